This design comes from an exercise in tuning for small area on the open sky130 flow, not from production work. At most, simulation tests tie the RTL to the original design; equivalence was not proved. Runs are listed by start time; runs that overlapped did not see each other's results, and the first one shown may already differ from the original design. The series may have gaps, and a smaller design here may also do less where the tests do not look. The RTL of runs 1 and 4 was laid out without a check of its function.

==> design.v <==
module debouncer (
    input CLK,
    input RST_N,
    input btn_in,   
    output reg btn_out 
);
    parameter CLK_FREQ = 50_000_000;
    parameter DB_TARGET = 20;  
    reg [4:0] db_cnt;
    reg btn_sync1, btn_sync2, btn_stable;
    always @(posedge CLK or negedge RST_N) begin
        if (!RST_N) begin
            btn_sync1 <= 0;
            btn_sync2 <= 0;
            btn_stable <= 0;
            db_cnt <= 0;
            btn_out <= 0;
        end else begin
            btn_sync1 <= btn_in;
            btn_sync2 <= btn_sync1;
            if (btn_sync2 != btn_stable) begin
                db_cnt <= db_cnt + 20'b1;  
                if (db_cnt == DB_TARGET - 1) begin
                    btn_stable <= btn_sync2; 
                    db_cnt <= 0;
                end
            end else begin
                db_cnt <= 0;  
            end
            btn_out <= btn_stable;
        end
    end
endmodule
module UART_RX(
    input RX,
    input CLK,
    input RST_N,
    output reg [5:0] FLOOR,
    output reg HALLup,  
    output reg HALLdown,  
    output reg CARcall,  
    output reg ERR  
);
parameter CLKRATE = 4'd8;  
parameter HALFCLK = 4'd4;
localparam IDLE = 3'd0;  
localparam START = 3'd1;  
localparam DATA = 3'd2;  
localparam STOP = 3'd3;  
reg [2:0] rx_state;  
reg [2:0] clk_cnt; 
reg [2:0] bit_cnt;  
reg [7:0] rx_byte; 
reg rx_done;  
reg [7:0] rx_buffer [0:7];  
reg [2:0] rx_buffer_idx;  
reg rx_buffer_rdy;  
reg [2:0] cmd_len;  
reg [5:0] parsed_floor_num;  
reg [3:0] parsed_len; 
reg [7:0] parsed_digit1, parsed_digit0;  
always @(posedge CLK or negedge RST_N) begin
    if (!RST_N) begin
        rx_state <= IDLE;
        clk_cnt <= 10'd0;
        bit_cnt <= 3'd0;
        rx_byte <= 8'd0;
        rx_done <= 1'b0;
        rx_buffer_idx <= 3'd0;
        rx_buffer_rdy <= 1'b0;
        cmd_len <= 3'd0;
        HALLup <= 1'b0;
        HALLdown <= 1'b0;
        CARcall <= 1'b0;
        ERR <= 1'b0;
        FLOOR <= 6'd0;
    end else begin
        rx_done <= 1'b0;
        rx_buffer_rdy <= 1'b0;
        HALLup <= 1'b0;
        HALLdown <= 1'b0;
        CARcall <= 1'b0;
        ERR <= 1'b0;
        case (rx_state)
            IDLE: begin  
                if (RX == 1'b0) begin
                    rx_state <= START;
                    clk_cnt <= 10'd0;
                end
            end
            START: begin 
                if (clk_cnt == HALFCLK) begin  
                    if (RX == 1'b0) begin
                        rx_state <= DATA;
                        clk_cnt <= 10'd0;
                        bit_cnt <= 3'd0;
                    end else begin
                        rx_state <= IDLE;  
                    end
                end else clk_cnt <= clk_cnt + 1'b1;
            end
            DATA: begin
                if (clk_cnt == CLKRATE - 1) begin
                    clk_cnt <= 10'd0;
                    rx_byte[bit_cnt] <= RX; 
                    if (bit_cnt == 3'd7)
                        rx_state <= STOP;  
                    else
                        bit_cnt <= bit_cnt + 1'b1;
                end else clk_cnt <= clk_cnt + 1'b1;
            end
            STOP: begin
                if (clk_cnt == CLKRATE - 1) begin
                    if (RX == 1'b1) rx_done <= 1'b1;  
                    rx_state <= IDLE;
                    clk_cnt <= 10'd0;
                end else clk_cnt <= clk_cnt + 1'b1;
            end
        endcase
        if (rx_done) begin  
            if (rx_byte == 8'h0D) begin   
                rx_buffer_rdy <= 1'b1;
                cmd_len <= rx_buffer_idx;
                rx_buffer_idx <= 3'd0;
            end else if (rx_buffer_idx < 3'd7) begin
                rx_buffer[rx_buffer_idx] <= rx_byte;
                rx_buffer_idx <= rx_buffer_idx + 1'b1;
            end
        end
        if (rx_buffer_rdy) begin
            parsed_floor_num = 6'd0;  
            if (rx_buffer[0] == 8'h43) begin   
                parsed_len = (cmd_len - 1) - 3'd1 + 1'd1;  
                if (parsed_len == 1) begin
                    parsed_digit0 = rx_buffer[3'd1] - 8'd48;  
                    if (parsed_digit0 <= 9)
                        parsed_floor_num = parsed_digit0;
                end else if (parsed_len == 2) begin
                    parsed_digit1 = rx_buffer[3'd1] - 8'd48;      
                    parsed_digit0 = rx_buffer[3'd1 + 1] - 8'd48;  
                    if (parsed_digit1 <= 9 && parsed_digit0 <= 9)
                        parsed_floor_num = (parsed_digit1 * 10) + parsed_digit0;
                end
                if (parsed_floor_num < 1 || parsed_floor_num > 32)
                    parsed_floor_num = 6'd0;  
                if (parsed_floor_num >= 1 && parsed_floor_num <= 32) begin
                    CARcall <= 1'b1;
                    FLOOR <= parsed_floor_num;
                end else ERR <= 1'b1;
            end else if (cmd_len >= 3 && 
                         rx_buffer[cmd_len-2] == 8'h55 &&  
                         rx_buffer[cmd_len-1] == 8'h50) begin  
                parsed_len = (cmd_len - 3) - 3'd0 + 1'd1;  
                if (parsed_len == 1) begin
                    parsed_digit0 = rx_buffer[3'd0] - 8'd48;  
                    if (parsed_digit0 <= 9)
                        parsed_floor_num = parsed_digit0;
                end else if (parsed_len == 2) begin
                    parsed_digit1 = rx_buffer[3'd0] - 8'd48;      
                    parsed_digit0 = rx_buffer[3'd0 + 1] - 8'd48;  
                    if (parsed_digit1 <= 9 && parsed_digit0 <= 9)
                        parsed_floor_num = (parsed_digit1 * 10) + parsed_digit0;
                end
                if (parsed_floor_num < 1 || parsed_floor_num > 32)
                    parsed_floor_num = 6'd0;  
                if (parsed_floor_num >= 1 && parsed_floor_num <= 32) begin
                    HALLup <= 1'b1;
                    FLOOR <= parsed_floor_num;
                end else ERR <= 1'b1;
            end else if (cmd_len >= 5 && 
                         rx_buffer[cmd_len-4] == 8'h44 &&  
                         rx_buffer[cmd_len-3] == 8'h4F &&  
                         rx_buffer[cmd_len-2] == 8'h57 &&  
                         rx_buffer[cmd_len-1] == 8'h4E) begin  
                parsed_len = (cmd_len - 5) - 3'd0 + 1'd1;  
                if (parsed_len == 1) begin
                    parsed_digit0 = rx_buffer[3'd0] - 8'd48; 
                    if (parsed_digit0 <= 9)
                        parsed_floor_num = parsed_digit0;
                end else if (parsed_len == 2) begin
                    parsed_digit1 = rx_buffer[3'd0] - 8'd48;     
                    parsed_digit0 = rx_buffer[3'd0 + 1] - 8'd48; 
                    if (parsed_digit1 <= 9 && parsed_digit0 <= 9)
                        parsed_floor_num = (parsed_digit1 * 10) + parsed_digit0;
                end
                if (parsed_floor_num < 1 || parsed_floor_num > 32)
                    parsed_floor_num = 6'd0;  
                if (parsed_floor_num >= 1 && parsed_floor_num <= 32) begin
                    HALLdown <= 1'b1;
                    FLOOR <= parsed_floor_num;
                end else ERR <= 1'b1;
            end else ERR <= 1'b1;  
        end
    end
end
endmodule
module UART_TX (
output reg TX,
input [5:0] FLOOR,     
input [1:0] DIR,       
input ERR,
input CLK,
input RST_N,
input TX_temp_stop     
);
parameter CLKRATE = 4'd8;  
parameter T_TICK  = 11'd2000;  
reg [10:0] sec_counter;
reg one_sec_tick; 
always @(posedge CLK or negedge RST_N) begin
if (!RST_N) begin
sec_counter   <= 26'd0;
one_sec_tick  <= 1'b0;
end else if (sec_counter >= T_TICK - 1) begin
sec_counter   <= 26'd0;
one_sec_tick  <= 1'b1;
end else begin
sec_counter   <= sec_counter + 1'b1;
one_sec_tick  <= 1'b0;
end
end
reg [2:0] cnt;
reg tick;
always @(posedge CLK or negedge RST_N) begin
if (!RST_N) begin
cnt  <= 16'd0;
tick <= 1'b0;
end else if (cnt >= CLKRATE - 1) begin
cnt  <= 16'd0;
tick <= 1'b1;
end else begin
cnt  <= cnt + 1'b1;
tick <= 1'b0;
end
end
reg [7:0] msg [0:31]; 
reg [5:0] len;  
reg [5:0] msg_idx;  
reg [3:0] bit_idx;  
reg tx_busy;  
reg abort_req;
reg [7:0] floor_tens;
reg [7:0] floor_ones;
always @(posedge CLK or negedge RST_N) begin
if (!RST_N) begin
TX       <= 1'b1;
tx_busy  <= 1'b0;
msg_idx  <= 6'd0;
bit_idx  <= 4'd0;
len      <= 6'd0;
abort_req<= 1'b0;
end else begin
if (TX_temp_stop && tx_busy)
abort_req <= 1'b1;
    if (ERR && !tx_busy && !TX_temp_stop) begin
        msg[0]  <= "E";
        msg[1]  <= "R"; msg[2]  <= "R"; msg[3]  <= ":";
        msg[4]  <= "C"; msg[5]  <= "M";
        msg[6]  <= "D";
        msg[7]  <= "\r"; msg[8] <= "\n";  
        len     <= 6'd9;     
        tx_busy <= 1'b1;
        msg_idx <= 6'd0;
        bit_idx <= 4'd0;
    end
    else if (!ERR && one_sec_tick && !tx_busy && !TX_temp_stop) begin
        floor_tens = (FLOOR / 10) + 8'd48;
        floor_ones = (FLOOR % 10) + 8'd48;
        msg[0]  <= "F";
        msg[1]  <= ":";
        msg[2]  <= floor_tens;
        msg[3]  <= floor_ones;
        msg[4]  <= ",";
        msg[5]  <= "D";
        msg[6]  <= "I";
        msg[7]  <= "R";
        msg[8]  <= ":";
        case(DIR)
            2'b00: begin  
                msg[9]  <= "U";
                msg[10] <= "P";
                msg[11] <= "\r";
                msg[12] <= "\n";
                len     <= 6'd13;
            end
            2'b01: begin  
                msg[9]  <= "S";
                msg[10] <= "T";
                msg[11] <= "O";
                msg[12] <= "P";
                msg[13] <= "\r";
                msg[14] <= "\n";
                len     <= 6'd15;
            end
            2'b10: begin  
                msg[9]  <= "D";
                msg[10] <= "O";
                msg[11] <= "W";
                msg[12] <= "N";
                msg[13] <= "\r";
                msg[14] <= "\n";
                len     <= 6'd15;
            end
            default: begin  
                msg[9]  <= "?";
                msg[10] <= "\r";
                msg[11] <= "\n";
                len     <= 6'd12;
            end
        endcase
        tx_busy <= 1'b1;
        msg_idx <= 6'd0;
        bit_idx <= 4'd0;
    end
    if (tick) begin
        if (tx_busy) begin
            case (bit_idx)
                4'd0:  TX <= 1'b0;  
                4'd1, 4'd2, 4'd3, 4'd4, 4'd5, 4'd6, 4'd7, 4'd8:
                       TX <= msg[msg_idx][bit_idx-1];
                4'd9:  TX <= 1'b1;   
                default: TX <= 1'b1;
            endcase
            if (bit_idx == 4'd9) begin
                bit_idx <= 4'd0;  
                if (abort_req) begin
                    tx_busy   <= 1'b0;
                    abort_req <= 1'b0;
                end else if (msg_idx < len - 1) begin
                    msg_idx <= msg_idx + 1'b1;
                end else begin
                    tx_busy <= 1'b0;  
                end
            end else begin
                bit_idx <= bit_idx + 1'b1;
            end
        end else begin
            TX <= 1'b1;
            if (!TX_temp_stop)
                abort_req <= 1'b0;
        end
    end
end
end
endmodule
module elevator_controller (
input CLK,
input RST_N,
input BTN_OPEN_db,
input BTN_CLOSE_db,
input EMG_STOP,
input UART_RX,  
input TX_temp_stop_db,  
output UART_TX, 
output reg MOTOR_UP,
output reg MOTOR_DN,
output reg DOOR_OPEN_DRV,
output reg DOOR_CLOSE_DRV,
output [5:0] o_current_floor,
output [1:0] o_report_dir
);
localparam TICK         = 2000;  
 localparam BAUD_RATE         = 115200; 
localparam DOOR_TIME         = 1*TICK; 
localparam DWELL_TIME        = 3*TICK; 
localparam FLOOR_TRAVEL_TIME = 2*TICK; 
localparam MIN_FLOOR         = 1;
localparam MAX_FLOOR         = 32;
localparam FLOOR_BITS        = 6;
localparam START_FLOOR       = 6'd1;
localparam S_IDLE_STOP    = 4'd0;
localparam S_DOOR_OPEN    = 4'd1;  
localparam S_DWELL        = 4'd2;
localparam S_DOOR_CLOSE   = 4'd3;  
localparam S_MOVING_UP    = 4'd4;
localparam S_MOVING_DOWN  = 4'd5;  
localparam S_EMG_STOP     = 4'd6;
localparam DIR_UP   = 2'b00;
localparam DIR_STOP = 2'b01;
localparam DIR_DOWN = 2'b10;
reg [FLOOR_BITS-1:0] current_floor;
reg [3:0] state, next_state;
reg [12:0] timer;
reg [1:0] current_dir;
reg [1:0] report_dir;
reg [3:0]  saved_state;
reg [12:0] saved_timer;
reg [3:0]  resume_state;
reg        resume_pending;
reg [1:0] next_dir;
reg        timer_load_req_c;
reg [12:0] timer_load_value_c;
reg close_req;
reg [MAX_FLOOR:MIN_FLOOR] hall_up_calls;  
reg [MAX_FLOOR:MIN_FLOOR] hall_down_calls;
reg [MAX_FLOOR:MIN_FLOOR] car_calls;  
wire [FLOOR_BITS-1:0] rx_floor;  
wire rx_hall_up, rx_hall_down, rx_car_call, rx_err_pulse;  
reg  tx_err_req;  
 UART_RX i_uart_rx (
 .CLK(CLK), .RST_N(RST_N), .RX(UART_RX),
 .FLOOR(rx_floor), .HALLup(rx_hall_up), .HALLdown(rx_hall_down),
 .CARcall(rx_car_call), .ERR(rx_err_pulse)
 );
 UART_TX i_uart_tx (
 .CLK(CLK), .RST_N(RST_N), .FLOOR(current_floor),
 .DIR(report_dir), .ERR(tx_err_req), .TX(UART_TX), .TX_temp_stop(TX_temp_stop_db)
 );
reg clr_hall_up_c, clr_hall_down_c;
always @(posedge CLK or negedge RST_N) begin
integer k;
if (!RST_N) begin
    state           <= S_IDLE_STOP;
    current_floor   <= START_FLOOR;
    timer           <= 32'd0;
    current_dir     <= DIR_STOP;
    hall_up_calls   <= 'b0;
    hall_down_calls <= 'b0;
    car_calls       <= 'b0;
    tx_err_req      <= 1'b0; 
    saved_state     <= S_IDLE_STOP;
    saved_timer     <= 32'd0;
    resume_state    <= S_IDLE_STOP;
    resume_pending  <= 1'b0;
    close_req       <= 1'b0;
end else begin
    if (EMG_STOP) begin
        if (state != S_EMG_STOP) begin
            saved_state <= state;
            saved_timer <= timer;
        end
        state          <= S_EMG_STOP;
        current_dir    <= DIR_STOP;
        resume_pending <= 1'b0;    
        close_req      <= 1'b0;
    end else begin
        state <= next_state;
       current_dir <= next_dir;
       if (state != next_state) begin
           if (timer_load_req_c)
               timer <= timer_load_value_c;
           else
               timer <= 32'd0;
       end else begin
            case (state)
                S_MOVING_UP, S_MOVING_DOWN, S_DOOR_OPEN, S_DOOR_CLOSE:
                    timer <= timer + 1; 
                S_DWELL: begin
                    if (BTN_OPEN_db) timer <= 32'd0; 
                    else              timer <= timer + 1; 
                end
                default: timer <= 32'd0; 
            endcase
		 end
        if (state == S_EMG_STOP && next_state == S_IDLE_STOP) begin
            resume_state   <= saved_state;
            if (saved_state == S_DOOR_OPEN  ||
                saved_state == S_DOOR_CLOSE ||
                saved_state == S_DWELL      ||
                saved_state == S_MOVING_UP  ||
                saved_state == S_MOVING_DOWN) begin
                resume_pending <= 1'b1;
            end else begin
                resume_pending <= 1'b0;
            end
        end
        if (state == S_IDLE_STOP && resume_pending && next_state == resume_state) begin
            resume_pending <= 1'b0;
        end
        if (state == S_DOOR_OPEN || state == S_DWELL) begin
            if (BTN_OPEN_db)       close_req <= 1'b0;
            else if (BTN_CLOSE_db) close_req <= 1'b1;
        end
        if (next_state == S_DOOR_CLOSE) close_req <= 1'b0;
        if (state == S_MOVING_UP && next_state == S_IDLE_STOP && current_floor < MAX_FLOOR)
            current_floor <= current_floor + 1'd1;
        if (state == S_MOVING_DOWN && next_state == S_IDLE_STOP && current_floor > MIN_FLOOR)
            current_floor <= current_floor - 1'd1;
         if (rx_hall_up   && rx_floor >= MIN_FLOOR && rx_floor <= MAX_FLOOR) hall_up_calls[rx_floor]   <= 1'b1; 
         if (rx_hall_down && rx_floor >= MIN_FLOOR && rx_floor <= MAX_FLOOR) hall_down_calls[rx_floor] <= 1'b1; 
         if (rx_car_call  && rx_floor >= MIN_FLOOR && rx_floor <= MAX_FLOOR) car_calls[rx_floor]       <= 1'b1; 
         if (rx_err_pulse) tx_err_req <= 1'b1; 
         else              tx_err_req <= 1'b0; 
        if (next_state == S_DOOR_OPEN && state != S_DOOR_OPEN) begin
            car_calls[current_floor] <= 1'b0;
            if (clr_hall_up_c)   hall_up_calls[current_floor]   <= 1'b0;
            if (clr_hall_down_c) hall_down_calls[current_floor] <= 1'b0;
        end
    end
end
end
always @(*) begin
reg stop_here;  
reg call_in_dir_up;  
reg call_in_dir_down;  
reg any_call_above;  
reg any_call_below;  
integer i;
reg [FLOOR_BITS-1:0] closest_call_above;  
reg [FLOOR_BITS-1:0] closest_call_below;  
reg [FLOOR_BITS-1:0] dist_up;  
reg [FLOOR_BITS-1:0] dist_down;
reg is_highest_call;  
reg is_lowest_call; 
stop_here = 1'b0;
call_in_dir_up = 1'b0;
call_in_dir_down = 1'b0;
any_call_above = 1'b0;
any_call_below = 1'b0;
closest_call_above = current_floor;
closest_call_below = current_floor;
timer_load_req_c   = 1'b0;
timer_load_value_c = 32'd0;
clr_hall_up_c   = 1'b0;
clr_hall_down_c = 1'b0;
for (i = MIN_FLOOR; i <= MAX_FLOOR; i = i + 1) begin
    if (i > current_floor) begin
        if (hall_up_calls[i] || hall_down_calls[i] || car_calls[i]) begin
            any_call_above = 1'b1;
            if (closest_call_above == current_floor) closest_call_above = i;
            else if (i < closest_call_above) closest_call_above = i;
        end
        if (hall_up_calls[i] || car_calls[i]) call_in_dir_up = 1'b1;
    end else if (i < current_floor) begin
        if (hall_up_calls[i] || hall_down_calls[i] || car_calls[i]) begin
            any_call_below = 1'b1;
            if (closest_call_below == current_floor) closest_call_below = i;
            else if (i > closest_call_below) closest_call_below = i;
        end
        if (hall_down_calls[i] || car_calls[i]) call_in_dir_down = 1'b1;
    end
end
is_highest_call = (hall_up_calls[current_floor] || hall_down_calls[current_floor] || car_calls[current_floor]) && !any_call_above;
is_lowest_call  = (hall_up_calls[current_floor] || hall_down_calls[current_floor] || car_calls[current_floor]) && !any_call_below;
stop_here = (car_calls[current_floor]) ||
            (hall_up_calls[current_floor] && current_dir != DIR_DOWN) ||
            (hall_down_calls[current_floor] && current_dir != DIR_UP) ||
            (current_dir == DIR_UP && is_highest_call) ||
            (current_dir == DIR_DOWN && is_lowest_call) ||
            (current_dir == DIR_STOP && (hall_up_calls[current_floor] || hall_down_calls[current_floor]));
next_dir = current_dir;
next_state    = state;
MOTOR_UP      = 1'b0;
MOTOR_DN    = 1'b0;
DOOR_OPEN_DRV = 1'b0;
DOOR_CLOSE_DRV= 1'b0;
case (state)
S_IDLE_STOP: begin
            if (resume_pending) begin
                next_state = resume_state;  
                if (resume_state == S_MOVING_UP)
                    next_dir = DIR_UP;
                else if (resume_state == S_MOVING_DOWN)
                    next_dir = DIR_DOWN;
                else
                    next_dir = DIR_STOP;  
                if (resume_state == S_DOOR_OPEN || resume_state == S_DOOR_CLOSE) begin
                    timer_load_req_c   = 1'b1;
                    timer_load_value_c = 32'd0;  
                end else if (resume_state == S_DWELL ||
                             resume_state == S_MOVING_UP ||
                             resume_state == S_MOVING_DOWN) begin
                    timer_load_req_c   = 1'b1;
                    timer_load_value_c = saved_timer;
                end
            end else if (stop_here) begin  
                next_state = S_DOOR_OPEN;
            end else if (current_dir == DIR_UP) begin  
                if (any_call_above) begin  
                    next_state = S_MOVING_UP;
                end else if (any_call_below) begin  
                    next_state = S_MOVING_DOWN;
                    next_dir   = DIR_DOWN;  
                end else begin
                    next_dir = DIR_STOP;  
                end
            end else if (current_dir == DIR_DOWN) begin  
                if (any_call_below) begin  
                    next_state = S_MOVING_DOWN;
                end else if (any_call_above) begin  
                    next_state = S_MOVING_UP;
                    next_dir   = DIR_UP;  
                end else begin
                    next_dir = DIR_STOP;  
                end
            end else begin  
                if (any_call_above && !any_call_below) begin
                    next_state = S_MOVING_UP; 
                    next_dir   = DIR_UP;  
                end else if (!any_call_above && any_call_below) begin
                    next_state = S_MOVING_DOWN;
                    next_dir   = DIR_DOWN;  
                end else if (any_call_above && any_call_below) begin
                    dist_up   = closest_call_above - current_floor;
                    dist_down = current_floor - closest_call_below;
                    if (dist_up <= dist_down) begin  
                        next_state = S_MOVING_UP;
                        next_dir   = DIR_UP;  
                   end else begin
						  next_state = S_MOVING_DOWN;
                    next_dir   = DIR_DOWN;  
                    end
                end
            end
        end
    S_MOVING_UP: begin
        MOTOR_UP = 1'b1;  
		  next_dir = DIR_UP;
        if (current_floor >= MAX_FLOOR || timer >= FLOOR_TRAVEL_TIME - 1)
            next_state = S_IDLE_STOP;
    end
    S_MOVING_DOWN: begin
        MOTOR_DN = 1'b1;  
		  next_dir = DIR_DOWN;
        if (current_floor <= MIN_FLOOR || timer >= FLOOR_TRAVEL_TIME - 1)
            next_state = S_IDLE_STOP;
    end
    S_DOOR_OPEN: begin
        DOOR_OPEN_DRV = 1'b1;
        if (timer >= DOOR_TIME - 1) begin
            if (close_req || BTN_CLOSE_db) next_state = S_DOOR_CLOSE;  
            else                           next_state = S_DWELL;       
        end
    end
    S_DWELL: begin
        DOOR_OPEN_DRV = 1'b1;
        if (BTN_OPEN_db) begin
            next_state = S_DOOR_OPEN;                 
        end else if (BTN_CLOSE_db || close_req) begin
            next_state = S_DOOR_CLOSE;            
        end else if (timer >= DWELL_TIME - 1) begin
            next_state = S_DOOR_CLOSE;            
        end
    end
    S_DOOR_CLOSE: begin
        DOOR_CLOSE_DRV = 1'b1;
        if (BTN_OPEN_db) next_state = S_DOOR_OPEN;                
        else if (timer >= DOOR_TIME - 1) next_state = S_IDLE_STOP;  
    end
    S_EMG_STOP: begin
	 next_dir = DIR_STOP;
        if (!EMG_STOP) next_state = S_IDLE_STOP;  
    end
endcase
case (state)
    S_MOVING_UP:   report_dir = DIR_UP;
    S_MOVING_DOWN: report_dir = DIR_DOWN;
    default:       report_dir = DIR_STOP;
endcase
if (state != S_DOOR_OPEN && next_state == S_DOOR_OPEN) begin
    reg at_up, at_dn;
    at_up = hall_up_calls[current_floor];  
    at_dn = hall_down_calls[current_floor]; 
    if (at_up || at_dn) begin
        if (at_up && at_dn) begin
            if (current_dir == DIR_UP) begin
                if (any_call_above) begin
                    clr_hall_up_c   = 1'b1;
                    clr_hall_down_c = 1'b0;
                end else begin
                    clr_hall_up_c   = 1'b1;
                    clr_hall_down_c = 1'b1;
                end
            end else if (current_dir == DIR_DOWN) begin
                if (any_call_below) begin
                    clr_hall_up_c   = 1'b0;
                    clr_hall_down_c = 1'b1;
                end else begin
                    clr_hall_up_c   = 1'b1;
                    clr_hall_down_c = 1'b1;
                end
            end else begin
                if (any_call_above && !any_call_below) begin
                    clr_hall_up_c   = 1'b1;
                    clr_hall_down_c = 1'b0;
                end else if (!any_call_above && any_call_below) begin
                    clr_hall_up_c   = 1'b0;
                    clr_hall_down_c = 1'b1;
                end else if (any_call_above && any_call_below) begin
                    dist_up   = closest_call_above - current_floor;
                    dist_down = current_floor - closest_call_below;
                    if (dist_up < dist_down) begin
                        clr_hall_up_c   = 1'b1; clr_hall_down_c = 1'b0;
                    end else begin
                        clr_hall_up_c   = 1'b0; clr_hall_down_c = 1'b1;
                    end
                end else begin
                    clr_hall_up_c   = 1'b1;
                    clr_hall_down_c = 1'b1;
                end
            end
        end else begin
            clr_hall_up_c   = at_up;
            clr_hall_down_c = at_dn;
        end
    end
end
if (MOTOR_UP && MOTOR_DN) begin
    MOTOR_UP = 1'b0;
    MOTOR_DN = 1'b0;
end
if (DOOR_OPEN_DRV && DOOR_CLOSE_DRV) begin
    DOOR_OPEN_DRV = 1'b0;
    DOOR_CLOSE_DRV = 1'b0;
end
if (DOOR_OPEN_DRV || state == S_DWELL || state == S_DOOR_OPEN) begin
    MOTOR_UP = 1'b0;
    MOTOR_DN = 1'b0;
end
end
assign o_current_floor = current_floor;
assign o_report_dir    = report_dir;
endmodule
module elevator_display_controller (
    input [5:0] current_floor,    
    input [1:0] report_dir,       
    output reg [6:0] HEX7_O,  
    output reg [6:0] HEX6_O,  
    output      [6:0] HEX5_O,     
    output      [6:0] HEX4_O,     
    output reg [6:0] HEX3_O,
    output reg [6:0] HEX2_O,
    output reg [6:0] HEX1_O,
    output reg [6:0] HEX0_O
);
localparam SEG_0 = 7'b1000000;
localparam SEG_1 = 7'b1111001;
localparam SEG_2 = 7'b0100100;
localparam SEG_3 = 7'b0110000;
localparam SEG_4 = 7'b0011001;
localparam SEG_5 = 7'b0010010;
localparam SEG_6 = 7'b0000010;
localparam SEG_7 = 7'b1111000;
localparam SEG_8 = 7'b0000000;
localparam SEG_9 = 7'b0010000;
localparam SEG_U = 7'b1000001;
localparam SEG_P = 7'b0001100;
localparam SEG_D = 7'b0100001;
localparam SEG_O = 7'b1000000;
localparam SEG_W = 7'b0010101;
localparam SEG_N = 7'b0101011;
localparam SEG_S = 7'b0010010;
localparam SEG_T = 7'b0000111;
localparam SEG_BLANK = 7'b1111111;
function [6:0] bcd_to_seg;
    input [3:0] bin;
    begin
        case (bin)
            4'd0: bcd_to_seg = SEG_0;
            4'd1: bcd_to_seg = SEG_1;
            4'd2: bcd_to_seg = SEG_2;
            4'd3: bcd_to_seg = SEG_3;
            4'd4: bcd_to_seg = SEG_4;
            4'd5: bcd_to_seg = SEG_5;
            4'd6: bcd_to_seg = SEG_6;
            4'd7: bcd_to_seg = SEG_7;
            4'd8: bcd_to_seg = SEG_8;
            4'd9: bcd_to_seg = SEG_9;
            default: bcd_to_seg = SEG_BLANK;
        endcase
    end
endfunction
wire [3:0] floor_tens = current_floor / 10;
wire [3:0] floor_ones = current_floor % 10;   
assign HEX5_O = bcd_to_seg(floor_tens);
assign HEX4_O = bcd_to_seg(floor_ones);
always @(*) begin
    case (report_dir)
        2'b00: begin   
            HEX7_O = SEG_U;
            HEX6_O = SEG_P;
            HEX3_O = SEG_BLANK;
            HEX2_O = SEG_BLANK;
            HEX1_O = SEG_BLANK;
            HEX0_O = SEG_BLANK;
        end
        2'b10: begin   
            HEX7_O = SEG_BLANK;
            HEX6_O = SEG_BLANK;
            HEX3_O = SEG_D;
            HEX2_O = SEG_O;
            HEX1_O = SEG_W;
            HEX0_O = SEG_N;
        end
        default: begin   
            HEX7_O = SEG_BLANK;
            HEX6_O = SEG_BLANK;
            HEX3_O = SEG_S;
            HEX2_O = SEG_T;
            HEX1_O = SEG_O;
            HEX0_O = SEG_P;
        end
    endcase
end
endmodule
module ELEVATOR_TOP (
    input CLK,
    input RST_N,
    input BTN_OPEN,
    input BTN_CLOSE,
    input EMG_STOP,  
    input UART_RXD, 
    input BTN_TX_STOP,
    output UART_TXD, 
    output [6:0] HEX0,
    output [6:0] HEX1,
    output [6:0] HEX2,
    output [6:0] HEX3,
    output [6:0] HEX4,
    output [6:0] HEX5,
    output [6:0] HEX6,
    output [6:0] HEX7,
    output MOTOR_UP,
    output MOTOR_DN,
    output DOOR_OPEN_DRV,
    output DOOR_CLOSE_DRV  
);
    wire [5:0] floor_w;
    wire [1:0] dir_w;
    wire btn_open_db;
    wire btn_close_db;
    wire btn_emg_db;
    wire tx_stop_db;  
    debouncer db_open (
        .CLK     (CLK),
        .RST_N    (RST_N),
        .btn_in  (~BTN_OPEN),      
        .btn_out (btn_open_db)
    );
    debouncer db_close (
        .CLK     (CLK),
        .RST_N    (RST_N),
        .btn_in  (~BTN_CLOSE),     
        .btn_out (btn_close_db)
    );
    debouncer db_emg (
        .CLK     (CLK),
        .RST_N    (RST_N),
        .btn_in  (~EMG_STOP),      
        .btn_out (btn_emg_db)
    );
  debouncer db_txstop (  
 .CLK     (CLK),
 .RST_N    (RST_N),
 .btn_in  (~BTN_TX_STOP),
 .btn_out (tx_stop_db)
 );
    elevator_controller i_controller ( 
        .CLK (CLK), 
        .RST_N (RST_N), 
        .BTN_OPEN_db (btn_open_db), 
        .BTN_CLOSE_db (btn_close_db), 
        .EMG_STOP (btn_emg_db), 
         .UART_RX (UART_RXD),  
         .TX_temp_stop_db(tx_stop_db),  
        .UART_TX (UART_TXD),  
        .MOTOR_UP (MOTOR_UP), 
        .MOTOR_DN (MOTOR_DN), 
        .DOOR_OPEN_DRV (DOOR_OPEN_DRV), 
        .DOOR_CLOSE_DRV (DOOR_CLOSE_DRV), 
        .o_current_floor(floor_w), 
        .o_report_dir (dir_w) 
    );
 elevator_display_controller i_display ( 
         .current_floor (floor_w),
         .report_dir    (dir_w),
         .HEX7_O        (HEX7),
         .HEX6_O        (HEX6),
         .HEX5_O        (HEX5),
         .HEX4_O        (HEX4),
         .HEX3_O        (HEX3),
         .HEX2_O        (HEX2),
         .HEX1_O        (HEX1),
         .HEX0_O        (HEX0)
       );
endmodule
==> run.sh <==
#!/bin/bash
# synth_recipe.tcl (not shown) runs the flow's synth.tcl, then flattens the netlist and writes it again
# the make line also repeats each setting of config.mk as NAME=value (left out here)
make -C /OpenROAD-flow-scripts/flow DESIGN_CONFIG=/design/flow/config.mk WORK_HOME=/design/flow/orfs CLKGATE_MAP_FILE= SYNTH_SCRIPT=/design/flow/synth_recipe.tcl finish
==> config.mk <==
export PLATFORM = sky130hd
export DESIGN_NAME = ELEVATOR_TOP
export DESIGN_NICKNAME = ELEVATOR_TOP
export VERILOG_FILES = /design/flow/design.v
export SDC_FILE = /design/flow/constraint.sdc
export NUM_CORES = 4
export LEC_CHECK = 0
export CAP_MARGIN = 20
export CORE_MARGIN = 2
export CORE_UTILIZATION = 40
export SLEW_MARGIN = 20
==> constraint.sdc <==
create_clock -name core_clock -period 25.0 [get_ports {CLK}]
set_input_delay 5.0000 -clock core_clock [delete_from_list [all_inputs] [get_ports {CLK}]]
set_output_delay 5.0000 -clock core_clock [all_outputs]
set_load 0.01 [all_outputs]
==> flow_summary.yaml, run 1 <==
synthesis:
  syn_area_per_cell_um2: 8.260
  synth_top_family_by_area: "compound AO/OA/AOI/OAI gates"
  synth_xor_xnor_area_share: 0.03724
  synth.distinct_cells: 130
  synth_flop_cell: "dfrtp_1"
  yosysSeqAreaShare: 0.3116
  synthAdderAreaFrac: 0.05834
  muxShareOfSynthArea: 0.05280
  synth-simple-area-share: 0.2356
  yosys_warnings: 143
  syn_area_um2: 28700
  synth_compound_area_frac: 0.2561
  synth_edf_count: 91
  ys_ff_latch: 339
  async_flop_share: 0.7316
  netlist_instances: 3474
drt:
  drtPass1Iterations: 5
  routedWlPerCell_um: 21.37
  drt_iter0_drc: 3191
  post-route-drc-count: 0
  viasPerCell: 6.248
  wirelength_um: 93860
  routed-via-count: 27450
  ant_nets: 0
timing:
  max_freq_mhz: 51.10
  clock_skew_ns: 0.02771
  fin_crit_sh: 0.7828
  max_slew.worst_pin.slew_ns: 1.131
  max_slew_margin: 0.2393
  finalHoldViolCount: 0
  rsz0062_at_grt: "no"
  setup_viol: 0
  drv_slew: 0
  period_needed_ns: 19.57
  setup_tns_ns: 0
floorplan:
  core_um2: 71240
  rows: 98
  fp.dieW_um: 271.8
  die_h_um: 271.8
  ioPinCount: 68
  start_util: 0.4028
  die_area_um2: 73900
clocking:
  cts-buffers-inserted: 40
  clock_tree.buffer_depth: 3
  cts_hold_buffers: 0
  cts_tree: "done"
  htreeDepth: 2
  cts.clk_slew.worst_paths_ns: 0.06
  post_cts_resized: 0
  cts.sinks: 339
  clock_latency_ns: 0.57
  cts_setup_buffers: 0
  root_buffer: "clkbuf_16"
place:
  hpwl_um: 67440
  routabilityCongestion: 0.9547
  io_buffers: 62
global_route:
  track_usage: 0.2485
  grt_pass1_vias: 25940
  overflow: 0
  grt_max_degree: 128
  grt_pass1_wl_um: 148800
  antenna_found_initial: 1
worst_setup_path:
  rrSetupSlack_ns: 5.43
  cp.required_ns: 25.45
  end_kind: "flip-flop"
  cpMaxStageDelayCell: "dfrtp_2"
  crit_path_start_kind: "flip-flop"
  cp_data_arrival_time_ns: 20.02
  crit_top_cell: "a21oi_1"
  max_stage_delay_ns: 0.84
  critPathKind: "flip-flop to flip-flop"
  crit_fanout: 38
job:
  maxCapViolations: 0
cells_and_area:
  drive_above_1_share: 0.08800
  fin_util: 0.4390
  diodes: 0
  areaGrowthSynthToFinish_pct: 8.995
  fin_nets: 3549
  fillers: 7097
min_path:
  hp-class: "flip-flop to flip-flop"
outcome:
  status: "complete, no violations"
## cell usage after synthesis, types with 13 or more instances
master	count	area (um2)
edfxtp_1	91	2733
ha_1	125	1564
nand3b_1	13	97.59
nand3_1	123	615.6
o2111ai_1	16	140.1
buf_4	41	307.8
buf_1	27	101.4
o22ai_1	19	118.9
o21a_1	26	195.2
o21ai_0	229	1146
and2_1	48	300.3
a211oi_1	48	360.4
nand2b_1	54	337.8
nand2_1	321	1205
nor4_1	40	250.2
mux2i_1	31	310.3
xnor2_1	84	735.7
dfrtp_1	245	6131
and3_1	23	143.9
a21o_1	48	360.4
clkbuf_1	129	484.2
or3_1	37	231.5
nor3b_1	18	135.1
buf_2	15	75.07
nor3_1	129	645.6
a21oi_1	326	1632
inv_1	90	337.8
nor2_1	383	1438
a211o_1	15	131.4
mux2_2	37	416.7
o211ai_1	24	180.2
or2_2	31	193.9
o31ai_1	29	217.7
nor2b_1	36	225.2
a22o_1	20	175.2
xor2_1	33	289.0
mux4_2	35	788.3
a22oi_1	23	172.7
nand4_1	28	175.2
a31oi_1	86	538.0
## cell families after synthesis
logic type | after synthesis
buffers and inverters | 313
adder cells (fa/ha/maj) | 131
multiplexers | 103
other | 2
AND/OR/NAND/NOR | 1359
XOR/XNOR | 119
flip-flops | 339
AO/OA/AOI/OAI | 1108
## cells in the final DEF (no fill, tap or decap), drive strengths merged, types with 50 or more instances in the layout
master,synthesis,final
xnor2,86,86
nor3,135,135
a31oi,88,88
nor2,384,384
and2,50,50
nand2,321,321
nand2b,54,54
clkdlybuf4s50,0,61
clkbuf,129,52
edfxtp,91,91
dfrtp,245,245
a21oi,332,332
inv,90,97
a211oi,56,56
nand3,124,124
ha,125,125
o21ai,239,239
## cell type report
type | instances | area [um2] | area share
Clock buffer | 52 | 1137 | 0.03636
Clock inverter | 21 | 266.5 | 0.008521
Inverter | 97 | 364.1 | 0.01164
Multi-Input combinational cell | 2835 | 18450 | 0.5899
Sequential cell | 339 | 8954 | 0.2863
Tap cell | 950 | 1189 | 0.03800
Timing Repair Buffer | 99 | 915.9 | 0.02928
## final timing paths
| check | startpoint | end | cells after the start |
|---|---|---|---|
| max in group asynchronous | RST_N | i_controller.saved_timer[6] | 2 |
| min in group asynchronous | RST_N | db_emg.btn_sync1 | 1 |
| setup reg to reg | i_controller.current_floor[2] | i_controller.current_floor[5] | 70 |
| hold reg to reg | db_txstop.btn_sync1 | db_txstop.btn_sync2 | 0 |
| hold / removal | db_txstop.btn_sync1 | db_txstop.btn_sync2 | 0 |
| setup / recovery | i_controller.current_floor[2] | i_controller.current_floor[5] | 70 |
## through the flow
step	instances	hold slack [ns]	instance area (um2)	worst slack [ns]
2_1_floorplan	3487	0.3312	28740	8.075
3_3_place_gp	4320	0.3367	29870	6.064
3_5_place_dp	4320	0.3373	29870	5.842
4_1_cts	4393	0.3596	31270	5.779
5_1_grt	4393	0.3724	31280	3.705
6_report	4393	0.3558	31280	5.430
## flip-flops by register name (all words and copies together) (netlist names), 6 cells and up, named ones only
register / flops
i_controller.current_floor: 6
i_controller.timer: 13
i_controller.i_uart_rx.FLOOR: 6
i_controller.hall_down_calls: 32
i_controller.car_calls: 32
i_controller.i_uart_tx.msg: 27
i_controller.i_uart_rx.rx_byte: 8
i_controller.saved_timer: 13
i_controller.i_uart_rx.rx_buffer: 64
i_controller.i_uart_tx.msg_idx: 6
i_controller.hall_up_calls: 32
i_controller.i_uart_tx.sec_counter: 11
## worst max-delay path: cells and delay by family (launching register included)
kind / cells / cell delay [ns]
DFF: 1 / 0.84
adders and majority gates: 4 / 1.08
and+or+nand+nor: 18 / 4.41
buffers and inverters: 3 / 0.67
AOI/OAI and AO/OA: 41 / 11.75
xor gates and xnor gates: 4 / 0.64
## per-layer routing
metal  up-vias  global-route usage  part of all wire
li1      12790                   -                 -
met1     13280              0.3434              0.44
met2      1135              0.3912              0.44
met3       241             0.04267             0.080
met4         2             0.08820             0.037
met5         -                   0           0.00020
Power of run 1 is not shown: the default activity estimate is doubtful for this run.
==> run 2: changes to the inputs <==
==> design.v (replaced) <==
module debouncer (
    input  CLK,
    input  RST_N,
    input  btn_in,
    output reg btn_out
);
    reg [4:0] db_cnt;            
    reg btn_sync1, btn_sync2, btn_stable;
    wire diff = btn_sync2 ^ btn_stable;
    wire hit  = db_cnt[4] & db_cnt[1] & db_cnt[0];
    always @(posedge CLK or negedge RST_N) begin
        if (!RST_N) begin
            btn_sync1  <= 1'b0;
            btn_sync2  <= 1'b0;
            btn_stable <= 1'b0;
            db_cnt     <= 5'd0;
            btn_out    <= 1'b0;
        end else begin
            btn_sync1  <= btn_in;
            btn_sync2  <= btn_sync1;
            btn_stable <= btn_stable ^ (diff & hit);
            db_cnt     <= (diff & ~hit) ? db_cnt + 5'd1 : 5'd0;
            btn_out    <= btn_stable;
        end
    end
endmodule
module UART_RX (
    input        RX,
    input        CLK,
    input        RST_N,
    output [5:0] FLOOR,
    output       HALLup,
    output       HALLdown,
    output       CARcall,
    output       ERR
);
    localparam IDLE = 2'd0, START = 2'd1, DATA = 2'd2, STOP = 2'd3;
    localparam P_ST   = 4'd0,  P_C   = 4'd1,  P_C1  = 4'd2,  P_C2 = 4'd3,
               P_N1   = 4'd4,  P_N2  = 4'd5,  P_U   = 4'd6,  P_UP = 4'd7,
               P_D    = 4'd8,  P_DO  = 4'd9,  P_DOW = 4'd10, P_DOWN = 4'd11,
               P_BAD  = 4'd12;
    reg [1:0] rx_state;
    reg [2:0] clk_cnt;
    reg [8:0] sr;
    reg       rdy1, rdy2;
    reg [3:0] ps;
    reg [5:0] val;
    wire       rx_done = (rx_state == IDLE) && (clk_cnt == 3'd0) && sr[0];
    wire [7:0] b       = sr[8:1];
    wire       is_dig  = (b[7:4] == 4'h3) && (b[3:0] <= 4'd9);
    wire       is_C    = (b == 8'h43);
    wire       is_U    = (b == 8'h55);
    wire       is_P    = (b == 8'h50);
    wire       is_D    = (b == 8'h44);
    wire       is_O    = (b == 8'h4F);
    wire       is_W    = (b == 8'h57);
    wire       is_N    = (b == 8'h4E);
    wire       is_CR   = (b == 8'h0D);
    reg [3:0] ps_n;
    always @(*) begin
        ps_n = P_BAD;
        case (ps)
            P_ST:   if (is_C) ps_n = P_C; else if (is_dig) ps_n = P_N1;
            P_C:    if (is_dig) ps_n = P_C1;
            P_C1:   if (is_dig) ps_n = P_C2;
            P_N1:   if (is_dig) ps_n = P_N2; else if (is_U) ps_n = P_U; else if (is_D) ps_n = P_D;
            P_N2:   if (is_U) ps_n = P_U; else if (is_D) ps_n = P_D;
            P_U:    if (is_P) ps_n = P_UP;
            P_D:    if (is_O) ps_n = P_DO;
            P_DO:   if (is_W) ps_n = P_DOW;
            P_DOW:  if (is_N) ps_n = P_DOWN;
            default: ps_n = P_BAD;
        endcase
    end
    wire first_dig = (ps == P_ST) || (ps == P_C);
    wire [5:0] val10 = {val[2:0], 3'b000} + {val[4:0], 1'b0} + {2'b00, b[3:0]};
    always @(posedge CLK or negedge RST_N) begin
        if (!RST_N) begin
            rx_state <= IDLE;
            clk_cnt  <= 3'd1;
            rdy1     <= 1'b0;
            rdy2     <= 1'b0;
            ps       <= P_ST;
        end else begin
            rdy1 <= rx_done & is_CR;
            rdy2 <= rdy1;
            case (rx_state)
                IDLE: begin
                    if (RX == 1'b0) begin
                        rx_state <= START;
                        clk_cnt  <= 3'd0;
                    end else
                        clk_cnt  <= 3'd1;
                end
                START: begin
                    if (clk_cnt == 3'd4) begin
                        if (RX == 1'b0) begin
                            rx_state <= DATA;
                            clk_cnt  <= 3'd0;
                        end else
                            rx_state <= IDLE;
                    end else
                        clk_cnt <= clk_cnt + 3'd1;
                end
                DATA: begin
                    if (clk_cnt == 3'd7) begin
                        if (sr[1]) rx_state <= STOP;
                    end
                    clk_cnt <= clk_cnt + 3'd1;
                end
                STOP: begin
                    if (clk_cnt == 3'd7) rx_state <= IDLE;
                    clk_cnt <= clk_cnt + 3'd1;
                end
            endcase
            if (rdy2)
                ps <= P_ST;
            else if (rx_done && !is_CR)
                ps <= ps_n;
        end
    end
    always @(posedge CLK) begin
        if (rx_state == START && clk_cnt == 3'd4)
            sr <= 9'h100;
        else if (rx_state == DATA && clk_cnt == 3'd7)
            sr <= {RX, sr[8:1]};
        else if (rx_state == STOP && clk_cnt == 3'd7)
            sr[0] <= RX;
        if (rx_done && is_dig)
            val <= first_dig ? {2'b00, b[3:0]} : val10;
    end
    wire vok = (val[5] ? (val[4:0] == 5'd0) : (val[4:0] != 5'd0));
    wire c_ok  = (ps == P_C1) || (ps == P_C2);
    wire up_ok = (ps == P_UP);
    wire dn_ok = (ps == P_DOWN);
    assign FLOOR    = val;
    assign CARcall  = rdy2 & vok & c_ok;
    assign HALLup   = rdy2 & vok & up_ok;
    assign HALLdown = rdy2 & vok & dn_ok;
    assign ERR      = rdy2 & ~(vok & (c_ok | up_ok | dn_ok));
endmodule
module UART_TX (
    output reg  TX,
    input [4:0] FLOOR,       
    input       UP,          
    input       DN,          
    input       ERR,
    input       CLK,
    input       RST_N,
    input       TX_temp_stop
);
    reg [10:0] sec;
    wire sec_wrap = &{sec[10:6], sec[3:0]};           
    wire one_sec_tick = (sec == 11'd0);
    wire tick = (sec[2:0] == 3'd0);
    always @(posedge CLK or negedge RST_N) begin
        if (!RST_N) sec <= 11'h7FF;
        else if (sec_wrap) sec <= {10'd0, sec[4]};
        else sec <= sec + 11'd1;
    end
    reg [1:0] mt;
    reg [4:0] mf;
    reg [3:0] msg_idx;
    reg [3:0] bit_idx;
    reg tx_busy;
    reg abort_req;
    function [7:0] digit_tens;
        input [4:0] f;
        begin
            if (f >= 5'd29) digit_tens = "3";
            else if (f >= 5'd19) digit_tens = "2";
            else if (f >= 5'd9) digit_tens = "1";
            else digit_tens = "0";
        end
    endfunction
    function [7:0] digit_ones;
        input [4:0] f;
        reg [5:0] n;
        begin
            n = f + 6'd1;
            if (n >= 6'd30) n = n - 6'd30;
            else if (n >= 6'd20) n = n - 6'd20;
            else if (n >= 6'd10) n = n - 6'd10;
            digit_ones = {4'h3, n[3:0]};
        end
    endfunction
    reg [7:0] ch;
    always @(*) begin
        if (mt == 2'b11) begin
            case (msg_idx)
                4'd0: ch = "E";
                4'd1: ch = "R";
                4'd2: ch = "R";
                4'd3: ch = ":";
                4'd4: ch = "C";
                4'd5: ch = "M";
                4'd6: ch = "D";
                4'd7: ch = 8'h0D;
                default: ch = 8'h0A;
            endcase
        end else begin
            case (msg_idx)
                4'd0: ch = "F";
                4'd1: ch = ":";
                4'd2: ch = digit_tens(mf);
                4'd3: ch = digit_ones(mf);
                4'd4: ch = ",";
                4'd5: ch = "D";
                4'd6: ch = "I";
                4'd7: ch = "R";
                4'd8: ch = ":";
                4'd9: ch = (mt == 2'b00) ? "U" : (mt == 2'b01) ? "S" : "D";
                4'd10: ch = (mt == 2'b00) ? "P" : (mt == 2'b01) ? "T" : "O";
                4'd11: ch = (mt == 2'b00) ? 8'h0D : (mt == 2'b01) ? "O" : "W";
                4'd12: ch = (mt == 2'b00) ? 8'h0A : (mt == 2'b01) ? "P" : "N";
                4'd13: ch = 8'h0D;
                default: ch = 8'h0A;
            endcase
        end
    end
    wire last = (mt == 2'b11) ? (msg_idx == 4'd8) :
                (mt == 2'b00) ? (msg_idx == 4'd12) : (msg_idx == 4'd14);
    always @(posedge CLK or negedge RST_N) begin
        if (!RST_N) begin
            TX        <= 1'b1;
            tx_busy   <= 1'b0;
            abort_req <= 1'b0;
        end else begin
            if (TX_temp_stop && tx_busy)
                abort_req <= 1'b1;
            if ((ERR || one_sec_tick) && !tx_busy && !TX_temp_stop)
                tx_busy <= 1'b1;
            if (tick) begin
                if (tx_busy) begin
                    case (bit_idx)
                        4'd0: TX <= 1'b0;
                        4'd1, 4'd2, 4'd3, 4'd4, 4'd5, 4'd6, 4'd7, 4'd8:
                              TX <= ch[bit_idx - 4'd1];
                        default: TX <= 1'b1;
                    endcase
                    if (bit_idx == 4'd9) begin
                        if (abort_req) begin
                            tx_busy   <= 1'b0;
                            abort_req <= 1'b0;
                        end else if (last)
                            tx_busy <= 1'b0;
                    end
                end else begin
                    TX <= 1'b1;
                    if (!TX_temp_stop)
                        abort_req <= 1'b0;
                end
            end
        end
    end
    always @(posedge CLK) begin
        if ((ERR || one_sec_tick) && !tx_busy && !TX_temp_stop) begin
            mt      <= ERR ? 2'b11 : {DN, ~UP & ~DN};
            mf      <= FLOOR;
            msg_idx <= 4'd0;
            bit_idx <= 4'd0;
        end else if (tick && tx_busy) begin
            if (bit_idx == 4'd9) begin
                bit_idx <= 4'd0;
                if (!abort_req && !last)
                    msg_idx <= msg_idx + 4'd1;
            end else
                bit_idx <= bit_idx + 4'd1;
        end
    end
endmodule
module elevator_controller (
    input        CLK,
    input        RST_N,
    input        BTN_OPEN_db,
    input        BTN_CLOSE_db,
    input        EMG_STOP,
    input        UART_RX,
    input        TX_temp_stop_db,
    output       UART_TX,
    output       MOTOR_UP,
    output       MOTOR_DN,
    output       DOOR_OPEN_DRV,
    output       DOOR_CLOSE_DRV,
    output [4:0] o_floor,        
    output       o_up,
    output       o_dn
);
    localparam S_IDLE = 3'd0, S_MU = 3'd1, S_MD = 3'd2, S_DC = 3'd3,
               S_DO   = 3'd4, S_DW = 3'd5;
    localparam M_NORM = 2'd0, M_EMG = 2'd1, M_RES = 2'd2;
    localparam D_UP = 2'b00, D_STOP = 2'b01, D_DOWN = 2'b10;
    reg [2:0]  st;
    reg [1:0]  mode;
    reg [1:0]  dir;
    reg [4:0]  f;
    reg [12:0] timer;
    reg        close_req;
    reg        tx_err_req;
    reg [31:0] hu, hd, cc;      
    wire [5:0] rx_floor;
    wire rx_hall_up, rx_hall_down, rx_car_call, rx_err_pulse;
    UART_RX i_uart_rx (
        .CLK(CLK), .RST_N(RST_N), .RX(UART_RX),
        .FLOOR(rx_floor), .HALLup(rx_hall_up), .HALLdown(rx_hall_down),
        .CARcall(rx_car_call), .ERR(rx_err_pulse)
    );
    wire norm = (mode == M_NORM);
    wire res  = (mode == M_RES);
    wire emg  = EMG_STOP;
    assign MOTOR_UP       = norm & (st == S_MU);
    assign MOTOR_DN       = norm & (st == S_MD);
    assign DOOR_OPEN_DRV  = norm & ((st == S_DO) | (st == S_DW));
    assign DOOR_CLOSE_DRV = norm & (st == S_DC);
    assign o_floor = f;
    assign o_up    = MOTOR_UP;
    assign o_dn    = MOTOR_DN;
    UART_TX i_uart_tx (
        .CLK(CLK), .RST_N(RST_N), .FLOOR(f), .UP(o_up), .DN(o_dn),
        .ERR(tx_err_req), .TX(UART_TX), .TX_temp_stop(TX_temp_stop_db)
    );
    wire [31:0] anyc = hu | hd | cc;
    reg  [31:0] above_m, below_m;
    integer i;
    always @(*) begin
        for (i = 0; i < 32; i = i + 1) begin
            above_m[i] = (i > f);
            below_m[i] = (i < f);
        end
    end
    wire [31:0] A = anyc & above_m;
    wire [31:0] B = anyc & below_m;
    wire any_above = |A;
    wire any_below = |B;
    function [4:0] lowest;
        input [31:0] x;
        integer k;
        begin
            lowest = 5'd0;
            for (k = 31; k >= 0; k = k - 1) if (x[k]) lowest = k;
        end
    endfunction
    function [4:0] highest;
        input [31:0] x;
        integer k;
        begin
            highest = 5'd0;
            for (k = 0; k < 32; k = k + 1) if (x[k]) highest = k;
        end
    endfunction
    wire [4:0] ca = lowest(A);
    wire [4:0] cb = highest(B);
    wire at_up = hu[f];
    wire at_dn = hd[f];
    wire at_cc = cc[f];
    wire at_any = at_up | at_dn | at_cc;
    wire d_up = (dir == D_UP);
    wire d_dn = dir[1];
    wire d_st = dir[0];
    wire stop_here = at_cc | (at_up & ~d_dn) | (at_dn & ~d_up) |
                     (d_up & at_any & ~any_above) | (d_dn & at_any & ~any_below);
    wire [5:0] sum_ab = ca + cb;
    wire [5:0] two_f  = {f, 1'b0};
    wire up_le = (sum_ab <= two_f);
    wire up_lt = (sum_ab <  two_f);
    wire t_door  = &{timer[10:6], timer[3:0]};                
    wire t_move  = &{timer[11:7], timer[4:0]};                
    wire t_dwell = timer[12] & timer[10] & timer[9] & timer[8] &
                   timer[6] & timer[5] & timer[3] & timer[2] & timer[1] & timer[0];  
    reg [2:0] nst;
    reg [1:0] ndir;
    always @(*) begin
        nst  = st;
        ndir = dir;
        case (st)
            S_IDLE: begin
                if (stop_here)
                    nst = S_DO;
                else if (d_up) begin
                    if (any_above) nst = S_MU;
                    else if (any_below) begin nst = S_MD; ndir = D_DOWN; end
                    else ndir = D_STOP;
                end else if (d_dn) begin
                    if (any_below) nst = S_MD;
                    else if (any_above) begin nst = S_MU; ndir = D_UP; end
                    else ndir = D_STOP;
                end else begin
                    if (any_above && (!any_below || up_le)) begin nst = S_MU; ndir = D_UP; end
                    else if (any_below) begin nst = S_MD; ndir = D_DOWN; end
                end
            end
            S_MU: begin
                ndir = D_UP;
                if (f == 5'd31 || t_move) nst = S_IDLE;
            end
            S_MD: begin
                ndir = D_DOWN;
                if (f == 5'd0 || t_move) nst = S_IDLE;
            end
            S_DO: begin
                if (t_door) nst = (close_req || BTN_CLOSE_db) ? S_DC : S_DW;
            end
            S_DW: begin
                if (BTN_OPEN_db) nst = S_DO;
                else if (BTN_CLOSE_db || close_req || t_dwell) nst = S_DC;
            end
            S_DC: begin
                if (BTN_OPEN_db) nst = S_DO;
                else if (t_door) nst = S_IDLE;
            end
            default: ;
        endcase
    end
    wire open_ev = ~emg & ((norm & (nst == S_DO) & (st != S_DO)) | (res & (st == S_DO)));
    wire clr_up = at_up & (~at_dn | d_up | (d_dn & ~any_below) |
                  (d_st & ((any_above & ~any_below) | (any_above & any_below & up_lt) | (~any_above & ~any_below))));
    wire clr_dn = at_dn & (~at_up | d_dn | (d_up & ~any_above) |
                  (d_st & ((~any_above & any_below) | (any_above & any_below & ~up_lt) | (~any_above & ~any_below))));
    wire [31:0] f_hot = 32'd1 << f;
    wire [31:0] rx_hot = 32'd1 << (rx_floor[4:0] - 5'd1);
    always @(posedge CLK or negedge RST_N) begin
        if (!RST_N) begin
            st         <= S_IDLE;
            mode       <= M_NORM;
            dir        <= D_STOP;
            f          <= 5'd0;
            close_req  <= 1'b0;
            tx_err_req <= 1'b0;
            hu         <= 32'd0;
            hd         <= 32'd0;
            cc         <= 32'd0;
        end else if (emg) begin
            mode      <= M_EMG;
            if (res) st <= S_IDLE;
            dir       <= D_STOP;
            close_req <= 1'b0;
        end else begin
            case (mode)
                M_NORM: begin
                    st  <= nst;
                    dir <= ndir;
                end
                M_EMG: begin
                    mode <= (st == S_IDLE) ? M_NORM : M_RES;
                    dir  <= D_STOP;
                end
                default: begin
                    mode <= M_NORM;
                    dir  <= (st == S_MU) ? D_UP : (st == S_MD) ? D_DOWN : D_STOP;
                end
            endcase
            if (norm) begin
                if (st == S_DO || st == S_DW) begin
                    if (BTN_OPEN_db)       close_req <= 1'b0;
                    else if (BTN_CLOSE_db) close_req <= 1'b1;
                end
                if (nst == S_DC) close_req <= 1'b0;
                if (st == S_MU && t_move && f != 5'd31) f <= f + 5'd1;
                if (st == S_MD && t_move && f != 5'd0)  f <= f - 5'd1;
            end
            tx_err_req <= rx_err_pulse;
            hu <= (hu | (rx_hall_up   ? rx_hot : 32'd0)) & ~((open_ev & clr_up) ? f_hot : 32'd0);
            hd <= (hd | (rx_hall_down ? rx_hot : 32'd0)) & ~((open_ev & clr_dn) ? f_hot : 32'd0);
            cc <= (cc | (rx_car_call  ? rx_hot : 32'd0)) & ~(open_ev ? f_hot : 32'd0);
        end
    end
    always @(posedge CLK) begin
        if (!emg) begin
            if (norm)
                timer <= (nst != st) ? 13'd0 : timer + 13'd1;
            else if (res && (st == S_DO || st == S_DC))
                timer <= 13'd0;
        end
    end
endmodule
module elevator_display_controller (
    input  [4:0] floor_idx,      
    input        up,
    input        dn,
    output [6:0] HEX7_O,
    output [6:0] HEX6_O,
    output [6:0] HEX5_O,
    output [6:0] HEX4_O,
    output [6:0] HEX3_O,
    output [6:0] HEX2_O,
    output [6:0] HEX1_O,
    output [6:0] HEX0_O
);
    localparam SEG_U = 7'b1000001;
    localparam SEG_P = 7'b0001100;
    localparam SEG_D = 7'b0100001;
    localparam SEG_O = 7'b1000000;
    localparam SEG_W = 7'b0010101;
    localparam SEG_N = 7'b0101011;
    localparam SEG_S = 7'b0010010;
    localparam SEG_T = 7'b0000111;
    localparam SEG_BLANK = 7'b1111111;
    function [6:0] seg;
        input [3:0] d;
        begin
            case (d)
                4'd0: seg = 7'b1000000;
                4'd1: seg = 7'b1111001;
                4'd2: seg = 7'b0100100;
                4'd3: seg = 7'b0110000;
                4'd4: seg = 7'b0011001;
                4'd5: seg = 7'b0010010;
                4'd6: seg = 7'b0000010;
                4'd7: seg = 7'b1111000;
                4'd8: seg = 7'b0000000;
                default: seg = 7'b0010000;
            endcase
        end
    endfunction
    wire [5:0] n = floor_idx + 6'd1;
    wire [1:0] tens = (n >= 6'd30) ? 2'd3 : (n >= 6'd20) ? 2'd2 : (n >= 6'd10) ? 2'd1 : 2'd0;
    wire [5:0] ones = n - tens * 6'd10;
    assign HEX5_O = seg({2'b00, tens});
    assign HEX4_O = seg(ones[3:0]);
    assign HEX7_O = up ? SEG_U : SEG_BLANK;
    assign HEX6_O = up ? SEG_P : SEG_BLANK;
    assign HEX3_O = up ? SEG_BLANK : dn ? SEG_D : SEG_S;
    assign HEX2_O = up ? SEG_BLANK : dn ? SEG_O : SEG_T;
    assign HEX1_O = up ? SEG_BLANK : dn ? SEG_W : SEG_O;
    assign HEX0_O = up ? SEG_BLANK : dn ? SEG_N : SEG_P;
endmodule
module ELEVATOR_TOP (
    input CLK,
    input RST_N,
    input BTN_OPEN,
    input BTN_CLOSE,
    input EMG_STOP,
    input UART_RXD,
    input BTN_TX_STOP,
    output UART_TXD,
    output [6:0] HEX0,
    output [6:0] HEX1,
    output [6:0] HEX2,
    output [6:0] HEX3,
    output [6:0] HEX4,
    output [6:0] HEX5,
    output [6:0] HEX6,
    output [6:0] HEX7,
    output MOTOR_UP,
    output MOTOR_DN,
    output DOOR_OPEN_DRV,
    output DOOR_CLOSE_DRV
);
    wire [4:0] floor_w;
    wire up_w, dn_w;
    wire btn_open_db, btn_close_db, btn_emg_db, tx_stop_db;
    debouncer db_open   (.CLK(CLK), .RST_N(RST_N), .btn_in(~BTN_OPEN),    .btn_out(btn_open_db));
    debouncer db_close  (.CLK(CLK), .RST_N(RST_N), .btn_in(~BTN_CLOSE),   .btn_out(btn_close_db));
    debouncer db_emg    (.CLK(CLK), .RST_N(RST_N), .btn_in(~EMG_STOP),    .btn_out(btn_emg_db));
    debouncer db_txstop (.CLK(CLK), .RST_N(RST_N), .btn_in(~BTN_TX_STOP), .btn_out(tx_stop_db));
    elevator_controller i_controller (
        .CLK(CLK), .RST_N(RST_N),
        .BTN_OPEN_db(btn_open_db), .BTN_CLOSE_db(btn_close_db), .EMG_STOP(btn_emg_db),
        .UART_RX(UART_RXD), .TX_temp_stop_db(tx_stop_db), .UART_TX(UART_TXD),
        .MOTOR_UP(MOTOR_UP), .MOTOR_DN(MOTOR_DN),
        .DOOR_OPEN_DRV(DOOR_OPEN_DRV), .DOOR_CLOSE_DRV(DOOR_CLOSE_DRV),
        .o_floor(floor_w), .o_up(up_w), .o_dn(dn_w)
    );
    elevator_display_controller i_display (
        .floor_idx(floor_w), .up(up_w), .dn(dn_w),
        .HEX7_O(HEX7), .HEX6_O(HEX6), .HEX5_O(HEX5), .HEX4_O(HEX4),
        .HEX3_O(HEX3), .HEX2_O(HEX2), .HEX1_O(HEX1), .HEX0_O(HEX0)
    );
endmodule
==> run 2 against run 1 <==
Non-clock buffer count decreased by 17. Sequential share of layout area is 4.8 points higher. Largest cell class unchanged. Utilization increased by 0.57 points. Synthesized cell count down 50%. Routed wire length decreased by 54%. Setup slack gained 9.2 ns. Final area down 47%. Clock-buffer cell count fell by 11. Clock skew fell by 0.014 ns. Still clean on timing, DRC and antenna.
==> flow_summary.yaml, run 2 <==
outcome:
  status: "complete, no violations"
cells_and_area:
  drive_above_1_share: 0.07794
  fin_nets: 1798
  layout.cells.most_common: "a21oi_1"
  reg_top3: "i_controller.cc x32, i_controller.hd x32, i_controller.hu x32"
  diodes: 0
  areaGrowthSynthToFinish_pct: 10.53
  final_cell_mix: "a21oi_1 (259), nor2_1 (212), dfrtp_1 (155), nand2_1 (112), o21ai_0 (69)"
  final_area_um2: 16630
job:
  maxCapViolations: 0
synthesis:
  yosysSeqAreaShare: 0.3693
  yosysMostFrequentCell: "a21oi_1"
  netlist_instances: 1751
  synth.top_cells.by_count: "a21oi_1 (259), nor2_1 (212), dfrtp_1 (157)"
  synth_edf_count: 26
  yosysTopAreaCell: "dfrtp_1"
  async_flop_share: 0.7738
  syn_area_um2: 15050
  synth.distinct_cells: 91
  yosys_warnings: 5
  synthTopCellsByArea: "dfrtp_1 (26%), a21oi_1 (8.6%), nor2_1 (5.3%), edfxtp_1 (5.2%), ha_1 (5.2%)"
  yosys.area.top_type_share: 0.2611
  syn_area_per_cell_um2: 8.594
  ys_ff_latch: 221
  synth_flop_cell: "dfrtp_1"
clocking:
  cts_tree: "done"
  clock_latency_ns: 0.53
  cts-buffers-inserted: 27
  cts.sinks: 221
  cts_hold_buffers: 0
  root_buffer: "clkbuf_16"
  cts.clk_slew.worst_paths_ns: 0.06
  post_cts_resized: 0
  htreeDepth: 1
  clock_tree.buffer_depth: 3
  cts_setup_buffers: 0
drt:
  drt_iter0_drc: 1370
  ant_nets: 0
  wirelength_um: 43550
  viasPerCell: 5.942
  wl_met3_um: 3698
  top_layer_used: "met4"
  wl_met2_um: 19900
  routed-via-count: 13410
  post-route-drc-count: 0
  m1WireLength_um: 18630
  drtPass1Iterations: 6
  routedWlPerCell_um: 19.31
worst_setup_path:
  rrSetupSlack_ns: 17.59
  cp_data_arrival_time_ns: 5.40
  crit_fanout: 40
  end_kind: "output port"
  cp.required_ns: 20.00
  critPathKind: "flip-flop to output port"
  startpoint: "i_controller.f[0]"
  crit_path_start_kind: "flip-flop"
  r2r-start: "i_controller.f[0]"
floorplan:
  ioPinCount: 68
  core_um2: 37400
  fp.dieW_um: 198.0
  rows: 71
  die_area_um2: 39190
  start_util: 0.4024
  die_h_um: 198.0
global_route:
  antenna_found_initial: 0
  track_usage: 0.2212
  grt_max_degree: 107
  grt_pass1_wl_um: 69410
  grt_pass1_vias: 12560
  overflow: 0
place:
  hpwl_um: 30870
  io_buffers: 61
  routabilityCongestion: 0.9613
  place_area_um2: 15740
min_path:
  hp-class: "flip-flop to flip-flop"
  min_from: "db_close.btn_sync1"
timing:
  clock_skew_ns: 0.01346
  setup_viol: 0
  setup_tns_ns: 0
  drv_slew: 0
  fin_crit_sh: 0.4159
  max_slew.worst_pin.slew_ns: 1.017
  period_needed_ns: 10.40
  finalHoldViolCount: 0
  max_slew_margin: 0.3155
  rsz0062_at_grt: "no"
  max_freq_mhz: 96.17
==> run 2: worst max-delay path, stage by stage (launching register included) <==
cell	delay [ns]
dfrtp_2	0.71
buf_4	0.57
ha_1	0.32
nand2_1	0.11
nor2_1	0.16
ha_1	0.28
a21boi_0	0.17
o311a_1	0.20
nor2_1	0.17
ha_1	0.18
inv_1	0.05
fa_1	0.37
xnor2_1	0.15
xnor2_1	0.54
nor2_1	0.08
a21oi_1	0.14
o22a_1	0.14
clkdlybuf4s50_1	0.53
==> run 2: final cells by class <==
cell class,instances,area [um2]
fill,3654,20770
multi-input combinational,1333,8574
sequential,221,5560
timing repair buffer,82,807.0
clock buffer,41,758.2
tap,511,639.4
inverter,60,225.2
clock inverter,8,68.82
==> run 2: logic make-up (layout without fill, tap and decap cells) <==
kind of cell             count (synthesis)  count (layout)  synth area share
flip-flops                             221             221            0.3693
other                                    2               6         0.0004991
buffers and inverters                  201             191           0.06294
AO/OA/AOI/OAI                          537             537            0.2188
adder cells (fa/ha/maj)                 68              68           0.05820
AND/OR/NAND/NOR                        614             614            0.2019
XOR/XNOR                                64              64           0.03725
multiplexers                            44              44           0.05105
==> run 2: per-layer routing <==
metal  track usage  up-vias
li1              -     6301
met1        0.3068     6447
met2        0.3505      565
met3       0.03986       92
met4       0.07018        0
met5             0        -
==> run 2: metrics by stage <==
stage | util | std cells | hold WS, ns | setup slack [ns]
after global routing | 0.4447 | 2256 | 0.3540 | 14.08
final | 0.4447 | 2256 | 0.3485 | 14.60
after detailed placement | 0.4208 | 2203 | 0.3356 | 15.12
after floorplan | - | 1755 | 0.3312 | 15.91
after CTS | 0.4429 | 2252 | 0.3516 | 14.57
after global placement | 0.4208 | 2203 | 0.3338 | 15.27
==> run 2: final timing paths <==
check	cells after the start	to
setup reg to reg	24	i_controller.timer[7]
setup / recovery	17	HEX4[4]
max in group asynchronous	2	i_controller.f[0]
hold reg to reg	0	db_close.btn_sync2
hold / removal	0	db_close.btn_sync2
min in group asynchronous	1	async pin
Power of run 2 is not shown: the default activity estimate is doubtful for this run.
==> run 3: changes to the inputs <==
--- a/config.mk
+++ b/config.mk
@@ -7,5 +7,6 @@
 export LEC_CHECK = 0
 export CAP_MARGIN = 20
 export CORE_MARGIN = 2
-export CORE_UTILIZATION = 40
+export CORE_UTILIZATION = 60
+export CTS_BUF_LIST = sky130_fd_sc_hd__clkbuf_4
 export SLEW_MARGIN = 20
==> run 3 against run 2 <==
Synthesized area unchanged. Global-route usage up 10 points. Non-clock buffer count fell by 3. Clock-buffer cell count increased by 50. Sequential share of layout area up 0.69 points. Worst hold slack worse by 0.0024 ns. Clock skew rose by 0.041 ns. Fmax rose by 1.1%. Routed wire length is 2.0% lower. First-iteration DRC count up 27%.
==> flow_summary.yaml, run 3 <==
outcome:
  status: "complete, no violations"
synthesis:
  netlist_instances: 1751
  synth.top_cells.by_count: "a21oi_1 (259), nor2_1 (212), dfrtp_1 (157)"
  synth.distinct_cells: 91
  synth_edf_count: 26
  yosysMostFrequentCell: "a21oi_1"
  synth_xor_xnor_area_share: 0.03725
  yosysTopAreaCell: "dfrtp_1"
  muxShareOfSynthArea: 0.05105
  synth_compound_area_frac: 0.2188
  synthTopCellsByArea: "dfrtp_1 (26%), a21oi_1 (8.6%), nor2_1 (5.3%), edfxtp_1 (5.2%), ha_1 (5.2%)"
  synth-simple-area-share: 0.2019
  yosys_warnings: 5
  async_flop_share: 0.7738
  yosys.area.top_type_share: 0.2611
  yosysSeqAreaShare: 0.3693
  synthAdderAreaFrac: 0.05820
  synth_top_family_by_area: "compound AO/OA/AOI/OAI gates"
  ys_ff_latch: 221
  syn_area_per_cell_um2: 8.594
  synth_flop_cell: "dfrtp_1"
  syn_area_um2: 15050
timing:
  period_needed_ns: 10.29
  fin_crit_sh: 0.4115
  rsz0062_at_grt: "no"
  max_slew.worst_pin.slew_ns: 1.124
  drv_slew: 0
  max_freq_mhz: 97.19
  clock_skew_ns: 0.05417
  max_slew_margin: 0.2436
  setup_viol: 0
  finalHoldViolCount: 0
  setup_tns_ns: 0
floorplan:
  rows: 57
  start_util: 0.6152
  die_area_um2: 26360
  die_h_um: 162.4
  fp.dieW_um: 162.4
  core_um2: 24460
  ioPinCount: 68
drt:
  routedWlPerCell_um: 20.03
  viasPerCell: 6.501
  post-route-drc-count: 0
  ant_nets: 0
  routed-via-count: 13860
  wirelength_um: 42700
  drtPass1Iterations: 6
  drt_iter0_drc: 1734
cells_and_area:
  stdcell_count: 2132
  multi_input_area_um2: 8573
  areaGrowthSynthToFinish_pct: 8.306
  fin_nets: 1828
  fin_util: 0.6663
  drive_above_1_share: 0.1079
  fillers: 2067
  reg_top3: "i_controller.cc x32, i_controller.hd x32, i_controller.hu x32"
  final_cell_mix: "a21oi_1 (259), nor2_1 (212), dfrtp_1 (155), nand2_1 (112), clkbuf_4 (91)"
  register_area_um2: 5560
  layout.cells.most_common: "a21oi_1"
clocking:
  cts_setup_buffers: 0
  htreeDepth: 2
  cts.sinks: 221
  clock_latency_ns: 0.73
  post_cts_resized: 0
  cts_hold_buffers: 0
  root_buffer: "clkbuf_4"
  cts_tree: "done"
  cts-buffers-inserted: 60
  clock_tree.buffer_depth: 3
  cts.clk_slew.worst_paths_ns: 0.06
worst_setup_path:
  max_stage_delay_ns: 0.58
  crit_fanout: 63
  path_depth: 14
  end_kind: "output port"
  path_delay_family: "buffers and inverters"
  rr_worst_depth: 26
  critPathKind: "flip-flop to output port"
  cpMaxStageDelayCell: "buf_4"
  r2r-start: "i_controller.f[1]"
  rrSetupSlack_ns: 17.50
  r2r-end: "i_controller.hu[7]"
  path_cells: "buf_4 -> inv_1 -> ha_1 -> o311a_1 -> nor2_1 -> ha_1 -> inv_1 -> fa_1 -> xnor2_1 -> xnor2_1 -> nor2_1 -> a21oi_1 -> o22a_1 -> clkdlybuf4s50_1"
  cp.required_ns: 20.00
  cp_data_arrival_time_ns: 5.29
  crit_buf_inv: 4
  crit_path_start_kind: "flip-flop"
min_path:
  worstHoldPathCells: 0
  timing.hold.worst_endpoint: "db_open.btn_sync2"
  hp-class: "flip-flop to flip-flop"
  min_from: "db_open.btn_sync1"
global_route:
  busiest_layer: "met2"
  track_usage: 0.3227
  use_met2: 0.4847
  grt_pass1_vias: 12870
  grt_max_degree: 99
  met1_usage: 0.4635
  grt_pass1_wl_um: 68010
  overflow: 0
  grtUsageMet3: 0.08021
  antenna_found_initial: 1
place:
  hpwl_um: 29600
  dp.cells: 2017
  routabilityCongestion: 0.9902
  io_buffers: 61
job:
  maxCapViolations: 0
-- run 3: changes by cell type in the layout (fill, tap and decap cells not counted), moves of 2 or more --
cell       before  now
clkbuf_16      27    0
clkbuf_1       11    0
clkbuf_8        3    0
clkinv_1        5   19
buf_16          2    0
clkbuf_4        1   91
-- run 3: layout make-up --
cell class              instances  share of cell area
diodes                          1           0.0001535
clock buffers                  91             0.04192
clock inverters                23            0.006218
inverters                      60             0.01382
multi-input cells            1333              0.5260
flip-flops and latches        221              0.3412
well taps                     324             0.02487
repair buffers                 79             0.04583
-- run 3: worst max-delay path by stage --
| stage | to | slack, ns | start |
|---|---|---|---|
| after floorplan | HEX4[4] | 15.91 | i_controller.f[0] |
| after global placement | HEX4[4] | 15.60 | i_controller.f[2] |
| after detailed placement | HEX4[4] | 15.49 | i_controller.f[2] |
| after CTS | HEX4[4] | 14.73 | i_controller.f[2] |
| after global routing | HEX4[4] | 14.46 | i_controller.f[2] |
| final | HEX4[4] | 14.71 | i_controller.f[2] |
-- run 3: cells by family after synthesis --
family,after synthesis
buffers and inverters,201
AND/OR/NAND/NOR,614
multiplexers,44
other,2
XOR/XNOR,64
AO/OA/AOI/OAI,537
adder cells (fa/ha/maj),68
flip-flops,221
-- run 3: worst register-to-register path, delay by kind of cell, from the launching register on --
kind            cells  cell delay [ns]
buf+inv             5             1.46
compound gates     12             2.83
simple gates        4             0.86
flops               1             0.35
fa+ha+maj           4             1.64
xor+xnor            1             0.21
-- run 3: layer usage --
metal / share of wire / vias up / wire length, um
li1: - / 6439 / -
met1: 0.43 / 6613 / 18430
met2: 0.44 / 706 / 18580
met3: 0.11 / 103 / 4524
met4: 0.027 / 0 / 1168
met5: 0 / - / 0
-- run 3: metrics by stage --
| step | worst slack [ns] | hold WS, ns | cell area [um2] |
|---|---|---|---|
| final | 14.71 | 0.3461 | 16300 |
| after global routing | 14.46 | 0.3564 | 16300 |
| after CTS | 14.73 | 0.3497 | 16300 |
| after detailed placement | 15.49 | 0.3371 | 15510 |
| after global placement | 15.60 | 0.3334 | 15510 |
| after floorplan | 15.91 | 0.3312 | 15060 |
Power of run 3 is not shown: the default activity estimate is doubtful for this run.
==> run 4: changes to the inputs <==
--- a/design.v
+++ b/design.v
@@ -4,10 +4,11 @@
     input  btn_in,
     output reg btn_out
 );
-    reg [4:0] db_cnt;            
+    reg [4:0] db_cnt;
     reg btn_sync1, btn_sync2, btn_stable;
     wire diff = btn_sync2 ^ btn_stable;
-    wire hit  = db_cnt[4] & db_cnt[1] & db_cnt[0];
+    wire hit  = db_cnt[4] & ~db_cnt[2] & ~db_cnt[0];
+    wire run  = diff & ~hit;
     always @(posedge CLK or negedge RST_N) begin
         if (!RST_N) begin
             btn_sync1  <= 1'b0;
@@ -19,7 +20,7 @@
             btn_sync1  <= btn_in;
             btn_sync2  <= btn_sync1;
             btn_stable <= btn_stable ^ (diff & hit);
-            db_cnt     <= (diff & ~hit) ? db_cnt + 5'd1 : 5'd0;
+            db_cnt     <= run ? {db_cnt[3:0], ~(db_cnt[4] ^ db_cnt[0])} : 5'd0;
             btn_out    <= btn_stable;
         end
     end
@@ -141,9 +142,10 @@
 endmodule
 module UART_TX (
     output reg  TX,
-    input [4:0] FLOOR,       
-    input       UP,          
-    input       DN,          
+    input [1:0] TENS,
+    input [3:0] ONES,
+    input       UP,
+    input       DN,
     input       ERR,
     input       CLK,
     input       RST_N,
@@ -159,67 +161,36 @@
         else sec <= sec + 11'd1;
     end
     reg [1:0] mt;
-    reg [4:0] mf;
+    reg [1:0] mtens;
+    reg [3:0] mones;
     reg [3:0] msg_idx;
-    reg [3:0] bit_idx;
+    reg [3:0] bc;           
     reg tx_busy;
     reg abort_req;
-    function [7:0] digit_tens;
-        input [4:0] f;
-        begin
-            if (f >= 5'd29) digit_tens = "3";
-            else if (f >= 5'd19) digit_tens = "2";
-            else if (f >= 5'd9) digit_tens = "1";
-            else digit_tens = "0";
-        end
-    endfunction
-    function [7:0] digit_ones;
-        input [4:0] f;
-        reg [5:0] n;
-        begin
-            n = f + 6'd1;
-            if (n >= 6'd30) n = n - 6'd30;
-            else if (n >= 6'd20) n = n - 6'd20;
-            else if (n >= 6'd10) n = n - 6'd10;
-            digit_ones = {4'h3, n[3:0]};
-        end
-    endfunction
+    wire err = (mt == 2'b11);
     reg [7:0] ch;
     always @(*) begin
-        if (mt == 2'b11) begin
-            case (msg_idx)
-                4'd0: ch = "E";
-                4'd1: ch = "R";
-                4'd2: ch = "R";
-                4'd3: ch = ":";
-                4'd4: ch = "C";
-                4'd5: ch = "M";
-                4'd6: ch = "D";
-                4'd7: ch = 8'h0D;
-                default: ch = 8'h0A;
-            endcase
-        end else begin
-            case (msg_idx)
-                4'd0: ch = "F";
-                4'd1: ch = ":";
-                4'd2: ch = digit_tens(mf);
-                4'd3: ch = digit_ones(mf);
-                4'd4: ch = ",";
-                4'd5: ch = "D";
-                4'd6: ch = "I";
-                4'd7: ch = "R";
-                4'd8: ch = ":";
-                4'd9: ch = (mt == 2'b00) ? "U" : (mt == 2'b01) ? "S" : "D";
-                4'd10: ch = (mt == 2'b00) ? "P" : (mt == 2'b01) ? "T" : "O";
-                4'd11: ch = (mt == 2'b00) ? 8'h0D : (mt == 2'b01) ? "O" : "W";
-                4'd12: ch = (mt == 2'b00) ? 8'h0A : (mt == 2'b01) ? "P" : "N";
-                4'd13: ch = 8'h0D;
-                default: ch = 8'h0A;
-            endcase
-        end
+        case (msg_idx)
+            4'd0:  ch = "F";
+            4'd1:  ch = ":";
+            4'd2:  ch = {6'b001100, mtens};
+            4'd3:  ch = {4'h3, mones};
+            4'd4:  ch = ",";
+            4'd5:  ch = "D";
+            4'd6:  ch = err ? "E" : "I";
+            4'd7:  ch = "R";
+            4'd8:  ch = err ? "R" : ":";
+            4'd9:  ch = err ? ":" : (mt == 2'b00) ? "U" : (mt == 2'b01) ? "S" : "D";
+            4'd10: ch = err ? "C" : (mt == 2'b00) ? "P" : (mt == 2'b01) ? "T" : "O";
+            4'd11: ch = err ? "M" : (mt == 2'b00) ? 8'h0D : (mt == 2'b01) ? "O" : "W";
+            4'd12: ch = err ? "D" : (mt == 2'b00) ? 8'h0A : (mt == 2'b01) ? "P" : "N";
+            4'd13: ch = 8'h0D;
+            default: ch = 8'h0A;
+        endcase
     end
-    wire last = (mt == 2'b11) ? (msg_idx == 4'd8) :
-                (mt == 2'b00) ? (msg_idx == 4'd12) : (msg_idx == 4'd14);
+    wire last = (msg_idx == 4'd14) | ((mt == 2'b00) & (msg_idx == 4'd12));
+    wire load = (ERR || one_sec_tick) && !tx_busy && !TX_temp_stop;
+    wire cend = (bc == 4'd8);
     always @(posedge CLK or negedge RST_N) begin
         if (!RST_N) begin
             TX        <= 1'b1;
@@ -228,17 +199,12 @@
         end else begin
             if (TX_temp_stop && tx_busy)
                 abort_req <= 1'b1;
-            if ((ERR || one_sec_tick) && !tx_busy && !TX_temp_stop)
+            if (load)
                 tx_busy <= 1'b1;
             if (tick) begin
                 if (tx_busy) begin
-                    case (bit_idx)
-                        4'd0: TX <= 1'b0;
-                        4'd1, 4'd2, 4'd3, 4'd4, 4'd5, 4'd6, 4'd7, 4'd8:
-                              TX <= ch[bit_idx - 4'd1];
-                        default: TX <= 1'b1;
-                    endcase
-                    if (bit_idx == 4'd9) begin
+                    TX <= bc[3] ? ~bc[0] : ch[bc[2:0]];
+                    if (cend) begin
                         if (abort_req) begin
                             tx_busy   <= 1'b0;
                             abort_req <= 1'b0;
@@ -254,18 +220,19 @@
         end
     end
     always @(posedge CLK) begin
-        if ((ERR || one_sec_tick) && !tx_busy && !TX_temp_stop) begin
+        if (load) begin
             mt      <= ERR ? 2'b11 : {DN, ~UP & ~DN};
-            mf      <= FLOOR;
-            msg_idx <= 4'd0;
-            bit_idx <= 4'd0;
+            mtens   <= TENS;
+            mones   <= ONES;
+            msg_idx <= ERR ? 4'd6 : 4'd0;
+            bc      <= 4'd15;
         end else if (tick && tx_busy) begin
-            if (bit_idx == 4'd9) begin
-                bit_idx <= 4'd0;
+            if (cend) begin
+                bc <= 4'd15;
                 if (!abort_req && !last)
                     msg_idx <= msg_idx + 4'd1;
             end else
-                bit_idx <= bit_idx + 4'd1;
+                bc <= bc + 4'd1;
         end
     end
 endmodule
@@ -284,7 +251,9 @@
     output       DOOR_CLOSE_DRV,
     output [4:0] o_floor,        
     output       o_up,
-    output       o_dn
+    output       o_dn,
+    input  [1:0] i_tens,
+    input  [3:0] i_ones
 );
     localparam S_IDLE = 3'd0, S_MU = 3'd1, S_MD = 3'd2, S_DC = 3'd3,
                S_DO   = 3'd4, S_DW = 3'd5;
@@ -316,7 +285,7 @@
     assign o_up    = MOTOR_UP;
     assign o_dn    = MOTOR_DN;
     UART_TX i_uart_tx (
-        .CLK(CLK), .RST_N(RST_N), .FLOOR(f), .UP(o_up), .DN(o_dn),
+        .CLK(CLK), .RST_N(RST_N), .TENS(i_tens), .ONES(i_ones), .UP(o_up), .DN(o_dn),
         .ERR(tx_err_req), .TX(UART_TX), .TX_temp_stop(TX_temp_stop_db)
     );
     wire [31:0] anyc = hu | hd | cc;
@@ -477,6 +446,8 @@
     input  [4:0] floor_idx,      
     input        up,
     input        dn,
+    output [1:0] tens_o,
+    output [3:0] ones_o,
     output [6:0] HEX7_O,
     output [6:0] HEX6_O,
     output [6:0] HEX5_O,
@@ -515,6 +486,8 @@
     wire [5:0] n = floor_idx + 6'd1;
     wire [1:0] tens = (n >= 6'd30) ? 2'd3 : (n >= 6'd20) ? 2'd2 : (n >= 6'd10) ? 2'd1 : 2'd0;
     wire [5:0] ones = n - tens * 6'd10;
+    assign tens_o = tens;
+    assign ones_o = ones[3:0];
     assign HEX5_O = seg({2'b00, tens});
     assign HEX4_O = seg(ones[3:0]);
     assign HEX7_O = up ? SEG_U : SEG_BLANK;
@@ -548,6 +521,8 @@
 );
     wire [4:0] floor_w;
     wire up_w, dn_w;
+    wire [1:0] tens_w;
+    wire [3:0] ones_w;
     wire btn_open_db, btn_close_db, btn_emg_db, tx_stop_db;
     debouncer db_open   (.CLK(CLK), .RST_N(RST_N), .btn_in(~BTN_OPEN),    .btn_out(btn_open_db));
     debouncer db_close  (.CLK(CLK), .RST_N(RST_N), .btn_in(~BTN_CLOSE),   .btn_out(btn_close_db));
@@ -559,10 +534,12 @@
         .UART_RX(UART_RXD), .TX_temp_stop_db(tx_stop_db), .UART_TX(UART_TXD),
         .MOTOR_UP(MOTOR_UP), .MOTOR_DN(MOTOR_DN),
         .DOOR_OPEN_DRV(DOOR_OPEN_DRV), .DOOR_CLOSE_DRV(DOOR_CLOSE_DRV),
-        .o_floor(floor_w), .o_up(up_w), .o_dn(dn_w)
+        .o_floor(floor_w), .o_up(up_w), .o_dn(dn_w),
+        .i_tens(tens_w), .i_ones(ones_w)
     );
     elevator_display_controller i_display (
         .floor_idx(floor_w), .up(up_w), .dn(dn_w),
+        .tens_o(tens_w), .ones_o(ones_w),
         .HEX7_O(HEX7), .HEX6_O(HEX6), .HEX5_O(HEX5), .HEX4_O(HEX4),
         .HEX3_O(HEX3), .HEX2_O(HEX2), .HEX1_O(HEX1), .HEX0_O(HEX0)
     );
==> flow/run.sh (new file) <==
#!/bin/bash
# Own layout flow: the standard synthesis, then an area-oriented re-map of
# the combinational logic (registers untouched), then the standard layout
# with the port buffers made from the smallest buffer cell.
set -euo pipefail
HERE=$(pwd)
R=$HERE/orfs/results/$FLOW_PLATFORM/ELEVATOR_TOP/base
YOSYS=yosys
[[ -x $FLOW_HOME/../tools/install/yosys/bin/yosys ]] && YOSYS=$FLOW_HOME/../tools/install/yosys/bin/yosys

bash standard.sh synth > $HERE/log_1_standard_synth.log 2>&1

cp $R/1_2_yosys.v $HERE/1_2_yosys_standard.v
export REMAP_LIB=$FLOW_HOME/platforms/sky130hd/lib/sky130_fd_sc_hd__tt_025C_1v80.lib
export REMAP_DONT_USE="$(make -s -C $FLOW_HOME DESIGN_CONFIG=$HERE/config.mk WORK_HOME=$HERE/orfs print-DONT_USE_CELLS 2>/dev/null | tail -1 | sed 's/^DONT_USE_CELLS: //')"
export REMAP_IN=$HERE/1_2_yosys_standard.v
export REMAP_OUT=$HERE/1_2_yosys_remap.v
export REMAP_STAT=$HERE/remap_stat.txt
export REMAP_SCRIPT=$HERE/flow/remap.abc
$YOSYS -c $HERE/flow/remap.tcl > $HERE/log_2_remap.log 2>&1
cp $REMAP_OUT $R/1_2_yosys.v
touch $R/1_2_yosys.v

export BUFFER_PORTS_ARGS="-buffer_cell sky130_fd_sc_hd__buf_1"
bash standard.sh finish > $HERE/log_3_standard_layout.log 2>&1
==> flow/remap.abc (new file) <==
strash
ifraig
scorr
dc2
strash
&get -n
&st
&dch -f
&nf -a -R 1000
&put
topo
==> flow/remap.tcl (new file) <==
# Re-map the combinational logic of the standard synthesis netlist for area.
# Flip-flops and tie cells are kept as they are (same instances, names and
# cell types); only the gates between them are re-mapped by ABC.
yosys -import
set lib $::env(REMAP_LIB)
set dont_use {}
foreach c $::env(REMAP_DONT_USE) { lappend dont_use -dont_use $c }
read_liberty -ignore_miss_func $lib
read_verilog $::env(REMAP_IN)
hierarchy -top $::env(FLOW_TOP)
setattr -mod -set keep_hierarchy 1 sky130_fd_sc_hd__df* sky130_fd_sc_hd__edf* sky130_fd_sc_hd__sdf* sky130_fd_sc_hd__dl* sky130_fd_sc_hd__conb_1
flatten
opt_clean
select $::env(FLOW_TOP)
abc -liberty $lib {*}$dont_use -script $::env(REMAP_SCRIPT)
splitnets
opt_clean -purge
hilomap -singleton -hicell sky130_fd_sc_hd__conb_1 HI -locell sky130_fd_sc_hd__conb_1 LO
insbuf -buf sky130_fd_sc_hd__buf_1 A X
opt_clean -purge
tee -o $::env(REMAP_STAT) stat -liberty $lib
write_verilog -noattr -nohex -nodec -selected $::env(REMAP_OUT)
==> standard.sh (new file) <==
#!/bin/bash
# synth_recipe.tcl (not shown) runs the flow's synth.tcl, then flattens the netlist and writes it again
# the make line also repeats each setting of config.mk as NAME=value (left out here)
make -C /OpenROAD-flow-scripts/flow DESIGN_CONFIG=/design/flow/config.mk WORK_HOME=/design/flow/orfs CLKGATE_MAP_FILE= SYNTH_SCRIPT=/design/flow/synth_recipe.tcl "${@:-finish}"
--- a/config.mk
+++ b/config.mk
@@ -7,6 +7,5 @@
 export LEC_CHECK = 0
 export CAP_MARGIN = 20
 export CORE_MARGIN = 2
-export CORE_UTILIZATION = 60
-export CTS_BUF_LIST = sky130_fd_sc_hd__clkbuf_4
+export CORE_UTILIZATION = 40
 export SLEW_MARGIN = 20
removed: run.sh
==> run 4 against run 3 <==
Still clean. First-iteration DRC count down 15%. Final area down 15%. Via count down 13%. Sequential share of layout area up 5.3 points. Routed wire length down 4.9%. Critical endpoint is now HEX4[3].
==> flow_summary.yaml, run 4 <==
global_route:
  grt_max_degree: 67
  track_usage: 0.2562
  overflow: 0
  antenna_found_initial: 1
  grt_pass1_wl_um: 64200
  grt_pass1_vias: 11330
cells_and_area:
  final_area_um2: 13920
  areaGrowthSynthToFinish_pct: 14.18
  drive_above_1_share: 0.06126
  fillers: 2928
  register_area_um2: 5488
  reg_top3: "i_controller.cc x32, i_controller.hd x32, i_controller.hu x32"
  final_cell_mix: "a21oi_1 (226), nor2_1 (208), dfrtp_1 (157), nand2_1 (111), nor3_1 (86)"
  multi_input_area_um2: 6500
  diodes: 0
  fin_nets: 1556
  layout.cells.most_common: "a21oi_1"
min_path:
  worstHoldPathCells: 0
  hp-class: "flip-flop to flip-flop"
clocking:
  cts_setup_buffers: 0
  cts.clk_slew.worst_paths_ns: 0.06
  clock_latency_ns: 0.55
  root_buffer: "clkbuf_16"
  cts-buffers-inserted: 26
  post_cts_resized: 0
  htreeDepth: 1
  clock_tree.buffer_depth: 3
  cts_tree: "done"
  cts_hold_buffers: 0
  cts.sinks: 215
timing:
  drv_slew: 0
  fin_hold_ws_ns: 0.3493
  fin_crit_sh: 0.4129
  rsz0062_at_grt: "no"
  fin_ws_ns: 14.68
  period_needed_ns: 10.32
  setup_viol: 0
  max_slew_margin: 0.2265
  max_freq_mhz: 96.87
  setup_tns_ns: 0
  finalHoldViolCount: 0
  clock_skew_ns: 0.01430
  max_slew.worst_pin.slew_ns: 1.151
worst_setup_path:
  critPathKind: "flip-flop to output port"
  crit_fanout: 24
  crit_path_start_kind: "flip-flop"
  end_kind: "output port"
  rr_worst_depth: 31
  cp.required_ns: 20.00
  cp_data_arrival_time_ns: 5.32
drt:
  post-route-drc-count: 0
  routedWlPerCell_um: 20.74
  drtPass1Iterations: 6
  viasPerCell: 6.147
  drt_iter0_drc: 1476
  routed-via-count: 12030
  wirelength_um: 40580
  ant_nets: 0
job:
  maxCapViolations: 0
synthesis:
  syn_area_um2: 12200
  syn_area_per_cell_um2: 8.308
  yosys_warnings: 5
  netlist_instances: 1468
place:
  io_buffers: 61
  hpwl_um: 28050
  routabilityCongestion: 0.9917
  dpl_worst_slack_ns: 15.12
  place_area_um2: 13010
floorplan:
  core_um2: 29800
  rows: 63
  die_area_um2: 31900
  ioPinCount: 68
  fp.dieW_um: 178.6
  die_h_um: 178.6
  start_util: 0.4093
outcome:
  status: "complete, no violations"
## run 4: per-layer routing
metal	wire length, um	global-route usage
met4	1554	0.1009
met2	17840	0.3821
met1	17610	0.3681
met5	0	0
met3	3582	0.04604
## run 4: final cells by class
| cell class | count | area share |
|---|---|---|
| inverters | 30 | 0.008087 |
| multi-input cells | 1186 | 0.4668 |
| repair buffers | 90 | 0.03235 |
| clock inverters | 10 | 0.008357 |
| clock buffers | 36 | 0.05526 |
| flip-flops and latches | 215 | 0.3941 |
| well taps | 390 | 0.03504 |
## run 4: worst paths after layout
check | start | to | slack, ns
max | i_controller.f[0] | HEX4[3] | 14.68
min | db_txstop.btn_sync1 | db_txstop.btn_sync2 | 0.35
max reg2reg | i_controller.f[0] | i_controller.hd[16] | 16.28
min reg2reg | db_txstop.btn_sync1 | db_txstop.btn_sync2 | 0.35
max in group asynchronous | RST_N | i_controller.i_uart_tx.abort_req | 18.41
min in group asynchronous | RST_N | async pin | 4.50
## run 4: per-stage QoR
step	utilization	std cells
4_1_cts	0.4664	1956
6_report	0.4673	1957
2_1_floorplan	-	1472
5_1_grt	0.4673	1957
3_3_place_gp	0.4367	1910
3_5_place_dp	0.4367	1910
## run 4: critical path, stage by stage (launching register included)
cell	delay [ns]
dfrtp_1	0.32
buf_4	0.31
clkinv_1	0.67
nor2_2	0.87
or2_0	0.42
nand2_1	0.18
a221oi_1	0.39
or2_0	0.31
clkinv_1	0.16
xnor2_1	0.37
clkinv_1	0.17
a21oi_1	0.19
o21ai_0	0.13
nor2_1	0.12
buf_1	0.15
Power of run 4 is not shown: the default activity estimate is doubtful for this run.
==> run 5: changes to the inputs <==
--- a/design.v
+++ b/design.v
@@ -317,8 +317,17 @@
             for (k = 0; k < 32; k = k + 1) if (x[k]) highest = k;
         end
     endfunction
-    wire [4:0] ca = lowest(A);
-    wire [4:0] cb = highest(B);
+    wire [15:0] a1v = A[31:16] | A[15:0];
+    wire [4:0] ca, cb;
+    wire [31:0] Br;
+    genvar gi;
+    generate for (gi = 0; gi < 32; gi = gi + 1) begin : rv
+        assign Br[gi] = B[31-gi];
+    end endgenerate
+    wire [4:0] cbr;
+    penc32 pa (.x(A), .idx(ca));
+    penc32 pb (.x(Br), .idx(cbr));
+    assign cb = ~cbr;
     wire at_up = hu[f];
     wire at_dn = hd[f];
     wire at_cc = cc[f];
@@ -442,6 +451,38 @@
         end
     end
 endmodule
+module penc2 (input [1:0] x, output v, output idx);
+    assign v = x[0] | x[1];
+    assign idx = ~x[0];
+endmodule
+module penc32 (input [31:0] x, output [4:0] idx);
+    wire [15:0] v1; wire [15:0] i1;
+    genvar k;
+    generate for (k = 0; k < 16; k = k + 1) begin : l1
+        assign v1[k] = x[2*k] | x[2*k+1];
+        assign i1[k] = ~x[2*k];
+    end endgenerate
+    wire [7:0] v2; wire [15:0] i2;
+    generate for (k = 0; k < 8; k = k + 1) begin : l2
+        assign v2[k] = v1[2*k] | v1[2*k+1];
+        assign i2[2*k+1] = ~v1[2*k];
+        assign i2[2*k]   = v1[2*k] ? i1[2*k] : i1[2*k+1];
+    end endgenerate
+    wire [3:0] v3; wire [11:0] i3;
+    generate for (k = 0; k < 4; k = k + 1) begin : l3
+        assign v3[k] = v2[2*k] | v2[2*k+1];
+        assign i3[3*k+2] = ~v2[2*k];
+        assign i3[3*k+1 -: 2] = v2[2*k] ? i2[4*k+1 -: 2] : i2[4*k+3 -: 2];
+    end endgenerate
+    wire [1:0] v4; wire [7:0] i4;
+    generate for (k = 0; k < 2; k = k + 1) begin : l4
+        assign v4[k] = v3[2*k] | v3[2*k+1];
+        assign i4[4*k+3] = ~v3[2*k];
+        assign i4[4*k+2 -: 3] = v3[2*k] ? i3[6*k+2 -: 3] : i3[6*k+5 -: 3];
+    end endgenerate
+    assign idx[4] = ~v4[0];
+    assign idx[3:0] = v4[0] ? i4[3:0] : i4[7:4];
+endmodule
 module elevator_display_controller (
     input  [4:0] floor_idx,      
     input        up,
--- a/flow/run.sh
+++ b/flow/run.sh
@@ -22,4 +22,6 @@
 touch $R/1_2_yosys.v
 
 export BUFFER_PORTS_ARGS="-buffer_cell sky130_fd_sc_hd__buf_1"
+# clock tree: small clock buffers, larger sink clusters, no dummy loads
+export CTS_ARGS="$(cat $HERE/flow/cts_args.txt)"
 bash standard.sh finish > $HERE/log_3_standard_layout.log 2>&1
==> flow/cts_args.txt (new file) <==
-sink_clustering_enable -repair_clock_nets -dont_use_dummy_load -buf_list sky130_fd_sc_hd__clkbuf_4 -sink_clustering_size 10 -sink_clustering_max_diameter 60
==> run 5 against run 4 <==
Still clean. Critical path depth fell by 1. Final area fell by 6.6%. Setup slack improved by 0.47 ns. Register-to-register slack improved by 0.96 ns. Clock skew rose by 0.086 ns. Global-route usage fell by 1.7 points. Utilization fell by 2.9 points. Worst hold slack improved by 0.0065 ns. Synthesized cell count rose by 1.1%. First-iteration DRC count fell by 18%. Sequential cell count did not move.
==> flow_summary.yaml, run 5 <==
outcome:
  status: "complete, no violations"
cells_and_area:
  reg_top3: "i_controller.cc x32, i_controller.hd x32, i_controller.hu x32"
  final_cell_mix: "a21oi_1 (247), nor2_1 (236), dfrtp_1 (157), nand2_1 (143), nor3_1 (84)"
  layout.cells.most_common: "a21oi_1"
  drive_above_1_share: 0.04194
  fin_nets: 1559
  stdcell_count: 1941
  areaGrowthSynthToFinish_pct: 7.913
  fin_util: 0.4387
drt:
  routed-via-count: 11710
  post-route-drc-count: 0
  wirelength_um: 37610
  viasPerCell: 6.033
  ant_nets: 0
  drt_iter0_drc: 1206
  routedWlPerCell_um: 19.38
  drtPass1Iterations: 5
floorplan:
  ioPinCount: 68
  fp.dieW_um: 177.6
  rows: 63
  die_area_um2: 31520
  start_util: 0.4065
  die_h_um: 177.6
  core_um2: 29640
clocking:
  clock_latency_ns: 0.71
  post_cts_resized: 0
  clock_tree.buffer_depth: 3
  htreeDepth: 1
  cts.clk_slew.worst_paths_ns: 0.11
  cts_setup_buffers: 0
  cts_tree: "done"
  cts.sinks: 215
  cts_hold_buffers: 0
  cts-buffers-inserted: 27
  root_buffer: "clkbuf_4"
worst_setup_path:
  crit_path_start_kind: "flip-flop"
  cp-endpoint: "HEX4[3]"
  critPathKind: "flip-flop to output port"
  rr_worst_depth: 34
  end_kind: "output port"
  crit_fanout: 44
  rrSetupSlack_ns: 17.24
  startpoint: "i_controller.f[0]"
  r2r-start: "i_controller.f[0]"
  cp_data_arrival_time_ns: 4.85
  r2r-end: "i_controller.hd[13]"
  cp.required_ns: 20.00
place:
  hpwl_um: 26760
  dp.cells: 1913
  routabilityCongestion: 0.9775
  io_buffers: 61
timing:
  max_slew.worst_pin.slew_ns: 1.017
  rsz0062_at_grt: "no"
  drv_slew: 0
  max_freq_mhz: 101.5
  period_needed_ns: 9.855
  setup_tns_ns: 0
  fin_crit_sh: 0.3942
  setup_viol: 0
  max_slew_margin: 0.3156
  finalHoldViolCount: 0
  clock_skew_ns: 0.1005
global_route:
  overflow: 0
  antenna_found_initial: 2
  track_usage: 0.2392
  grt_max_degree: 64
  grt_pass1_vias: 10790
  grt_pass1_wl_um: 60220
job:
  maxCapViolations: 0
min_path:
  hp-class: "flip-flop to flip-flop"
  min_from: "db_close.btn_sync1"
synthesis:
  syn_area_per_cell_um2: 8.118
  yosys_warnings: 5
  syn_area_um2: 12050
  netlist_instances: 1484
run 5: area by class of cell:
cell class                 instances  area [um2]
fill                            3029       16640
clock buffer                      27       202.7
timing repair buffer              76       345.3
antenna                            1       2.502
multi-input combinational       1199        6351
inverter                          33       123.9
tap                              390       488.0
sequential                       215        5488
run 5: worst min-delay path by stage:
stage	to	slack [ns]	depth (start not counted)
after global routing	db_emg.btn_sync2	0.36	0
after CTS	db_emg.btn_sync2	0.36	0
after global placement	i_controller.i_uart_rx.rdy2	0.33	0
after detailed placement	db_emg.btn_sync2	0.34	0
after floorplan	db_close.btn_sync2	0.33	0
final	db_close.btn_sync2	0.36	0
run 5: per-layer routing:
layer / track usage / wire length, um / vias to the layer above
met5: 0 / 13 / -
met4: 0.07923 / 1031 / 2
met3: 0.04092 / 3251 / 75
met2: 0.3556 / 16340 / 559
met1: 0.3516 / 16980 / 5531
li1: - / - / 5543
run 5: worst max-delay path, stage by stage, from the launching register on:
cell and delay [ns]:
dfrtp_1 0.34, buf_4 0.42, clkinv_1 0.57, nor2_1 0.66, a21oi_1 0.28, nand2b_1 0.25, a211oi_1 0.46, or3_1 0.21
and2_0 0.26, clkinv_1 0.15, a21oi_1 0.19, nand2_1 0.10, nor2_1 0.10, buf_1 0.15
run 5: metrics by stage:
| step | setup slack [ns] | area [um2] | hold slack [ns] |
|---|---|---|---|
| 2_1_floorplan | 16.34 | 12060 | 0.3312 |
| 3_3_place_gp | 16.08 | 12780 | 0.3313 |
| 3_5_place_dp | 15.94 | 12780 | 0.3355 |
| 4_1_cts | 15.14 | 12990 | 0.3612 |
| 5_1_grt | 14.64 | 13000 | 0.3613 |
| 6_report | 15.15 | 13000 | 0.3558 |
Power of run 5 is not shown: the default activity estimate is doubtful for this run.
==> run 6: changes to the inputs <==
==> flow/cts_args.txt (replaced) <==
-sink_clustering_enable -repair_clock_nets -dont_use_dummy_load -buf_list sky130_fd_sc_hd__clkbuf_8 -sink_clustering_size 16 -sink_clustering_max_diameter 80
==> run 6 against run 5 <==
Clock-buffer cell count decreased by 9. Critical path depth unchanged. Synthesized cell count unchanged. Setup slack improved by 0.15 ns. Routed wire length about the same. Utilization increased by 0.14 points. Global-route usage decreased by 0.083 points. Sequential share of layout area decreased by 0.14 points. Final area increased by 0.33%. Non-clock buffer count unchanged.
==> flow_summary.yaml, run 6 <==
outcome:
  status: "complete, no violations"
worst_setup_path:
  end_kind: "output port"
  cp_data_arrival_time_ns: 4.71
  crit_path_start_kind: "flip-flop"
  cpMaxStageDelayCell: "nor2_1"
  crit_fanout: 44
  max_stage_delay_ns: 0.68
  critPathKind: "flip-flop to output port"
  path_cells: "buf_4 -> clkinv_1 -> nor2_1 -> a21oi_1 -> nand2b_1 -> a211oi_1 -> or3_1 -> and2_0 -> clkinv_1 -> a21oi_1 -> nand2_1 -> nor2_1 -> buf_1"
  cp.required_ns: 20.00
floorplan:
  die_h_um: 177.6
  die_area_um2: 31520
  core_um2: 29640
  fp.dieW_um: 177.6
  rows: 63
  ioPinCount: 68
  start_util: 0.4065
timing:
  clock_skew_ns: 0.07557
  setup_tns_ns: 0
  setup_viol: 0
  drv_slew: 0
  period_needed_ns: 9.707
  max_slew.worst_pin.slew_ns: 1.016
  fin_crit_sh: 0.3883
  rsz0062_at_grt: "no"
  max_freq_mhz: 103.0
  max_slew_margin: 0.3162
  finalHoldViolCount: 0
clocking:
  clock_latency_ns: 0.54
  cts.clk_slew.worst_paths_ns: 0.11
  cts_setup_buffers: 0
  root_buffer: "clkbuf_8"
  htreeDepth: 1
  cts.sinks: 215
  cts_tree: "done"
  post_cts_resized: 0
  cts-buffers-inserted: 18
  clock_tree.buffer_depth: 3
  cts_hold_buffers: 0
drt:
  drtPass1Iterations: 6
  wirelength_um: 37590
  routedWlPerCell_um: 19.47
  post-route-drc-count: 0
  drt_iter0_drc: 1239
  routed-via-count: 11650
  viasPerCell: 6.034
  ant_nets: 0
synthesis:
  syn_area_per_cell_um2: 8.118
  syn_area_um2: 12050
  yosys_warnings: 5
  netlist_instances: 1484
global_route:
  antenna_found_initial: 1
  track_usage: 0.2383
  overflow: 0
  grt_pass1_wl_um: 60020
  grt_pass1_vias: 10730
  grt_max_degree: 64
job:
  maxCapViolations: 0
place:
  hpwl_um: 26760
  io_buffers: 61
  routabilityCongestion: 0.9775
cells_and_area:
  diodes: 0
  reg_top3: "i_controller.cc x32, i_controller.hd x32, i_controller.hu x32"
  final_cell_mix: "a21oi_1 (247), nor2_1 (236), dfrtp_1 (157), nand2_1 (143), nor3_1 (84)"
  drive_above_1_share: 0.03634
  fin_nets: 1550
  areaGrowthSynthToFinish_pct: 8.267
  fillers: 3024
  layout.cells.most_common: "a21oi_1"
min_path:
  hp-class: "flip-flop to flip-flop"
-- run 6: final timing paths --
kind                                        startpoint                           to  slack (ns)  cells past startpoint
max                                  i_controller.f[0]                      HEX4[3]       15.29                     13
min in group asynchronous                        RST_N           i_controller.hu[5]        4.51                      1
min reg2reg                i_controller.i_uart_rx.rdy1  i_controller.i_uart_rx.rdy2        0.35                      0
max in group asynchronous                        RST_N          db_txstop.db_cnt[2]       18.43                      3
min                        i_controller.i_uart_rx.rdy1  i_controller.i_uart_rx.rdy2        0.35                      0
max reg2reg                          i_controller.f[0]          i_controller.hu[10]       17.18                     35
-- run 6: cell type report --
class | instances | area [um2] | share of cell area
Timing Repair Buffer | 76 | 345.3 | 0.02647
Tap cell | 390 | 488.0 | 0.03741
Inverter | 33 | 123.9 | 0.009496
Sequential cell | 215 | 5488 | 0.4207
Multi-Input combinational cell | 1199 | 6351 | 0.4869
Clock buffer | 18 | 247.7 | 0.01899
-- run 6: per-stage QoR --
stage / std cells / setup slack (ns) / hold WS, ns / cell area (um2) / utilization
4_1_cts: 1931 / 15.37 / 0.3590 / 13030 / 0.4397
6_report: 1931 / 15.29 / 0.3498 / 13040 / 0.4401
3_3_place_gp: 1913 / 16.08 / 0.3313 / 12780 / 0.4314
5_1_grt: 1931 / 14.88 / 0.3603 / 13040 / 0.4401
3_5_place_dp: 1913 / 15.94 / 0.3355 / 12780 / 0.4314
2_1_floorplan: 1488 / 16.34 / 0.3312 / 12060 / -
-- run 6: per-layer routing --
metal / up-vias / track usage / share of wire
li1: 5507 / - / -
met1: 5562 / 0.3535 / 0.45
met4: 2 / 0.07070 / 0.030
met5: - / 0 / 0.00035
met3: 75 / 0.03856 / 0.085
met2: 506 / 0.3563 / 0.43
-- run 6: worst max-delay path: cells and delay by family, from the launching register on --
family          cells  cell delay [ns]
compound gates      3             0.93
flops               1             0.34
buf+inv             4             1.31
simple gates        6             1.60
Power of run 6 is not shown: the default activity estimate is doubtful for this run.
==> run 7: changes to the inputs <==
==> flow/remap.abc (replaced) <==
strash
&get -n
&deepsyn -I 1 -J 10 -S 1
&put
strash
&get -n
&st
&dch -f
&nf -a -R 1000
&put
strash
&get -n
&st
&dch -f
&nf -a -R 1000
&put
strash
&get -n
&st
&dch -f
&nf -a -R 1000
&put
strash
&get -n
&st
&dch -f
&nf -a -R 1000
&put
topo
==> run 7 against run 6 <==
Final cell count fell by 8.0%. Global-route usage is 0.072 points higher. Non-clock buffer count down 2. Utilization is 0.30 points higher. Sequential cell count did not move. Largest cell class unchanged. Worst hold slack worse by 0.033 ns. Fmax grew 6.9%.
==> flow_summary.yaml, run 7 <==
outcome:
  status: "complete, no violations"
place:
  hpwl_um: 26300
  routabilityCongestion: 1.014
  io_buffers: 61
  dpl_worst_slack_ns: 16.63
global_route:
  overflow: 0
  grt_pass1_vias: 9971
  track_usage: 0.2391
  grt_pass1_wl_um: 57590
  antenna_found_initial: 0
  grt_max_degree: 79
drt:
  routed-via-count: 10860
  drtPass1Iterations: 6
  drt_iter0_drc: 1341
  wirelength_um: 37110
  routedWlPerCell_um: 20.88
  post-route-drc-count: 0
  viasPerCell: 6.113
  ant_nets: 0
cells_and_area:
  final_cell_mix: "a21oi_1 (267), nor2_1 (178), dfrtp_1 (157), nand2_1 (109)"
  fin_nets: 1408
  layout.cells.most_common: "a21oi_1"
  diodes: 0
  fillers: 2850
  reg_top3: "i_controller.cc x32, i_controller.hd x32, i_controller.hu x32"
  areaGrowthSynthToFinish_pct: 8.335
  multi_input_area_um2: 5709
  drive_above_1_share: 0.03574
  register_area_um2: 5488
timing:
  finalHoldViolCount: 0
  max_slew_margin: 0.2033
  drv_slew: 0
  setup_viol: 0
  period_needed_ns: 9.083
  setup_tns_ns: 0
  rsz0062_at_grt: "no"
  fin_ws_ns: 15.92
  fin_crit_sh: 0.3633
  max_freq_mhz: 110.1
  max_slew.worst_pin.slew_ns: 1.189
  clock_skew_ns: 0.04082
floorplan:
  ioPinCount: 68
  rows: 61
  start_util: 0.4090
  core_um2: 27930
  fp.dieW_um: 173
  die_h_um: 173
  die_area_um2: 29930
worst_setup_path:
  critPathKind: "flip-flop to output port"
  cp.required_ns: 20.00
  crit_path_start_kind: "flip-flop"
  cp_data_arrival_time_ns: 4.08
  r2r-start: "i_controller.f[4]"
  path_cells: "nor2b_1 -> nand2_1 -> nand2_1 -> clkinv_1 -> nor2_1 -> nor2_1 -> xnor2_1 -> and3_1 -> buf_1"
  cpMaxStageDelayCell: "dfrtp_1"
  startpoint: "i_controller.f[4]"
  crit_buf_inv: 2
  path_delay_family: "simple AND/OR/NAND/NOR gates"
  max_stage_delay_ns: 0.91
  end_kind: "output port"
  crit_fanout: 26
min_path:
  min_from: "db_emg.btn_sync1"
  hp-class: "flip-flop to flip-flop"
clocking:
  htreeDepth: 1
  clock_tree.buffer_depth: 3
  post_cts_resized: 0
  cts_tree: "done"
  cts.clk_slew.worst_paths_ns: 0.09
  cts.sinks: 215
  cts_setup_buffers: 0
  cts_hold_buffers: 0
  cts-buffers-inserted: 18
  root_buffer: "clkbuf_8"
  clock_latency_ns: 0.54
synthesis:
  netlist_instances: 1344
  syn_area_um2: 11420
  yosys_warnings: 5
  syn_area_per_cell_um2: 8.501
job:
  maxCapViolations: 0
==> run 7: final cells by class <==
cell class / instances / area share
Clock buffer: 18 / 0.02002
Inverter: 29 / 0.008795
Multi-Input combinational cell: 1063 / 0.4613
Sequential cell: 215 / 0.4434
Tap cell: 378 / 0.03821
Timing Repair Buffer: 74 / 0.02831
==> run 7: final timing paths <==
| kind | slack (ns) | cells after the start | to |
|---|---|---|---|
| hold / removal | 0.32 | 0 | db_emg.btn_sync2 |
| min in group asynchronous | 4.38 | 1 | i_controller.cc[19] |
| setup / recovery | 15.92 | 9 | HEX4[2] |
| max in group asynchronous | 19.38 | 2 | db_emg.btn_sync1 |
| hold reg to reg | 0.32 | 0 | db_emg.btn_sync2 |
| setup reg to reg | 16.76 | 32 | i_controller.hu[17] |
==> run 7: worst reg2reg max path: cells and delay by family, from the launching register on <==
family | cells | cell delay (ns)
buffers and inverters | 2 | 0.23
AND/OR/NAND/NOR | 12 | 3.34
AO/OA/AOI/OAI | 15 | 2.88
flip-flops | 1 | 0.91
adder cells (fa/ha/maj) | 1 | 0.19
XOR/XNOR | 2 | 0.54
==> run 7: per-stage QoR <==
stage	std cells	instance area (um2)	hold slack [ns]	util
after CTS	1776	12350	0.3151	0.4421
after floorplan	1348	11440	0.3312	-
after global placement	1758	12100	0.3337	0.4332
after global routing	1777	12380	0.3318	0.4431
after detailed placement	1758	12100	0.3418	0.4332
final	1777	12380	0.3171	0.4431
==> run 7: per-layer routing <==
| metal | up-vias | track usage | share of wire |
|---|---|---|---|
| met1 | 5271 | 0.3484 | 0.44 |
| met4 | 0 | 0.07556 | 0.035 |
| li1 | 4984 | - | - |
| met2 | 530 | 0.3670 | 0.44 |
| met3 | 78 | 0.03452 | 0.088 |
| met5 | - | 0 | 0 |
Power of run 7 is not shown: the default activity estimate is doubtful for this run.
==> run 8: changes to the inputs <==
--- a/config.mk
+++ b/config.mk
@@ -5,7 +5,7 @@
 export SDC_FILE = /design/flow/constraint.sdc
 export NUM_CORES = 4
 export LEC_CHECK = 0
-export CAP_MARGIN = 20
+export CAP_MARGIN = 0
 export CORE_MARGIN = 2
-export CORE_UTILIZATION = 40
-export SLEW_MARGIN = 20
+export CORE_UTILIZATION = 60
+export SLEW_MARGIN = 0
==> run 8 against run 7 <==
Still clean on timing, DRC and antenna. Synthesized area did not move. First-iteration DRC count is 8.7% higher. Worst hold slack better by 0.039 ns. Clock skew grew 0.022 ns. Sequential share of layout area grew 0.89 points. Non-clock buffer count fell by 4. Global-route usage grew 10 points. Critical endpoint unchanged. Highest routed layer unchanged.
==> flow_summary.yaml, run 8 <==
clocking:
  cts.clk_slew.worst_paths_ns: 0.11
  htreeDepth: 1
  clock_tree.buffer_depth: 3
  cts_setup_buffers: 0
  post_cts_resized: 0
  root_buffer: "clkbuf_8"
  cts-buffers-inserted: 17
  clock_latency_ns: 0.55
  cts.sinks: 215
  cts_tree: "done"
  cts_hold_buffers: 0
floorplan:
  start_util: 0.6108
  core_um2: 18710
  die_h_um: 142.0
  fp.dieW_um: 142.0
  ioPinCount: 68
  rows: 50
  die_area_um2: 20160
cells_and_area:
  areaGrowthSynthToFinish_pct: 6.199
  fin_nets: 1403
  reg_top3: "i_controller.cc x32, i_controller.hd x32, i_controller.hu x32"
  layout.cells.most_common: "a21oi_1"
  final_cell_mix: "a21oi_1 (267), nor2_1 (178), dfrtp_1 (157), nand2_1 (109)"
  fillers: 1597
  fin_util: 0.6486
  diodes: 0
  drive_above_1_share: 0.03228
worst_setup_path:
  crit_path_start_kind: "flip-flop"
  path_cells: "nor2b_1 -> nand2_1 -> nand2_1 -> clkinv_1 -> nor2_1 -> nor2_1 -> xnor2_1 -> and3_1 -> buf_1"
  max_stage_delay_ns: 0.83
  critPathKind: "flip-flop to output port"
  crit_fanout: 26
  cp_data_arrival_time_ns: 3.99
  end_kind: "output port"
  cpMaxStageDelayCell: "dfrtp_1"
  cp.required_ns: 20.00
timing:
  clock_skew_ns: 0.06262
  drv_slew: 0
  max_slew_margin: 0.1921
  rsz0062_at_grt: "no"
  fin_ws_ns: 16.01
  max_freq_mhz: 111.2
  period_needed_ns: 8.990
  fin_crit_sh: 0.3596
  setup_tns_ns: 0
  setup_viol: 0
  finalHoldViolCount: 0
  max_slew.worst_pin.slew_ns: 1.207
drt:
  routed-via-count: 10900
  drtPass1Iterations: 6
  drt_iter0_drc: 1457
  post-route-drc-count: 0
  routedWlPerCell_um: 21.36
  viasPerCell: 6.697
  ant_nets: 0
  wirelength_um: 34770
job:
  maxCapViolations: 0
place:
  routabilityCongestion: 1.067
  dpl_worst_slack_ns: 16.72
  io_buffers: 61
  hpwl_um: 25220
global_route:
  antenna_found_initial: 0
  grt_pass1_vias: 9845
  track_usage: 0.3429
  overflow: 0
  grt_pass1_wl_um: 54130
  grt_max_degree: 68
synthesis:
  netlist_instances: 1344
  syn_area_per_cell_um2: 8.501
  syn_area_um2: 11420
  yosys_warnings: 5
outcome:
  status: "complete, no violations"
min_path:
  hp-class: "flip-flop to flip-flop"
-- run 8: critical path: cells and delay by family (launching register included) --
family                    cells  cell delay [ns]
DFF                           1             0.83
and+or+nand+nor               6             1.84
xor gates and xnor gates      1             0.45
buffers and inverters         2             0.30
-- run 8: area by class of cell --
type | count | area (um2) | share of cell area
multi-input cells | 1063 | 5709 | 0.4706
flip-flops and latches | 215 | 5488 | 0.4523
inverters | 29 | 108.9 | 0.008972
well taps | 234 | 292.8 | 0.02413
repair buffers | 70 | 300.3 | 0.02475
clock buffers | 17 | 234.0 | 0.01928
-- run 8: worst paths after layout --
check | from | end | slack, ns | cells past startpoint
max | i_controller.f[4] | HEX4[2] | 16.01 | 9
min | i_controller.i_uart_rx.rdy1 | i_controller.i_uart_rx.rdy2 | 0.36 | 0
max reg2reg | i_controller.f[4] | i_controller.hu[27] | 16.72 | 32
min reg2reg | i_controller.i_uart_rx.rdy1 | i_controller.i_uart_rx.rdy2 | 0.36 | 0
max in group asynchronous | RST_N | i_controller.hu[29] | 18.42 | 3
min in group asynchronous | RST_N | i_controller.f[1] | 4.53 | 1
-- run 8: stage by stage --
step | hold WS (ns) | area [um2] | instances
2_1_floorplan | 0.3312 | 11440 | 1348
3_3_place_gp | 0.3328 | 11900 | 1611
3_5_place_dp | 0.3371 | 11900 | 1611
4_1_cts | 0.3596 | 12130 | 1628
5_1_grt | 0.3658 | 12130 | 1628
6_report | 0.3562 | 12130 | 1628
-- run 8: per-layer routing --
metal  wire length, um  global-route usage
met5                 0             0.01003
met4              1637              0.1426
met3              3995             0.09152
met1             14520              0.4881
met2             14620              0.4989
Power of run 8 is not shown: the default activity estimate is doubtful for this run.
==> run 9: changes to the inputs <==
--- a/design.v
+++ b/design.v
@@ -151,14 +151,15 @@
     input       RST_N,
     input       TX_temp_stop
 );
-    reg [10:0] sec;
+    reg [10:0] secn;    
+    wire [10:0] sec = ~secn;
     wire sec_wrap = &{sec[10:6], sec[3:0]};           
     wire one_sec_tick = (sec == 11'd0);
     wire tick = (sec[2:0] == 3'd0);
     always @(posedge CLK or negedge RST_N) begin
-        if (!RST_N) sec <= 11'h7FF;
-        else if (sec_wrap) sec <= {10'd0, sec[4]};
-        else sec <= sec + 11'd1;
+        if (!RST_N) secn <= 11'd0;
+        else if (sec_wrap) secn <= ~{10'd0, sec[4]};
+        else secn <= secn - 11'd1;
     end
     reg [1:0] mt;
     reg [1:0] mtens;
@@ -404,9 +405,6 @@
             f          <= 5'd0;
             close_req  <= 1'b0;
             tx_err_req <= 1'b0;
-            hu         <= 32'd0;
-            hd         <= 32'd0;
-            cc         <= 32'd0;
         end else if (emg) begin
             mode      <= M_EMG;
             if (res) st <= S_IDLE;
@@ -437,9 +435,23 @@
                 if (st == S_MD && t_move && f != 5'd0)  f <= f - 5'd1;
             end
             tx_err_req <= rx_err_pulse;
-            hu <= (hu | (rx_hall_up   ? rx_hot : 32'd0)) & ~((open_ev & clr_up) ? f_hot : 32'd0);
-            hd <= (hd | (rx_hall_down ? rx_hot : 32'd0)) & ~((open_ev & clr_dn) ? f_hot : 32'd0);
-            cc <= (cc | (rx_car_call  ? rx_hot : 32'd0)) & ~(open_ev ? f_hot : 32'd0);
+        end
+    end
+    wire [31:0] set_hu = (~emg & rx_hall_up)   ? rx_hot : 32'd0;
+    wire [31:0] set_hd = (~emg & rx_hall_down) ? rx_hot : 32'd0;
+    wire [31:0] set_cc = (~emg & rx_car_call)  ? rx_hot : 32'd0;
+    wire [31:0] clr_hu = (open_ev & clr_up) ? f_hot : 32'd0;
+    wire [31:0] clr_hd = (open_ev & clr_dn) ? f_hot : 32'd0;
+    wire [31:0] clr_cc = open_ev ? f_hot : 32'd0;
+    always @(posedge CLK or negedge RST_N) begin
+        if (!RST_N) begin
+            hu <= 32'd0;
+            hd <= 32'd0;
+            cc <= 32'd0;
+        end else begin
+            hu <= (hu | set_hu) & ~clr_hu;
+            hd <= (hd | set_hd) & ~clr_hd;
+            cc <= (cc | set_cc) & ~clr_cc;
         end
     end
     always @(posedge CLK) begin
--- a/flow/remap.abc
+++ b/flow/remap.abc
@@ -26,4 +26,28 @@
 &dch -f
 &nf -a -R 1000
 &put
+strash
+&get -n
+&st
+&dch -f
+&nf -a -R 1000
+&put
+strash
+&get -n
+&st
+&dch -f
+&nf -a -R 1000
+&put
+strash
+&get -n
+&st
+&dch -f
+&nf -a -R 1000
+&put
+strash
+&get -n
+&st
+&dch -f
+&nf -a -R 1000
+&put
 topo
--- a/config.mk
+++ b/config.mk
@@ -5,7 +5,7 @@
 export SDC_FILE = /design/flow/constraint.sdc
 export NUM_CORES = 4
 export LEC_CHECK = 0
-export CAP_MARGIN = 0
+export CAP_MARGIN = 20
 export CORE_MARGIN = 2
 export CORE_UTILIZATION = 60
-export SLEW_MARGIN = 0
+export SLEW_MARGIN = 20
==> run 9 against run 8 <==
Worst hold slack lost 0.00085 ns. Routed wire length is 3.7% higher. Setup slack worse by 0.37 ns. Global-route usage rose by 1.2 points. Still clean.
==> flow_summary.yaml, run 9 <==
timing:
  setup_viol: 0
  finalHoldViolCount: 0
  max_slew.worst_pin.slew_ns: 1.193
  rsz0062_at_grt: "no"
  max_slew_margin: 0.2019
  clock_skew_ns: 0.02880
  max_freq_mhz: 106.8
  period_needed_ns: 9.362
  drv_slew: 0
  fin_crit_sh: 0.3745
  setup_tns_ns: 0
floorplan:
  die_h_um: 143.2
  rows: 50
  fp.dieW_um: 143.2
  start_util: 0.6156
  ioPinCount: 68
  die_area_um2: 20510
  core_um2: 18890
global_route:
  grt_max_degree: 82
  antenna_found_initial: 0
  grt_pass1_vias: 10360
  track_usage: 0.3553
  grt_pass1_wl_um: 56980
  overflow: 0
drt:
  viasPerCell: 6.777
  drt_iter0_drc: 1442
  routedWlPerCell_um: 21.53
  ant_nets: 0
  post-route-drc-count: 0
  wirelength_um: 36050
  routed-via-count: 11350
  drtPass1Iterations: 8
place:
  dp.cells: 1656
  hpwl_um: 25730
  io_buffers: 61
  routabilityCongestion: 1.015
worst_setup_path:
  path_delay_family: "simple AND/OR/NAND/NOR gates"
  cpMaxStageDelayCell: "dfrtp_1"
  crit_fanout: 26
  crit_path_start_kind: "flip-flop"
  path_cells: "nand2_1 -> a21boi_0 -> clkinv_1 -> nor2_1 -> nor2_1 -> xnor2_1 -> nor2_1 -> a311oi_1 -> buf_1"
  cp_data_arrival_time_ns: 4.36
  rrSetupSlack_ns: 18.20
  critPathKind: "flip-flop to output port"
  max_stage_delay_ns: 0.95
  end_kind: "output port"
  crit_buf_inv: 2
  crit_top_cell: "nor2_1"
  cp.required_ns: 20.00
job:
  maxCapViolations: 0
clocking:
  cts_tree: "done"
  cts_setup_buffers: 0
  post_cts_resized: 0
  cts_hold_buffers: 0
  clock_tree.buffer_depth: 3
  cts.sinks: 215
  clock_latency_ns: 0.53
  root_buffer: "clkbuf_8"
  cts-buffers-inserted: 17
  htreeDepth: 1
  cts.clk_slew.worst_paths_ns: 0.10
cells_and_area:
  layout.cells.most_common: "a21oi_1"
  diodes: 0
  final_cell_mix: "a21oi_1 (220), dfrtp_1 (168), nor2_1 (163), nand2_1 (104)"
  areaGrowthSynthToFinish_pct: 7.132
  fillers: 1658
  drive_above_1_share: 0.03041
  fin_util: 0.6595
  fin_nets: 1423
  multi_input_area_um2: 5929
  register_area_um2: 5474
  stdcell_count: 1674
  reg_top3: "i_controller.cc x32, i_controller.hd x32, i_controller.hu x32"
outcome:
  status: "complete, no violations"
synthesis:
  netlist_instances: 1354
  syn_area_um2: 11630
  yosys_warnings: 5
  syn_area_per_cell_um2: 8.589
min_path:
  hp-class: "flip-flop to flip-flop"
## run 9: cell type report
cell class / instances / share of cell area
multi-input combinational: 1075 / 0.4759
timing repair buffer: 80 / 0.03173
sequential: 215 / 0.4393
inverter: 27 / 0.008134
tap: 260 / 0.02611
clock buffer: 17 / 0.01878
## run 9: metrics by stage
stage	hold WS, ns	instance area (um2)	worst slack [ns]
floorplan	0.3312	11640	16.89
global placement	0.3320	12200	16.42
detailed placement	0.3347	12200	16.31
CTS	0.3569	12430	15.73
global route	0.3623	12460	15.36
finish	0.3553	12460	15.64
## run 9: routing by layer
metal  routed length [um]  GRT usage  vias to the layer above
met5                    0          0                        -
met4                 1376     0.1078                        0
met3                 4100    0.07176                      117
met2                15760     0.5460                      702
met1                14810     0.5118                     5394
li1                     -          -                     5132
## run 9: final timing paths
path / endpoint / cells past startpoint / startpoint
max in group asynchronous: i_controller.cc[3] / 2 / RST_N
setup / recovery: HEX4[5] / 9 / i_controller.f[1]
hold / removal: db_open.btn_sync2 / 0 / db_open.btn_sync1
setup reg to reg: i_controller.hd[17] / 25 / i_controller.f[1]
hold reg to reg: db_open.btn_sync2 / 0 / db_open.btn_sync1
min in group asynchronous: db_txstop.db_cnt[4] / 1 / RST_N
## run 9: worst reg2reg max path: cells and delay by family, from the launching register on
| kind | cells | cell delay (ns) |
|---|---|---|
| AND/OR/NAND/NOR | 8 | 2.49 |
| AO/OA/AOI/OAI | 13 | 2.33 |
| flip-flops | 1 | 0.73 |
| buffers and inverters | 2 | 0.49 |
| adder cells (fa/ha/maj) | 1 | 0.43 |
| XOR/XNOR | 1 | 0.16 |
Power of run 9 is not shown: the default activity estimate is doubtful for this run.
==> run 10: changes to the inputs <==
==> flow/cts_args.txt (replaced) <==
-sink_clustering_enable -repair_clock_nets -dont_use_dummy_load -buf_list sky130_fd_sc_hd__clkbuf_4 -sink_clustering_size 10 -sink_clustering_max_diameter 40
==> run 10 against run 9 <==
First-iteration DRC count is 2.2% higher. Synthesized cell count is the same. Final area is essentially flat. Sequential cell count did not move. Global-route usage rose by 0.065 points. Still clean on timing, DRC and antenna. Clock-buffer cell count up 13. Final cell count up 0.90%. Synthesized area stayed put.
==> flow_summary.yaml, run 10 <==
place:
  hpwl_um: 25730
  routabilityCongestion: 1.015
  dp.cells: 1656
  io_buffers: 61
clocking:
  root_buffer: "clkbuf_4"
  cts.clk_slew.worst_paths_ns: 0.10
  cts-buffers-inserted: 30
  cts_hold_buffers: 0
  htreeDepth: 1
  cts.sinks: 215
  post_cts_resized: 0
  clock_latency_ns: 0.76
  clock_tree.buffer_depth: 3
  cts_tree: "done"
  cts_setup_buffers: 0
drt:
  post-route-drc-count: 0
  drt_iter0_drc: 1474
  ant_nets: 0
  viasPerCell: 6.705
  routed-via-count: 11320
  wirelength_um: 36060
  routedWlPerCell_um: 21.35
  drtPass1Iterations: 8
cells_and_area:
  reg_top3: "i_controller.cc x32, i_controller.hd x32, i_controller.hu x32"
  areaGrowthSynthToFinish_pct: 7.122
  fin_util: 0.6594
  stdcell_count: 1689
  drive_above_1_share: 0.03922
  final_cell_mix: "a21oi_1 (220), dfrtp_1 (168), nor2_1 (164), nand2_1 (104)"
  layout.cells.most_common: "a21oi_1"
  fin_nets: 1437
global_route:
  grtUsageMet3: 0.07881
  busiest_layer: "met2"
  track_usage: 0.3559
  overflow: 0
  grt_pass1_vias: 10430
  grt_pass1_wl_um: 56990
  use_met2: 0.5460
  antenna_found_initial: 1
  grt_max_degree: 82
  met1_usage: 0.5058
timing:
  setup_viol: 0
  finalHoldViolCount: 0
  max_freq_mhz: 105.2
  max_slew.worst_pin.slew_ns: 1.173
  setup_tns_ns: 0
  fin_crit_sh: 0.3803
  period_needed_ns: 9.507
  fin_hold_ws_ns: 0.3577
  rsz0062_at_grt: "no"
  drv_slew: 0
  clock_skew_ns: 0.1593
  max_slew_margin: 0.2152
synthesis:
  syn_area_um2: 11630
  syn_area_per_cell_um2: 8.589
  netlist_instances: 1354
  yosys_warnings: 5
min_path:
  min_from: "db_open.btn_sync1"
  hp-class: "flip-flop to flip-flop"
worst_setup_path:
  startpoint: "i_controller.f[1]"
  crit_fanout: 26
  crit_path_start_kind: "flip-flop"
  cp_data_arrival_time_ns: 4.51
  end_kind: "output port"
  cp.required_ns: 20.00
  r2r-start: "i_controller.f[1]"
  critPathKind: "flip-flop to output port"
floorplan:
  fp.dieW_um: 143.2
  rows: 50
  die_h_um: 143.2
  start_util: 0.6156
  die_area_um2: 20510
  core_um2: 18890
  ioPinCount: 68
outcome:
  status: "complete, no violations"
job:
  maxCapViolations: 0
==> run 10: changes by cell type in the layout (fill, tap and decap cells not counted) <==
cell	previous run	this run
diode_2	0	1
nor2_1	163	164
clkbuf_8	17	0
nor2_2	1	0
clkbuf_4	1	31
buf_4	18	19
==> run 10: critical path: stages, from the launching register on <==
cell	delay [ns]
dfrtp_1	0.97
nand2_1	0.59
a21boi_0	0.63
clkinv_1	0.26
nor2_1	0.23
nor2_1	0.12
xnor2_1	0.33
nor2_1	0.12
a311oi_1	0.40
buf_1	0.20
==> run 10: metal layers <==
metal,share of wire,vias to the layer above
met5,0,-
met4,0.041,0
met3,0.12,129
met2,0.43,728
met1,0.41,5311
li1,-,5156
==> run 10: cell type report <==
class	instances	area [um2]
fillers	1655	6435
multi-input cells	1075	5927
flip-flops and latches	215	5474
repair buffers	81	402.9
well taps	260	325.3
clock buffers	30	225.2
inverters	27	101.3
diodes	1	2.502
==> run 10: per-stage QoR <==
step	worst slack, ns	cell area, um2
2_1_floorplan	16.89	11640
3_3_place_gp	16.42	12200
3_5_place_dp	16.31	12200
4_1_cts	15.59	12420
5_1_grt	15.20	12460
6_report	15.49	12460
==> run 10: worst paths after layout <==
path                                                     end  slack, ns  cells after the start
setup / recovery                                     HEX4[5]      15.49                      9
hold / removal                             db_open.btn_sync2       0.36                      0
setup reg to reg                         i_controller.hd[17]      18.35                     22
hold reg to reg                            db_open.btn_sync2       0.36                      0
max in group asynchronous                  i_controller.f[4]      19.51                      2
min in group asynchronous  i_controller.i_uart_rx.clk_cnt[2]       4.25                      1
Power of run 10 is not shown: the default activity estimate is doubtful for this run.
==> run 11: changes to the inputs <==
--- a/flow/run.sh
+++ b/flow/run.sh
@@ -14,11 +14,21 @@
 export REMAP_LIB=$FLOW_HOME/platforms/sky130hd/lib/sky130_fd_sc_hd__tt_025C_1v80.lib
 export REMAP_DONT_USE="$(make -s -C $FLOW_HOME DESIGN_CONFIG=$HERE/config.mk WORK_HOME=$HERE/orfs print-DONT_USE_CELLS 2>/dev/null | tail -1 | sed 's/^DONT_USE_CELLS: //')"
 export REMAP_IN=$HERE/1_2_yosys_standard.v
-export REMAP_OUT=$HERE/1_2_yosys_remap.v
-export REMAP_STAT=$HERE/remap_stat.txt
-export REMAP_SCRIPT=$HERE/flow/remap.abc
-$YOSYS -c $HERE/flow/remap.tcl > $HERE/log_2_remap.log 2>&1
-cp $REMAP_OUT $R/1_2_yosys.v
+# several ABC runs (different deepsyn seeds) in parallel; keep the smallest netlist
+for s in 1 2 3 4; do
+  ( REMAP_OUT=$HERE/1_2_yosys_remap_$s.v REMAP_STAT=$HERE/remap_stat_$s.txt REMAP_SCRIPT=$HERE/flow/remap_$s.abc \
+    $YOSYS -c $HERE/flow/remap.tcl > $HERE/log_2_remap_$s.log 2>&1 ) &
+done
+wait
+best=""; besta=""
+for s in 1 2 3 4; do
+  a=$(grep "Chip area for module" $HERE/remap_stat_$s.txt 2>/dev/null | tail -1 | awk '{print $NF}')
+  [[ -n "$a" && -s $HERE/1_2_yosys_remap_$s.v ]] || continue
+  if [[ -z "$best" ]] || awk -v a="$a" -v b="$besta" 'BEGIN{exit !(a<b)}'; then best=$s; besta=$a; fi
+done
+[[ -n "$best" ]]
+echo "remap: kept run $best, area $besta" > $HERE/remap_choice.txt
+cp $HERE/1_2_yosys_remap_$best.v $R/1_2_yosys.v
 touch $R/1_2_yosys.v
 
 export BUFFER_PORTS_ARGS="-buffer_cell sky130_fd_sc_hd__buf_1"
==> flow/cts_args.txt (replaced) <==
-sink_clustering_enable -repair_clock_nets -dont_use_dummy_load -buf_list sky130_fd_sc_hd__clkbuf_8 -sink_clustering_size 16 -sink_clustering_max_diameter 80
==> flow/remap_1.abc (new file) <==
strash
&get -n
&deepsyn -I 1 -J 10 -S 1
&put
strash
&get -n
&st
&dch -f
&nf -a -R 1000
&put
strash
&get -n
&st
&dch -f
&nf -a -R 1000
&put
strash
&get -n
&st
&dch -f
&nf -a -R 1000
&put
strash
&get -n
&st
&dch -f
&nf -a -R 1000
&put
strash
&get -n
&st
&dch -f
&nf -a -R 1000
&put
strash
&get -n
&st
&dch -f
&nf -a -R 1000
&put
strash
&get -n
&st
&dch -f
&nf -a -R 1000
&put
strash
&get -n
&st
&dch -f
&nf -a -R 1000
&put
topo
==> flow/remap_2.abc (new file) <==
strash
&get -n
&deepsyn -I 1 -J 10 -S 2
&put
strash
&get -n
&st
&dch -f
&nf -a -R 1000
&put
strash
&get -n
&st
&dch -f
&nf -a -R 1000
&put
strash
&get -n
&st
&dch -f
&nf -a -R 1000
&put
strash
&get -n
&st
&dch -f
&nf -a -R 1000
&put
strash
&get -n
&st
&dch -f
&nf -a -R 1000
&put
strash
&get -n
&st
&dch -f
&nf -a -R 1000
&put
strash
&get -n
&st
&dch -f
&nf -a -R 1000
&put
strash
&get -n
&st
&dch -f
&nf -a -R 1000
&put
topo
==> flow/remap_3.abc (new file) <==
strash
&get -n
&deepsyn -I 1 -J 10 -S 3
&put
strash
&get -n
&st
&dch -f
&nf -a -R 1000
&put
strash
&get -n
&st
&dch -f
&nf -a -R 1000
&put
strash
&get -n
&st
&dch -f
&nf -a -R 1000
&put
strash
&get -n
&st
&dch -f
&nf -a -R 1000
&put
strash
&get -n
&st
&dch -f
&nf -a -R 1000
&put
strash
&get -n
&st
&dch -f
&nf -a -R 1000
&put
strash
&get -n
&st
&dch -f
&nf -a -R 1000
&put
strash
&get -n
&st
&dch -f
&nf -a -R 1000
&put
topo
==> flow/remap_4.abc (new file) <==
strash
&get -n
&deepsyn -I 1 -J 10 -S 4
&put
strash
&get -n
&st
&dch -f
&nf -a -R 1000
&put
strash
&get -n
&st
&dch -f
&nf -a -R 1000
&put
strash
&get -n
&st
&dch -f
&nf -a -R 1000
&put
strash
&get -n
&st
&dch -f
&nf -a -R 1000
&put
strash
&get -n
&st
&dch -f
&nf -a -R 1000
&put
strash
&get -n
&st
&dch -f
&nf -a -R 1000
&put
strash
&get -n
&st
&dch -f
&nf -a -R 1000
&put
strash
&get -n
&st
&dch -f
&nf -a -R 1000
&put
topo
removed: flow/remap.abc
==> run 11 against run 10 <==
Non-clock buffer count rose by 2. First-iteration DRC count rose by 12%. Clock skew fell by 0.12 ns. Register-to-register slack got worse by 1.1 ns. Synthesized area fell by 1.1%. Clock-buffer cell count fell by 13. Routed wire length rose by 0.53%. Synthesized cell count fell by 0.30%. Critical path type unchanged. Largest cell class unchanged.
==> flow_summary.yaml, run 11 <==
timing:
  setup_viol: 0
  rsz0062_at_grt: "no"
  fin_crit_sh: 0.3802
  drv_slew: 0
  finalHoldViolCount: 0
  max_freq_mhz: 105.2
  max_slew.worst_pin.slew_ns: 1.076
  setup_tns_ns: 0
  max_slew_margin: 0.2790
  clock_skew_ns: 0.03520
  period_needed_ns: 9.505
floorplan:
  die_area_um2: 20300
  core_um2: 18770
  fp.dieW_um: 142.5
  rows: 50
  die_h_um: 142.5
  ioPinCount: 68
  start_util: 0.6129
drt:
  drtPass1Iterations: 6
  viasPerCell: 6.803
  wirelength_um: 36250
  drt_iter0_drc: 1657
  routedWlPerCell_um: 22.01
  routed-via-count: 11210
  ant_nets: 0
  post-route-drc-count: 0
job:
  maxCapViolations: 0
global_route:
  grt_pass1_wl_um: 57130
  grt_max_degree: 82
  antenna_found_initial: 0
  overflow: 0
  grt_pass1_vias: 10430
  track_usage: 0.3589
cells_and_area:
  areaGrowthSynthToFinish_pct: 6.906
  drive_above_1_share: 0.03185
  fin_nets: 1422
  reg_top3: "i_controller.cc x32, i_controller.hd x32, i_controller.hu x32"
  final_cell_mix: "a21oi_1 (259), dfrtp_1 (168), nor2_1 (161), nand2_1 (99)"
  layout.cells.most_common: "a21oi_1"
  diodes: 0
clocking:
  cts_tree: "done"
  clock_latency_ns: 0.55
  cts-buffers-inserted: 17
  cts_hold_buffers: 0
  root_buffer: "clkbuf_8"
  clock_tree.buffer_depth: 3
  post_cts_resized: 0
  cts.clk_slew.worst_paths_ns: 0.10
  cts.sinks: 215
  cts_setup_buffers: 0
  htreeDepth: 1
place:
  routabilityCongestion: 1.037
  hpwl_um: 26030
  io_buffers: 61
worst_setup_path:
  crit_fanout: 19
  rr_worst_depth: 29
  crit_path_start_kind: "flip-flop"
  end_kind: "output port"
  critPathKind: "flip-flop to output port"
  cp.required_ns: 20.00
  cp_data_arrival_time_ns: 4.51
synthesis:
  netlist_instances: 1350
  syn_area_um2: 11500
  syn_area_per_cell_um2: 8.521
  yosys_warnings: 5
min_path:
  worstHoldPathCells: 0
  hp-class: "flip-flop to flip-flop"
outcome:
  status: "complete, no violations"
==> run 11: path summary, 6_finish.rpt <==
check	end	from	slack [ns]
setup / recovery	HEX4[1]	i_controller.f[3]	15.50
hold / removal	i_controller.i_uart_rx.rdy2	i_controller.i_uart_rx.rdy1	0.36
setup reg to reg	i_controller.hd[17]	i_controller.f[4]	17.30
hold reg to reg	i_controller.i_uart_rx.rdy2	i_controller.i_uart_rx.rdy1	0.36
max in group asynchronous	i_controller.hd[13]	RST_N	19.42
min in group asynchronous	i_controller.i_uart_tx.secn[8]	RST_N	4.39
==> run 11: per-stage QoR <==
step	instance area (um2)	std cells	setup WS (ns)	hold WS (ns)	util
global placement	12060	1629	16.32	0.3334	0.6423
global route	12300	1647	15.14	0.3630	0.6553
detailed placement	12060	1629	16.13	0.3378	0.6423
CTS	12290	1646	15.53	0.3602	0.6548
finish	12300	1647	15.50	0.3582	0.6553
floorplan	11520	1354	16.36	0.3312	-
==> run 11: cell type report <==
class | instances | area, um2
timing repair buffer | 83 | 399.1
tap | 234 | 292.8
sequential | 215 | 5474
multi-input combinational | 1067 | 5782
inverter | 31 | 116.4
clock buffer | 17 | 234.0
fill | 1582 | 6470
==> run 11: worst max-delay path, cell delays in order (launching register included) <==
cell      delay, ns
dfrtp_1        0.77
clkinv_1       0.49
a21boi_0       0.46
clkinv_1       0.23
a31oi_1        0.27
nor2_1         0.14
a21oi_1        0.15
nor2_1         0.07
nor4_1         0.59
o21ai_0        0.23
o21a_1         0.16
a21o_1         0.16
nor2_1         0.08
buf_1          0.16
==> run 11: routing by layer <==
metal	vias to the layer above	part of all wire	global-route usage
met2	715	0.44	0.5478
met3	120	0.11	0.07100
met1	5283	0.41	0.5006
met5	-	0	0
met4	0	0.051	0.1600
li1	5087	-	-
Power of run 11 is not shown: the default activity estimate is doubtful for this run.
==> run 12: changes to the inputs <==
--- a/design.v
+++ b/design.v
@@ -151,15 +151,14 @@
     input       RST_N,
     input       TX_temp_stop
 );
-    reg [10:0] secn;    
-    wire [10:0] sec = ~secn;
+    reg [10:0] sec;
     wire sec_wrap = &{sec[10:6], sec[3:0]};           
     wire one_sec_tick = (sec == 11'd0);
     wire tick = (sec[2:0] == 3'd0);
     always @(posedge CLK or negedge RST_N) begin
-        if (!RST_N) secn <= 11'd0;
-        else if (sec_wrap) secn <= ~{10'd0, sec[4]};
-        else secn <= secn - 11'd1;
+        if (!RST_N) sec <= 11'h7FF;
+        else if (sec_wrap) sec <= {10'd0, sec[4]};
+        else sec <= sec + 11'd1;
     end
     reg [1:0] mt;
     reg [1:0] mtens;
@@ -405,6 +404,9 @@
             f          <= 5'd0;
             close_req  <= 1'b0;
             tx_err_req <= 1'b0;
+            hu         <= 32'd0;
+            hd         <= 32'd0;
+            cc         <= 32'd0;
         end else if (emg) begin
             mode      <= M_EMG;
             if (res) st <= S_IDLE;
@@ -435,23 +437,9 @@
                 if (st == S_MD && t_move && f != 5'd0)  f <= f - 5'd1;
             end
             tx_err_req <= rx_err_pulse;
-        end
-    end
-    wire [31:0] set_hu = (~emg & rx_hall_up)   ? rx_hot : 32'd0;
-    wire [31:0] set_hd = (~emg & rx_hall_down) ? rx_hot : 32'd0;
-    wire [31:0] set_cc = (~emg & rx_car_call)  ? rx_hot : 32'd0;
-    wire [31:0] clr_hu = (open_ev & clr_up) ? f_hot : 32'd0;
-    wire [31:0] clr_hd = (open_ev & clr_dn) ? f_hot : 32'd0;
-    wire [31:0] clr_cc = open_ev ? f_hot : 32'd0;
-    always @(posedge CLK or negedge RST_N) begin
-        if (!RST_N) begin
-            hu <= 32'd0;
-            hd <= 32'd0;
-            cc <= 32'd0;
-        end else begin
-            hu <= (hu | set_hu) & ~clr_hu;
-            hd <= (hd | set_hd) & ~clr_hd;
-            cc <= (cc | set_cc) & ~clr_cc;
+            hu <= (hu | (rx_hall_up   ? rx_hot : 32'd0)) & ~((open_ev & clr_up) ? f_hot : 32'd0);
+            hd <= (hd | (rx_hall_down ? rx_hot : 32'd0)) & ~((open_ev & clr_dn) ? f_hot : 32'd0);
+            cc <= (cc | (rx_car_call  ? rx_hot : 32'd0)) & ~(open_ev ? f_hot : 32'd0);
         end
     end
     always @(posedge CLK) begin
--- a/flow/run.sh
+++ b/flow/run.sh
@@ -14,14 +14,15 @@
 export REMAP_LIB=$FLOW_HOME/platforms/sky130hd/lib/sky130_fd_sc_hd__tt_025C_1v80.lib
 export REMAP_DONT_USE="$(make -s -C $FLOW_HOME DESIGN_CONFIG=$HERE/config.mk WORK_HOME=$HERE/orfs print-DONT_USE_CELLS 2>/dev/null | tail -1 | sed 's/^DONT_USE_CELLS: //')"
 export REMAP_IN=$HERE/1_2_yosys_standard.v
-# several ABC runs (different deepsyn seeds) in parallel; keep the smallest netlist
-for s in 1 2 3 4; do
+# eight ABC runs (different deepsyn seeds), four at a time; keep the smallest netlist
+for s in 1 2 3 4 5 6 7 8; do
+  if (( s == 5 )); then wait; fi
   ( REMAP_OUT=$HERE/1_2_yosys_remap_$s.v REMAP_STAT=$HERE/remap_stat_$s.txt REMAP_SCRIPT=$HERE/flow/remap_$s.abc \
     $YOSYS -c $HERE/flow/remap.tcl > $HERE/log_2_remap_$s.log 2>&1 ) &
 done
 wait
 best=""; besta=""
-for s in 1 2 3 4; do
+for s in 1 2 3 4 5 6 7 8; do
   a=$(grep "Chip area for module" $HERE/remap_stat_$s.txt 2>/dev/null | tail -1 | awk '{print $NF}')
   [[ -n "$a" && -s $HERE/1_2_yosys_remap_$s.v ]] || continue
   if [[ -z "$best" ]] || awk -v a="$a" -v b="$besta" 'BEGIN{exit !(a<b)}'; then best=$s; besta=$a; fi
==> flow/remap_5.abc (new file) <==
strash
&get -n
&deepsyn -I 1 -J 10 -S 5
&put
strash
&get -n
&st
&dch -f
&nf -a -R 1000
&put
strash
&get -n
&st
&dch -f
&nf -a -R 1000
&put
strash
&get -n
&st
&dch -f
&nf -a -R 1000
&put
strash
&get -n
&st
&dch -f
&nf -a -R 1000
&put
strash
&get -n
&st
&dch -f
&nf -a -R 1000
&put
strash
&get -n
&st
&dch -f
&nf -a -R 1000
&put
strash
&get -n
&st
&dch -f
&nf -a -R 1000
&put
strash
&get -n
&st
&dch -f
&nf -a -R 1000
&put
topo
==> flow/remap_6.abc (new file) <==
strash
&get -n
&deepsyn -I 1 -J 10 -S 6
&put
strash
&get -n
&st
&dch -f
&nf -a -R 1000
&put
strash
&get -n
&st
&dch -f
&nf -a -R 1000
&put
strash
&get -n
&st
&dch -f
&nf -a -R 1000
&put
strash
&get -n
&st
&dch -f
&nf -a -R 1000
&put
strash
&get -n
&st
&dch -f
&nf -a -R 1000
&put
strash
&get -n
&st
&dch -f
&nf -a -R 1000
&put
strash
&get -n
&st
&dch -f
&nf -a -R 1000
&put
strash
&get -n
&st
&dch -f
&nf -a -R 1000
&put
topo
==> flow/remap_7.abc (new file) <==
strash
&get -n
&deepsyn -I 1 -J 10 -S 7
&put
strash
&get -n
&st
&dch -f
&nf -a -R 1000
&put
strash
&get -n
&st
&dch -f
&nf -a -R 1000
&put
strash
&get -n
&st
&dch -f
&nf -a -R 1000
&put
strash
&get -n
&st
&dch -f
&nf -a -R 1000
&put
strash
&get -n
&st
&dch -f
&nf -a -R 1000
&put
strash
&get -n
&st
&dch -f
&nf -a -R 1000
&put
strash
&get -n
&st
&dch -f
&nf -a -R 1000
&put
strash
&get -n
&st
&dch -f
&nf -a -R 1000
&put
topo
==> flow/remap_8.abc (new file) <==
strash
&get -n
&deepsyn -I 1 -J 10 -S 8
&put
strash
&get -n
&st
&dch -f
&nf -a -R 1000
&put
strash
&get -n
&st
&dch -f
&nf -a -R 1000
&put
strash
&get -n
&st
&dch -f
&nf -a -R 1000
&put
strash
&get -n
&st
&dch -f
&nf -a -R 1000
&put
strash
&get -n
&st
&dch -f
&nf -a -R 1000
&put
strash
&get -n
&st
&dch -f
&nf -a -R 1000
&put
strash
&get -n
&st
&dch -f
&nf -a -R 1000
&put
strash
&get -n
&st
&dch -f
&nf -a -R 1000
&put
topo
==> run 12 against run 11 <==
Still clean on timing, DRC and antenna. Synthesized area is 1.1% lower. Die area is 1.1% lower. Non-clock buffer count is 3 lower. Largest cell class unchanged.
==> flow_summary.yaml, run 12 <==
worst_setup_path:
  end_kind: "output port"
  cp_data_arrival_time_ns: 3.70
  cp.required_ns: 20.00
  crit_fanout: 16
  startpoint: "i_controller.f[0]"
  r2r-start: "i_controller.f[0]"
  critPathKind: "flip-flop to output port"
  crit_path_start_kind: "flip-flop"
clocking:
  htreeDepth: 1
  cts.sinks: 215
  cts_setup_buffers: 0
  post_cts_resized: 0
  cts-buffers-inserted: 17
  cts_hold_buffers: 0
  root_buffer: "clkbuf_8"
  cts.clk_slew.worst_paths_ns: 0.09
  clock_latency_ns: 0.55
  clock_tree.buffer_depth: 3
  cts_tree: "done"
global_route:
  overflow: 0
  track_usage: 0.3546
  grt_pass1_wl_um: 55950
  grt_pass1_vias: 10240
  grt_max_degree: 80
  antenna_found_initial: 0
synthesis:
  syn_area_um2: 11370
  syn_area_per_cell_um2: 8.590
  yosys_warnings: 5
  netlist_instances: 1324
timing:
  period_needed_ns: 8.701
  setup_viol: 0
  drv_slew: 0
  finalHoldViolCount: 0
  setup_tns_ns: 0
  fin_crit_sh: 0.3480
  max_slew_margin: 0.2173
  rsz0062_at_grt: "no"
  max_slew.worst_pin.slew_ns: 1.168
  max_freq_mhz: 114.9
  clock_skew_ns: 0.04643
drt:
  routedWlPerCell_um: 22.12
  drtPass1Iterations: 6
  wl_met2_um: 15570
  drt_iter0_drc: 1339
  top_layer_used: "met4"
  m1WireLength_um: 14590
  wirelength_um: 35790
  post-route-drc-count: 0
  ant_nets: 0
  wl_met3_um: 3575
  viasPerCell: 6.742
  routed-via-count: 10910
cells_and_area:
  final_cell_mix: "a21oi_1 (274), dfrtp_1 (157), nor2_1 (147), nand2_1 (111)"
  reg_top3: "i_controller.cc x32, i_controller.hd x32, i_controller.hu x32"
  diodes: 0
  fin_nets: 1393
  layout.cells.most_common: "a21oi_1"
  drive_above_1_share: 0.03974
  areaGrowthSynthToFinish_pct: 7.073
  fin_util: 0.6532
floorplan:
  start_util: 0.6101
  rows: 50
  die_area_um2: 20070
  core_um2: 18640
  ioPinCount: 68
  die_h_um: 141.7
  fp.dieW_um: 141.7
min_path:
  hp-class: "flip-flop to flip-flop"
  min_from: "i_controller.i_uart_rx.rdy1"
outcome:
  status: "complete, no violations"
place:
  hpwl_um: 25670
  routabilityCongestion: 1.044
  io_buffers: 61
job:
  maxCapViolations: 0
run 12: critical path: stages, from the launching register on:
cell and delay (ns):
dfrtp_1 0.69, clkinv_1 0.37, nor2_1 0.60, a21o_1 0.32
nor2b_1 0.28, xnor2_1 0.23, nor2_1 0.12, nor3_1 0.34
buf_1 0.24
run 12: final timing paths:
check,end,slack [ns],cells after the start
setup / recovery,HEX4[2],16.30,8
hold / removal,i_controller.i_uart_rx.rdy2,0.36,0
setup reg to reg,i_controller.hu[8],17.31,25
max in group asynchronous,i_controller.i_uart_tx.sec[3],18.77,4
min in group asynchronous,i_controller.hd[1],4.32,1
hold reg to reg,i_controller.i_uart_rx.rdy2,0.36,0
run 12: routing by layer:
layer,track usage,up-vias
li1,-,4957
met1,0.4983,5087
met2,0.5335,696
met3,0.06277,169
met4,0.1779,0
met5,0,-
run 12: cell type report:
| type | count | area, um2 |
|---|---|---|
| sequential | 215 | 5488 |
| multi-input combinational | 1041 | 5652 |
| tap | 234 | 292.8 |
| inverter | 31 | 116.4 |
| clock buffer | 17 | 234.0 |
| timing repair buffer | 80 | 395.4 |
| fill | 1621 | 6465 |
run 12: metrics by stage:
stage                     cells  setup slack (ns)  instance area (um2)  hold slack [ns]
after CTS                  1617             16.38                12150           0.3557
after global placement     1600             17.11                11920           0.3327
after detailed placement   1600             16.96                11920           0.3347
after floorplan            1328             17.33                11390           0.3312
after global routing       1618             16.10                12180           0.3689
final                      1618             16.30                12180           0.3556
Power of run 12 is not shown: the default activity estimate is doubtful for this run.
==> run 13: changes to the inputs <==
--- a/config.mk
+++ b/config.mk
@@ -7,5 +7,6 @@
 export LEC_CHECK = 0
 export CAP_MARGIN = 20
 export CORE_MARGIN = 2
-export CORE_UTILIZATION = 60
+export CORE_UTILIZATION = 40
+export GPL_TIMING_DRIVEN = 0
 export SLEW_MARGIN = 20
==> run 13 against run 12 <==
Die area grew 48%. Routed wire length grew 1.4%. Register-to-register slack lost 1.2 ns. Highest routed layer unchanged. Largest cell class unchanged. Fmax shrank 5.3%. Still clean on timing, DRC and antenna. Critical path depth is the same.
==> flow_summary.yaml, run 13 <==
outcome:
  status: "complete, no violations"
worst_setup_path:
  cp_data_arrival_time_ns: 4.19
  crit_path_start_kind: "flip-flop"
  startpoint: "i_controller.f[0]"
  cp.required_ns: 20.00
  end_kind: "output port"
  r2r-start: "i_controller.f[0]"
  critPathKind: "flip-flop to output port"
  crit_fanout: 16
timing:
  max_slew.worst_pin.slew_ns: 1.137
  drv_slew: 0
  period_needed_ns: 9.189
  max_freq_mhz: 108.8
  max_slew_margin: 0.2365
  clock_skew_ns: 0.07947
  rsz0062_at_grt: "no"
  finalHoldViolCount: 0
  setup_tns_ns: 0
  fin_hold_ws_ns: 0.3552
  fin_crit_sh: 0.3676
  setup_viol: 0
place:
  hpwl_um: 26330
  io_buffers: 61
  place_area_um2: 12390
  dp.cells: 1786
  routabilityCongestion: 0.9788
synthesis:
  syn_area_per_cell_um2: 8.590
  netlist_instances: 1324
  syn_area_um2: 11370
  yosys_warnings: 5
clocking:
  post_cts_resized: 0
  clock_tree.buffer_depth: 3
  cts_hold_buffers: 0
  root_buffer: "clkbuf_8"
  cts-buffers-inserted: 18
  cts.sinks: 215
  cts_tree: "done"
  clock_latency_ns: 0.56
  htreeDepth: 1
  cts.clk_slew.worst_paths_ns: 0.10
  cts_setup_buffers: 0
drt:
  ant_nets: 0
  routedWlPerCell_um: 20.10
  post-route-drc-count: 0
  wirelength_um: 36290
  drtPass1Iterations: 7
  viasPerCell: 5.963
  routed-via-count: 10760
  drt_iter0_drc: 1088
floorplan:
  core_um2: 27860
  fp.dieW_um: 172.6
  start_util: 0.4083
  die_area_um2: 29800
  ioPinCount: 68
  rows: 61
  die_h_um: 172.6
cells_and_area:
  diodes: 0
  final_area_um2: 12640
  stdcell_count: 1805
  drive_above_1_share: 0.04765
  layout.cells.most_common: "a21oi_1"
  fillers: 2749
  fin_nets: 1436
  reg_top3: "i_controller.cc x32, i_controller.hd x32, i_controller.hu x32"
  areaGrowthSynthToFinish_pct: 11.15
  final_cell_mix: "a21oi_1 (274), dfrtp_1 (157), nor2_1 (142), nand2_1 (111), buf_1 (101)"
global_route:
  antenna_found_initial: 0
  grt_pass1_vias: 9986
  track_usage: 0.2375
  grt_max_degree: 33
  overflow: 0
  grt_pass1_wl_um: 56970
job:
  maxCapViolations: 0
min_path:
  hp-class: "flip-flop to flip-flop"
  min_from: "db_open.btn_sync1"
-- run 13: changes by cell type in the layout (fill, tap and decap cells not counted), moves of 2 or more --
cell    previous run  this run
buf_6              0         3
nor3_1            71        65
nor2_2             0         5
nor3_2             3         9
buf_12             0         5
nor2_1           147       142
buf_1             60       101
buf_4             18         9
buf_2              0         2
-- run 13: critical path, cell delays in order, from the launching register on --
cell and delay [ns]:
dfrtp_1 0.78, clkinv_1 0.46, nor2_1 0.87, a21o_1 0.41
nor2b_1 0.27, xnor2_1 0.22, nor2_1 0.09, nor3_1 0.38
buf_1 0.20
-- run 13: final timing paths --
path	to	slack, ns	cells after the start
max	HEX4[2]	15.81	8
min	db_open.btn_sync2	0.36	0
max reg2reg	i_controller.hu[25]	16.07	28
min reg2reg	db_open.btn_sync2	0.36	0
max in group asynchronous	i_controller.i_uart_tx.sec[9]	19.58	4
min in group asynchronous	i_controller.hd[24]	4.39	1
-- run 13: routing by layer --
layer,wire [um],share of wire,GRT usage,vias up
met4,1384,0.038,0.08120,0
met2,15610,0.43,0.3573,481
met1,15830,0.44,0.3336,5126
met5,0,0,0,-
met3,3461,0.095,0.06003,104
li1,-,-,-,5053
-- run 13: per-stage QoR --
step	util	worst slack (ns)
CTS	0.4536	15.96
global placement	0.4340	10.39
detailed placement	0.4447	16.45
global route	0.4538	15.67
floorplan	-	17.33
finish	0.4538	15.81
-- run 13: area by class of cell --
type	count	area, um2	area share
Clock buffer	18	247.7	0.01960
Inverter	31	116.4	0.009204
Multi-Input combinational cell	1041	5694	0.4504
Sequential cell	215	5488	0.4341
Buffer	41	153.9	0.01217
Timing Repair Buffer	81	469.2	0.03711
Tap cell	378	473.0	0.03741
Power of run 13 is not shown: the default activity estimate is doubtful for this run.
==> run 14: changes to the inputs <==
==> config.mk (replaced) <==
export PLATFORM = sky130hd
export DESIGN_NAME = ELEVATOR_TOP
export DESIGN_NICKNAME = ELEVATOR_TOP
export VERILOG_FILES = /design/flow/design.v
export SDC_FILE = /design/flow/constraint.sdc
export NUM_CORES = 4
export LEC_CHECK = 0
export CAP_MARGIN = 0
export CORE_MARGIN = 2
export CORE_UTILIZATION = 60
export SLEW_MARGIN = 0
==> run 14 against run 13 <==
Still clean on timing, DRC and antenna. Register-to-register slack improved by 1.2 ns. Synthesized cell count did not move. Synthesized area did not move. Sequential cell count did not move. Die area fell by 33%. Critical path depth did not move. Setup slack improved by 0.51 ns. Worst hold slack barely moved.
==> flow_summary.yaml, run 14 <==
outcome:
  status: "complete, no violations"
clocking:
  cts_hold_buffers: 0
  cts.clk_slew.worst_paths_ns: 0.09
  cts.sinks: 215
  clock_tree.buffer_depth: 3
  cts_tree: "done"
  htreeDepth: 1
  clock_latency_ns: 0.54
  post_cts_resized: 0
  cts-buffers-inserted: 17
  cts_setup_buffers: 0
  root_buffer: "clkbuf_8"
min_path:
  timing.hold.worst_endpoint: "i_controller.i_uart_rx.rdy2"
  worstHoldPathCells: 0
  hp-class: "flip-flop to flip-flop"
  min_from: "i_controller.i_uart_rx.rdy1"
timing:
  period_needed_ns: 8.682
  fin_crit_sh: 0.3473
  setup_viol: 0
  max_slew.worst_pin.slew_ns: 1.125
  max_freq_mhz: 115.2
  setup_tns_ns: 0
  drv_slew: 0
  finalHoldViolCount: 0
  max_slew_margin: 0.2456
  rsz0062_at_grt: "no"
  clock_skew_ns: 0.04229
global_route:
  grt_pass1_vias: 10240
  grt_max_degree: 80
  antenna_found_initial: 0
  overflow: 0
  grt_pass1_wl_um: 55950
  track_usage: 0.3546
worst_setup_path:
  end_kind: "output port"
  path_delay_family: "simple AND/OR/NAND/NOR gates"
  cp_data_arrival_time_ns: 3.68
  rr_worst_depth: 25
  rrSetupSlack_ns: 17.31
  r2r-start: "i_controller.f[0]"
  crit_fanout: 16
  max_stage_delay_ns: 0.70
  crit_top_cell: "nor2_1"
  critPathKind: "flip-flop to output port"
  cpMaxStageDelayCell: "dfrtp_1"
  r2r-end: "i_controller.hu[8]"
  cp.required_ns: 20.00
  crit_buf_inv: 2
  crit_path_start_kind: "flip-flop"
  path_cells: "clkinv_1 -> nor2_1 -> a21o_1 -> nor2b_1 -> xnor2_1 -> nor2_1 -> nor3_1 -> buf_1"
cells_and_area:
  drive_above_1_share: 0.03905
  areaGrowthSynthToFinish_pct: 6.832
  diodes: 0
  final_cell_mix: "a21oi_1 (274), dfrtp_1 (157), nor2_1 (147), nand2_1 (111)"
  reg_top3: "i_controller.cc x32, i_controller.hd x32, i_controller.hu x32"
  layout.cells.most_common: "a21oi_1"
  fin_nets: 1392
job:
  maxCapViolations: 0
drt:
  ant_nets: 0
  routedWlPerCell_um: 22.14
  post-route-drc-count: 0
  wirelength_um: 35800
  viasPerCell: 6.748
  routed-via-count: 10910
  drtPass1Iterations: 8
  drt_iter0_drc: 1396
synthesis:
  yosys_warnings: 5
  syn_area_per_cell_um2: 8.590
  netlist_instances: 1324
  syn_area_um2: 11370
floorplan:
  ioPinCount: 68
  die_area_um2: 20070
  rows: 50
  start_util: 0.6101
  fp.dieW_um: 141.7
  die_h_um: 141.7
  core_um2: 18640
place:
  hpwl_um: 25670
  io_buffers: 61
  routabilityCongestion: 1.044
## run 14: cell count changes in the layout (fill, tap and decap cells not counted), sizes merged
cell	before	now
buf	121	78
clkbuf	19	18
## run 14: final cells by class
class	instances	area, um2
Fill cell	1623	6492
Multi-Input combinational cell	1041	5652
Timing Repair Buffer	79	367.9
Inverter	31	116.4
Clock buffer	17	234.0
Sequential cell	215	5488
Tap cell	234	292.8
## run 14: metal layers
layer | share of wire | vias up | global-route usage
met2 | 0.44 | 668 | 0.5335
li1 | - | 4953 | -
met5 | 0 | - | 0
met4 | 0.057 | 0 | 0.1779
met1 | 0.40 | 5125 | 0.4983
met3 | 0.10 | 166 | 0.06277
## run 14: stage by stage
step | setup slack (ns) | hold WS (ns) | area, um2 | util | instances
6_report | 16.32 | 0.3555 | 12150 | 0.6517 | 1617
5_1_grt | 16.10 | 0.3689 | 12150 | 0.6517 | 1617
4_1_cts | 16.38 | 0.3557 | 12150 | 0.6517 | 1617
3_5_place_dp | 16.96 | 0.3347 | 11920 | 0.6392 | 1600
3_3_place_gp | 17.11 | 0.3327 | 11920 | 0.6392 | 1600
2_1_floorplan | 17.33 | 0.3312 | 11390 | - | 1328
## run 14: worst max path at each step
stage | startpoint | to | slack, ns | cells after the start
after floorplan | i_controller.f[2] | HEX4[0] | 17.33 | 7
after global placement | i_controller.f[0] | HEX4[2] | 17.11 | 8
after detailed placement | i_controller.f[0] | HEX4[2] | 16.96 | 8
after CTS | i_controller.f[0] | HEX4[2] | 16.38 | 8
after global routing | i_controller.f[0] | HEX4[2] | 16.10 | 8
final | i_controller.f[0] | HEX4[2] | 16.32 | 8
Power of run 14 is not shown: the default activity estimate is doubtful for this run.
==> run 15: changes to the inputs <==
--- a/config.mk
+++ b/config.mk
@@ -7,5 +7,5 @@
 export LEC_CHECK = 0
 export CAP_MARGIN = 0
 export CORE_MARGIN = 2
-export CORE_UTILIZATION = 60
+export CORE_UTILIZATION = 40
 export SLEW_MARGIN = 0
==> run 15 against run 14 <==
Worst hold slack gained 0.0012 ns. Sequential share of layout area decreased by 0.74 points. Die area rose by 48%. Register-to-register slack lost 0.25 ns. Largest cell class unchanged. Highest routed layer unchanged.
==> flow_summary.yaml, run 15 <==
synthesis:
  netlist_instances: 1324
  syn_area_per_cell_um2: 8.590
  yosys_warnings: 5
  syn_area_um2: 11370
floorplan:
  fp.dieW_um: 172.6
  core_um2: 27860
  rows: 61
  ioPinCount: 68
  start_util: 0.4083
  die_h_um: 172.6
  die_area_um2: 29800
clocking:
  cts_hold_buffers: 0
  clock_tree.buffer_depth: 3
  post_cts_resized: 0
  root_buffer: "clkbuf_8"
  clock_latency_ns: 0.54
  cts_tree: "done"
  cts_setup_buffers: 0
  htreeDepth: 1
  cts-buffers-inserted: 18
  cts.sinks: 215
  cts.clk_slew.worst_paths_ns: 0.10
global_route:
  antenna_found_initial: 0
  grt_pass1_vias: 10020
  track_usage: 0.2377
  overflow: 0
  grt_pass1_wl_um: 57100
  grt_max_degree: 74
worst_setup_path:
  cp_data_arrival_time_ns: 3.61
  crit_buf_inv: 2
  critPathKind: "flip-flop to output port"
  path_delay_family: "simple AND/OR/NAND/NOR gates"
  max_stage_delay_ns: 0.69
  path_cells: "clkinv_1 -> nor2_1 -> a21o_1 -> nor2b_1 -> xnor2_1 -> nor2_1 -> nor3_1 -> buf_1"
  crit_top_cell: "nor2_1"
  crit_fanout: 16
  cp.required_ns: 20.00
  crit_path_start_kind: "flip-flop"
  end_kind: "output port"
  cpMaxStageDelayCell: "dfrtp_1"
place:
  io_buffers: 61
  routabilityCongestion: 0.9825
  hpwl_um: 25900
  dpl_worst_slack_ns: 17.01
timing:
  setup_viol: 0
  period_needed_ns: 8.606
  max_freq_mhz: 116.2
  fin_ws_ns: 16.39
  fin_crit_sh: 0.3442
  drv_slew: 0
  rsz0062_at_grt: "no"
  clock_skew_ns: 0.04504
  setup_tns_ns: 0
  finalHoldViolCount: 0
  max_slew_margin: 0.05577
  max_slew.worst_pin.slew_ns: 1.403
cells_and_area:
  diodes: 0
  reg_top3: "i_controller.cc x32, i_controller.hd x32, i_controller.hu x32"
  layout.cells.most_common: "a21oi_1"
  final_cell_mix: "a21oi_1 (274), dfrtp_1 (157), nor2_1 (146), nand2_1 (111), o21ai_0 (71)"
  fin_nets: 1393
  fillers: 2762
  drive_above_1_share: 0.04118
  areaGrowthSynthToFinish_pct: 8.602
drt:
  viasPerCell: 6.120
  routedWlPerCell_um: 20.75
  routed-via-count: 10780
  drtPass1Iterations: 11
  post-route-drc-count: 0
  drt_iter0_drc: 1088
  ant_nets: 0
  wirelength_um: 36560
job:
  maxCapViolations: 0
outcome:
  status: "complete, no violations"
min_path:
  hp-class: "flip-flop to flip-flop"
==> run 15: final cells by class <==
class / count / area (um2) / area share
Clock buffer: 18 / 247.7 / 0.02006
Inverter: 31 / 116.4 / 0.009421
Multi-Input combinational cell: 1041 / 5659 / 0.4582
Sequential cell: 215 / 5488 / 0.4443
Tap cell: 378 / 473.0 / 0.03829
Timing Repair Buffer: 79 / 367.9 / 0.02978
==> run 15: final timing paths <==
| check | endpoint | start | slack [ns] | cells past startpoint |
|---|---|---|---|---|
| worst max-delay path | HEX4[2] | i_controller.f[0] | 16.39 | 8 |
| worst min-delay path | db_txstop.btn_sync2 | db_txstop.btn_sync1 | 0.36 | 0 |
| worst max register to register | i_controller.hu[15] | i_controller.f[0] | 17.06 | 25 |
| worst min register to register | db_txstop.btn_sync2 | db_txstop.btn_sync1 | 0.36 | 0 |
| max in group asynchronous | db_txstop.db_cnt[4] | RST_N | 19.15 | 2 |
| min in group asynchronous | i_controller.i_uart_rx.clk_cnt[2] | RST_N | 4.51 | 1 |
==> run 15: per-layer routing <==
metal / global-route usage / up-vias / wire (um)
li1: - / 4955 / -
met1: 0.3386 / 5174 / 15950
met2: 0.3543 / 527 / 15610
met3: 0.04464 / 127 / 3171
met4: 0.1015 / 0 / 1832
met5: 0 / - / 0
==> run 15: stage by stage <==
step,std cells,area (um2),util,hold slack (ns)
2_1_floorplan,1328,11390,-,0.3312
4_1_cts,1762,12350,0.4434,0.3612
6_report,1762,12350,0.4434,0.3568
5_1_grt,1762,12350,0.4434,0.3711
3_3_place_gp,1744,12100,0.4345,0.3330
3_5_place_dp,1744,12100,0.4345,0.3358
Power of run 15 is not shown: the default activity estimate is doubtful for this run.
==> run 16: changes to the inputs <==
--- a/flow/run.sh
+++ b/flow/run.sh
@@ -14,7 +14,8 @@
 export REMAP_LIB=$FLOW_HOME/platforms/sky130hd/lib/sky130_fd_sc_hd__tt_025C_1v80.lib
 export REMAP_DONT_USE="$(make -s -C $FLOW_HOME DESIGN_CONFIG=$HERE/config.mk WORK_HOME=$HERE/orfs print-DONT_USE_CELLS 2>/dev/null | tail -1 | sed 's/^DONT_USE_CELLS: //')"
 export REMAP_IN=$HERE/1_2_yosys_standard.v
-# eight ABC runs (different deepsyn seeds), four at a time; keep the smallest netlist
+# eight ABC runs (four deepsyn seeds, each followed by eight or by four
+# rounds of area mapping), four at a time; keep the smallest netlist
 for s in 1 2 3 4 5 6 7 8; do
   if (( s == 5 )); then wait; fi
   ( REMAP_OUT=$HERE/1_2_yosys_remap_$s.v REMAP_STAT=$HERE/remap_stat_$s.txt REMAP_SCRIPT=$HERE/flow/remap_$s.abc \
==> flow/remap_5.abc (replaced) <==
strash
&get -n
&deepsyn -I 1 -J 10 -S 1
&put
strash
&get -n
&st
&dch -f
&nf -a -R 1000
&put
strash
&get -n
&st
&dch -f
&nf -a -R 1000
&put
strash
&get -n
&st
&dch -f
&nf -a -R 1000
&put
strash
&get -n
&st
&dch -f
&nf -a -R 1000
&put
topo
==> flow/remap_6.abc (replaced) <==
strash
&get -n
&deepsyn -I 1 -J 10 -S 2
&put
strash
&get -n
&st
&dch -f
&nf -a -R 1000
&put
strash
&get -n
&st
&dch -f
&nf -a -R 1000
&put
strash
&get -n
&st
&dch -f
&nf -a -R 1000
&put
strash
&get -n
&st
&dch -f
&nf -a -R 1000
&put
topo
==> flow/remap_7.abc (replaced) <==
strash
&get -n
&deepsyn -I 1 -J 10 -S 3
&put
strash
&get -n
&st
&dch -f
&nf -a -R 1000
&put
strash
&get -n
&st
&dch -f
&nf -a -R 1000
&put
strash
&get -n
&st
&dch -f
&nf -a -R 1000
&put
strash
&get -n
&st
&dch -f
&nf -a -R 1000
&put
topo
==> flow/remap_8.abc (replaced) <==
strash
&get -n
&deepsyn -I 1 -J 10 -S 4
&put
strash
&get -n
&st
&dch -f
&nf -a -R 1000
&put
strash
&get -n
&st
&dch -f
&nf -a -R 1000
&put
strash
&get -n
&st
&dch -f
&nf -a -R 1000
&put
strash
&get -n
&st
&dch -f
&nf -a -R 1000
&put
topo
--- a/config.mk
+++ b/config.mk
@@ -7,5 +7,5 @@
 export LEC_CHECK = 0
 export CAP_MARGIN = 0
 export CORE_MARGIN = 2
-export CORE_UTILIZATION = 40
+export CORE_UTILIZATION = 60
 export SLEW_MARGIN = 0
==> run 16 against run 15 <==
Still clean. Die area shrank 33%. Final area shrank 1.6%. Critical path depth is the same. Sequential share of layout area grew 0.73 points. Register-to-register slack lost 0.28 ns. Synthesized cell count shrank 0.23%. Synthesized area shrank 0.23%. Fmax shrank 1.9%. Via count grew 2.3%. Sequential cell count is the same. Setup slack lost 0.16 ns. Worst hold slack lost 0.0074 ns. Largest cell class unchanged.
==> flow_summary.yaml, run 16 <==
timing:
  fin_crit_sh: 0.3507
  max_slew_margin: 0.2906
  clock_skew_ns: 0.05828
  drv_slew: 0
  max_slew.worst_pin.slew_ns: 1.058
  max_freq_mhz: 114.0
  period_needed_ns: 8.768
  rsz0062_at_grt: "no"
  setup_viol: 0
  finalHoldViolCount: 0
  setup_tns_ns: 0
worst_setup_path:
  crit_path_start_kind: "flip-flop"
  cp_data_arrival_time_ns: 3.77
  crit_fanout: 22
  critPathKind: "flip-flop to output port"
  cp.required_ns: 20.00
  rrSetupSlack_ns: 16.78
  end_kind: "output port"
cells_and_area:
  drive_above_1_share: 0.04055
  fillers: 1627
  areaGrowthSynthToFinish_pct: 7.090
  diodes: 0
  fin_nets: 1390
  layout.cells.most_common: "a21oi_1"
  final_cell_mix: "a21oi_1 (273), dfrtp_1 (157), nor2_1 (149), nand2_1 (102), nor3_1 (75)"
  reg_top3: "i_controller.cc x32, i_controller.hd x32, i_controller.hu x32"
drt:
  ant_nets: 0
  drt_iter0_drc: 1229
  post-route-drc-count: 0
  viasPerCell: 6.828
  routedWlPerCell_um: 22.02
  wirelength_um: 35560
  routed-via-count: 11030
  drtPass1Iterations: 8
clocking:
  post_cts_resized: 0
  cts_hold_buffers: 0
  clock_latency_ns: 0.55
  root_buffer: "clkbuf_8"
  cts-buffers-inserted: 18
  cts.clk_slew.worst_paths_ns: 0.09
  cts_setup_buffers: 0
  htreeDepth: 1
  cts.sinks: 215
  cts_tree: "done"
  clock_tree.buffer_depth: 3
global_route:
  track_usage: 0.3506
  grt_max_degree: 62
  grt_pass1_wl_um: 55310
  antenna_found_initial: 0
  overflow: 0
  grt_pass1_vias: 10110
floorplan:
  rows: 50
  die_h_um: 141.5
  fp.dieW_um: 141.5
  die_area_um2: 20030
  start_util: 0.6087
  core_um2: 18640
  ioPinCount: 68
synthesis:
  syn_area_um2: 11350
  syn_area_per_cell_um2: 8.590
  netlist_instances: 1321
  yosys_warnings: 5
place:
  io_buffers: 61
  routabilityCongestion: 1.097
  hpwl_um: 25390
min_path:
  hp-class: "flip-flop to flip-flop"
job:
  maxCapViolations: 0
outcome:
  status: "complete, no violations"
-- run 16: through the flow --
step | instances | area, um2 | setup WS [ns] | hold slack (ns) | util
after floorplan | 1325 | 11360 | 17.57 | 0.3312 | -
after global routing | 1615 | 12150 | 16.12 | 0.3539 | 0.6518
after detailed placement | 1597 | 11900 | 16.88 | 0.3358 | 0.6385
after global placement | 1597 | 11900 | 17.02 | 0.3326 | 0.6385
after CTS | 1615 | 12150 | 16.38 | 0.3511 | 0.6518
final | 1615 | 12150 | 16.23 | 0.3494 | 0.6518
-- run 16: path summary, 6_finish.rpt --
| check | from | end | cells after the start |
|---|---|---|---|
| max in group asynchronous | RST_N | db_txstop.btn_out | 3 |
| min reg2reg | db_txstop.btn_sync1 | db_txstop.btn_sync2 | 0 |
| min | db_txstop.btn_sync1 | db_txstop.btn_sync2 | 0 |
| min in group asynchronous | RST_N | i_controller.hd[26] | 1 |
| max reg2reg | i_controller.f[0] | i_controller.hd[1] | 28 |
| max | i_controller.f[2] | HEX4[2] | 8 |
-- run 16: worst max-delay path, stage by stage (launching register included) --
cell,delay [ns]
dfrtp_1,0.86
clkinv_1,0.54
or3_1,0.54
and2_0,0.23
nor2_1,0.23
xnor2_1,0.26
nor2_1,0.11
nor3_1,0.31
buf_1,0.19
-- run 16: per-layer routing --
layer,vias to the layer above,track usage,part of all wire
li1,4964,-,-
met1,5207,0.4954,0.41
met5,-,0,0
met3,154,0.07290,0.11
met2,702,0.5248,0.43
met4,0,0.1605,0.053
-- run 16: final cells by class --
type	instances	area, um2	area share
clock buffer	18	247.7	0.02039
inverter	30	112.6	0.009267
multi-input combinational	1039	5643	0.4644
sequential	215	5488	0.4516
tap	234	292.8	0.02409
timing repair buffer	79	367.9	0.03027
Power of run 16 is not shown: the default activity estimate is doubtful for this run.
==> run 17: changes to the inputs <==
==> flow/cts_args.txt (replaced) <==
-sink_clustering_enable -repair_clock_nets -dont_use_dummy_load -buf_list sky130_fd_sc_hd__clkbuf_8 -sink_clustering_size 22 -sink_clustering_max_diameter 60
==> run 17 against run 16 <==
Still clean on timing, DRC and antenna. Sequential cell count stayed put. Routed wire length is 0.20% lower. Non-clock buffer count stayed put. Final cell count stayed put. Register-to-register slack better by 0.02 ns. Setup slack better by 0.0039 ns. Global-route usage hardly changed. Clock-buffer cell count stayed put. Via count is 0.19% lower. Final area stayed put. Fmax hardly changed. First-iteration DRC count is 13% higher. Critical path type unchanged. Largest cell class unchanged.
==> flow_summary.yaml, run 17 <==
cells_and_area:
  reg_top3: "i_controller.cc x32, i_controller.hd x32, i_controller.hu x32"
  fin_nets: 1390
  final_cell_mix: "a21oi_1 (273), dfrtp_1 (157), nor2_1 (149), nand2_1 (102), nor3_1 (75)"
  drive_above_1_share: 0.04055
  final_area_um2: 12150
  fillers: 1630
  diodes: 0
  areaGrowthSynthToFinish_pct: 7.090
  fin_util: 0.6518
  layout.cells.most_common: "a21oi_1"
timing:
  clock_skew_ns: 0.06984
  finalHoldViolCount: 0
  setup_tns_ns: 0
  max_freq_mhz: 114.1
  max_slew_margin: 0.2691
  setup_viol: 0
  drv_slew: 0
  max_slew.worst_pin.slew_ns: 1.090
  fin_crit_sh: 0.3506
  rsz0062_at_grt: "no"
  period_needed_ns: 8.764
worst_setup_path:
  end_kind: "output port"
  critPathKind: "flip-flop to output port"
  cp_data_arrival_time_ns: 3.76
  path_cells: "clkinv_1 -> or3_1 -> and2_0 -> nor2_1 -> xnor2_1 -> nor2_1 -> nor3_1 -> buf_1"
  max_stage_delay_ns: 0.85
  rrSetupSlack_ns: 16.80
  cpMaxStageDelayCell: "dfrtp_1"
  crit_top_cell: "nor2_1"
  cp.required_ns: 20.00
  crit_fanout: 22
  crit_path_start_kind: "flip-flop"
outcome:
  status: "complete, no violations"
floorplan:
  start_util: 0.6087
  rows: 50
  core_um2: 18640
  fp.dieW_um: 141.5
  ioPinCount: 68
  die_h_um: 141.5
  die_area_um2: 20030
synthesis:
  syn_area_um2: 11350
  syn_area_per_cell_um2: 8.590
  netlist_instances: 1321
  yosys_warnings: 5
clocking:
  post_cts_resized: 0
  cts.sinks: 215
  cts_setup_buffers: 0
  clock_tree.buffer_depth: 3
  htreeDepth: 1
  clock_latency_ns: 0.55
  cts_tree: "done"
  cts.clk_slew.worst_paths_ns: 0.09
  root_buffer: "clkbuf_8"
  cts-buffers-inserted: 18
  cts_hold_buffers: 0
place:
  io_buffers: 61
  routabilityCongestion: 1.097
  hpwl_um: 25390
  place_area_um2: 11900
global_route:
  grt_pass1_vias: 10050
  overflow: 0
  grt_max_degree: 62
  grt_pass1_wl_um: 55250
  antenna_found_initial: 0
  track_usage: 0.3510
drt:
  wirelength_um: 35490
  drt_iter0_drc: 1386
  drtPass1Iterations: 8
  viasPerCell: 6.815
  routedWlPerCell_um: 21.98
  routed-via-count: 11010
  post-route-drc-count: 0
  ant_nets: 0
job:
  maxCapViolations: 0
min_path:
  hp-class: "flip-flop to flip-flop"
-- run 17: area by class of cell --
cell class,count,area [um2],area share
Timing Repair Buffer,79,367.9,0.03027
Multi-Input combinational cell,1039,5643,0.4644
Sequential cell,215,5488,0.4516
Tap cell,234,292.8,0.02409
Inverter,30,112.6,0.009267
Clock buffer,18,247.7,0.02039
-- run 17: worst max-delay path, delay by kind of cell, from the launching register on --
family	cells	cell delay, ns
xor gates and xnor gates	1	0.25
buffers and inverters	2	0.72
and+or+nand+nor	5	1.41
DFF	1	0.85
-- run 17: metal layers --
metal,wire length (um),track usage
met1,14070,0.4976
met2,15410,0.5235
met3,4102,0.07189
met4,1906,0.1621
met5,0,0
-- run 17: final timing paths --
| check | startpoint | end | depth (start not counted) |
|---|---|---|---|
| worst min-delay path | db_txstop.btn_sync1 | db_txstop.btn_sync2 | 0 |
| min in group asynchronous | RST_N | i_controller.hd[26] | 1 |
| worst max-delay path | i_controller.f[2] | HEX4[2] | 8 |
| worst max register to register | i_controller.f[2] | i_controller.hd[1] | 28 |
| worst min register to register | db_txstop.btn_sync1 | db_txstop.btn_sync2 | 0 |
| max in group asynchronous | RST_N | i_controller.hu[17] | 3 |
-- run 17: per-stage QoR --
stage	setup WS (ns)	cells	hold slack, ns
2_1_floorplan	17.57	1325	0.3312
3_3_place_gp	17.02	1597	0.3326
3_5_place_dp	16.88	1597	0.3358
4_1_cts	16.35	1615	0.3594
5_1_grt	16.10	1615	0.3672
6_report	16.24	1615	0.3562
Power of run 17 is not shown: the default activity estimate is doubtful for this run.

afterwards: timing with drivers on the ports:
In the flow no input, the clock included, has a driving cell. The finished layouts below were timed again as built, in two steps.
Step 1 (the two cells are an assumption about what drives the block):
set clk [get_ports {CLK}]
set_driving_cell -lib_cell sky130_fd_sc_hd__clkbuf_16 $clk
set_driving_cell -lib_cell sky130_fd_sc_hd__buf_2 [delete_from_list [all_inputs] $clk]
Step 2, shift: input delay + t, output delay - t, t = (earliest + latest rising clock arrival at the registers) / 2. This alone moves slack from input paths to output paths.
Slacks: ideal / step 1 / step 2; pairs: ideal / step 1.
run | shift t [ns] | setup WS [ns] | worst setup path after step 2 | slew at the worst register clock pin (ns) | worst data-port slew with drivers (ns)
run 1 | 0.619 | 5.430 / 5.430 / 5.430 | register to register | 0.07 / 0.07 | 0.09
run 2 | 0.575 | 14.601 / 14.550 / 15.125 | register to output | 0.07 / 0.07 | 0.04
run 3 | 0.750 | 14.711 / 14.664 / 15.414 | register to output | 0.08 / 0.08 | 0.04
run 4 | 0.585 | 14.677 / 14.629 / 15.214 | register to output | 0.07 / 0.07 | 0.03
run 5 | 0.701 | 15.145 / 15.101 / 15.802 | register to output | 0.12 / 0.12 | 0.03
run 6 | 0.552 | 15.294 / 15.247 / 15.799 | register to output | 0.11 / 0.11 | 0.03
run 7 | 0.563 | 15.918 / 15.875 / 16.438 | register to output | 0.11 / 0.11 | 0.03
run 8 | 0.560 | 16.010 / 15.966 / 16.526 | register to output | 0.11 / 0.11 | 0.05
run 9 | 0.562 | 15.639 / 15.596 / 16.159 | register to output | 0.11 / 0.11 | 0.03
run 10 | 0.721 | 15.493 / 15.454 / 16.174 | register to output | 0.12 / 0.12 | 0.03
run 11 | 0.564 | 15.495 / 15.456 / 16.019 | register to output | 0.11 / 0.11 | 0.04
run 12 | 0.573 | 16.299 / 16.250 / 16.823 | register to output | 0.11 / 0.11 | 0.03
run 13 | 0.560 | 15.811 / 15.769 / 16.074 | register to register | 0.11 / 0.11 | 0.03
run 14 | 0.568 | 16.318 / 16.270 / 16.838 | register to output | 0.11 / 0.11 | 0.03
run 15 | 0.554 | 16.394 / 16.353 / 16.907 | register to output | 0.11 / 0.11 | 0.03
run 16 | 0.560 | 16.232 / 16.189 / 16.749 | register to output | 0.11 / 0.11 | 0.03
run 17 | 0.561 | 16.236 / 16.193 / 16.754 | register to output | 0.12 / 0.12 | 0.03
After both steps setup and hold are still met in every run listed.
